Context: an optimization exercise on an open-source flow, tuned for small area. The choices shown serve that exercise and are no tape-out recipe. At most, simulation tests tie the RTL to the original design; equivalence was not proved. Order is by start time. A run may have started before the one above it ended, and the first run may already hold edits. Not every run is shown, and edits may drop behaviour that the tests do not exercise. No functional check of the RTL was part of run 1.

`design/flow/config.mk`:
```
export PLATFORM = sky130hd
export DESIGN_NAME = ERM16_microprocessor
export DESIGN_NICKNAME = ERM16_microprocessor
export VERILOG_FILES = /design/flow/design.v
export SDC_FILE = /design/flow/constraint.sdc
export NUM_CORES = 4
export LEC_CHECK = 0
export CAP_MARGIN = 20
export CORE_MARGIN = 2
export CORE_UTILIZATION = 40
export SLEW_MARGIN = 20
```
`design/flow/constraint.sdc`:
```
create_clock -name core_clock -period 30.0 [get_ports {clk}]
set_input_delay 6.0000 -clock core_clock [delete_from_list [all_inputs] [get_ports {clk}]]
set_output_delay 6.0000 -clock core_clock [all_outputs]
set_load 0.01 [all_outputs]
```
`design/flow/design.v`:
```
module register 
 #(parameter bits = 6)
 (input logic [bits-1:0]  D,input logic clk,rst,hlt,output logic [bits-1:0] Q);
 always_ff @ (posedge clk) begin
	 if (rst) Q <= 'b0;
	 else if (hlt) Q <= D;
 end
endmodule
module muxN
 #(parameter bits = 16,size = 2,set=1)
 (input logic [size-1:0] [bits-1:0] DI,input logic [set-1:0] sel,output logic [bits-1:0] DO);
 assign DO = DI[sel];
 endmodule
module muxflags (input logic [5:0] DI,input logic [2:0] sel,output logic DO);
assign DO = DI[sel];
endmodule
module extension
#(parameter inp_bits = 6)
(input logic [inp_bits-1:0] DI,output logic [2*inp_bits-1:0] DO);
always_comb begin
	DO = 'b0;
	case(DI[inp_bits-1])
		1: begin 
			DO[inp_bits-1:0] = DI;
			DO[2*inp_bits-1:inp_bits] = 'b11111111;
		end
		0: begin
			DO[inp_bits-1:0] = DI;
			DO[2*inp_bits-1:inp_bits] = 'b0;
		 end
		default: DO = 'b0;
	endcase
end
endmodule
module reg_file
 #(parameter bits = 16,N = 3)
 (input logic [N-1:0] RA1,RA2,WA3,input logic WE3,clk,rst,input logic [bits-1:0] WD3,output logic [bits-1:0] RD1,RD2);
 logic [bits-1:0] sram [2**N-1:0];
 always_ff @ (posedge clk) begin
	 if (rst) begin
		 sram[0] <= 'b0;
		 sram[1] <= 'b0;
		 sram[2] <= 'b0;
		 sram[3] <= 'b0;
		 sram[4] <= 'b0;
		 sram[5] <= 'b0;
		 sram[6] <= 'b0;
		 sram[7] <= 'b0;
	end
	 else if (WE3) sram[WA3] <= WD3;
 end
 assign RD1 = sram[RA1];
 assign RD2 = sram[RA2];
endmodule
module alu16
 #(parameter control_alu = 5)
 (input logic [15:0] a,b,input logic [control_alu-1:0] func,input logic [5:0] flagsin,output logic [5:0] flagsout,output logic [15:0] y);
 always_comb begin
	flagsout = 'b0;
	y = 'b0;
	case(func)
		0: {flagsout[4],y} = a+b+flagsin[3];  
		1: {flagsout[4],y} = a-b-flagsin[3];
		2: {flagsout[4],y} = a*b;
		3: {flagsout[4],y} = (b == 16'h0) ? 17'h0ffff : a/b;
		4: y = (b == 16'h0) ? a : a%b;
		5: y = ~b;
		6: y = a|b;
		7: y = a&b;
		8: y = ~(a|b);
		9: y = ~(a&b);
		10: y = a^b;
		11: y = ~(a^b);
		12: begin
			y[7:0] = b[15:8];
			y[15:8] = b[7:0];
		    end
		13: {flagsout[3],y} = a << b;
		14: {flagsout[3],y} = a >> b;
		15: {flagsout[3],y} = a >>> b;
		16: y = y;
		17: begin
		flagsout[5] = (a == b);
		flagsout[2] = (y%2);
		flagsout[1] = (a>b);
		flagsout[0] = (a<b); 
		end
		default: begin
			y = 'b0;
			flagsout = 'b0;
		 end
	endcase
 end	 
endmodule
module control_unit
 #(parameter FLAGS_size = 6)
 (input logic [6:0] opcode,input logic clk,state_flag_bit,init,
 output logic wrmem,ioe,intreq,decodeinstr,we3,rst,hlt,wrpc,prefix,jump,ch,ret,wrflags,seladdr,
 output logic [FLAGS_size-1:0] Jcc,output logic [4:0] func,output logic [2:0] stwr,
 output logic [1:0] spc_a,output logic [2:0] spc_b);
 typedef enum logic [5:0] {LDW = 6'b0,STW,MOV,
			HLT,RST,INT,IN,OUT,CH,RET,
			ADD,SUB,MUL,DIV,
			MVN,OR,AND,ORN,ANDN,EOR,EON,LSL,
			LSR,ASR,REV,
			J,JZ,JNZ,JC,JNC,JO,JNO,JP,JNP,JG,JL,JNG,JNL,CMP,MOD} instr;
	typedef enum logic [4:0] {ADD_OP = 5'b0,SUB_OP,MUL_OP,DIV_OP,MOD_OP,
			MVN_OP,OR_OP,AND_OP,ORN_OP,ANDN_OP,EOR_OP,EON_OP,REV_OP,
			LSL_OP,LSR_OP,ASR_OP,
			NOP_OP,CMP_OP} alu;
 typedef enum logic {r=1'b0,i} prefx;
 instr command;
 alu alu_op;
 prefx ext;
 logic [2:0] state;
 assign {command,ext} = opcode;
 always_ff @(posedge clk,posedge init) begin
	if (init) begin
		func <= NOP_OP;
		wrmem <= 0;
		ioe <= 0;
		intreq <= 0;
		decodeinstr <= 1; 
		stwr <= 'b0;
		we3 <= 0;
		rst <= 1;
		wrpc <= 0;
		prefix <= 0;
		jump <= 0;
		ch <= 0;
		hlt <= 0;
		ret <= 0;
		spc_a <= 'b0;
		spc_b <= 'b0;
		wrflags <= 0;
		Jcc <= 'b0;
		seladdr <= 0;
		state <= 0;
	end
	else begin
		if (hlt) state <= state;
		else begin 
			hlt <= 0;
			state <= state + 3'b001;
		end
		case(state)
			0: begin  
				func <= NOP_OP;
				wrmem <= 0;
				ioe <= 0;
				intreq <= 0;
				decodeinstr <= 1;
				stwr <= 'b0;
				we3 <= 0;
				rst <= 0;
				wrpc <= 0; 
				prefix <= 0;
				jump <= 0;
				ch <= 0;
				hlt <= 0;
				ret <= 0;
				spc_a <= 'b0;
				spc_b <= 'b0;
				wrflags <= 0;
				Jcc <= 'b0;
				seladdr <= 0;
			   end
			 1: begin  
				spc_a <= 1;
				spc_b <= 2;
				func <= ADD_OP;
				decodeinstr <= 0;
			   end
			2: begin
				wrpc <= 1;
			  end 
			3: begin  
				case(command)
					LDW: begin  
						seladdr <= 1;
						wrpc <= 0;
						func <= NOP_OP;
					   end
					STW: begin  
						wrpc <= 0;
						func <= NOP_OP;
						seladdr <= 1;
					   end
					 MOV: begin  
						func <= NOP_OP;
						wrpc <= 0;
						we3 <= 1;
						if (ext == r) stwr <= 2;
						else stwr <= 1;
						state <= 0;
					   end
					  RST: begin  
						rst <= 1;
						state <= 0;
					  end
					  HLT: begin  
						hlt <= 1;
						wrpc <= 0;
						state <= 7;
					  end
					  IN: begin  
						wrpc <= 0;
						func <= NOP_OP;
						seladdr <= 1;
					   end
					   OUT: begin  
						wrpc <= 0;
						func <= NOP_OP;
						seladdr <= 1;
					  end
					  INT: begin  
						wrpc <= 0;
						func <= NOP_OP;
						seladdr <= 1;
					   end
					  CH: begin  
						wrpc <= 0;
						ch <= 1;
						if (ext == r) prefix <= 0;
						else prefix <= i;
						jump <= 1;
						stwr <= 0;
					   end
					   RET: begin  
						wrpc <= 0;
						func <= NOP_OP;
						ret <= 1;
						prefix <= 0;
						jump <= 1;
					   end
					   CMP: begin
						   spc_a <=0;
						   func <= CMP_OP;
						   wrflags <= 1;
						   wrpc <= 0;
						   state <= 0;
					     end
					   ADD: begin  
						spc_a <= 0;
						func <= ADD_OP;
						wrflags <= 1;
						wrpc <= 0;
						stwr <= 0;
						we3 <= 1;
						state <= 0;
						if (ext == r) spc_b <= 0;
						else spc_b <= 1;
					    end
					   SUB: begin  
						spc_a <= 0;
						func <= SUB_OP;
						wrflags <= 1;
						wrpc <= 0;
						stwr <= 0;
						we3 <= 1;
						state <= 0;
						if (ext == r) spc_b <= 0;
						else spc_b <= 1;
					    end
					   MUL: begin  
						spc_a <= 0;
						func <= MUL_OP;
						wrflags <= 1;
						wrpc <= 0;
						stwr <= 0;
						we3 <= 1;
						state <= 0;
						if (ext == r) spc_b <= 0;
						else spc_b <= 1;
					    end
					    DIV: begin  
						spc_a <= 0;
						func <= DIV_OP;			
						wrflags <= 1;
						wrpc <= 0;
						stwr <= 0;
						we3 <= 1;
						state <= 0;
						if (ext == r) spc_b <= 0;
						else spc_b <= 1;
					    end
					    MOD: begin  
						spc_a <= 0;
						func <= MOD_OP;
						wrflags <= 1;
						wrpc <= 0;
						stwr <= 0;
						we3 <= 1;
						state <= 0;
						if (ext == r) spc_b <= 0;
						else spc_b <= 1;
					    end
					   MVN: begin  
						spc_a <= 0;
						func <= MVN_OP;
						wrflags <= 1;
						wrpc <= 0;
						stwr <= 0;
						we3 <= 1;
						state <= 0;
						if (ext == r) spc_b <= 0;
						else spc_b <= 1;
					    end
					    OR: begin  
						spc_a <= 0;
						func <= OR_OP;
						wrflags <= 1;
						wrpc <= 0;
						stwr <= 0;
						we3 <= 1;
						state <= 0;
						if (ext == r) spc_b <= 0;
						else spc_b <= 1;
					    end
					    AND: begin  
						spc_a <= 0;
						func <= AND_OP;
						wrflags <= 1;
						wrpc <= 0;
						stwr <= 0;
						we3 <= 1;
						state <= 0;
						if (ext == r) spc_b <= 0;
						else spc_b <= 1;
					    end
					   ANDN: begin  
						spc_a <= 0;
						func <= ANDN_OP;
						wrflags <= 1;
						wrpc <= 0;
						stwr <= 0;
						we3 <= 1;
						state <= 0;
						if (ext == r) spc_b <= 0;
						else spc_b <= 1;
					    end
					    ORN: begin  
						spc_a <= 0;
						func <= ORN_OP;
						wrflags <= 1;
						wrpc <= 0;
						stwr <= 0;
						we3 <= 1;
						state <= 0;
						if (ext == r) spc_b <= 0;
						else spc_b <= 1;
					    end
						EOR: begin  
						spc_a <= 0;
						func <= EOR_OP;
						wrflags <= 1;
						wrpc <= 0;
						stwr <= 0;
						we3 <= 1;
						state <= 0;
						if (ext == r) spc_b <= 0;
						else spc_b <= 1;
					    end
					    EON: begin  
						spc_a <= 0;
						func <= EON_OP;
						wrflags <= 1;
						wrpc <= 0;
						stwr <= 0;
						we3 <= 1;
						state <= 0;
						if (ext == r) spc_b <= 0;
						else spc_b <= 1;
					    end
					    REV: begin  
						spc_a <= 0;
						func <= REV_OP;
						wrflags <= 1;
						wrpc <= 0;
						stwr <= 0;
						we3 <= 1;
						state <= 0;
						if (ext == r) spc_b <= 0;
						else spc_b <= 1;
					    end
					    LSL: begin  
						spc_a <= 0;
						func <= LSL_OP;
						wrflags <= 1;
						wrpc <= 0;
						stwr <= 0;
						we3 <= 1;
						state <= 0;
						if (ext == r) spc_b <= 0;
						else spc_b <= 1;
					    end
					    LSR: begin  
						spc_a <= 0;
						func <= LSR_OP;
						wrflags <= 1;
						wrpc <= 0;
						stwr <= 0;
						we3 <= 1;
						state <= 0;
						if (ext == r) spc_b <= 0;
						else spc_b <= 1;
					    end
					    ASR: begin  
						spc_a <= 0;
						func <= ASR_OP;
						wrflags <= 1;
						wrpc <= 0;
						stwr <= 0;
						we3 <= 1;
						state <= 0;
						if (ext == r) spc_b <= 0;
						else spc_b <= 1;
					    end
					    J: begin  
						if (ext == r) prefix <= 0;
						else prefix <= 1;
						jump <= 1;
						func <= NOP_OP;
						wrpc <= 0;
						end
						JZ: begin  
						if (ext == r) prefix <= 0;
						else prefix <= 1;
						Jcc <= 5;
						jump <= 1;
						func <= NOP_OP;
						wrpc <= 0;
						end
						JNZ: begin  
						if (ext == r) prefix <= 0;
						else prefix <= 1;
						Jcc <= 5;
						jump <= 1;
						func <= NOP_OP;
						wrpc <= 0;
						end
						JC: begin  
						if (ext == r) prefix <= 0;
						else prefix <= 1;
						Jcc <= 3;
						jump <= 1;
						func <= NOP_OP;
						wrpc <= 0;
						end
						JNC: begin  
						if (ext == r) prefix <= 0;
						else prefix <= 1;
						Jcc <= 3;
						jump <= 1;
						func <= NOP_OP;
						wrpc <= 0;
						end
						JO: begin  
						if (ext == r) prefix <= 0;
						else prefix <= 1;
						Jcc <= 4;
						jump <= 1;
						func <= NOP_OP;
						wrpc <= 0;
						end
						JNO: begin  
						if (ext == r) prefix <= 0;
						else prefix <= 1;
						Jcc <= 4;
						jump <= 1;
						func <= NOP_OP;
						wrpc <= 0;
						end
						JP: begin  
						if (ext == r) prefix <= 0;
						else prefix <= 1;
						Jcc <= 2;
						jump <= 1;
						func <= NOP_OP;
						wrpc <= 0;
						end
						JNP: begin  
						if (ext == r) prefix <= 0;
						else prefix <= 1;
						Jcc <= 2;
						jump <= 1;
						func <= NOP_OP;
						wrpc <= 0;
						end
						JG: begin  
						if (ext == r) prefix <= 0;
						else prefix <= 1;
						Jcc <= 1;
						jump <= 1;
						func <= NOP_OP;
						wrpc <= 0;
						end
						JL: begin  
						if (ext == r) prefix <= 0;
						else prefix <= 1;
						Jcc <= 0;
						jump <= 1;
						func <= NOP_OP;
						wrpc <= 0;
						end
						JNG: begin  
						if (ext == r) prefix <= 0;
						else prefix <= 1;
						Jcc <= 1;
						jump <= 1;
						func <= NOP_OP;
						wrpc <= 0;
						end
						JNL: begin  
						if (ext == r) prefix <= 0;
						else prefix <= 1;
						Jcc <= 0;
						jump <= 1;
						func <= NOP_OP;
						wrpc <= 0;
						end
					    default: state <= 0;
				endcase
			   end
			4: begin  
				case(command)
					LDW: begin  
						stwr <= 4;
						we3 <= 1;
						seladdr <= 0;
						state <= 0;
					   end
					STW: begin  
						wrmem <= 1;
						state <= 0;
					   end
					IN: begin  
							ioe <= 1;
					end
					OUT: begin  
							ioe <= 1;
							state <= 0;
					end
					INT: begin  
							intreq <= 1;
							state <= 0;
					end
					CH: begin  
						we3 <= 1;
						ch <= 0;
					 end
					RET: begin  
						wrpc <= 1;
						state <= 0;
					end
					J: begin  
						state <= 0;
						wrpc <= 1;
					end
					JZ: begin  
						state <= 0;
						wrpc <= state_flag_bit;
					end
					JNZ: begin  
						state <= 0;
						wrpc <= ~state_flag_bit;
					end
					JC: begin  
						state <= 0;
						wrpc <= state_flag_bit;
					end
					JNC: begin  
						state <= 0;
						wrpc <= ~state_flag_bit;
					end
					JO: begin  
						state <= 0;
						wrpc <= state_flag_bit;
					end
					JNO: begin  
						state <= 0;
						wrpc <= ~state_flag_bit;
					end
					JP: begin  
						state <= 0;
						wrpc <= state_flag_bit;
					end
					JNP: begin  
						state <= 0;
						wrpc <= ~state_flag_bit;
					end
					JG: begin  
						state <= 0;
						wrpc <= state_flag_bit;
					end
					JL: begin  
						state <= 0;
						wrpc <= state_flag_bit;
					end
					JNG: begin  
						state <= 0;
						wrpc <= ~state_flag_bit;
					end
					JNL: begin  
						state <= 0;
						wrpc <= ~state_flag_bit;
					end				
				endcase
			end
			    5: begin  
					if(command == CH) begin
						wrpc <= 1;
						state <= 0;
					end
					else if(command == IN) begin
						stwr <= 4;
						we3 <= 1;
						state <= 0;
					end
				end 
			endcase	
		end
 end
endmodule
module ERM16_microprocessor (input logic init,clk,input logic [15:0] DI,output logic [15:0] ADDR_BUS,DO,output logic wrmem,ioe,intreq);
logic [15:0] WD3,RD1,RD2;
logic [6:0] q_ir;
logic [8:0] q_op;
logic [15:0] imm,a,b,ALUresult;
logic [15:0] DI_PC,DO_PC;
logic [2:0] A1,A3;
logic [2:0] raf_const;
logic [15:0] w1,w2;
logic [15:0] A_ALU,B_ALU;
logic [5:0] flags_in,flags_out;
logic decodeinstr,we3,rst,hlt,wrpc,prefix,jump,ch,ret,wrflags,seladdr,state_flag_bit;
 logic [5:0] Jcc;
 logic [4:0] func;
 logic [2:0] stwr;
 logic [1:0] spc_a;
 logic [2:0] spc_b;
 logic [15:0] w_ALUresult;
register #(7) IR(DI[15:9],clk,rst,~hlt|decodeinstr,q_ir);
register #(9) AR(DI[8:0],clk,rst,~hlt|decodeinstr,q_op);
muxN #(16,5,3) mux4({DI,a,b,imm,w_ALUresult},stwr,WD3);
assign raf_const = 3'b111; 
muxN #(3) mux_A1 ({raf_const,q_op[8:6]},ret,A1);
muxN #(3) mux_A3 ({raf_const,q_op[8:6]},ch,A3);
reg_file regfile(A1,q_op[5:3],A3,we3,clk,rst,WD3,RD1,RD2);
extension ext16(q_op[5:0],imm[11:0]);
assign imm[15:12] = {4{imm[11]}};
register #(16*2) DR({RD1,RD2},clk,rst,~hlt,{a,b});
muxN #(16,2,2) mux_spc_a ({DO_PC,a},spc_a,A_ALU);
muxN #(16,3,3) mux_spc_b ({16'b010,imm,b},spc_b,B_ALU);
alu16 ALU(A_ALU,B_ALU,func,flags_out,flags_in,ALUresult);
latch_mem save_aluresultREG(ALUresult,clk,rst,~wrpc,w_ALUresult);
register flags(flags_in,clk,rst,wrflags,flags_out);
muxflags mux_Jcc(flags_out,Jcc[2:0],state_flag_bit);
muxN mux_prefix({imm,a},prefix,w1);
muxN mux_jump({w1,w_ALUresult},jump,DI_PC);
register #(16) PC(DI_PC,clk,rst,wrpc,DO_PC);
muxN mux_sel_addr ({b,DO_PC},seladdr,w2);
register #(16) ARR(w2,clk,rst,~hlt,ADDR_BUS);
register #(16) MD(a,clk,rst,~hlt,DO);
control_unit cb(q_ir,clk,state_flag_bit,init,wrmem,ioe,intreq,decodeinstr,we3,rst,hlt,wrpc,prefix,jump,ch,ret,wrflags,seladdr,Jcc,func,stwr,spc_a,spc_b);
endmodule
module latch_mem (input logic [15:0] DI,input logic clk,rst,wrpc,output logic [15:0] DO);
logic [15:0] held;
always_ff @ (posedge clk) begin
	if (wrpc) held <= DI;
end
assign DO = wrpc ? DI : (rst ? 16'h0 : held);
endmodule
```
`design/flow/run.sh`:
```
#!/bin/bash
# synth_recipe.tcl (not shown) runs the flow's synth.tcl, then flattens the netlist and writes it again
# the make line also repeats each setting of config.mk as NAME=value (left out here)
make -C /OpenROAD-flow-scripts/flow DESIGN_CONFIG=/design/flow/config.mk WORK_HOME=/design/flow/orfs CLKGATE_MAP_FILE= SYNTH_SCRIPT=/design/flow/synth_recipe.tcl finish
```
==> qor.txt, run 1 <==
# rows: 115
Worst R2R Setup Slack: 1.04 ns
Crit Path Max Fanout: 19
r2r startpoint: cb.spc_b[0]
Worst-Margin Slew: 1.15 ns
Synth Cell Area: 0.0397 mm²
synth unique cells: 111
number of DRC markers in iteration 0: 4,329
via count: 41,100
drt pass-1 iters: 6
cell family with most CP delay: compound AO/OA/AOI/OAI gates
GRT met3 Usage: 0.0537
Final Cycle Share: 0.965
Slew headroom: 0.225
Critical Path End Type: register
IO Pins: 53
status: no timing/DRC/antenna violations
Seq/Total Area, Yosys: 0.179
final wirelength: 170,000 µm
CP peak stage delay: 0.60 ns
Worst Path Arrival: 29.26 ns
Place WS: -1.27 ns
CTS tree: done
Crit path top cell by count: ha_1
Core ar.: 0.0984 mm²
RR Endpoint: regfile.sram[0][0]
final-report max-slew violation count: 0
IO Port Bufs: 52
first-pass GRT wire length: 249,000 µm
top_reg_cell synth: edfxtp_1
Worst-Skew Late Latency: 0.59 ns
most used routing layer in global routing: met2
Setup WS post-layout: 1.04 ns
vias per inst: 6.32
initial antenna violation count: 2
Final setup viols: 0
Hold Fails Final Rpt: 0
Synth Instances: 5,031
Buf/Inv on CP: 11
largest net degree at the start of global routing: 78
CTS root buffer: clkbuf_16
Avg Cell Area, Syn: 7.90 µm²
H-tree depth: 1
CP max-delay cell: o31ai_2
die height: 319 µm
clk buf depth: 3
Synth area leaders: ha_1 13%, edfxtp_1 11%, nor2_1 6.2%
residual DRC count: 0
share of Yosys cell area claimed by the top area cell type: 0.132
depth of the most critical reg-to-reg path: 131
synth warn: 10
WL per Instance: 26.1 µm
Worst Hold Launch: flags.Q[5]
Final min period: 28.96 ns
grt total ovfl: 0
CP Launch Type: register
Antenna Cells: 0
required time of the critical path: 30.30 ns
Total Routing Usage GR: 0.318
Initial Util: 0.404
worst hold path type: register to register
skew final: 0.0216 ns
Num CTS Buffers: 29
Final Net Count: 5,724
die width: 319 µm
antenna-violating nets left: 0
Fmax: 0.0345 GHz
Max Cap Violations: 0
clock sinks: 276
grt met2 use: 0.505
routability cong.: 1.02
Area growth syn-to-layout: 13.9%
M1 GR Usage: 0.422
die area: 0.102 mm²
syn_nets: 5,568
share of cells above drive strength 1: 0.144
post-synth top area cell: ha_1
worst hold stages: 2
vias in the first global route: 38,800
Seq cells post-synth: 276
WHS Endpoint: flags.Q[5]
Synth async-reset ratio: 0.112
clock-pin slew on the worst setup and hold paths: 0.07 ns
placed wire-length estimate: 126,000 µm
Post-synth EDFFs: 144
crit path kind: register to register
-- state kept, by name, indices dropped and copies added (netlist names), 2 cells and up --
| signal | count |
|---|---|
| AR.Q | 9 |
| ARR.Q | 16 |
| DR.Q | 32 |
| IR.Q | 7 |
| MD.Q | 16 |
| PC.Q | 16 |
| cb.Jcc | 3 |
| cb.func | 5 |
| cb.spc_b | 2 |
| cb.state | 3 |
| cb.stwr | 3 |
| flags.Q | 5 |
| regfile.sram | 128 |
| save_aluresultREG.held | 16 |
-- worst min-delay path, delay by kind of cell (launching register included) --
family / cells / cell delay, ns
AOI/OAI and AO/OA: 1 / 0.05
DFF: 1 / 0.31
and+or+nand+nor: 1 / 0.05
-- routing by layer --
layer / routed length (µm) / part of all wire
met4: 9270 / 0.055
met1: 69500 / 0.41
met2: 75000 / 0.44
met3: 15800 / 0.093
met5: 23 / 0.00014
-- cell usage after synthesis (17+ instances only) --
master / instances
a211o_1: 32
dfrtp_1: 28
buf_1: 36
buf_2: 35
o21ai_0: 254
o211ai_1: 54
and3_1: 24
o21a_1: 87
or3_1: 54
mux2i_1: 119
nand2b_1: 61
and2_1: 26
a211oi_1: 68
mux2_2: 80
xor2_1: 81
nor2_1: 655
mux4_2: 58
clkbuf_1: 163
o31ai_1: 26
nand4_1: 30
a2111oi_0: 19
a21o_1: 93
edfxtp_1: 144
nor4_1: 27
nand3_1: 120
o22ai_1: 51
a21oi_1: 394
a22oi_1: 26
inv_1: 268
nor2b_1: 45
ha_1: 420
nor3_1: 137
nand2_1: 467
a31oi_1: 62
xnor2_1: 164
a21boi_0: 24
or2_2: 34
o221ai_1: 17
dfxtp_1: 101
fa_1: 99
-- cell type report --
cell class	count	area [µm²]
fill	9930	53200
multi-input combinational	4225	31300
sequential	276	7140
timing repair buffer	371	3080
tap	1287	1610
inverter	284	1070
clock buffer	44	895
clock inverter	10	145
-- per-stage QoR --
step	instance area, µm²	TNS, ns	utilization	cells	hold WS (ns)
after CTS	44200	0	0.449	6451	0.456
after floorplan	39800	0	-	5031	0.429
after detailed placement	43000	-40.43	0.437	6393	0.446
after global routing	45300	-2.38	0.460	6497	0.505
after global placement	43000	-30.32	0.437	6393	0.440
final	45300	0	0.460	6497	0.452
-- worst max-delay path by stage --
stage | startpoint | endpoint | slack [ns] | depth (start not counted)
floorplan | cb.spc_b[0] | regfile.sram[0][0] | 0.05 | 141
global placement | cb.spc_b[0] | regfile.sram[4][0] | -0.68 | 132
detailed placement | cb.spc_b[0] | regfile.sram[0][0] | -1.27 | 132
CTS | cb.spc_b[0] | regfile.sram[0][0] | 0.04 | 133
global route | cb.spc_b[0] | regfile.sram[2][0] | -0.23 | 137
finish | cb.spc_b[0] | regfile.sram[0][0] | 1.04 | 131
-- kinds of logic after synthesis --
logic type,Yosys count,share of synthesized area
AND/OR/NAND/NOR,1756,0.202
AO/OA/AOI/OAI,1438,0.240
buffers and inverters,533,0.0536
adder cells (fa/ha/maj),519,0.182
flip-flops,276,0.179
multiplexers,264,0.0886
XOR/XNOR,245,0.0540
-- cells in the final DEF (no fill, tap or decap), types with 19 or more instances in the layout --
cell type        count
nor2_1             643
a31oi_1             53
nor4_1              23
a211o_1             32
o211ai_1            54
mux4_2              58
a21oi_1            373
a22oi_1             26
nor3_1             126
clkdlybuf4s50_1     52
dfxtp_1            100
or2_2               36
clkbuf_16           32
or3_1               52
nand4_1             30
o22ai_1             50
and2_1              25
o31ai_1             21
o21ai_0            236
dfrtp_1             23
o21ai_1             22
nand2_1            464
mux2_2              80
a211oi_1            60
xor2_1              81
and3_1              24
a21boi_0            21
nand2b_1            58
nor2b_1             45
a21o_1              92
nand3_1            118
inv_1              267
buf_4              301
o21a_1              87
ha_1               416
xnor2_1            164
a21oi_2             19
fa_1                99
edfxtp_1           144
mux2i_1            109
-- what timing repair did --
| item | CTS | global route |
|---|---|---|
| resized for setup | 29 | 152 |
| gates cloned | 0 | 6 |
| hold buffers | 0 | 0 |
| pin swaps | 4 | 35 |
| endpoints found under the setup margin | 129 | 144 |
| setup buffers | 4 | 39 |
| hold endpoints to repair | 0 | 0 |
Power of run 1 is left out: the tool's default activity adds up to more than one toggle a clock period on the data nets, which glitch-free logic cannot reach.
==> run 2: changes to the inputs <==
==> design/flow/design.v (replaced) <==
module muxflags (input logic [5:0] DI, input logic [2:0] sel, output logic DO);
  always_comb begin
    case (sel)
      3'd0: DO = DI[0];
      3'd1: DO = DI[1];
      3'd3: DO = DI[3];
      3'd4: DO = DI[4];
      3'd5: DO = DI[5];
      default: DO = 1'b0;
    endcase
  end
endmodule
module reg_file (input logic clk, rst, input logic [2:0] RA1, RA2, WA3, input logic WE3,
                 input logic [15:0] WD3, output logic [15:0] RD1, RD2);
  logic [15:0] sram [0:7];
  logic [15:0] wd;
  logic [7:0]  en, s1, s2;
  assign wd = WD3 & {16{~rst}};
  always_comb begin
    for (int i = 0; i < 8; i++) begin
      en[i] = rst | (WE3 & (WA3 == 3'(i)));
      s1[i] = (RA1 == 3'(i));
      s2[i] = (RA2 == 3'(i));
    end
  end
  always_ff @(posedge clk) begin
    for (int i = 0; i < 8; i++)
      if (en[i]) sram[i] <= wd;
  end
  always_comb begin
    RD1 = 16'h0;
    RD2 = 16'h0;
    for (int i = 0; i < 8; i++) begin
      RD1 = RD1 | (sram[i] & {16{s1[i]}});
      RD2 = RD2 | (sram[i] & {16{s2[i]}});
    end
  end
endmodule
module alu16 (input logic [15:0] a, b, input logic [4:0] func, input logic f3in,
              output logic [5:0] flagsout, output logic [15:0] y);
  logic sub;
  logic [16:0] sum;
  assign sub = (func == 5'd1);
  assign sum = {1'b0, a} + {1'b0, b ^ {16{sub}}} + {16'b0, f3in ^ sub};
  logic [16:0] prod;
  mul17 u_mul(.a(a), .b(b), .p(prod));
  logic [15:0] quo, rem;
  divmod16 u_div(.a(a), .b(b), .q(quo), .r(rem));
  logic [16:0] shl;
  logic [15:0] shr;
  assign shl = {1'b0, a} << b;
  assign shr = a >> b;
  logic cmp_eq, cmp_lt;
  assign cmp_lt = (a[15:1] == 15'd0);
  assign cmp_eq = (a[15:2] == 14'd0) & a[1] & ~a[0];
  always_comb begin
    flagsout = 6'b0;
    y = 16'b0;
    case (func)
      5'd0, 5'd1: begin y = sum[15:0]; flagsout[4] = sum[16] ^ sub; end
      5'd2:  begin y = prod[15:0]; flagsout[4] = prod[16]; end
      5'd3:  y = quo;
      5'd4:  y = rem;
      5'd5:  y = ~b;
      5'd6:  y = a | b;
      5'd7:  y = a & b;
      5'd8:  y = ~(a | b);
      5'd9:  y = ~(a & b);
      5'd10: y = a ^ b;
      5'd11: y = ~(a ^ b);
      5'd12: y = {b[7:0], b[15:8]};
      5'd13: begin y = shl[15:0]; flagsout[3] = shl[16]; end
      5'd14, 5'd15: y = shr;
      5'd17: begin flagsout[5] = cmp_eq; flagsout[0] = cmp_lt; flagsout[1] = ~cmp_eq & ~cmp_lt; end
      default: ;
    endcase
  end
endmodule
module mul17 (input logic [15:0] a, b, output logic [16:0] p);
  logic [16:0] s, c, pp, ns, nc;
  always_comb begin
    s = {1'b0, a & {16{b[0]}}};
    c = 17'd0;
    for (int j = 1; j < 16; j++) begin
      pp = ({1'b0, a} << j) & {17{b[j]}};
      for (int k = 0; k < 17; k++) begin
        ns[k] = s[k] ^ c[k] ^ pp[k];
        nc[k] = (s[k] & c[k]) | (s[k] & pp[k]) | (c[k] & pp[k]);
      end
      s = ns;
      c = {nc[15:0], 1'b0};
    end
  end
  assign p = s + c;
endmodule
module divmod16 (input logic [15:0] a, b, output logic [15:0] q, r);
  logic [16:0] hz;
  always_comb begin
    hz[16] = 1'b1;
    for (int k = 15; k >= 0; k--) hz[k] = hz[k+1] & ~b[k];
  end
  genvar i;
  generate for (i = 15; i >= 0; i--) begin : row
    localparam int W = 16 - i;
    logic [W-1:0] s, rr;
    logic [W:0] d;
    if (W == 1) begin : f
      assign s = a[i];
    end else begin : n
      assign s = {row[i+1].rr[W-2:0], a[i]};
    end
    assign d = {1'b0, s} - {1'b0, b[W-1:0]};
    assign q[i] = hz[W] & ~d[W];
    assign rr = q[i] ? d[W-1:0] : s;
  end endgenerate
  assign r = row[0].rr;
endmodule
module control_unit (
  input  logic [6:0] opcode, input logic clk, state_flag_bit, init,
  output logic wrmem, ioe, intreq, we3, rst, hlt, wrpc, pcen, prefix, jump, ch, ret, wrflags, seladdr,
  output logic [2:0] jsel, output logic [4:0] func, output logic [2:0] stwr,
  output logic spc_a, output logic [1:0] spc_b);
  typedef enum logic [5:0] {LDW = 6'b0,STW,MOV,HLT,RST,INT,IN,OUT,CH,RET,
    ADD,SUB,MUL,DIV,MVN,OR,AND,ORN,ANDN,EOR,EON,LSL,LSR,ASR,REV,
    J,JZ,JNZ,JC,JNC,JO,JNO,JP,JNP,JG,JL,JNG,JNL,CMP,MOD} instr;
  localparam logic [4:0] ADD_OP=0, SUB_OP=1, MUL_OP=2, DIV_OP=3, MOD_OP=4, MVN_OP=5, OR_OP=6, AND_OP=7,
    ORN_OP=8, ANDN_OP=9, EOR_OP=10, EON_OP=11, REV_OP=12, LSL_OP=13, LSR_OP=14, ASR_OP=15, NOP_OP=16, CMP_OP=17;
  instr command;
  logic ext;
  logic [2:0] state;
  assign {command, ext} = opcode;
  assign pcen = wrpc & ~(state == 3'd3 && command == HLT);
  always_ff @(posedge clk, posedge init) begin
    if (init) begin
      func <= NOP_OP; wrmem <= 0; ioe <= 0; intreq <= 0; stwr <= 0; we3 <= 0; rst <= 1; wrpc <= 0;
      prefix <= 0; jump <= 0; ch <= 0; hlt <= 0; ret <= 0; spc_a <= 0; spc_b <= 0; wrflags <= 0;
      jsel <= 0; seladdr <= 0; state <= 0;
    end else begin
      if (!hlt) state <= state + 3'd1;
      case (state)
        3'd0: begin
          func <= NOP_OP; wrmem <= 0; ioe <= 0; intreq <= 0; stwr <= 0; we3 <= 0; rst <= 0; wrpc <= 0;
          prefix <= 0; jump <= 0; ch <= 0; hlt <= 0; ret <= 0; spc_a <= 0; spc_b <= 0; wrflags <= 0;
          jsel <= 0; seladdr <= 0;
        end
        3'd1: begin
          spc_a <= 1; spc_b <= 2; func <= ADD_OP;
        end
        3'd2: wrpc <= 1;
        3'd3: begin
          case (command)
            LDW, STW, IN, OUT, INT: begin seladdr <= 1; wrpc <= 0; func <= NOP_OP; end
            MOV: begin func <= NOP_OP; wrpc <= 0; we3 <= 1; stwr <= ext ? 3'd1 : 3'd2; state <= 0; end
            RST: begin rst <= 1; state <= 0; end
            HLT: begin hlt <= 1; wrpc <= 0; state <= 7; end
            CH:  begin wrpc <= 0; ch <= 1; prefix <= ext; jump <= 1; stwr <= 0; end
            RET: begin wrpc <= 0; func <= NOP_OP; ret <= 1; prefix <= 0; jump <= 1; end
            CMP: begin spc_a <= 0; func <= CMP_OP; wrflags <= 1; wrpc <= 0; state <= 0; end
            ADD, SUB, MUL, DIV, MOD, MVN, OR, AND, ANDN, ORN, EOR, EON, REV, LSL, LSR, ASR: begin
              spc_a <= 0; wrflags <= 1; wrpc <= 0; stwr <= 0; we3 <= 1; state <= 0; spc_b <= {1'b0, ext};
              case (command)
                ADD: func <= ADD_OP;   SUB: func <= SUB_OP;   MUL: func <= MUL_OP;   DIV: func <= DIV_OP;
                MOD: func <= MOD_OP;   MVN: func <= MVN_OP;   OR:  func <= OR_OP;    AND: func <= AND_OP;
                ANDN: func <= ANDN_OP; ORN: func <= ORN_OP;   EOR: func <= EOR_OP;   EON: func <= EON_OP;
                REV: func <= REV_OP;   LSL: func <= LSL_OP;   LSR: func <= LSR_OP;   default: func <= ASR_OP;
              endcase
            end
            J, JZ, JNZ, JC, JNC, JO, JNO, JP, JNP, JG, JL, JNG, JNL: begin
              prefix <= ext; jump <= 1; func <= NOP_OP; wrpc <= 0;
              case (command)
                JZ, JNZ: jsel <= 5;
                JC, JNC: jsel <= 3;
                JO, JNO: jsel <= 4;
                JP, JNP: jsel <= 2;
                JG, JNG: jsel <= 1;
                default: jsel <= 0;
              endcase
            end
            default: begin wrpc <= 0; state <= 0; end
          endcase
        end
        3'd4: begin
          case (command)
            LDW: begin stwr <= 4; we3 <= 1; seladdr <= 0; state <= 0; end
            STW: begin wrmem <= 1; state <= 0; end
            IN:  ioe <= 1;
            OUT: begin ioe <= 1; state <= 0; end
            INT: begin intreq <= 1; state <= 0; end
            CH:  begin we3 <= 1; ch <= 0; end
            RET, J: begin wrpc <= 1; state <= 0; end
            JZ, JC, JO, JP, JG, JL: begin wrpc <= state_flag_bit; state <= 0; end
            JNZ, JNC, JNO, JNP, JNG, JNL: begin wrpc <= ~state_flag_bit; state <= 0; end
            default: ;
          endcase
        end
        3'd5: begin
          if (command == CH) begin wrpc <= 1; state <= 0; end
          else if (command == IN) begin stwr <= 4; we3 <= 1; state <= 0; end
        end
        default: ;
      endcase
    end
  end
endmodule
module ERM16_microprocessor (input logic init,clk,input logic [15:0] DI,output logic [15:0] ADDR_BUS,DO,output logic wrmem,ioe,intreq);
  logic we3, rst, hlt, wrpc, pcen, prefix, jump, ch, ret, wrflags, seladdr, spc_a, flagbit;
  logic [1:0] spc_b;
  logic [2:0] stwr;
  logic [4:0] func;
  logic [6:0]  q_ir;
  logic [8:0]  q_op;
  logic [15:0] RD1, RD2, a, b, imm, PC, A_ALU, B_ALU, y, WD3;
  logic [2:0]  A1, A3;
  logic [5:0]  flags, flags_in;
  always_ff @(posedge clk) begin
    q_ir <= DI[15:9];
    q_op <= DI[8:0];
  end
  assign imm = {{10{q_op[5]}}, q_op[5:0]};
  assign A1  = ret ? 3'b111 : q_op[8:6];
  assign A3  = ch  ? 3'b111 : q_op[8:6];
  always_comb begin
    case (stwr)
      3'd1:    WD3 = imm;
      3'd2:    WD3 = b;
      3'd4:    WD3 = DI;
      default: WD3 = y;
    endcase
  end
  reg_file regfile(.clk(clk), .rst(rst), .RA1(A1), .RA2(q_op[5:3]), .WA3(A3), .WE3(we3), .WD3(WD3), .RD1(RD1), .RD2(RD2));
  always_ff @(posedge clk) begin
    if (rst) a <= 16'h0; else if (!hlt) a <= RD1;
    b <= RD2;
  end
  assign A_ALU = spc_a ? PC : a;
  always_comb begin
    case (spc_b)
      2'd0:    B_ALU = b;
      2'd1:    B_ALU = imm;
      default: B_ALU = 16'd2;
    endcase
  end
  alu16 ALU(.a(A_ALU), .b(B_ALU), .func(func), .f3in(flags[3]), .flagsout(flags_in), .y(y));
  always_ff @(posedge clk) begin
    if (rst) flags <= 6'h0; else if (wrflags) flags <= flags_in;
  end
  muxflags mux_Jcc(.DI(flags), .sel(jsel), .DO(flagbit));
  logic [2:0] jsel;
  always_ff @(posedge clk) begin
    if (rst) PC <= 16'h0;
    else if (pcen) PC <= jump ? (prefix ? imm : a) : y;
  end
  always_ff @(posedge clk) begin
    if (rst) ADDR_BUS <= 16'h0; else ADDR_BUS <= seladdr ? b : PC;
    if (rst) DO <= 16'h0; else if (!hlt) DO <= a;
  end
  control_unit cb(.opcode(q_ir), .clk(clk), .state_flag_bit(flagbit), .init(init),
    .wrmem(wrmem), .ioe(ioe), .intreq(intreq), .we3(we3), .rst(rst), .hlt(hlt), .wrpc(wrpc), .pcen(pcen),
    .prefix(prefix), .jump(jump), .ch(ch), .ret(ret), .wrflags(wrflags), .seladdr(seladdr),
    .jsel(jsel), .func(func), .stwr(stwr), .spc_a(spc_a), .spc_b(spc_b));
endmodule
==> qor.txt, run 2 <==
status: no timing/DRC/antenna violations
Num CTS Buffers: 25
Largest Register: regfile.sram
Area growth syn-to-layout: 11.5%
crit path kind: register to register
DP Area: 0.0299 mm²
antenna-violating nets left: 0
max FFs per register: 128
non-filler instance count after layout: 4,215
routability cong.: 1.01
die width: 268 µm
skew final: 0.0156 ns
grt total ovfl: 0
mux share of post-synthesis cell area: 0.0682
CP peak stage delay: 0.65 ns
Slew headroom: 0.154
synth unique cells: 112
Core ar.: 0.0687 mm²
Synth Cell Area: 0.0278 mm²
Seq/Total Area, Yosys: 0.241
die height: 268 µm
Hold Fails Final Rpt: 0
CTS tree: done
vias in the first global route: 25,800
design area: 0.0310 mm²
Final Net Count: 3,629
CTS root buffer: clkbuf_16
most common cell in the netlist: nand2_1
Final min period: 28.24 ns
Final setup viols: 0
vias per inst: 6.34
post-synth top area cell: edfxtp_1
placed wire-length estimate: 80,000 µm
Max Cap Violations: 0
required time of the critical path: 30.25 ns
RSZ-0062 raised after global routing: false
Fmax: 0.0354 GHz
# rows: 96
number of DRC markers in iteration 0: 3,187
top_reg_cell synth: edfxtp_1
CP max-delay cell: a31oi_1
Cells after DPL: 4,162
commonest cells after routing, fill and taps aside: 290 x nand2_1, 275 x nor2_1, 224 x ha_1, 208 x a21oi_1, 175 x o21ai_0
WL per Instance: 25.9 µm
Avg Cell Area, Syn: 8.63 µm²
clk buf depth: 3
most common cell after layout, fill and taps aside: nand2_1
post-synthesis xor/xnor area fraction: 0.0472
largest net degree at the start of global routing: 54
Seq cells post-synth: 263
Antenna Cells: 0
Worst-Skew Late Latency: 0.56 ns
simple-gate share of the synthesized area: 0.168
syn_nets: 3,589
clock-pin slew on the worst setup and hold paths: 0.06 ns
Worst Path Arrival: 28.49 ns
initial antenna violation count: 2
Post-synth EDFFs: 128
top cells by count, synth: 292 x nand2_1, 281 x nor2_1, 224 x ha_1
worst hold path type: register to register
Worst-Margin Slew: 1.24 ns
H-tree depth: 1
Total Routing Usage GR: 0.299
first-pass GRT wire length: 163,000 µm
clock sinks: 263
IO Port Bufs: 52
combinational family with the most area after synthesis: compound AO/OA/AOI/OAI gates
final wirelength: 109,000 µm
residual DRC count: 0
Crit path top cell by count: ha_1
adder-cell share of the synthesized area: 0.188
Synth Instances: 3,225
TNS Setup: 0 ns
share of Yosys cell area claimed by the top area cell type: 0.138
Synth area leaders: edfxtp_1 14%, ha_1 10%, fa_1 8.8%
Crit Path Max Fanout: 26
via count: 26,700
Final Cycle Share: 0.941
Compound-Gate Fraction of Synth Area: 0.244
Synth async-reset ratio: 0.114
hold_buf cts: 0
Critical Path End Type: register
CP Launch Type: register
die area: 0.0717 mm²
drt pass-1 iters: 6
IO Pins: 53
Initial Util: 0.405
share of cells above drive strength 1: 0.102
final-report max-slew violation count: 0
synth warn: 8
==> run 2: cell types whose count changed in the layout (fill, tap and decap cells not counted), moves of 62 or more <==
cell and delta:
buf_4 -182, nor2_1 -368, inv_1 -119, ha_1 -192, nand2_1 -174, a21oi_1 -165
nand3_1 -62
==> run 2: critical path, delay by kind of cell, from the launching register on <==
family / cells / cell delay, ns
and+or+nand+nor: 29 / 5.77
AOI/OAI and AO/OA: 53 / 12.05
adders and majority gates: 16 / 5.47
buffers and inverters: 11 / 1.84
muxes: 6 / 2.10
DFF: 1 / 0.62
==> run 2: final timing paths <==
path / startpoint / end / slack (ns) / cells after the start
hold reg to reg: register / cb.func[2] / 0.45 / 1
min in group asynchronous: init / cb.state[1] / 5.83 / 3
setup / recovery: cb.spc_b[0] / regfile.sram[6][7] / 1.76 / 115
setup reg to reg: cb.spc_b[0] / regfile.sram[6][7] / 1.76 / 115
hold / removal: register / cb.func[2] / 0.45 / 1
max in group asynchronous: init / cb.func[4] / 23.84 / 3
==> run 2: cells by family (layout without fill, tap and decap cells) <==
group	after synthesis	in the layout
XOR/XNOR	150	150
AO/OA/AOI/OAI	991	991
flip-flops	263	263
multiplexers	169	169
buffers and inverters	320	379
adder cells (fa/ha/maj)	346	346
AND/OR/NAND/NOR	986	986
==> run 2: per-stage QoR <==
step / setup WS [ns] / utilization / hold WS (ns)
detailed placement: 0.0138 / 0.435 / 0.436
floorplan: 0.825 / - / 0.427
global route: 0.0270 / 0.452 / 0.485
CTS: 0.139 / 0.448 / 0.451
global placement: 0.279 / 0.435 / 0.430
finish: 1.76 / 0.452 / 0.448
==> run 2: per-layer routing <==
metal / vias up / global-route usage / part of all wire
met5: - / 0 / 0.00021
met4: 4 / 0.150 / 0.060
met3: 330 / 0.0428 / 0.094
met2: 1461 / 0.462 / 0.43
met1: 12900 / 0.410 / 0.42
li1: 12000 / - / -
==> run 2: timing repair <==
action / in CTS / in global routing
gates resized for setup: 2 / 49
cloned: 0 / 0
buffers inserted: 0 / 6
pin swaps: 0 / 5
setup endpoints to repair: 16 / 144
endpoints found under the hold margin: 0 / 0
==> run 2: final cells by class <==
class	count	area, µm²
fill	6851	37700
multi-input combinational	2642	20300
sequential	263	6710
timing repair buffer	172	1430
tap	931	1160
clock buffer	31	668
inverter	161	604
clock inverter	15	181
Power of run 2 is left out for the same reason.
==> run 3: changes to the inputs <==
--- a/design/flow/design.v
+++ b/design/flow/design.v
@@ -40,6 +40,15 @@
               output logic [5:0] flagsout, output logic [15:0] y);
-  logic sub;
+  logic is_logic, is_as, is_sub, is_mul, is_div, is_mod, is_rev, is_lsl, is_lsr, is_cmp;
+  assign is_logic = func[4];
+  assign is_as  = (func[4:1] == 4'b0000);
+  assign is_sub = is_as & func[0];
+  assign is_mul = (func == 5'b00010);
+  assign is_div = (func == 5'b00011);
+  assign is_mod = (func == 5'b00100);
+  assign is_rev = (func == 5'b00101);
+  assign is_lsl = (func == 5'b00110);
+  assign is_lsr = (func == 5'b00111);
+  assign is_cmp = (func == 5'b01000);
   logic [16:0] sum;
-  assign sub = (func == 5'd1);
-  assign sum = {1'b0, a} + {1'b0, b ^ {16{sub}}} + {16'b0, f3in ^ sub};
+  assign sum = {1'b0, a} + {1'b0, b ^ {16{func[0]}}} + {16'b0, f3in ^ func[0]};
   logic [16:0] prod;
@@ -48,6 +57,16 @@
   divmod16 u_div(.a(a), .b(b), .q(quo), .r(rem));
-  logic [16:0] shl;
-  logic [15:0] shr;
-  assign shl = {1'b0, a} << b;
-  assign shr = a >> b;
+  logic [15:0] lg;
+  always_comb
+    for (int i = 0; i < 16; i++) lg[i] = func[{a[i], b[i]}];
+  logic [16:0] sx, sz;
+  always_comb begin
+    for (int i = 0; i < 17; i++) sx[i] = is_lsl ? (i == 0 ? 1'b0 : a[16-i]) : (i == 16 ? 1'b0 : a[i]);
+    sz = (b[15:5] != 11'd0) ? 17'd0 : (sx >> b[4:0]);
+  end
+  logic [15:0] shl, shr;
+  always_comb
+    for (int i = 0; i < 16; i++) begin
+      shl[i] = sz[16-i];
+      shr[i] = sz[i];
+    end
   logic cmp_eq, cmp_lt;
@@ -55,24 +74,16 @@
   assign cmp_eq = (a[15:2] == 14'd0) & a[1] & ~a[0];
-  always_comb begin
-    flagsout = 6'b0;
-    y = 16'b0;
-    case (func)
-      5'd0, 5'd1: begin y = sum[15:0]; flagsout[4] = sum[16] ^ sub; end
-      5'd2:  begin y = prod[15:0]; flagsout[4] = prod[16]; end
-      5'd3:  y = quo;
-      5'd4:  y = rem;
-      5'd5:  y = ~b;
-      5'd6:  y = a | b;
-      5'd7:  y = a & b;
-      5'd8:  y = ~(a | b);
-      5'd9:  y = ~(a & b);
-      5'd10: y = a ^ b;
-      5'd11: y = ~(a ^ b);
-      5'd12: y = {b[7:0], b[15:8]};
-      5'd13: begin y = shl[15:0]; flagsout[3] = shl[16]; end
-      5'd14, 5'd15: y = shr;
-      5'd17: begin flagsout[5] = cmp_eq; flagsout[0] = cmp_lt; flagsout[1] = ~cmp_eq & ~cmp_lt; end
-      default: ;
-    endcase
-  end
+  assign y = ({16{is_logic}} & lg)
+           | ({16{is_as}}    & sum[15:0])
+           | ({16{is_mul}}   & prod[15:0])
+           | ({16{is_div}}   & quo)
+           | ({16{is_mod}}   & rem)
+           | ({16{is_rev}}   & {b[7:0], b[15:8]})
+           | ({16{is_lsl}}   & shl)
+           | ({16{is_lsr}}   & shr);
+  assign flagsout[5] = is_cmp & cmp_eq;
+  assign flagsout[4] = (is_as & (sum[16] ^ func[0])) | (is_mul & prod[16]);
+  assign flagsout[3] = is_lsl & sz[0];
+  assign flagsout[2] = 1'b0;
+  assign flagsout[1] = is_cmp & ~cmp_eq & ~cmp_lt;
+  assign flagsout[0] = is_cmp & cmp_lt;
 endmodule
@@ -125,4 +136,6 @@
     J,JZ,JNZ,JC,JNC,JO,JNO,JP,JNP,JG,JL,JNG,JNL,CMP,MOD} instr;
-  localparam logic [4:0] ADD_OP=0, SUB_OP=1, MUL_OP=2, DIV_OP=3, MOD_OP=4, MVN_OP=5, OR_OP=6, AND_OP=7,
-    ORN_OP=8, ANDN_OP=9, EOR_OP=10, EON_OP=11, REV_OP=12, LSL_OP=13, LSR_OP=14, ASR_OP=15, NOP_OP=16, CMP_OP=17;
+  localparam logic [4:0] ADD_OP=5'b00000, SUB_OP=5'b00001, MUL_OP=5'b00010, DIV_OP=5'b00011, MOD_OP=5'b00100,
+    REV_OP=5'b00101, LSL_OP=5'b00110, LSR_OP=5'b00111, ASR_OP=5'b00111, CMP_OP=5'b01000,
+    MVN_OP=5'b10101, OR_OP=5'b11110, AND_OP=5'b11000, ORN_OP=5'b10001, ANDN_OP=5'b10111,
+    EOR_OP=5'b10110, EON_OP=5'b11001, NOP_OP=5'b10000;
   instr command;
--- a/design/flow/config.mk
+++ b/design/flow/config.mk
@@ -7,2 +7,3 @@
 export LEC_CHECK = 0
+export ABC_AREA = 1
 export CAP_MARGIN = 20
==> qor.txt, run 3 <==
Hold WS: 0.458 ns
Core ar.: 0.0619 mm²
crit path kind: register to register
share of Yosys cell area claimed by the top area cell type: 0.153
H-tree depth: 1
most common cell in the netlist: nand2_1
cell family with most CP delay: compound AO/OA/AOI/OAI gates
final-report max-slew violation count: 0
vias per inst: 5.63
IO Pins: 53
non-filler instance count after layout: 4,270
CP Launch Type: register
vias in the first global route: 22,700
Final Net Count: 3,746
antenna-violating nets left: 0
Largest Register: regfile.sram
via count: 24,000
synth warn: 8
Slew headroom: 0.250
required time of the critical path: 30.27 ns
CP peak stage delay: 0.46 ns
Crit path top cell by count: nand2_1
Synth Cell Area: 0.0252 mm²
Post-synth EDFFs: 128
placed wire-length estimate: 67,100 µm
Critical Path End Type: register
most common cell after layout, fill and taps aside: nand2_1
TNS Setup: 0 ns
Initial Util: 0.406
WHS Endpoint: cb.func[3]
clk buf depth: 3
skew final: 0.0242 ns
IO Port Bufs: 52
CTS tree: done
Final min period: 27.50 ns
post-synth top area cell: edfxtp_1
die height: 255 µm
Synth Instances: 3,306
Hold Fails Final Rpt: 0
Worst-Skew Late Latency: 0.55 ns
WL per Instance: 21.1 µm
Num CTS Buffers: 26
die width: 255 µm
worst hold stages: 2
share of cells above drive strength 1: 0.114
Cells after DPL: 4,175
clock-pin slew on the worst setup and hold paths: 0.07 ns
fin util: 0.461
# rows: 91
routability cong.: 0.995
Fmax: 0.0364 GHz
status: no timing/DRC/antenna violations
first-pass GRT wire length: 136,000 µm
Total Routing Usage GR: 0.274
Synth area leaders: edfxtp_1 15%, nand2_1 9.9%, fa_1 9.7%
synth unique cells: 70
Buf/Inv on CP: 23
max FFs per register: 128
worst hold path type: register to register
Final Cycle Share: 0.917
die area: 0.0649 mm²
Avg Cell Area, Syn: 7.61 µm²
Antenna Cells: 0
drt pass-1 iters: 6
r2r startpoint: cb.spc_b[0]
Synth async-reset ratio: 0.114
top_reg_cell synth: edfxtp_1
clock sinks: 264
Max Cap Violations: 0
CTS root buffer: clkbuf_16
residual DRC count: 0
largest net degree at the start of global routing: 49
Worst Path Arrival: 27.77 ns
Worst-Margin Slew: 1.10 ns
final wirelength: 90,100 µm
Crit Path Max Fanout: 21
Seq cells post-synth: 264
grt total ovfl: 0
hold_buf cts: 0
depth of the most critical reg-to-reg path: 194
commonest cells after routing, fill and taps aside: 659 x nand2_1, 429 x inv_1, 244 x a21oi_1, 233 x nor2_1, 200 x o21ai_0
top cells by count, synth: 664 x nand2_1, 433 x inv_1, 253 x a21oi_1
RR Endpoint: regfile.sram[6][7]
Final setup viols: 0
Area growth syn-to-layout: 13.4%
Seq/Total Area, Yosys: 0.267
Worst R2R Setup Slack: 2.50 ns
number of DRC markers in iteration 0: 2,695
initial antenna violation count: 0
syn_nets: 3,639
CP max-delay cell: fa_1
-- run 3: logic make-up after synthesis --
logic type / synth area share
AOI/OAI and AO/OA: 0.204
xor gates and xnor gates: 0.0400
adders and majority gates: 0.193
buffers and inverters: 0.0881
DFF: 0.267
muxes: 0.00169
and+or+nand+nor: 0.207
-- run 3: worst max-delay path by stage --
stage                start            endpoint  slack, ns  cells after the start
6_report       cb.spc_b[0]  regfile.sram[6][7]       2.50                    194
3_5_place_dp   cb.spc_b[0]  regfile.sram[1][2]      -0.96                    188
2_1_floorplan  cb.spc_b[0]  regfile.sram[0][2]       2.71                    196
5_1_grt        cb.spc_b[0]  regfile.sram[4][1]      -0.13                    197
4_1_cts        cb.spc_b[0]  regfile.sram[6][7]       0.01                    189
3_3_place_gp   cb.spc_b[0]  regfile.sram[6][8]      -0.30                    189
-- run 3: worst register-to-register path: cells and delay by family (launching register included) --
kind | cells | cell delay, ns
adder cells (fa/ha/maj) | 15 | 5.41
flip-flops | 1 | 0.42
AND/OR/NAND/NOR | 73 | 6.60
AO/OA/AOI/OAI | 83 | 12.08
buffers and inverters | 23 | 2.77
-- run 3: metrics by stage --
stage / setup slack, ns / area [µm²]
5_1_grt: -0.126 / 28500
6_report: 2.50 / 28500
3_5_place_dp: -0.958 / 27000
3_3_place_gp: -0.295 / 27000
4_1_cts: 0.0120 / 27900
2_1_floorplan: 2.71 / 25200
-- run 3: what timing repair did --
action,CTS,global route
buffers inserted,0,40
pin swaps,0,33
gates cloned,1,6
resized for setup,8,88
endpoints found under the setup margin,134,144
-- run 3: layout make-up --
type / count / area (µm²)
repair inverters: 2 / 15.0
clock buffers: 40 / 778
fillers: 6271 / 33400
repair buffers: 190 / 1580
flip-flops and latches: 264 / 6720
clock inverters: 8 / 82.6
multi-input cells: 2473 / 16600
inverters: 456 / 1730
well taps: 837 / 1050
-- run 3: per-layer routing --
| layer | vias up | global-route usage | share of wire | routed length [µm] |
|---|---|---|---|---|
| met5 | - | 0 | 0 | 0 |
| met4 | 0 | 0.120 | 0.051 | 4610 |
| met3 | 244 | 0.0404 | 0.082 | 7350 |
| met1 | 11300 | 0.366 | 0.42 | 37700 |
| met2 | 1078 | 0.440 | 0.45 | 40400 |
| li1 | 11400 | - | - | - |
Power of run 3 is left out for the same reason.
==> run 4: changes to the inputs <==
--- a/design/flow/design.v
+++ b/design/flow/design.v
@@ -53,6 +53,2 @@
   assign sum = {1'b0, a} + {1'b0, b ^ {16{func[0]}}} + {16'b0, f3in ^ func[0]};
-  logic [16:0] prod;
-  mul17 u_mul(.a(a), .b(b), .p(prod));
-  logic [15:0] quo, rem;
-  divmod16 u_div(.a(a), .b(b), .q(quo), .r(rem));
   logic [15:0] lg;
@@ -76,5 +72,2 @@
            | ({16{is_as}}    & sum[15:0])
-           | ({16{is_mul}}   & prod[15:0])
-           | ({16{is_div}}   & quo)
-           | ({16{is_mod}}   & rem)
            | ({16{is_rev}}   & {b[7:0], b[15:8]})
@@ -83,3 +76,3 @@
   assign flagsout[5] = is_cmp & cmp_eq;
-  assign flagsout[4] = (is_as & (sum[16] ^ func[0])) | (is_mul & prod[16]);
+  assign flagsout[4] = is_as & (sum[16] ^ func[0]);
   assign flagsout[3] = is_lsl & sz[0];
@@ -89,21 +82,6 @@
 endmodule
-module mul17 (input logic [15:0] a, b, output logic [16:0] p);
-  logic [16:0] s, c, pp, ns, nc;
-  always_comb begin
-    s = {1'b0, a & {16{b[0]}}};
-    c = 17'd0;
-    for (int j = 1; j < 16; j++) begin
-      pp = ({1'b0, a} << j) & {17{b[j]}};
-      for (int k = 0; k < 17; k++) begin
-        ns[k] = s[k] ^ c[k] ^ pp[k];
-        nc[k] = (s[k] & c[k]) | (s[k] & pp[k]) | (c[k] & pp[k]);
-      end
-      s = ns;
-      c = {nc[15:0], 1'b0};
-    end
-  end
-  assign p = s + c;
-endmodule
-module divmod16 (input logic [15:0] a, b, output logic [15:0] q, r);
-  logic [16:0] hz;
+module mdu_rows #(parameter int TLO = 0, THI = 15) (
+  input  logic [TLO:0] rin, input logic [15-TLO:15-THI] abit, input logic [15:0] b, input logic mul,
+  output logic [15-TLO:15-THI] q, output logic [THI+1:0] rout);
+  logic [16:0] hz;    
   always_comb begin
@@ -112,17 +90,30 @@
   end
-  genvar i;
-  generate for (i = 15; i >= 0; i--) begin : row
-    localparam int W = 16 - i;
-    logic [W-1:0] s, rr;
-    logic [W:0] d;
-    if (W == 1) begin : f
-      assign s = a[i];
+  genvar t, k;
+  generate for (t = TLO; t <= THI; t++) begin : row
+    logic [t+1:0] s, yv, sm, r;
+    logic [t+2:0] c;
+    logic sel;
+    assign s[0] = ~mul & abit[15-t];
+    if (t == TLO) begin : f
+      assign s[t+1:1] = rin;
     end else begin : n
-      assign s = {row[i+1].rr[W-2:0], a[i]};
-    end
-    assign d = {1'b0, s} - {1'b0, b[W-1:0]};
-    assign q[i] = hz[W] & ~d[W];
-    assign rr = q[i] ? d[W-1:0] : s;
+      assign s[t+1:1] = row[t-1].r;
+    end
+    for (k = 0; k <= t + 1; k++) begin : bitk
+      if (k < 16) begin : lo
+        assign yv[k] = mul ? (abit[15-t] & b[k]) : ~b[k];
+      end else begin : hi
+        assign yv[k] = ~mul;
+      end
+    end
+    assign c[0] = ~mul;
+    for (k = 0; k <= t + 1; k++) begin : add
+      assign sm[k] = s[k] ^ yv[k] ^ c[k];
+      assign c[k+1] = (s[k] & yv[k]) | (s[k] & c[k]) | (yv[k] & c[k]);
+    end
+    assign q[15-t] = hz[t+1] & c[t+1];
+    assign sel = mul | q[15-t];
+    assign r = sel ? sm : s;
   end endgenerate
-  assign r = row[0].rr;
+  assign rout = row[THI].r;
 endmodule
@@ -242,6 +233,35 @@
   end
-  reg_file regfile(.clk(clk), .rst(rst), .RA1(A1), .RA2(q_op[5:3]), .WA3(A3), .WE3(we3), .WD3(WD3), .RD1(RD1), .RD2(RD2));
-  always_ff @(posedge clk) begin
-    if (rst) a <= 16'h0; else if (!hlt) a <= RD1;
-    b <= RD2;
+  logic md_e, mul_e;
+  assign md_e  = (func == 5'b00010) | (func == 5'b00011) | (func == 5'b00100);
+  assign mul_e = (func == 5'b00010);
+  logic [15:8] q1;  logic [8:0]  r1o;
+  logic [7:3]  q2;  logic [13:0] r2o;
+  logic [2:0]  q3;  logic [16:0] r3o;
+  logic v1, v2, m1, m2, dv1, dv2, a_stale;
+  logic [2:0] d1, d2;
+  logic [8:0]  r1;
+  logic [13:0] r2;
+  logic [15:0] x1, x2, mdres;
+  mdu_rows #(0, 7)   mdu1(.rin(1'b0), .abit(A_ALU[15:8]), .b(B_ALU), .mul(mul_e), .q(q1), .rout(r1o));
+  mdu_rows #(8, 12)  mdu2(.rin(r1), .abit(x1[7:3]), .b(b), .mul(m1), .q(q2), .rout(r2o));
+  mdu_rows #(13, 15) mdu3(.rin(r2), .abit(x2[2:0]), .b(b), .mul(m2), .q(q3), .rout(r3o));
+  always_ff @(posedge clk) begin
+    v1 <= md_e; m1 <= mul_e; dv1 <= (func == 5'b00011); d1 <= A3;
+    r1 <= r1o; x1 <= {q1, A_ALU[7:0]};
+    v2 <= v1 & ~rst; m2 <= m1; dv2 <= dv1; d2 <= d1;
+    r2 <= r2o; x2 <= {x1[15:8], q2, x1[2:0]};
+    a_stale <= (A1 == d1);
+  end
+  assign mdres = (dv2 & ~m2) ? {x2[15:3], q3} : r3o[15:0];
+  logic fwd1, rf_we;
+  logic [2:0] rf_wa;
+  logic [15:0] rf_wd;
+  assign fwd1  = v2 & (A1 == d2);
+  assign rf_we = (we3 & ~md_e) | v2;
+  assign rf_wa = v2 ? d2 : A3;
+  assign rf_wd = v2 ? mdres : WD3;
+  reg_file regfile(.clk(clk), .rst(rst), .RA1(A1), .RA2(q_op[5:3]), .WA3(rf_wa), .WE3(rf_we), .WD3(rf_wd), .RD1(RD1), .RD2(RD2));
+  always_ff @(posedge clk) begin
+    if (rst) a <= 16'h0; else if (!hlt) a <= fwd1 ? mdres : RD1;
+    b <= (md_e | v1) ? B_ALU : RD2;
   end
@@ -257,3 +277,5 @@
   always_ff @(posedge clk) begin
-    if (rst) flags <= 6'h0; else if (wrflags) flags <= flags_in;
+    if (rst) flags <= 6'h0;
+    else if (wrflags) flags <= flags_in;
+    else if (v2 & m2) flags[4] <= r3o[16];
   end
@@ -267,3 +289,3 @@
     if (rst) ADDR_BUS <= 16'h0; else ADDR_BUS <= seladdr ? b : PC;
-    if (rst) DO <= 16'h0; else if (!hlt) DO <= a;
+    if (rst) DO <= 16'h0; else if (!hlt) DO <= (v2 & a_stale) ? mdres : a;
   end
==> qor.txt, run 4 <==
status: no timing/DRC/antenna violations
crit path kind: register to register
depth of the most critical reg-to-reg path: 78
share of Yosys cell area claimed by the top area cell type: 0.165
Initial Util: 0.404
Area growth syn-to-layout: 11.4%
Slew headroom: 0.246
CTS resizes: 0
CTS tree: done
commonest cells after routing, fill and taps aside: 771 x nand2_1, 345 x o21ai_0, 343 x inv_1, 217 x a21oi_1, 206 x nor2_1
Seq/Total Area, Yosys: 0.347
Worst-Margin Slew: 1.13 ns
non-filler instance count after layout: 3,895
Worst-Skew Late Latency: 0.60 ns
IO Port Bufs: 52
Avg Cell Area, Syn: 7.53 µm²
Final Cycle Share: 0.828
die area: 0.0601 mm²
Antenna Cells: 0
largest net degree at the start of global routing: 65
IO Pins: 53
combinational family with the most area after synthesis: simple AND/OR/NAND/NOR gates
drt pass-1 iters: 7
CP max-delay cell: inv_1
final wirelength: 92,000 µm
synth warn: 9
synth unique cells: 68
die width: 245 µm
antenna-violating nets left: 0
TNS Setup: 0 ns
Synth Instances: 3,090
clock-pin slew on the worst setup and hold paths: 0.05 ns
cell family with most CP delay: adder cells
via count: 22,800
Critical Path End Type: register
placed wire-length estimate: 68,800 µm
Largest Register: regfile.sram
adder-cell share of the synthesized area: 0.117
die height: 245 µm
Post-synth EDFFs: 128
Buf/Inv on CP: 9
share of cells above drive strength 1: 0.0636
first-pass GRT wire length: 138,000 µm
Max Cap Violations: 0
Setup Fix Bufs, Post-CTS: 0
initial antenna violation count: 2
Total Routing Usage GR: 0.306
mux share of post-synthesis cell area: 0.0181
routability cong.: 0.952
vias in the first global route: 21,900
hold_buf cts: 0
Synth async-reset ratio: 0.0904
CTS root buffer: clkbuf_16
required time of the critical path: 30.43 ns
Cells after DPL: 3,825
Core ar.: 0.0576 mm²
WL per Instance: 23.6 µm
Synth area leaders: edfxtp_1 17%, dfxtp_1 15%, nand2_1 12%
grt total ovfl: 0
most common cell in the netlist: nand2_1
CP peak stage delay: 0.63 ns
post-synthesis xor/xnor area fraction: 0.0188
skew final: 0.0468 ns
Synth Cell Area: 0.0233 mm²
# rows: 88
RSZ-0062 raised after global routing: false
simple-gate share of the synthesized area: 0.215
Final Net Count: 3,264
Final min period: 24.83 ns
max FFs per register: 128
syn_nets: 3,254
top_reg_cell synth: dfxtp_1
residual DRC count: 0
Compound-Gate Fraction of Synth Area: 0.201
clk buf depth: 3
final-report max-slew violation count: 0
Final setup viols: 0
number of DRC markers in iteration 0: 2,614
post-synth top area cell: edfxtp_1
top cells by count, synth: 771 x nand2_1, 353 x o21ai_0, 344 x inv_1
H-tree depth: 2
worst hold path type: register to register
Hold Fails Final Rpt: 0
vias per inst: 5.85
Crit path top cell by count: fa_1
CP Launch Type: register
Crit Path Max Fanout: 59
Seq cells post-synth: 332
critical path depth: 78
Worst Path Arrival: 25.26 ns
Fmax: 0.0403 GHz
Num CTS Buffers: 38
worst hold stages: 0
clock sinks: 332
most common cell after layout, fill and taps aside: nand2_1
run 4: final cells by class:
cell class | count | area [µm²]
fillers | 5749 | 31700
inverters | 366 | 1380
flip-flops and latches | 332 | 8080
well taps | 765 | 957
clock inverters | 23 | 284
clock buffers | 47 | 1030
multi-input cells | 2261 | 13300
repair buffers | 101 | 888
run 4: metrics by stage:
stage	instance area [µm²]	util	setup WS (ns)	hold slack [ns]
2_1_floorplan	23300	-	7.33	0.310
3_3_place_gp	24600	0.427	5.69	0.313
3_5_place_dp	24600	0.427	5.32	0.312
4_1_cts	25900	0.450	5.25	0.319
5_1_grt	25900	0.450	3.90	0.337
6_report	25900	0.450	5.17	0.322
run 4: worst reg2reg max path: cells and delay by family, from the launching register on:
kind | cells | cell delay (ns)
fa+ha+maj | 48 | 18.92
simple gates | 14 | 2.54
buf+inv | 9 | 1.64
compound gates | 6 | 1.04
flops | 1 | 0.29
mux | 1 | 0.28
run 4: worst paths after layout:
path / start / to / slack [ns]
setup / recovery: m1 / r2[3] / 5.17
hold / removal: x1[9] / x2[9] / 0.32
setup reg to reg: m1 / r2[3] / 5.17
hold reg to reg: x1[9] / x2[9] / 0.32
max in group asynchronous: init / cb.func[4] / 23.85
min in group asynchronous: init / cb.ioe / 5.56
run 4: cell families after synthesis:
| family | after synthesis |
|---|---|
| AND/OR/NAND/NOR | 1205 |
| AO/OA/AOI/OAI | 818 |
| buffers and inverters | 497 |
| flip-flops | 332 |
| adder cells (fa/ha/maj) | 146 |
| XOR/XNOR | 50 |
| multiplexers | 42 |
run 4: layer usage:
metal | vias up | global-route usage | wire length [µm]
met1 | 10900 | 0.410 | 38000
li1 | 10400 | - | -
met3 | 225 | 0.0529 | 8510
met5 | - | 0 | 7
met2 | 1241 | 0.478 | 40700
met4 | 2 | 0.146 | 4740
Power of run 4 is not shown: the default activity estimate is doubtful for this run.
==> run 5: changes to the inputs <==
--- a/design/flow/design.v
+++ b/design/flow/design.v
@@ -124,14 +124,66 @@
   output logic spc_a, output logic [1:0] spc_b);
-  typedef enum logic [5:0] {LDW = 6'b0,STW,MOV,HLT,RST,INT,IN,OUT,CH,RET,
-    ADD,SUB,MUL,DIV,MVN,OR,AND,ORN,ANDN,EOR,EON,LSL,LSR,ASR,REV,
-    J,JZ,JNZ,JC,JNC,JO,JNO,JP,JNP,JG,JL,JNG,JNL,CMP,MOD} instr;
-  localparam logic [4:0] ADD_OP=5'b00000, SUB_OP=5'b00001, MUL_OP=5'b00010, DIV_OP=5'b00011, MOD_OP=5'b00100,
-    REV_OP=5'b00101, LSL_OP=5'b00110, LSR_OP=5'b00111, ASR_OP=5'b00111, CMP_OP=5'b01000,
-    MVN_OP=5'b10101, OR_OP=5'b11110, AND_OP=5'b11000, ORN_OP=5'b10001, ANDN_OP=5'b10111,
-    EOR_OP=5'b10110, EON_OP=5'b11001, NOP_OP=5'b10000;
-  instr command;
-  logic ext;
+  localparam logic [4:0] ADD_OP=5'b00000, NOP_OP=5'b10000, CMP_OP=5'b01000;
+  logic [5:0] c;
+  logic e;
   logic [2:0] state;
-  assign {command, ext} = opcode;
-  assign pcen = wrpc & ~(state == 3'd3 && command == HLT);
+  assign {c, e} = opcode;
+  logic i_ldw, i_stw, i_mov, i_hlt, i_rst, i_int, i_in, i_out, i_ch, i_ret, i_cmp, i_j;
+  logic c_mem, c_alu, c_jmp, c_jpos, c_jneg, c_def;
+  assign i_ldw = (c == 6'd0);
+  assign i_stw = (c == 6'd1);
+  assign i_mov = (c == 6'd2);
+  assign i_hlt = (c == 6'd3);
+  assign i_rst = (c == 6'd4);
+  assign i_int = (c == 6'd5);
+  assign i_in  = (c == 6'd6);
+  assign i_out = (c == 6'd7);
+  assign i_ch  = (c == 6'd8);
+  assign i_ret = (c == 6'd9);
+  assign i_j   = (c == 6'd25);
+  assign i_cmp = (c == 6'd38);
+  assign c_mem = i_ldw | i_stw | i_int | i_in | i_out;
+  assign c_alu = ((c >= 6'd10) && (c <= 6'd24)) | (c == 6'd39);
+  assign c_jmp = (c >= 6'd25) && (c <= 6'd37);
+  assign c_jpos = (c == 6'd26) | (c == 6'd28) | (c == 6'd30) | (c == 6'd32) | (c == 6'd34) | (c == 6'd35);
+  assign c_jneg = (c == 6'd27) | (c == 6'd29) | (c == 6'd31) | (c == 6'd33) | (c == 6'd36) | (c == 6'd37);
+  assign c_def = (c >= 6'd40);
+  logic [4:0] alu_code;
+  always_comb begin
+    case (c)
+      6'd10: alu_code = 5'b00000;  
+      6'd11: alu_code = 5'b00001;  
+      6'd12: alu_code = 5'b00010;  
+      6'd13: alu_code = 5'b00011;  
+      6'd39: alu_code = 5'b00100;  
+      6'd14: alu_code = 5'b10101;  
+      6'd15: alu_code = 5'b11110;  
+      6'd16: alu_code = 5'b11000;  
+      6'd17: alu_code = 5'b10001;  
+      6'd18: alu_code = 5'b10111;  
+      6'd19: alu_code = 5'b10110;  
+      6'd20: alu_code = 5'b11001;  
+      6'd21: alu_code = 5'b00110;  
+      6'd24: alu_code = 5'b00101;  
+      default: alu_code = 5'b00111;  
+    endcase
+  end
+  logic [2:0] jcode;
+  always_comb begin
+    case (c)
+      6'd26, 6'd27: jcode = 3'd5;
+      6'd28, 6'd29: jcode = 3'd3;
+      6'd30, 6'd31: jcode = 3'd4;
+      6'd32, 6'd33: jcode = 3'd2;
+      6'd34, 6'd36: jcode = 3'd1;
+      default:      jcode = 3'd0;
+    endcase
+  end
+  logic s0, s1, s2, s3, s4, s5;
+  assign s0 = (state == 3'd0);
+  assign s1 = (state == 3'd1);
+  assign s2 = (state == 3'd2);
+  assign s3 = (state == 3'd3);
+  assign s4 = (state == 3'd4);
+  assign s5 = (state == 3'd5);
+  assign pcen = wrpc & ~(s3 & i_hlt);
   always_ff @(posedge clk, posedge init) begin
@@ -142,65 +194,42 @@
     end else begin
-      if (!hlt) state <= state + 3'd1;
-      case (state)
-        3'd0: begin
-          func <= NOP_OP; wrmem <= 0; ioe <= 0; intreq <= 0; stwr <= 0; we3 <= 0; rst <= 0; wrpc <= 0;
-          prefix <= 0; jump <= 0; ch <= 0; hlt <= 0; ret <= 0; spc_a <= 0; spc_b <= 0; wrflags <= 0;
-          jsel <= 0; seladdr <= 0;
-        end
-        3'd1: begin
-          spc_a <= 1; spc_b <= 2; func <= ADD_OP;
-        end
-        3'd2: wrpc <= 1;
-        3'd3: begin
-          case (command)
-            LDW, STW, IN, OUT, INT: begin seladdr <= 1; wrpc <= 0; func <= NOP_OP; end
-            MOV: begin func <= NOP_OP; wrpc <= 0; we3 <= 1; stwr <= ext ? 3'd1 : 3'd2; state <= 0; end
-            RST: begin rst <= 1; state <= 0; end
-            HLT: begin hlt <= 1; wrpc <= 0; state <= 7; end
-            CH:  begin wrpc <= 0; ch <= 1; prefix <= ext; jump <= 1; stwr <= 0; end
-            RET: begin wrpc <= 0; func <= NOP_OP; ret <= 1; prefix <= 0; jump <= 1; end
-            CMP: begin spc_a <= 0; func <= CMP_OP; wrflags <= 1; wrpc <= 0; state <= 0; end
-            ADD, SUB, MUL, DIV, MOD, MVN, OR, AND, ANDN, ORN, EOR, EON, REV, LSL, LSR, ASR: begin
-              spc_a <= 0; wrflags <= 1; wrpc <= 0; stwr <= 0; we3 <= 1; state <= 0; spc_b <= {1'b0, ext};
-              case (command)
-                ADD: func <= ADD_OP;   SUB: func <= SUB_OP;   MUL: func <= MUL_OP;   DIV: func <= DIV_OP;
-                MOD: func <= MOD_OP;   MVN: func <= MVN_OP;   OR:  func <= OR_OP;    AND: func <= AND_OP;
-                ANDN: func <= ANDN_OP; ORN: func <= ORN_OP;   EOR: func <= EOR_OP;   EON: func <= EON_OP;
-                REV: func <= REV_OP;   LSL: func <= LSL_OP;   LSR: func <= LSR_OP;   default: func <= ASR_OP;
-              endcase
-            end
-            J, JZ, JNZ, JC, JNC, JO, JNO, JP, JNP, JG, JL, JNG, JNL: begin
-              prefix <= ext; jump <= 1; func <= NOP_OP; wrpc <= 0;
-              case (command)
-                JZ, JNZ: jsel <= 5;
-                JC, JNC: jsel <= 3;
-                JO, JNO: jsel <= 4;
-                JP, JNP: jsel <= 2;
-                JG, JNG: jsel <= 1;
-                default: jsel <= 0;
-              endcase
-            end
-            default: begin wrpc <= 0; state <= 0; end
-          endcase
-        end
-        3'd4: begin
-          case (command)
-            LDW: begin stwr <= 4; we3 <= 1; seladdr <= 0; state <= 0; end
-            STW: begin wrmem <= 1; state <= 0; end
-            IN:  ioe <= 1;
-            OUT: begin ioe <= 1; state <= 0; end
-            INT: begin intreq <= 1; state <= 0; end
-            CH:  begin we3 <= 1; ch <= 0; end
-            RET, J: begin wrpc <= 1; state <= 0; end
-            JZ, JC, JO, JP, JG, JL: begin wrpc <= state_flag_bit; state <= 0; end
-            JNZ, JNC, JNO, JNP, JNG, JNL: begin wrpc <= ~state_flag_bit; state <= 0; end
-            default: ;
-          endcase
-        end
-        3'd5: begin
-          if (command == CH) begin wrpc <= 1; state <= 0; end
-          else if (command == IN) begin stwr <= 4; we3 <= 1; state <= 0; end
-        end
-        default: ;
-      endcase
+      if ((s3 & (i_mov | i_rst | i_cmp | c_alu | c_def)) |
+          (s4 & (i_ldw | i_stw | i_out | i_int | i_ret | i_j | c_jpos | c_jneg)) |
+          (s5 & (i_ch | i_in)))
+        state <= 3'd0;
+      else if ((s3 & i_hlt) | hlt)
+        state <= 3'd7;
+      else
+        state <= state + 3'd1;
+      if (s0) func <= NOP_OP;
+      else if (s1) func <= ADD_OP;
+      else if (s3 & (c_mem | i_mov | i_ret | c_jmp)) func <= NOP_OP;
+      else if (s3 & i_cmp) func <= CMP_OP;
+      else if (s3 & c_alu) func <= alu_code;
+      wrmem  <= s4 & i_stw;
+      intreq <= s4 & i_int;
+      if (s0) ioe <= 0; else if (s4 & (i_in | i_out)) ioe <= 1;
+      if (s0) stwr <= 0;
+      else if (s3 & i_mov) stwr <= e ? 3'd1 : 3'd2;
+      else if (s3 & (i_ch | c_alu)) stwr <= 0;
+      else if ((s4 & i_ldw) | (s5 & i_in)) stwr <= 3'd4;
+      if (s0) we3 <= 0;
+      else if ((s3 & (i_mov | c_alu)) | (s4 & (i_ldw | i_ch)) | (s5 & i_in)) we3 <= 1;
+      if (s0) rst <= 0; else if (s3 & i_rst) rst <= 1;
+      if (s0) wrpc <= 0;
+      else if (s2) wrpc <= 1;
+      else if (s3 & ~i_rst) wrpc <= 0;
+      else if (s4 & (i_ret | i_j)) wrpc <= 1;
+      else if (s4 & c_jpos) wrpc <= state_flag_bit;
+      else if (s4 & c_jneg) wrpc <= ~state_flag_bit;
+      else if (s5 & i_ch) wrpc <= 1;
+      if (s0) prefix <= 0; else if (s3 & (i_ch | c_jmp)) prefix <= e; else if (s3 & i_ret) prefix <= 0;
+      if (s0) jump <= 0; else if (s3 & (i_ch | i_ret | c_jmp)) jump <= 1;
+      if (s0) ch <= 0; else if (s3 & i_ch) ch <= 1; else if (s4 & i_ch) ch <= 0;
+      if (s0) hlt <= 0; else if (s3 & i_hlt) hlt <= 1;
+      if (s0) ret <= 0; else if (s3 & i_ret) ret <= 1;
+      if (s0) spc_a <= 0; else if (s1) spc_a <= 1; else if (s3 & (i_cmp | c_alu)) spc_a <= 0;
+      if (s0) spc_b <= 0; else if (s1) spc_b <= 2; else if (s3 & c_alu) spc_b <= {1'b0, e};
+      if (s0) wrflags <= 0; else if (s3 & (i_cmp | c_alu)) wrflags <= 1;
+      if (s0) jsel <= 0; else if (s3 & c_jmp) jsel <= jcode;
+      if (s0) seladdr <= 0; else if (s3 & c_mem) seladdr <= 1; else if (s4 & i_ldw) seladdr <= 0;
     end
@@ -236,21 +265,26 @@
   assign mul_e = (func == 5'b00010);
-  logic [15:8] q1;  logic [8:0]  r1o;
-  logic [7:3]  q2;  logic [13:0] r2o;
-  logic [2:0]  q3;  logic [16:0] r3o;
-  logic v1, v2, m1, m2, dv1, dv2, a_stale;
+  logic v1, v2, m1, m2, dv1, dv2, a_stale, smul;
   logic [2:0] d1, d2;
-  logic [8:0]  r1;
-  logic [13:0] r2;
-  logic [15:0] x1, x2, mdres;
-  mdu_rows #(0, 7)   mdu1(.rin(1'b0), .abit(A_ALU[15:8]), .b(B_ALU), .mul(mul_e), .q(q1), .rout(r1o));
-  mdu_rows #(8, 12)  mdu2(.rin(r1), .abit(x1[7:3]), .b(b), .mul(m1), .q(q2), .rout(r2o));
-  mdu_rows #(13, 15) mdu3(.rin(r2), .abit(x2[2:0]), .b(b), .mul(m2), .q(q3), .rout(r3o));
+  logic [12:0] R;           
+  logic [15:0] X;           
+  logic [6:0]  rin0;
+  logic [5:0]  abs;
+  logic [15:10] qs;
+  logic [12:0] rs;
+  logic [3:0]  q3;
+  logic [16:0] r3o;
+  logic [15:0] mdres;
+  assign smul = mul_e | m1;
+  assign rin0 = v1 ? R[6:0] : 7'd0;
+  assign abs  = v1 ? X[15:10] : A_ALU[15:10];
+  mdu_rows #(6, 11)  mdus(.rin(rin0), .abit(abs), .b(B_ALU), .mul(smul), .q(qs), .rout(rs));
+  mdu_rows #(12, 15) mdu3(.rin(R), .abit(X[15:12]), .b(b), .mul(m2), .q(q3), .rout(r3o));
   always_ff @(posedge clk) begin
     v1 <= md_e; m1 <= mul_e; dv1 <= (func == 5'b00011); d1 <= A3;
-    r1 <= r1o; x1 <= {q1, A_ALU[7:0]};
     v2 <= v1 & ~rst; m2 <= m1; dv2 <= dv1; d2 <= d1;
-    r2 <= r2o; x2 <= {x1[15:8], q2, x1[2:0]};
+    R <= rs;
+    X <= {v1 ? X[9:0] : A_ALU[9:0], qs};
     a_stale <= (A1 == d1);
   end
-  assign mdres = (dv2 & ~m2) ? {x2[15:3], q3} : r3o[15:0];
+  assign mdres = (dv2 & ~m2) ? {X[11:0], q3} : r3o[15:0];
   logic fwd1, rf_we;
==> qor.txt, run 5 <==
status: no timing/DRC/antenna violations
Max Cap Violations: 0
design area: 0.0245 mm²
CP Launch Type: register
CTS resizes: 0
worst hold path type: register to register
Setup Fix Bufs, Post-CTS: 0
Synth Cell Area: 0.0219 mm²
die height: 238 µm
IO Port Bufs: 52
Post-synth EDFFs: 128
Seq/Total Area, Yosys: 0.345
Largest Register: regfile.sram
share of cells above drive strength 1: 0.0669
placed wire-length estimate: 69,100 µm
clock-pin slew on the worst setup and hold paths: 0.07 ns
Final Cycle Share: 0.915
vias in the first global route: 21,300
top cells by count, synth: 735 x nand2_1, 382 x o21ai_0, 327 x inv_1
post-synth top area cell: edfxtp_1
Seq cells post-synth: 306
Place WS: 2.81 ns
Worst Setup SP: cb.func[1]
hold_buf cts: 0
largest net degree at the start of global routing: 77
GRT met3 Usage: 0.0580
die width: 238 µm
H-tree depth: 2
Final Net Count: 3,123
sequential cell area: 0.00756 mm²
Critical Path End Type: register
clock sinks: 306
max FFs per register: 128
Total Routing Usage GR: 0.320
routability cong.: 1.04
Crit Path Max Fanout: 48
most common cell after layout, fill and taps aside: nand2_1
commonest cells after routing, fill and taps aside: 735 x nand2_1, 374 x o21ai_0, 325 x inv_1, 235 x a21oi_1, 189 x nor2_1
Synth Instances: 2,964
number of DRC markers in iteration 0: 2,520
synth warn: 8
grt total ovfl: 0
WL per Instance: 24.7 µm
Avg Cell Area, Syn: 7.39 µm²
Hold Fails Final Rpt: 0
initial antenna violation count: 1
crit path kind: register to register
die area: 0.0566 mm²
Worst-Skew Late Latency: 0.57 ns
share of Yosys cell area claimed by the top area cell type: 0.176
first-pass GRT wire length: 136,000 µm
Area growth syn-to-layout: 11.7%
Initial Util: 0.406
Final setup viols: 0
final wirelength: 91,300 µm
IO Pins: 53
Worst Hold Launch: dv1
Crit path top cell by count: fa_1
DP Area: 0.0232 mm²
skew final: 0.0325 ns
Core ar.: 0.0539 mm²
Worst-Margin Slew: 1.11 ns
Worst Path Arrival: 27.91 ns
antenna-violating nets left: 0
required time of the critical path: 30.47 ns
drt pass-1 iters: 8
Slew headroom: 0.257
final-report max-slew violation count: 0
final-layout fill cell count: 5,413
clk buf depth: 3
Synth area leaders: edfxtp_1 18%, dfxtp_1 14%, nand2_1 13%
via count: 22,300
CTS tree: done
most common cell in the netlist: nand2_1
top_reg_cell synth: dfxtp_1
multi-input combinational cell area: 0.0125 mm²
grt met2 use: 0.505
vias per inst: 6.02
M1 GR Usage: 0.434
Num CTS Buffers: 35
synth unique cells: 68
CTS root buffer: clkbuf_16
CP peak stage delay: 0.61 ns
CP max-delay cell: inv_1
Synth async-reset ratio: 0.0980
Fmax: 0.0364 GHz
# rows: 85
r2r startpoint: cb.func[1]
most used routing layer in global routing: met2
fin util: 0.454
Final min period: 27.44 ns
syn_nets: 3,110
residual DRC count: 0
TNS Setup: 0 ns
Setup WS post-layout: 2.56 ns
RSZ-0062 raised after global routing: false
run 5: changes by cell type after synthesis, sizes merged, moves of 22 or more:
cell / before / now
nand2: 780 / 751
o22ai: 57 / 25
nor2: 222 / 200
mux2i: 41 / 17
dfxtp: 174 / 148
inv: 360 / 337
run 5: final timing paths:
kind | slack, ns | end | cells after the start
min in group asynchronous | 5.83 | cb.func[1] | 3
min | 0.34 | dv2 | 0
max | 2.56 | R[12] | 94
max in group asynchronous | 23.83 | cb.rst | 3
min reg2reg | 0.34 | dv2 | 0
max reg2reg | 2.56 | R[12] | 94
run 5: layout make-up:
class                           instances  area share
Multi-Input combinational cell       2186       0.513
Inverter                              342      0.0526
Tap cell                              696      0.0356
Sequential cell                       306       0.309
Antenna cell                            2    0.000205
Clock inverter                         17      0.0106
Clock buffer                           47      0.0410
Timing Repair Buffer                  106      0.0378
run 5: through the flow:
stage | cells | hold WS (ns)
detailed placement | 3635 | 0.321
floorplan | 2964 | 0.310
CTS | 3699 | 0.335
global placement | 3635 | 0.317
finish | 3702 | 0.338
global route | 3700 | 0.346
run 5: worst max-delay path, delay by kind of cell (launching register included):
| kind | cells | cell delay (ns) |
|---|---|---|
| simple gates | 24 | 3.87 |
| flops | 1 | 0.57 |
| xor+xnor | 3 | 0.46 |
| fa+ha+maj | 48 | 19.14 |
| compound gates | 5 | 0.65 |
| buf+inv | 14 | 2.64 |
run 5: routing by layer:
metal	part of all wire	wire length, µm
met1	0.42	37900
met2	0.45	40800
met3	0.091	8350
met4	0.047	4250
met5	0	0
run 5: cells by family after synthesis:
family | count (synthesis) | synth area share
buffers and inverters | 472 | 0.0834
muxes | 17 | 0.00777
and+or+nand+nor | 1166 | 0.222
adders and majority gates | 128 | 0.108
AOI/OAI and AO/OA | 850 | 0.224
xor gates and xnor gates | 25 | 0.0100
DFF | 306 | 0.345
Power of run 5 is not shown: default switching activity piles up to over one toggle a cycle in this logic, so the estimate is an artifact.
==> run 6: changes to the inputs <==
--- a/design/flow/design.v
+++ b/design/flow/design.v
@@ -39,4 +39,5 @@
 module alu16 (input logic [15:0] a, b, input logic [4:0] func, input logic f3in,
+              input logic md_v, input logic [15:0] md_res,
               output logic [5:0] flagsout, output logic [15:0] y);
-  logic is_logic, is_as, is_sub, is_mul, is_div, is_mod, is_rev, is_lsl, is_lsr, is_cmp;
+  logic is_logic, is_as, is_sub, is_rev, is_cmp;
   assign is_logic = func[4];
@@ -44,8 +45,3 @@
   assign is_sub = is_as & func[0];
-  assign is_mul = (func == 5'b00010);
-  assign is_div = (func == 5'b00011);
-  assign is_mod = (func == 5'b00100);
   assign is_rev = (func == 5'b00101);
-  assign is_lsl = (func == 5'b00110);
-  assign is_lsr = (func == 5'b00111);
   assign is_cmp = (func == 5'b01000);
@@ -56,13 +52,2 @@
     for (int i = 0; i < 16; i++) lg[i] = func[{a[i], b[i]}];
-  logic [16:0] sx, sz;
-  always_comb begin
-    for (int i = 0; i < 17; i++) sx[i] = is_lsl ? (i == 0 ? 1'b0 : a[16-i]) : (i == 16 ? 1'b0 : a[i]);
-    sz = (b[15:5] != 11'd0) ? 17'd0 : (sx >> b[4:0]);
-  end
-  logic [15:0] shl, shr;
-  always_comb
-    for (int i = 0; i < 16; i++) begin
-      shl[i] = sz[16-i];
-      shr[i] = sz[i];
-    end
   logic cmp_eq, cmp_lt;
@@ -71,9 +56,8 @@
   assign y = ({16{is_logic}} & lg)
-           | ({16{is_as}}    & sum[15:0])
-           | ({16{is_rev}}   & {b[7:0], b[15:8]})
-           | ({16{is_lsl}}   & shl)
-           | ({16{is_lsr}}   & shr);
+           | ({16{is_as & ~md_v}} & sum[15:0])
+           | ({16{md_v}}     & md_res)
+           | ({16{is_rev}}   & {b[7:0], b[15:8]});
   assign flagsout[5] = is_cmp & cmp_eq;
   assign flagsout[4] = is_as & (sum[16] ^ func[0]);
-  assign flagsout[3] = is_lsl & sz[0];
+  assign flagsout[3] = 1'b0;
   assign flagsout[2] = 1'b0;
@@ -83,3 +67,3 @@
 module mdu_rows #(parameter int TLO = 0, THI = 15) (
-  input  logic [TLO:0] rin, input logic [15-TLO:15-THI] abit, input logic [15:0] b, input logic mul,
+  input  logic [TLO:0] rin, input logic [15-TLO:15-THI] abit, input logic [15:0] b, input logic b16, input logic mul,
   output logic [15-TLO:15-THI] q, output logic [THI+1:0] rout);
@@ -105,3 +89,3 @@
       end else begin : hi
-        assign yv[k] = ~mul;
+        assign yv[k] = mul ? (abit[15-t] & b16) : 1'b1;
       end
@@ -245,2 +229,3 @@
   logic [15:0] RD1, RD2, a, b, imm, PC, A_ALU, B_ALU, y, WD3;
+  logic bh;
   logic [2:0]  A1, A3;
@@ -262,6 +247,15 @@
   end
-  logic md_e, mul_e;
-  assign md_e  = (func == 5'b00010) | (func == 5'b00011) | (func == 5'b00100);
-  assign mul_e = (func == 5'b00010);
-  logic v1, v2, m1, m2, dv1, dv2, a_stale, smul;
+  logic md_e, mul_e, sh_e;
+  logic [15:0] boh, bin;
+  logic b16e, bz;
+  assign md_e  = (func == 5'b00010) | (func == 5'b00011) | (func == 5'b00100) | (func[4:1] == 4'b0011);
+  assign mul_e = (func == 5'b00010) | (func == 5'b00110);
+  assign sh_e  = (func[4:1] == 4'b0011);
+  always_comb begin
+    boh = 16'd0;
+    if (B_ALU[15:4] == 12'd0) boh[B_ALU[3:0]] = 1'b1;
+  end
+  assign b16e = sh_e & (B_ALU == 16'd16);
+  assign bin  = sh_e ? boh : B_ALU;
+  logic v1, v2, m1, m2, qs1, qs2, k1, k2, a_stale, smul;
   logic [2:0] d1, d2;
@@ -279,7 +273,7 @@
   assign abs  = v1 ? X[15:10] : A_ALU[15:10];
-  mdu_rows #(6, 11)  mdus(.rin(rin0), .abit(abs), .b(B_ALU), .mul(smul), .q(qs), .rout(rs));
-  mdu_rows #(12, 15) mdu3(.rin(R), .abit(X[15:12]), .b(b), .mul(m2), .q(q3), .rout(r3o));
+  mdu_rows #(6, 11)  mdus(.rin(rin0), .abit(abs), .b(bin), .b16(1'b0), .mul(smul), .q(qs), .rout(rs));
+  mdu_rows #(12, 15) mdu3(.rin(R), .abit(X[15:12]), .b(b), .b16(bh), .mul(m2), .q(q3), .rout(r3o));
   always_ff @(posedge clk) begin
-    v1 <= md_e; m1 <= mul_e; dv1 <= (func == 5'b00011); d1 <= A3;
-    v2 <= v1 & ~rst; m2 <= m1; dv2 <= dv1; d2 <= d1;
+    v1 <= md_e; m1 <= mul_e; qs1 <= (func == 5'b00011) | (func == 5'b00111); k1 <= sh_e; d1 <= A3;
+    v2 <= v1 & ~rst; m2 <= m1; qs2 <= qs1; k2 <= k1; d2 <= d1;
     R <= rs;
@@ -288,3 +282,4 @@
   end
-  assign mdres = (dv2 & ~m2) ? {X[11:0], q3} : r3o[15:0];
+  assign bz = (b == 16'd0);
+  assign mdres = qs2 ? ((k2 & bz) ? 16'd0 : {X[11:0], q3}) : r3o[15:0];
   logic fwd1, rf_we;
@@ -295,9 +290,10 @@
   assign rf_wa = v2 ? d2 : A3;
-  assign rf_wd = v2 ? mdres : WD3;
+  assign rf_wd = WD3;    
   reg_file regfile(.clk(clk), .rst(rst), .RA1(A1), .RA2(q_op[5:3]), .WA3(rf_wa), .WE3(rf_we), .WD3(rf_wd), .RD1(RD1), .RD2(RD2));
   always_ff @(posedge clk) begin
-    if (rst) a <= 16'h0; else if (!hlt) a <= fwd1 ? mdres : RD1;
-    b <= (md_e | v1) ? B_ALU : RD2;
+    if (rst) a <= 16'h0; else a <= fwd1 ? mdres : RD1;
+    b <= (md_e | v1) ? bin : RD2;
+    bh <= md_e ? b16e : bh;
   end
-  assign A_ALU = spc_a ? PC : a;
+  assign A_ALU = wrflags ? a : PC;
   always_comb begin
@@ -309,3 +305,3 @@
   end
-  alu16 ALU(.a(A_ALU), .b(B_ALU), .func(func), .f3in(flags[3]), .flagsout(flags_in), .y(y));
+  alu16 ALU(.a(A_ALU), .b(B_ALU), .func(func), .f3in(flags[3]), .md_v(v2), .md_res(mdres), .flagsout(flags_in), .y(y));
   always_ff @(posedge clk) begin
@@ -313,3 +309,4 @@
     else if (wrflags) flags <= flags_in;
-    else if (v2 & m2) flags[4] <= r3o[16];
+    else if (v2 & m2 & ~k2) flags[4] <= r3o[16];
+    else if (v2 & m2 & k2) flags[3] <= r3o[16];
   end
==> qor.txt, run 6 <==
share of Yosys cell area claimed by the top area cell type: 0.182
CTS root buffer: clkbuf_16
Hold Fails Final Rpt: 0
required time of the critical path: 30.27 ns
clk buf depth: 3
IO Port Bufs: 52
Avg Cell Area, Syn: 7.66 µm²
Synth Instances: 2,773
CP peak stage delay: 0.53 ns
CTS resizes: 0
Num CTS Buffers: 37
most common cell in the netlist: nand2_1
drt pass-1 iters: 7
CP max-delay cell: inv_1
Max Cap Violations: 0
share of cells above drive strength 1: 0.0638
via count: 20,500
Final Net Count: 2,962
Final min period: 27.53 ns
first-pass GRT wire length: 125,000 µm
Synth async-reset ratio: 0.0942
vias in the first global route: 19,500
Slew headroom: 0.216
vias per inst: 5.83
post-synth top area cell: edfxtp_1
Seq cells post-synth: 308
Total Routing Usage GR: 0.308
placed wire-length estimate: 64,300 µm
Seq/Total Area, Yosys: 0.358
H-tree depth: 2
commonest cells after routing, fill and taps aside: 573 x nand2_1, 422 x inv_1, 320 x o21ai_0, 175 x a21oi_1, 156 x nand3_1
grt total ovfl: 0
Synth area leaders: edfxtp_1 18%, dfxtp_1 14%, nand2_1 10%
Crit path top cell by count: fa_1
Setup WS post-layout: 2.47 ns
status: no timing/DRC/antenna violations
hold_buf cts: 0
top cells by count, synth: 573 x nand2_1, 423 x inv_1, 328 x o21ai_0
Fmax: 0.0363 GHz
Largest Register: regfile.sram
Worst-Skew Late Latency: 0.57 ns
Synth Cell Area: 0.0212 mm²
Setup Fix Bufs, Post-CTS: 0
IO Pins: 53
number of DRC markers in iteration 0: 2,314
antenna-violating nets left: 0
# rows: 84
worst hold path type: register to register
max FFs per register: 128
Critical Path End Type: register
clock-pin slew on the worst setup and hold paths: 0.06 ns
Final setup viols: 0
clock sinks: 308
die area: 0.0550 mm²
top_reg_cell synth: dfxtp_1
die width: 234 µm
Place WS: 2.78 ns
Area growth syn-to-layout: 12.7%
CTS tree: done
most common cell after layout, fill and taps aside: nand2_1
crit path kind: register to register
Worst-Margin Slew: 1.16 ns
Final Cycle Share: 0.918
largest net degree at the start of global routing: 66
Worst Path Arrival: 27.80 ns
final-layout fill cell count: 5,282
residual DRC count: 0
routability cong.: 1.01
Core ar.: 0.0526 mm²
initial antenna violation count: 2
RSZ-0062 raised after global routing: false
Initial Util: 0.404
CP Launch Type: register
final-report max-slew violation count: 0
Post-synth EDFFs: 129
WL per Instance: 24.0 µm
final wirelength: 84,600 µm
synth unique cells: 63
skew final: 0.0383 ns
die height: 234 µm
TNS Setup: 0 ns
Buf/Inv on CP: 8
syn_nets: 2,928
synth warn: 8
Crit Path Max Fanout: 50
cell family with most CP delay: adder cells
-- run 6: cell count changes in the layout (fill, tap and decap cells not counted), moves of 10 or more --
cell,change
o21ai_1,-16
nand3_1,+32
a21oi_1,-60
xor2_1,+13
o21ai_0,-54
nor3_1,-13
o22ai_1,+32
inv_1,+97
nand2_1,-162
and2_1,+12
nor2_1,-40
nor4_1,+10
a22oi_1,-16
-- run 6: routing by layer --
| layer | part of all wire | routed length (µm) | vias up | GRT usage |
|---|---|---|---|---|
| li1 | - | - | 9397 | - |
| met1 | 0.42 | 35700 | 9910 | 0.416 |
| met2 | 0.44 | 37600 | 1027 | 0.479 |
| met3 | 0.086 | 7290 | 204 | 0.0591 |
| met4 | 0.048 | 4040 | 2 | 0.138 |
| met5 | 0.00013 | 11 | - | 0 |
-- run 6: path summary, 6_finish.rpt --
| check | start | to | slack (ns) | depth (start not counted) |
|---|---|---|---|---|
| min in group asynchronous | init | cb.func[0] | 5.82 | 3 |
| worst max register to register | m2 | regfile.sram[3][9] | 2.47 | 82 |
| worst max-delay path | m2 | regfile.sram[3][9] | 2.47 | 82 |
| worst min register to register | qs1 | qs2 | 0.33 | 0 |
| worst min-delay path | qs1 | qs2 | 0.33 | 0 |
| max in group asynchronous | init | cb.rst | 23.83 | 3 |
-- run 6: area by class of cell --
type	count	area, µm²	share of cell area
timing repair buffer	103	907	0.0379
multi-input combinational	1923	11600	0.486
clock buffer	45	977	0.0408
antenna	1	2.50	0.000104
tap	688	861	0.0359
sequential	308	7600	0.318
clock inverter	23	322	0.0134
inverter	434	1630	0.0681
-- run 6: logic make-up after synthesis --
kind of cell | Yosys count | synth area share
compound gates | 738 | 0.204
flops | 308 | 0.358
mux | 14 | 0.00665
xor+xnor | 35 | 0.0144
simple gates | 999 | 0.201
buf+inv | 542 | 0.0967
fa+ha+maj | 137 | 0.118
-- run 6: stage by stage --
stage	hold WS, ns	cells	area, µm²	utilization
2_1_floorplan	0.310	2773	21200	-
3_3_place_gp	0.311	3455	22600	0.431
3_5_place_dp	0.314	3456	22600	0.431
4_1_cts	0.327	3524	23900	0.456
5_1_grt	0.333	3524	23900	0.456
6_report	0.327	3525	24000	0.456
Power of run 6 is left out for the same reason.
==> run 7: changes to the inputs <==
--- a/design/flow/config.mk
+++ b/design/flow/config.mk
@@ -11,2 +11,5 @@
 export CORE_UTILIZATION = 40
+export CTS_BUF_LIST = sky130_fd_sc_hd__clkbuf_16
+export CTS_CLUSTER_DIAMETER = 100
+export CTS_CLUSTER_SIZE = 30
 export SLEW_MARGIN = 20
==> qor.txt, run 7 <==
Total Routing Usage GR: 0.305
first-pass GRT wire length: 124,000 µm
Synth Cell Area: 0.0212 mm²
Worst-Skew Late Latency: 0.55 ns
Final Cycle Share: 0.914
die width: 234 µm
Critical Path End Type: register
worst hold stages: 0
Final min period: 27.41 ns
adder-cell share of the synthesized area: 0.118
routability cong.: 1.01
Post-synth EDFFs: 129
syn_nets: 2,928
Hold Fails Final Rpt: 0
Seq/Total Area, Yosys: 0.358
largest net degree at the start of global routing: 66
design area: 0.0232 mm²
Initial Util: 0.404
final-layout fill cell count: 5,350
number of DRC markers in iteration 0: 2,348
sequential cell area: 0.00760 mm²
Compound-Gate Fraction of Synth Area: 0.204
TNS Setup: 0 ns
max FFs per register: 128
skew final: 0.0318 ns
required time of the critical path: 30.27 ns
fin util: 0.442
mux share of post-synthesis cell area: 0.00665
Avg Cell Area, Syn: 7.66 µm²
hold_buf cts: 0
Core ar.: 0.0526 mm²
CTS tree: done
residual DRC count: 0
placed wire-length estimate: 64,300 µm
WL per Instance: 24.1 µm
Final setup viols: 0
crit path kind: register to register
Largest Register: regfile.sram
Synth area leaders: edfxtp_1 18%, dfxtp_1 14%, nand2_1 10%
Num CTS Buffers: 16
vias in the first global route: 19,200
combinational family with the most area after synthesis: compound AO/OA/AOI/OAI gates
CP Launch Type: register
grt total ovfl: 0
DP Area: 0.0226 mm²
multi-input combinational cell area: 0.0116 mm²
share of Yosys cell area claimed by the top area cell type: 0.182
Setup Fix Bufs, Post-CTS: 0
via count: 20,300
final wirelength: 83,900 µm
clock-pin slew on the worst setup and hold paths: 0.12 ns
Crit Path Max Fanout: 50
antenna-violating nets left: 0
simple-gate share of the synthesized area: 0.201
most common cell in the netlist: nand2_1
CP peak stage delay: 0.53 ns
vias per inst: 5.83
Worst Path Arrival: 27.68 ns
Max Cap Violations: 0
H-tree depth: 1
synth warn: 8
initial antenna violation count: 2
commonest cells after routing, fill and taps aside: 573 x nand2_1, 427 x inv_1, 320 x o21ai_0, 175 x a21oi_1, 156 x nand3_1
depth of the most critical reg-to-reg path: 82
worst hold path type: register to register
synth unique cells: 63
CP max-delay cell: inv_1
IO Port Bufs: 52
Area growth syn-to-layout: 9.22%
Synth Instances: 2,773
post-synth top area cell: edfxtp_1
CTS root buffer: clkbuf_16
CTS resizes: 0
final-report max-slew violation count: 0
status: no timing/DRC/antenna violations
clk buf depth: 3
# rows: 84
top_reg_cell synth: dfxtp_1
most common cell after layout, fill and taps aside: nand2_1
Worst-Margin Slew: 1.14 ns
Synth async-reset ratio: 0.0942
share of cells above drive strength 1: 0.0529
Fmax: 0.0365 GHz
RSZ-0062 raised after global routing: false
die area: 0.0550 mm²
clock sinks: 308
Final Net Count: 2,941
die height: 234 µm
Slew headroom: 0.243
IO Pins: 53
drt pass-1 iters: 5
Crit path top cell by count: fa_1
top cells by count, synth: 573 x nand2_1, 423 x inv_1, 328 x o21ai_0
Seq cells post-synth: 308
post-synthesis xor/xnor area fraction: 0.0144
## run 7: cell counts after synthesis
Identical to the previous run, type by type.
## run 7: metrics by stage
| step | worst slack [ns] | hold slack [ns] | cells |
|---|---|---|---|
| after floorplan | 5.35 | 0.310 | 2773 |
| after global placement | 3.18 | 0.311 | 3455 |
| after detailed placement | 2.78 | 0.314 | 3456 |
| after CTS | 2.78 | 0.339 | 3484 |
| after global routing | 1.48 | 0.346 | 3484 |
| final | 2.59 | 0.339 | 3485 |
## run 7: worst paths after layout
check | from | end | slack [ns]
max | m2 | regfile.sram[3][9] | 2.59
min | qs1 | qs2 | 0.34
max reg2reg | m2 | regfile.sram[3][9] | 2.59
min reg2reg | qs1 | qs2 | 0.34
max in group asynchronous | init | cb.rst | 23.83
min in group asynchronous | init | cb.stwr[1] | 5.84
## run 7: cells by family (layout without fill, tap and decap cells)
family	Yosys count	after routing
multiplexers	14	14
XOR/XNOR	35	35
buffers and inverters	542	565
adder cells (fa/ha/maj)	137	137
AND/OR/NAND/NOR	999	999
AO/OA/AOI/OAI	738	738
flip-flops	308	308
other	0	1
## run 7: layer usage
layer | vias up | track usage | routed length [µm]
met3 | 180 | 0.0500 | 7020
met4 | 2 | 0.121 | 3750
met2 | 986 | 0.480 | 37400
met1 | 9820 | 0.418 | 35700
met5 | - | 0 | 12
li1 | 9322 | - | -
## run 7: final cells by class
class,count,area share
Multi-Input combinational cell,1923,0.502
Tap cell,688,0.0371
Timing Repair Buffer,103,0.0391
Inverter,434,0.0703
Clock inverter,11,0.00555
Sequential cell,308,0.328
Antenna cell,1,0.000108
Clock buffer,17,0.0183
## run 7: critical path: cells and delay by family, from the launching register on
kind / cells / cell delay (ns)
AND/OR/NAND/NOR: 11 / 1.67
flip-flops: 1 / 0.31
AO/OA/AOI/OAI: 9 / 1.78
buffers and inverters: 8 / 1.77
adder cells (fa/ha/maj): 54 / 21.58
Power of run 7 is left out for the same reason.
==> run 8: changes to the inputs <==
--- a/design/flow/config.mk
+++ b/design/flow/config.mk
@@ -11,5 +11,5 @@
 export CORE_UTILIZATION = 40
-export CTS_BUF_LIST = sky130_fd_sc_hd__clkbuf_16
-export CTS_CLUSTER_DIAMETER = 100
-export CTS_CLUSTER_SIZE = 30
+export CTS_BUF_LIST = sky130_fd_sc_hd__clkbuf_8
+export CTS_CLUSTER_DIAMETER = 60
+export CTS_CLUSTER_SIZE = 16
 export SLEW_MARGIN = 20
==> qor.txt, run 8 <==
Avg Cell Area, Syn: 7.66 µm²
clk buf depth: 3
TNS Setup: 0 ns
CTS root buffer: clkbuf_8
depth of the most critical reg-to-reg path: 82
worst hold stages: 0
commonest cells after routing, fill and taps aside: 573 x nand2_1, 430 x inv_1, 320 x o21ai_0, 175 x a21oi_1, 156 x nand3_1
largest net degree at the start of global routing: 66
placed wire-length estimate: 64,300 µm
Crit Path Max Fanout: 50
final-report max-slew violation count: 0
synth unique cells: 63
most common cell after layout, fill and taps aside: nand2_1
die area: 0.0550 mm²
first-pass GRT wire length: 124,000 µm
crit path kind: register to register
WL per Instance: 23.9 µm
top cells by count, synth: 573 x nand2_1, 423 x inv_1, 328 x o21ai_0
Synth area leaders: edfxtp_1 18%, dfxtp_1 14%, nand2_1 10%
vias in the first global route: 19,400
status: no timing/DRC/antenna violations
synth warn: 8
Max Cap Violations: 0
post-synth top area cell: edfxtp_1
Total Routing Usage GR: 0.305
Initial Util: 0.404
skew final: 0.0340 ns
Final Net Count: 2,956
Final setup viols: 0
CTS resizes: 0
final wirelength: 84,100 µm
Seq/Total Area, Yosys: 0.358
residual DRC count: 0
DP Area: 0.0226 mm²
Worst Path Arrival: 27.93 ns
Synth async-reset ratio: 0.0942
required time of the critical path: 30.38 ns
antenna-violating nets left: 0
H-tree depth: 1
Area growth syn-to-layout: 9.87%
grt total ovfl: 0
Num CTS Buffers: 31
syn_nets: 2,928
CP Launch Type: register
Cells after DPL: 3,456
RSZ-0062 raised after global routing: false
most common cell in the netlist: nand2_1
Worst-Skew Late Latency: 0.66 ns
Post-synth EDFFs: 129
Largest Register: regfile.sram
Slew headroom: 0.219
die width: 234 µm
share of cells above drive strength 1: 0.0616
IO Port Bufs: 52
clock-pin slew on the worst setup and hold paths: 0.10 ns
Fmax: 0.0363 GHz
max FFs per register: 128
Crit path top cell by count: fa_1
via count: 20,500
routability cong.: 1.01
Seq cells post-synth: 308
Critical Path End Type: register
Hold Fails Final Rpt: 0
Antenna Cells: 0
Setup Fix Bufs, Post-CTS: 0
Setup WS post-layout: 2.45 ns
# rows: 84
vias per inst: 5.83
design area: 0.0233 mm²
hold_buf cts: 0
die height: 234 µm
CP max-delay cell: inv_1
Final min period: 27.55 ns
IO Pins: 53
CP peak stage delay: 0.52 ns
Worst-Margin Slew: 1.16 ns
CTS tree: done
top_reg_cell synth: dfxtp_1
share of Yosys cell area claimed by the top area cell type: 0.182
initial antenna violation count: 1
Place WS: 2.78 ns
worst hold path type: register to register
Synth Cell Area: 0.0212 mm²
Synth Instances: 2,773
number of DRC markers in iteration 0: 2,293
Core ar.: 0.0526 mm²
clock sinks: 308
drt pass-1 iters: 6
non-filler instance count after layout: 3,513
Final Cycle Share: 0.918
[run 8: cell types whose count changed in the layout (fill, tap and decap cells not counted), moves of 2 or more]
cell       before  now
clkbuf_16      17    0
inv_1         427  430
inv_8           1    5
bufinv_16       0    2
clkinv_16       2    0
inv_6           0    2
clkbuf_8        0   32
[run 8: layer usage]
metal,routed length (µm),up-vias,track usage
li1,-,9374,-
met5,0,-,0
met2,37600,1023,0.481
met3,7260,189,0.0510
met1,35600,9895,0.418
met4,3670,0,0.123
[run 8: kinds of logic (layout without fill, tap and decap cells)]
group                    after synthesis  count (layout)  share of synthesized area
AND/OR/NAND/NOR                      999             999                      0.201
AO/OA/AOI/OAI                        738             738                      0.204
buffers and inverters                542             594                     0.0967
flip-flops                           308             308                      0.358
adder cells (fa/ha/maj)              137             137                      0.118
XOR/XNOR                              35              35                     0.0144
multiplexers                          14              14                    0.00665
[run 8: worst paths after layout]
check                      from                  to  slack (ns)
hold reg to reg              k1                  k2        0.34
setup reg to reg             m2  regfile.sram[5][9]        2.45
min in group asynchronous  init          cb.func[0]        5.73
setup / recovery             m2  regfile.sram[5][9]        2.45
max in group asynchronous  init              cb.rst       23.93
hold / removal               k1                  k2        0.34
[run 8: area by class of cell]
class | count | area, µm²
Clock inverter | 25 | 255
Sequential cell | 308 | 7600
Tap cell | 688 | 861
Timing Repair Buffer | 103 | 907
Fill cell | 5349 | 29200
Clock buffer | 32 | 440
Multi-Input combinational cell | 1923 | 11600
Inverter | 434 | 1630
[run 8: per-stage QoR]
stage	hold slack [ns]	utilization
3_5_place_dp	0.314	0.431
4_1_cts	0.334	0.444
2_1_floorplan	0.310	-
5_1_grt	0.342	0.444
3_3_place_gp	0.311	0.431
6_report	0.336	0.444
[run 8: critical path: cells and delay by family, from the launching register on]
kind / cells / cell delay [ns]
AO/OA/AOI/OAI: 9 / 1.83
adder cells (fa/ha/maj): 54 / 21.65
buffers and inverters: 8 / 1.76
flip-flops: 1 / 0.31
AND/OR/NAND/NOR: 11 / 1.73
Power of run 8 is left out for the same reason.
==> run 9: changes to the inputs <==
--- a/design/flow/design.v
+++ b/design/flow/design.v
@@ -106,4 +106,4 @@
   output logic wrmem, ioe, intreq, we3, rst, hlt, wrpc, pcen, prefix, jump, ch, ret, wrflags, seladdr,
-  output logic [2:0] jsel, output logic [4:0] func, output logic [2:0] stwr,
-  output logic spc_a, output logic [1:0] spc_b);
+  output logic [2:0] jsel, output logic [4:0] func, output logic [1:0] stwr,
+  output logic [1:0] spc_b);
   localparam logic [4:0] ADD_OP=5'b00000, NOP_OP=5'b10000, CMP_OP=5'b01000;
@@ -175,3 +175,3 @@
       func <= NOP_OP; wrmem <= 0; ioe <= 0; intreq <= 0; stwr <= 0; we3 <= 0; rst <= 1; wrpc <= 0;
-      prefix <= 0; jump <= 0; ch <= 0; hlt <= 0; ret <= 0; spc_a <= 0; spc_b <= 0; wrflags <= 0;
+      prefix <= 0; jump <= 0; ch <= 0; hlt <= 0; ret <= 0; spc_b <= 0; wrflags <= 0;
       jsel <= 0; seladdr <= 0; state <= 0;
@@ -195,5 +195,5 @@
       if (s0) stwr <= 0;
-      else if (s3 & i_mov) stwr <= e ? 3'd1 : 3'd2;
+      else if (s3 & i_mov) stwr <= e ? 2'd1 : 2'd2;
       else if (s3 & (i_ch | c_alu)) stwr <= 0;
-      else if ((s4 & i_ldw) | (s5 & i_in)) stwr <= 3'd4;
+      else if ((s4 & i_ldw) | (s5 & i_in)) stwr <= 2'd3;
       if (s0) we3 <= 0;
@@ -213,3 +213,2 @@
       if (s0) ret <= 0; else if (s3 & i_ret) ret <= 1;
-      if (s0) spc_a <= 0; else if (s1) spc_a <= 1; else if (s3 & (i_cmp | c_alu)) spc_a <= 0;
       if (s0) spc_b <= 0; else if (s1) spc_b <= 2; else if (s3 & c_alu) spc_b <= {1'b0, e};
@@ -222,5 +221,5 @@
 module ERM16_microprocessor (input logic init,clk,input logic [15:0] DI,output logic [15:0] ADDR_BUS,DO,output logic wrmem,ioe,intreq);
-  logic we3, rst, hlt, wrpc, pcen, prefix, jump, ch, ret, wrflags, seladdr, spc_a, flagbit;
+  logic we3, rst, hlt, wrpc, pcen, prefix, jump, ch, ret, wrflags, seladdr, flagbit;
   logic [1:0] spc_b;
-  logic [2:0] stwr;
+  logic [1:0] stwr;
   logic [4:0] func;
@@ -241,5 +240,5 @@
     case (stwr)
-      3'd1:    WD3 = imm;
-      3'd2:    WD3 = b;
-      3'd4:    WD3 = DI;
+      2'd1:    WD3 = imm;
+      2'd2:    WD3 = b;
+      2'd3:    WD3 = DI;
       default: WD3 = y;
@@ -259,4 +258,4 @@
   assign bin  = sh_e ? boh : B_ALU;
-  logic v1, v2, m1, m2, qs1, qs2, k1, k2, a_stale, smul;
-  logic [2:0] d1, d2;
+  logic v1, v2, m1, qs1, k1, a_stale, smul;
+  logic [2:0] d1;
   logic [12:0] R;           
@@ -270,12 +269,15 @@
   logic [15:0] mdres;
-  assign smul = mul_e | m1;
+  assign smul = v1 ? m1 : mul_e;
   assign rin0 = v1 ? R[6:0] : 7'd0;
-  assign abs  = v1 ? X[15:10] : A_ALU[15:10];
+  assign abs  = v1 ? X[15:10] : a[15:10];
   mdu_rows #(6, 11)  mdus(.rin(rin0), .abit(abs), .b(bin), .b16(1'b0), .mul(smul), .q(qs), .rout(rs));
-  mdu_rows #(12, 15) mdu3(.rin(R), .abit(X[15:12]), .b(b), .b16(bh), .mul(m2), .q(q3), .rout(r3o));
+  mdu_rows #(12, 15) mdu3(.rin(R), .abit(X[15:12]), .b(b), .b16(bh), .mul(m1), .q(q3), .rout(r3o));
   always_ff @(posedge clk) begin
-    v1 <= md_e; m1 <= mul_e; qs1 <= (func == 5'b00011) | (func == 5'b00111); k1 <= sh_e; d1 <= A3;
-    v2 <= v1 & ~rst; m2 <= m1; qs2 <= qs1; k2 <= k1; d2 <= d1;
+    v1 <= md_e;
+    v2 <= v1 & ~rst;
+    if (md_e) begin
+      m1 <= mul_e; qs1 <= (func == 5'b00011) | (func == 5'b00111); k1 <= sh_e; d1 <= A3;
+    end
     R <= rs;
-    X <= {v1 ? X[9:0] : A_ALU[9:0], qs};
+    X <= {v1 ? X[9:0] : a[9:0], qs};
     a_stale <= (A1 == d1);
@@ -283,3 +285,3 @@
   assign bz = (b == 16'd0);
-  assign mdres = qs2 ? ((k2 & bz) ? 16'd0 : {X[11:0], q3}) : r3o[15:0];
+  assign mdres = qs1 ? ((k1 & bz) ? 16'd0 : {X[11:0], q3}) : r3o[15:0];
   logic fwd1, rf_we;
@@ -287,5 +289,5 @@
   logic [15:0] rf_wd;
-  assign fwd1  = v2 & (A1 == d2);
+  assign fwd1  = v2 & (A1 == d1);
   assign rf_we = (we3 & ~md_e) | v2;
-  assign rf_wa = v2 ? d2 : A3;
+  assign rf_wa = v2 ? d1 : A3;
   assign rf_wd = WD3;    
@@ -309,4 +311,4 @@
     else if (wrflags) flags <= flags_in;
-    else if (v2 & m2 & ~k2) flags[4] <= r3o[16];
-    else if (v2 & m2 & k2) flags[3] <= r3o[16];
+    else if (v2 & m1 & ~k1) flags[4] <= r3o[16];
+    else if (v2 & m1 & k1) flags[3] <= r3o[16];
   end
@@ -325,3 +327,3 @@
     .prefix(prefix), .jump(jump), .ch(ch), .ret(ret), .wrflags(wrflags), .seladdr(seladdr),
-    .jsel(jsel), .func(func), .stwr(stwr), .spc_a(spc_a), .spc_b(spc_b));
+    .jsel(jsel), .func(func), .stwr(stwr), .spc_b(spc_b));
 endmodule
==> qor.txt, run 9 <==
Final min period: 26.93 ns
Crit path top cell by count: fa_1
synth unique cells: 62
clock-pin slew on the worst setup and hold paths: 0.10 ns
TNS Setup: 0 ns
RR Endpoint: regfile.sram[6][1]
Crit Path Max Fanout: 50
Worst Setup SP: m1
Final Cycle Share: 0.898
share of Yosys cell area claimed by the top area cell type: 0.191
Largest Register: regfile.sram
required time of the critical path: 30.40 ns
Synth area leaders: edfxtp_1 19%, dfxtp_1 13%, fa_1 10%
Core ar.: 0.0526 mm²
Synth Cell Area: 0.0212 mm²
antenna-violating nets left: 0
CP Launch Type: register
clk buf depth: 3
WHS Endpoint: DO[15]
via count: 20,400
# rows: 84
Worst-Skew Late Latency: 0.69 ns
IO Pins: 53
most common cell after layout, fill and taps aside: nand2_1
r2r startpoint: m1
Final Net Count: 2,917
routability cong.: 1.00
initial antenna violation count: 2
Worst Hold Launch: DO[15]
placed wire-length estimate: 65,500 µm
CTS root buffer: clkbuf_8
Setup Fix Bufs, Post-CTS: 0
worst hold stages: 2
drt pass-1 iters: 5
Hold Fails Final Rpt: 0
share of cells above drive strength 1: 0.0678
Worst-Margin Slew: 1.14 ns
hold_buf cts: 0
Worst R2R Setup Slack: 3.07 ns
die width: 234 µm
vias per inst: 5.87
Synth async-reset ratio: 0.0930
Post-synth EDFFs: 135
Fmax: 0.0371 GHz
post-synth top area cell: edfxtp_1
residual DRC count: 0
worst hold path type: register to register
skew final: 0.0467 ns
Critical Path End Type: register
Seq cells post-synth: 301
syn_nets: 2,906
Slew headroom: 0.237
Total Routing Usage GR: 0.312
Area growth syn-to-layout: 9.11%
Num CTS Buffers: 30
RSZ-0062 raised after global routing: false
crit path kind: register to register
max FFs per register: 128
WL per Instance: 24.7 µm
number of DRC markers in iteration 0: 2,242
CP max-delay cell: fa_1
Worst Path Arrival: 27.34 ns
largest net degree at the start of global routing: 60
final-report max-slew violation count: 0
cell family with most CP delay: adder cells
status: no timing/DRC/antenna violations
first-pass GRT wire length: 126,000 µm
commonest cells after routing, fill and taps aside: 565 x nand2_1, 410 x inv_1, 303 x o21ai_0, 178 x a21oi_1, 139 x nand3_1
Seq/Total Area, Yosys: 0.354
Buf/Inv on CP: 8
Max Cap Violations: 0
top cells by count, synth: 565 x nand2_1, 408 x inv_1, 311 x o21ai_0
top_reg_cell synth: dfxtp_1
die area: 0.0550 mm²
grt total ovfl: 0
Initial Util: 0.404
Synth Instances: 2,751
Avg Cell Area, Syn: 7.72 µm²
H-tree depth: 1
clock sinks: 301
IO Port Bufs: 52
final wirelength: 85,900 µm
most common cell in the netlist: nand2_1
synth warn: 8
Final setup viols: 0
depth of the most critical reg-to-reg path: 80
vias in the first global route: 19,700
CTS resizes: 0
CP peak stage delay: 0.50 ns
die height: 234 µm
CTS tree: done
run 9: cell count changes in the layout (fill, tap and decap cells not counted), sizes merged, moves of 11 or more:
cell	previous run	this run
buf	51	34
dfxtp	150	138
inv	445	433
nor2	164	146
o211ai	29	44
o21ai	338	327
run 9: how the worst max path moves through the flow:
stage                    endpoint  slack [ns]  depth (start not counted)
2_1_floorplan  regfile.sram[0][1]        5.34                         84
3_3_place_gp   regfile.sram[0][9]        3.57                         82
3_5_place_dp   regfile.sram[3][9]        3.29                         80
4_1_cts        regfile.sram[3][9]        3.27                         80
5_1_grt        regfile.sram[3][9]        1.78                         80
6_report       regfile.sram[6][1]        3.07                         80
run 9: through the flow:
stage / setup slack, ns / hold slack, ns / instance area, µm² / instances / util
2_1_floorplan: 5.34 / 0.425 / 21200 / 2751 / -
3_3_place_gp: 3.57 / 0.444 / 22500 / 3418 / 0.428
3_5_place_dp: 3.29 / 0.447 / 22500 / 3418 / 0.428
4_1_cts: 3.27 / 0.461 / 23200 / 3474 / 0.441
5_1_grt: 1.78 / 0.487 / 23200 / 3474 / 0.441
6_report: 3.07 / 0.461 / 23200 / 3475 / 0.441
run 9: kinds of logic after synthesis:
group           synth area share
buf+inv                   0.0971
fa+ha+maj                  0.118
simple gates               0.208
xor+xnor                  0.0128
flops                      0.354
compound gates             0.204
mux                      0.00660
run 9: layout make-up:
class / instances / area, µm²
multi-input cells: 1909 / 11700
clock buffers: 31 / 427
clock inverters: 25 / 259
flip-flops and latches: 301 / 7520
inverters: 434 / 1640
fillers: 5328 / 29400
diodes: 1 / 2.50
repair buffers: 86 / 776
well taps: 688 / 861
run 9: metal layers:
layer  track usage  wire length, µm  up-vias
li1              -                -     9295
met4         0.157             5080        2
met5             0               12        -
met2         0.495            38500     1048
met1         0.404            34300     9822
met3        0.0624             7960      228
run 9: tightest hold or removal path, delay by kind of cell (launching register included):
kind	cells	cell delay (ns)
flops	1	0.32
simple gates	1	0.05
compound gates	1	0.05
Power of run 9 is left out for the same reason.
==> run 10: changes to the inputs <==
--- a/design/flow/config.mk
+++ b/design/flow/config.mk
@@ -14,2 +14,3 @@
 export CTS_CLUSTER_SIZE = 16
+export GPL_TIMING_DRIVEN = 0
 export SLEW_MARGIN = 20
==> qor.txt, run 10 <==
Hold Fails Final Rpt: 0
first-pass GRT wire length: 128,000 µm
Seq cells post-synth: 301
Initial Util: 0.404
crit path kind: register to register
skew final: 0.0515 ns
Num CTS Buffers: 36
drt pass-1 iters: 8
Worst-Skew Late Latency: 0.65 ns
design area: 0.0235 mm²
Setup Fix Bufs, Post-CTS: 0
Slew headroom: 0.166
post-synth top area cell: edfxtp_1
Avg Cell Area, Syn: 7.72 µm²
Critical Path End Type: register
Worst R2R Setup Slack: 1.04 ns
IO Port Bufs: 52
max FFs per register: 128
commonest cells after routing, fill and taps aside: 565 x nand2_1, 410 x inv_1, 303 x o21ai_0, 178 x a21oi_1, 139 x nand3_1
die width: 234 µm
vias per inst: 5.89
RR Endpoint: regfile.sram[3][13]
top cells by count, synth: 565 x nand2_1, 408 x inv_1, 311 x o21ai_0
status: no timing/DRC/antenna violations
Area growth syn-to-layout: 10.8%
Post-synth EDFFs: 135
clock-pin slew on the worst setup and hold paths: 0.09 ns
worst hold path type: register to register
most common cell after layout, fill and taps aside: nand2_1
RSZ-0062 raised after global routing: false
routability cong.: 1.03
initial antenna violation count: 2
Synth Instances: 2,751
antenna-violating nets left: 0
simple-gate share of the synthesized area: 0.208
die height: 234 µm
Synth Cell Area: 0.0212 mm²
worst hold stages: 2
residual DRC count: 0
most common cell in the netlist: nand2_1
Hold WS: 0.474 ns
syn_nets: 2,906
CP Launch Type: register
Total Routing Usage GR: 0.317
Largest Register: regfile.sram
depth of the most critical reg-to-reg path: 84
# rows: 84
Worst Path Arrival: 29.29 ns
Max Cap Violations: 0
mux share of post-synthesis cell area: 0.00660
Worst Hold Launch: DO[3]
TNS Setup: 0 ns
synth unique cells: 62
Synth area leaders: edfxtp_1 19%, dfxtp_1 13%, fa_1 10%
final-report max-slew violation count: 0
CTS resizes: 0
die area: 0.0550 mm²
Crit path top cell by count: fa_1
synth warn: 8
Worst-Margin Slew: 1.24 ns
required time of the critical path: 30.33 ns
adder-cell share of the synthesized area: 0.118
DP Area: 0.0228 mm²
CTS root buffer: clkbuf_8
Compound-Gate Fraction of Synth Area: 0.204
Core ar.: 0.0526 mm²
combinational family with the most area after synthesis: simple AND/OR/NAND/NOR gates
placed wire-length estimate: 69,900 µm
share of cells above drive strength 1: 0.0627
grt total ovfl: 0
WL per Instance: 24.6 µm
hold_buf cts: 0
CP max-delay cell: o211ai_1
Final Cycle Share: 0.965
CP peak stage delay: 0.68 ns
Seq/Total Area, Yosys: 0.354
Fmax: 0.0345 GHz
clock sinks: 301
Final Net Count: 3,003
final wirelength: 87,700 µm
Final min period: 28.96 ns
IO Pins: 53
via count: 21,000
Final setup viols: 0
largest net degree at the start of global routing: 29
H-tree depth: 2
r2r startpoint: m1
top_reg_cell synth: dfxtp_1
Crit Path Max Fanout: 10
CTS tree: done
post-synthesis xor/xnor area fraction: 0.0128
Synth async-reset ratio: 0.0930
number of DRC markers in iteration 0: 2,599
share of Yosys cell area claimed by the top area cell type: 0.191
WHS Endpoint: DO[3]
clk buf depth: 3
vias in the first global route: 19,400
-- run 10: cell count changes in the layout (fill, tap and decap cells not counted), sizes merged --
cell      change
buf          -10
clkinvlp      +2
bufinv        -2
clkinv        -3
inv           +5
clkbuf       +95
-- run 10: worst max path at each step --
stage / slack, ns / startpoint / endpoint
final: 1.04 / m1 / regfile.sram[3][13]
after global routing: 0.28 / m1 / regfile.sram[3][13]
after CTS: 1.64 / m1 / regfile.sram[3][13]
after detailed placement: 1.73 / m1 / regfile.sram[2][13]
after global placement: 1.84 / m1 / regfile.sram[3][13]
after floorplan: 5.34 / m1 / regfile.sram[0][1]
-- run 10: kinds of logic (layout without fill, tap and decap cells) --
logic type	count (synthesis)	count (layout)
AOI/OAI and AO/OA	736	736
and+or+nand+nor	991	991
adders and majority gates	137	137
buffers and inverters	541	663
other	0	1
muxes	14	14
xor gates and xnor gates	31	31
DFF	301	301
-- run 10: stage by stage --
stage | worst slack, ns | utilization | cells
floorplan | 5.34 | - | 2751
global placement | 1.84 | 0.431 | 3491
detailed placement | 1.73 | 0.433 | 3498
CTS | 1.64 | 0.448 | 3561
global route | 0.281 | 0.448 | 3561
finish | 1.04 | 0.448 | 3562
-- run 10: per-layer routing --
layer / vias to the layer above / global-route usage / share of wire
met1: 10200 / 0.447 / 0.43
met3: 189 / 0.0552 / 0.095
met4: 2 / 0.115 / 0.038
met2: 1137 / 0.488 / 0.44
li1: 9455 / - / -
met5: - / 0 / 0.00014
-- run 10: layout make-up --
class,instances,area (µm²)
diodes,1,2.50
clock inverters,27,272
repair buffers,59,611
multi-input cells,1909,11700
plain buffers,107,425
clock buffers,36,495
flip-flops and latches,301,7520
inverters,434,1640
fillers,5400,29000
well taps,688,861
-- run 10: worst max-delay path: cells and delay by family, from the launching register on --
kind / cells / cell delay (ns)
adder cells (fa/ha/maj): 53 / 21.78
flip-flops: 1 / 0.48
AND/OR/NAND/NOR: 14 / 2.19
buffers and inverters: 11 / 2.52
AO/OA/AOI/OAI: 6 / 1.64
Power of run 10 is left out for the same reason.
==> run 11: changes to the inputs <==
--- a/design/flow/design.v
+++ b/design/flow/design.v
@@ -48,3 +48,13 @@
   logic [16:0] sum;
-  assign sum = {1'b0, a} + {1'b0, b ^ {16{func[0]}}} + {16'b0, f3in ^ func[0]};
+  logic [15:0] bx;
+  assign bx = b ^ {16{func[0]}};
+  always_comb begin
+    logic c;
+    c = f3in ^ func[0];
+    for (int i = 0; i < 16; i++) begin
+      sum[i] = a[i] ^ bx[i] ^ c;
+      c = (a[i] & bx[i]) | (a[i] & c) | (bx[i] & c);
+    end
+    sum[16] = c;
+  end
   logic [15:0] lg;
--- a/design/flow/config.mk
+++ b/design/flow/config.mk
@@ -14,3 +14,2 @@
 export CTS_CLUSTER_SIZE = 16
-export GPL_TIMING_DRIVEN = 0
 export SLEW_MARGIN = 20
==> qor.txt, run 11 <==
initial antenna violation count: 2
Fmax: 0.0359 GHz
final-report max-slew violation count: 0
Core ar.: 0.0513 mm²
clock-pin slew on the worst setup and hold paths: 0.10 ns
CP peak stage delay: 0.93 ns
post-synth top area cell: edfxtp_1
Initial Util: 0.405
Worst Setup SP: cb.func[1]
RR Endpoint: R[12]
Setup Fix Bufs, Post-CTS: 0
CTS resizes: 0
first-pass GRT wire length: 124,000 µm
Synth area leaders: edfxtp_1 20%, dfxtp_1 13%, fa_1 12%
Slew headroom: 0.250
Hold Fails Final Rpt: 0
Total Routing Usage GR: 0.311
Worst-Margin Slew: 1.12 ns
routability cong.: 1.06
Cells after DPL: 3,313
synth warn: 8
met2 wire len: 36,800 µm
CTS root buffer: clkbuf_8
Final Cycle Share: 0.928
Worst Path Arrival: 28.39 ns
largest net degree at the start of global routing: 65
TNS Setup: 0 ns
die width: 232 µm
crit path kind: register to register
Seq/Total Area, Yosys: 0.362
vias per inst: 5.94
via count: 20,000
synth unique cells: 69
required time of the critical path: 30.54 ns
die area: 0.0538 mm²
Crit Path Max Fanout: 26
vias in the first global route: 19,000
Seq cells post-synth: 301
Final min period: 27.85 ns
top cells by count, synth: 566 x nand2_1, 396 x inv_1, 281 x o21ai_0
IO Pins: 53
die height: 232 µm
syn_nets: 2,809
antenna-violating nets left: 0
fin util: 0.442
top_reg_cell synth: dfxtp_1
IO Port Bufs: 52
Hold WS: 0.471 ns
Synth Instances: 2,655
number of DRC markers in iteration 0: 2,896
Area growth syn-to-layout: 9.13%
M1 WL: 34,700 µm
status: no timing/DRC/antenna violations
Worst R2R Setup Slack: 2.15 ns
# rows: 83
worst hold path type: register to register
depth of the most critical reg-to-reg path: 104
Avg Cell Area, Syn: 7.82 µm²
residual DRC count: 0
skew final: 0.0719 ns
Max Cap Violations: 0
Antenna Cells: 0
hold_buf cts: 0
clock sinks: 301
met3 WL post-DR: 8280 µm
max FFs per register: 128
share of cells above drive strength 1: 0.0591
r2r startpoint: cb.func[1]
clk buf depth: 3
grt total ovfl: 0
Largest Register: regfile.sram
drt pass-1 iters: 7
H-tree depth: 1
RSZ-0062 raised after global routing: false
Worst setup endpoint: R[12]
Synth Cell Area: 0.0208 mm²
CP max-delay cell: clkinv_1
Final Net Count: 2,819
CTS tree: done
WL per Instance: 25.1 µm
max layer used: met4
Final setup viols: 0
Critical Path End Type: register
commonest cells after routing, fill and taps aside: 566 x nand2_1, 402 x inv_1, 272 x o21ai_0, 182 x a21oi_1, 143 x nand3_1
Worst-Skew Late Latency: 0.69 ns
final wirelength: 84,500 µm
most common cell after layout, fill and taps aside: nand2_1
most common cell in the netlist: nand2_1
placed wire-length estimate: 63,500 µm
share of Yosys cell area claimed by the top area cell type: 0.195
non-filler instance count after layout: 3,369
Crit path top cell by count: fa_1
Post-synth EDFFs: 135
Synth async-reset ratio: 0.0930
Num CTS Buffers: 30
CP Launch Type: register
[run 11: cell types whose count changed after synthesis, moves of 7 or more]
cell | before | now
xor2_1 | 26 | 14
o21ai_0 | 311 | 281
ha_1 | 30 | 15
o21ai_1 | 13 | 1
fa_1 | 107 | 121
o2111ai_1 | 12 | 5
inv_1 | 408 | 396
or2_2 | 14 | 5
nand3_2 | 18 | 10
[run 11: cell families after synthesis]
| kind of cell | synth area share |
|---|---|
| xor gates and xnor gates | 0.00717 |
| buffers and inverters | 0.0954 |
| DFF | 0.362 |
| adders and majority gates | 0.126 |
| muxes | 0.00627 |
| AOI/OAI and AO/OA | 0.199 |
| and+or+nand+nor | 0.204 |
[run 11: area by class of cell]
cell class | instances | area [µm²]
fillers | 5185 | 28600
multi-input cells | 1834 | 11300
flip-flops and latches | 301 | 7520
inverters | 412 | 1550
well taps | 680 | 851
repair buffers | 86 | 776
clock buffers | 31 | 427
clock inverters | 25 | 251
[run 11: through the flow]
| step | setup slack (ns) | area [µm²] |
|---|---|---|
| after floorplan | 5.36 | 20800 |
| after global placement | 2.61 | 22000 |
| after detailed placement | 2.43 | 22000 |
| after CTS | 2.38 | 22700 |
| after global routing | 0.695 | 22700 |
| final | 2.15 | 22700 |
[run 11: routing by layer]
layer  vias to the layer above  global-route usage
met5                         -                   0
met4                         0               0.152
met3                       242              0.0609
met2                      1159               0.472
met1                      9655               0.425
li1                       8946                   -
[run 11: worst min path at each step]
stage | slack, ns | start | to | depth (start not counted)
4_1_cts | 0.48 | DO[7] | DO[7] | 2
3_3_place_gp | 0.46 | DO[7] | DO[7] | 2
3_5_place_dp | 0.47 | DO[7] | DO[7] | 2
2_1_floorplan | 0.43 | X[5] | X[11] | 2
6_report | 0.47 | DO[7] | DO[7] | 2
5_1_grt | 0.49 | DO[8] | DO[8] | 2
[run 11: critical path, delay by kind of cell (launching register included)]
kind,cells,cell delay [ns]
fa+ha+maj,50,18.57
simple gates,32,5.10
buf+inv,19,2.98
compound gates,3,0.65
flops,1,0.43
Power of run 11 is left out for the same reason.
==> run 12: changes to the inputs <==
--- a/design/flow/config.mk
+++ b/design/flow/config.mk
@@ -11,5 +11,5 @@
 export CORE_UTILIZATION = 40
-export CTS_BUF_LIST = sky130_fd_sc_hd__clkbuf_8
-export CTS_CLUSTER_DIAMETER = 60
-export CTS_CLUSTER_SIZE = 16
+export CTS_BUF_LIST = sky130_fd_sc_hd__clkbuf_16
+export CTS_CLUSTER_DIAMETER = 80
+export CTS_CLUSTER_SIZE = 24
 export SLEW_MARGIN = 20
==> qor.txt, run 12 <==
share of cells above drive strength 1: 0.0553
placed wire-length estimate: 63,500 µm
synth warn: 8
grt total ovfl: 0
Final min period: 27.85 ns
clock sinks: 301
clock-pin slew on the worst setup and hold paths: 0.08 ns
share of Yosys cell area claimed by the top area cell type: 0.195
top cells by count, synth: 566 x nand2_1, 396 x inv_1, 281 x o21ai_0
Final setup viols: 0
Final Cycle Share: 0.928
Worst-Skew Late Latency: 0.59 ns
r2r startpoint: cb.func[1]
die area: 0.0538 mm²
max FFs per register: 128
Largest Register: regfile.sram
critical path depth: 104
multi-input combinational cell area: 0.0113 mm²
IO Pins: 53
Seq cells post-synth: 301
top_reg_cell synth: dfxtp_1
Buf/Inv on CP: 19
Total Routing Usage GR: 0.311
initial antenna violation count: 4
vias in the first global route: 18,900
drt pass-1 iters: 8
antenna-violating nets left: 0
die width: 232 µm
WL per Instance: 25.2 µm
H-tree depth: 1
Worst Hold Launch: DO[7]
Worst-Margin Slew: 1.13 ns
final-report max-slew violation count: 0
Crit path top cell by count: fa_1
CTS root buffer: clkbuf_16
Final Net Count: 2,812
Crit Path Max Fanout: 26
Seq/Total Area, Yosys: 0.362
syn_nets: 2,809
clk buf depth: 3
Worst Path Arrival: 28.31 ns
Area growth syn-to-layout: 9.59%
synth unique cells: 69
IO Port Bufs: 52
commonest cells after routing, fill and taps aside: 566 x nand2_1, 397 x inv_1, 272 x o21ai_0, 182 x a21oi_1, 143 x nand3_1
TNS Setup: 0 ns
final wirelength: 84,600 µm
Slew headroom: 0.247
CP peak stage delay: 0.93 ns
Fmax: 0.0359 GHz
hold_buf cts: 0
most common cell after layout, fill and taps aside: nand2_1
RSZ-0062 raised after global routing: false
largest net degree at the start of global routing: 65
Avg Cell Area, Syn: 7.82 µm²
Post-synth EDFFs: 135
Max Cap Violations: 0
Hold Fails Final Rpt: 0
residual DRC count: 0
vias per inst: 5.94
first-pass GRT wire length: 124,000 µm
Worst Setup SP: cb.func[1]
Synth Instances: 2,655
Core ar.: 0.0513 mm²
crit path kind: register to register
Cells after DPL: 3,313
worst hold stages: 2
skew final: 0.0360 ns
non-filler instance count after layout: 3,356
# rows: 83
Num CTS Buffers: 23
post-synth top area cell: edfxtp_1
final-layout fill cell count: 5,162
depth of the most critical reg-to-reg path: 104
CTS tree: done
Initial Util: 0.405
CP Launch Type: register
Synth Cell Area: 0.0208 mm²
status: no timing/DRC/antenna violations
Synth async-reset ratio: 0.0930
sequential cell area: 0.00752 mm²
CP max-delay cell: clkinv_1
worst hold path type: register to register
via count: 19,900
number of DRC markers in iteration 0: 2,901
cell family with most CP delay: adder cells
most common cell in the netlist: nand2_1
Setup Fix Bufs, Post-CTS: 0
Synth area leaders: edfxtp_1 20%, dfxtp_1 13%, fa_1 12%
Critical Path End Type: register
required time of the critical path: 30.47 ns
die height: 232 µm
CTS resizes: 0
routability cong.: 1.06
run 12: cell counts after synthesis:
Identical to the previous run, type by type.
run 12: kinds of logic after synthesis:
family	count (synthesis)	synth area share
and+or+nand+nor	967	0.204
AOI/OAI and AO/OA	701	0.199
buffers and inverters	520	0.0954
DFF	301	0.362
adders and majority gates	136	0.126
xor gates and xnor gates	17	0.00717
muxes	13	0.00627
run 12: cell type report:
cell class | count | area share
Tap cell | 680 | 0.0374
Multi-Input combinational cell | 1834 | 0.496
Clock buffer | 23 | 0.0253
Clock inverter | 19 | 0.00858
Sequential cell | 301 | 0.330
Antenna cell | 1 | 0.000110
Timing Repair Buffer | 86 | 0.0341
Inverter | 412 | 0.0680
run 12: final timing paths:
kind / to / slack (ns)
max: R[12] / 2.15
min: DO[7] / 0.47
max reg2reg: R[12] / 2.15
min reg2reg: DO[7] / 0.47
max in group asynchronous: cb.func[4] / 23.89
min in group asynchronous: cb.we3 / 5.80
run 12: stage by stage:
step	setup slack (ns)	hold WS [ns]	util	area [µm²]
floorplan	5.36	0.425	-	20800
global placement	2.61	0.460	0.429	22000
detailed placement	2.43	0.467	0.429	22000
CTS	2.40	0.477	0.444	22800
global route	0.705	0.495	0.444	22800
finish	2.15	0.469	0.444	22800
run 12: worst reg2reg max path, delay by kind of cell, from the launching register on:
family	cells	cell delay (ns)
adders and majority gates	50	18.57
and+or+nand+nor	32	5.10
buffers and inverters	19	3.02
AOI/OAI and AO/OA	3	0.68
DFF	1	0.42
run 12: per-layer routing:
metal	share of wire	global-route usage	vias up
met4	0.060	0.160	2
met5	0.00012	0	-
met2	0.43	0.472	1171
met3	0.10	0.0693	250
met1	0.40	0.415	9559
li1	-	-	8945
Power of run 12 is left out for the same reason.
==> run 13: changes to the inputs <==
==> design/flow/flow/run.sh (new file) <==
#!/bin/bash
# The standard layout (standard.sh, unchanged), with the input and output port buffers
# made from the smallest buffer cell instead of the flow's default. Every port still gets
# its own buffer. All of make's output goes to standard_flow.log in this folder.
set -euo pipefail
export BUFFER_PORTS_ARGS="-buffer_cell sky130_fd_sc_hd__buf_1"
bash standard.sh > standard_flow.log 2>&1
==> design/flow/standard.sh (new file) <==
#!/bin/bash
# synth_recipe.tcl (not shown) runs the flow's synth.tcl, then flattens the netlist and writes it again
# the make line also repeats each setting of config.mk as NAME=value (left out here)
make -C /OpenROAD-flow-scripts/flow DESIGN_CONFIG=/design/flow/config.mk WORK_HOME=/design/flow/orfs CLKGATE_MAP_FILE= SYNTH_SCRIPT=/design/flow/synth_recipe.tcl "${@:-finish}"
--- a/design/flow/config.mk
+++ b/design/flow/config.mk
@@ -11,5 +11,5 @@
 export CORE_UTILIZATION = 40
-export CTS_BUF_LIST = sky130_fd_sc_hd__clkbuf_16
-export CTS_CLUSTER_DIAMETER = 80
-export CTS_CLUSTER_SIZE = 24
+export CTS_BUF_LIST = sky130_fd_sc_hd__clkbuf_8
+export CTS_CLUSTER_DIAMETER = 60
+export CTS_CLUSTER_SIZE = 16
 export SLEW_MARGIN = 20
removed: design/flow/run.sh
==> qor.txt, run 13 <==
Hold Fails Final Rpt: 0
Worst Setup SP: cb.func[1]
Core ar.: 0.0513 mm²
Synth area leaders: edfxtp_1 20%, dfxtp_1 13%, fa_1 12%
synth unique cells: 69
final wirelength: 83,600 µm
clk buf depth: 3
skew final: 0.0364 ns
CP Launch Type: register
Worst-Skew Late Latency: 0.66 ns
Slew headroom: 0.232
Place WS: 2.25 ns
first-pass GRT wire length: 122,000 µm
drt pass-1 iters: 8
top cells by count, synth: 566 x nand2_1, 396 x inv_1, 281 x o21ai_0
RSZ-0062 raised after global routing: false
share of cells above drive strength 1: 0.0588
Final Cycle Share: 0.937
max FFs per register: 128
Largest Register: regfile.sram
grt met2 use: 0.461
Setup Fix Bufs, Post-CTS: 0
Worst Path Arrival: 28.64 ns
Final min period: 28.10 ns
Synth Instances: 2,655
Setup WS post-layout: 1.90 ns
CTS resizes: 0
Synth Cell Area: 0.0208 mm²
clock sinks: 301
H-tree depth: 1
initial antenna violation count: 2
final-report max-slew violation count: 0
Area growth syn-to-layout: 7.28%
Final setup viols: 0
vias per inst: 5.97
routability cong.: 1.06
Worst setup endpoint: R[12]
residual DRC count: 0
TNS Setup: 0 ns
Worst R2R Setup Slack: 1.90 ns
placed wire-length estimate: 63,300 µm
antenna-violating nets left: 0
Post-synth EDFFs: 135
share of Yosys cell area claimed by the top area cell type: 0.195
post-synth top area cell: edfxtp_1
Fmax: 0.0356 GHz
RR Endpoint: R[12]
Initial Util: 0.405
most common cell after layout, fill and taps aside: nand2_1
depth of the most critical reg-to-reg path: 104
Synth async-reset ratio: 0.0930
die height: 232 µm
r2r startpoint: cb.func[1]
fin util: 0.434
Crit Path Max Fanout: 26
die area: 0.0538 mm²
largest net degree at the start of global routing: 65
grt total ovfl: 0
Worst-Margin Slew: 1.15 ns
syn_nets: 2,809
IO Pins: 53
Max Cap Violations: 0
top_reg_cell synth: dfxtp_1
CTS root buffer: clkbuf_8
most common cell in the netlist: nand2_1
Seq/Total Area, Yosys: 0.362
Critical Path End Type: register
hold_buf cts: 0
CTS tree: done
synth warn: 8
Num CTS Buffers: 29
clock-pin slew on the worst setup and hold paths: 0.09 ns
status: no timing/DRC/antenna violations
Avg Cell Area, Syn: 7.82 µm²
commonest cells after routing, fill and taps aside: 566 x nand2_1, 403 x inv_1, 273 x o21ai_0, 182 x a21oi_1, 143 x nand3_1
CP max-delay cell: clkinv_1
required time of the critical path: 30.54 ns
via count: 20,100
vias in the first global route: 19,100
WL per Instance: 24.8 µm
Final Net Count: 2,820
CP peak stage delay: 0.96 ns
Crit path top cell by count: fa_1
die width: 232 µm
Seq cells post-synth: 301
Total Routing Usage GR: 0.306
M1 GR Usage: 0.420
GRT met3 Usage: 0.0599
Worst Hold Launch: DO[9]
# rows: 83
IO Port Bufs: 52
worst hold path type: register to register
number of DRC markers in iteration 0: 2,848
most used routing layer in global routing: met2
crit path kind: register to register
==> run 13: cell counts after synthesis <==
No cell type changed its count.
==> run 13: worst min-delay path by stage <==
stage	endpoint	slack, ns	cells after the start
global placement	X[12]	0.45	2
global route	DO[9]	0.50	2
floorplan	X[11]	0.43	2
finish	DO[9]	0.47	2
detailed placement	X[12]	0.46	2
CTS	DO[1]	0.48	2
==> run 13: stage by stage <==
step	cell area [µm²]	hold slack [ns]	std cells
2_1_floorplan	20800	0.425	2655
3_3_place_gp	21700	0.450	3315
3_5_place_dp	21700	0.461	3315
4_1_cts	22300	0.478	3369
5_1_grt	22300	0.497	3370
6_report	22300	0.475	3373
==> run 13: critical path, delay by kind of cell (launching register included) <==
| family | cells | cell delay [ns] |
|---|---|---|
| fa+ha+maj | 50 | 18.46 |
| simple gates | 32 | 5.13 |
| buf+inv | 19 | 3.01 |
| compound gates | 3 | 0.94 |
| flops | 1 | 0.44 |
==> run 13: area by class of cell <==
cell class                      count  area (µm²)
Antenna cell                        4        10.0
Clock buffer                       29         399
Clock inverter                     25         201
Fill cell                        5237       29000
Inverter                          412        1550
Multi-Input combinational cell   1834       11300
Sequential cell                   301        7520
Tap cell                          680         851
Timing Repair Buffer               88         465
==> run 13: cell families (layout without fill, tap and decap cells) <==
kind of cell,count (synthesis),in the layout,share of synthesized area
other cells,0,4,0
simple gates,967,967,0.204
fa+ha+maj,136,136,0.126
xor+xnor,17,17,0.00717
flops,301,301,0.362
compound gates,701,701,0.199
mux,13,13,0.00627
buf+inv,520,554,0.0954
==> run 13: per-layer routing <==
metal	routed length (µm)	up-vias
li1	-	8967
met1	34500	9751
met2	35900	1160
met3	8460	249
met4	4730	2
met5	13	-
Power of run 13 is left out for the same reason.
==> run 14: changes to the inputs <==
--- a/design/flow/design.v
+++ b/design/flow/design.v
@@ -61,3 +61,3 @@
   always_comb
-    for (int i = 0; i < 16; i++) lg[i] = func[{a[i], b[i]}];
+    for (int i = 0; i < 16; i++) lg[i] = b[i] ? (a[i] ? func[3] : func[1]) : (a[i] ? func[2] : func[0]);
   logic cmp_eq, cmp_lt;
@@ -262,6 +262,4 @@
   assign sh_e  = (func[4:1] == 4'b0011);
-  always_comb begin
-    boh = 16'd0;
-    if (B_ALU[15:4] == 12'd0) boh[B_ALU[3:0]] = 1'b1;
-  end
+  always_comb
+    for (int i = 0; i < 16; i++) boh[i] = (B_ALU[15:4] == 12'd0) && (B_ALU[3:0] == 4'(i));
   assign b16e = sh_e & (B_ALU == 16'd16);
==> qor.txt, run 14 <==
IO Pins: 53
drt pass-1 iters: 8
Synth Instances: 2,667
final-layout fill cell count: 5,254
clock-pin slew on the worst setup and hold paths: 0.11 ns
Worst Path Arrival: 28.11 ns
IO Port Bufs: 52
# rows: 83
Worst-Skew Late Latency: 0.68 ns
largest net degree at the start of global routing: 50
CP Launch Type: register
max FFs per register: 128
initial antenna violation count: 1
die area: 0.0540 mm²
top_reg_cell synth: dfxtp_1
Hold Fails Final Rpt: 0
H-tree depth: 1
Core ar.: 0.0514 mm²
Num CTS Buffers: 31
residual DRC count: 0
Final Net Count: 2,828
Final min period: 27.76 ns
Seq/Total Area, Yosys: 0.361
Synth Cell Area: 0.0208 mm²
via count: 20,000
final wirelength: 86,200 µm
Final setup viols: 0
top cells by count, synth: 650 x nand2_1, 334 x inv_1, 314 x o21ai_0
Setup Fix Bufs, Post-CTS: 0
required time of the critical path: 30.35 ns
Avg Cell Area, Syn: 7.82 µm²
CP max-delay cell: o21ai_0
antenna-violating nets left: 0
clock sinks: 301
clk buf depth: 3
hold_buf cts: 0
CTS tree: done
placed wire-length estimate: 64,400 µm
Synth async-reset ratio: 0.0930
WL per Instance: 25.4 µm
routability cong.: 1.01
die height: 232 µm
Area growth syn-to-layout: 7.96%
Hold WS: 0.473 ns
synth unique cells: 72
crit path kind: register to register
Max Cap Violations: 0
most common cell after layout, fill and taps aside: nand2_1
Final Cycle Share: 0.925
Seq cells post-synth: 301
commonest cells after routing, fill and taps aside: 650 x nand2_1, 338 x inv_1, 305 x o21ai_0, 155 x nor2_1, 138 x dfxtp_1
synth warn: 8
Post-synth EDFFs: 135
Crit path top cell by count: fa_1
Largest Register: regfile.sram
Worst-Margin Slew: 1.15 ns
status: no timing/DRC/antenna violations
Fmax: 0.0360 GHz
Critical Path End Type: register
number of DRC markers in iteration 0: 2,761
skew final: 0.0494 ns
Slew headroom: 0.233
Crit Path Max Fanout: 24
TNS Setup: 0 ns
post-synth top area cell: edfxtp_1
vias per inst: 5.91
grt total ovfl: 0
CTS root buffer: clkbuf_8
most common cell in the netlist: nand2_1
Synth area leaders: edfxtp_1 19%, dfxtp_1 13%, nand2_1 12%
share of Yosys cell area claimed by the top area cell type: 0.194
Initial Util: 0.406
first-pass GRT wire length: 126,000 µm
CTS resizes: 0
vias in the first global route: 19,100
syn_nets: 2,814
CP peak stage delay: 0.67 ns
share of cells above drive strength 1: 0.0787
die width: 232 µm
worst hold path type: register to register
final-report max-slew violation count: 0
RSZ-0062 raised after global routing: false
Total Routing Usage GR: 0.315
-- run 14: cell types whose count changed in the layout (fill, tap and decap cells not counted), moves of 15 or more --
cell,previous run,this run
o21ai_0,273,305
o211ai_1,47,29
nand3_1,143,99
nor3_1,28,13
a21oi_1,182,126
a221oi_1,34,58
nor2_1,121,155
o21ai_2,2,18
o22ai_1,64,27
nand2_1,566,650
inv_1,403,338
-- run 14: critical path: cells and delay by family, from the launching register on --
family / cells / cell delay [ns]
adders and majority gates: 53 / 21.33
and+or+nand+nor: 12 / 2.13
buffers and inverters: 8 / 1.77
muxes: 1 / 0.30
AOI/OAI and AO/OA: 7 / 1.53
DFF: 1 / 0.38
-- run 14: final timing paths --
path | start | end | slack (ns) | cells past startpoint
max in group asynchronous | init | cb.state[2] | 24.19 | 2
setup reg to reg | m1 | regfile.sram[3][4] | 2.24 | 81
hold reg to reg | DO[10] | DO[10] | 0.47 | 2
min in group asynchronous | init | cb.stwr[0] | 5.38 | 2
hold / removal | DO[10] | DO[10] | 0.47 | 2
setup / recovery | m1 | regfile.sram[3][4] | 2.24 | 81
-- run 14: logic make-up after synthesis --
| group | share of synthesized area |
|---|---|
| adders and majority gates | 0.120 |
| muxes | 0.00630 |
| and+or+nand+nor | 0.213 |
| xor gates and xnor gates | 0.0146 |
| buffers and inverters | 0.0879 |
| DFF | 0.361 |
| AOI/OAI and AO/OA | 0.197 |
-- run 14: routing by layer --
metal	up-vias	track usage	wire (µm)
met3	207	0.0605	8680
met2	1189	0.485	37800
met5	-	0	14
met4	2	0.127	3850
met1	9653	0.433	35800
li1	8969	-	-
-- run 14: cell type report --
class / count / area, µm² / area share
clock buffer: 34 / 468 / 0.0208
inverter: 358 / 1350 / 0.0599
clock inverter: 24 / 238 / 0.0106
sequential: 301 / 7520 / 0.334
timing repair buffer: 97 / 533 / 0.0237
tap: 680 / 851 / 0.0378
multi-input combinational: 1892 / 11500 / 0.513
antenna: 1 / 2.50 / 0.000111
-- run 14: through the flow --
step	instances	util	instance area (µm²)	setup WS, ns
floorplan	2667	-	20800	5.13
global placement	3328	0.424	21800	2.40
detailed placement	3328	0.424	21800	2.19
CTS	3386	0.438	22500	2.19
global route	3386	0.438	22500	1.38
finish	3387	0.438	22500	2.24
Power of run 14 is left out for the same reason.
==> run 15: changes to the inputs <==
==> design/flow/run.sh (new file) <==
#!/bin/bash
# synth_recipe.tcl (not shown) runs the flow's synth.tcl, then flattens the netlist and writes it again
# the make line also repeats each setting of config.mk as NAME=value (left out here)
make -C /OpenROAD-flow-scripts/flow DESIGN_CONFIG=/design/flow/config.mk WORK_HOME=/design/flow/orfs CLKGATE_MAP_FILE= SYNTH_SCRIPT=/design/flow/synth_recipe.tcl finish
removed: design/flow/flow/run.sh
removed: design/flow/standard.sh
==> qor.txt, run 15 <==
synth unique cells: 72
CTS tree: done
multi-input combinational cell area: 0.0115 mm²
routability cong.: 1.01
Synth Cell Area: 0.0208 mm²
Max Cap Violations: 0
via count: 20,000
simple-gate share of the synthesized area: 0.213
r2r startpoint: m1
adder-cell share of the synthesized area: 0.120
number of DRC markers in iteration 0: 2,518
Worst Path Arrival: 27.54 ns
Final min period: 27.15 ns
synth warn: 8
die width: 232 µm
combinational family with the most area after synthesis: simple AND/OR/NAND/NOR gates
WHS Endpoint: cb.func[1]
clock sinks: 301
CP max-delay cell: fa_1
max FFs per register: 128
worst hold stages: 2
share of Yosys cell area claimed by the top area cell type: 0.194
Seq cells post-synth: 301
largest net degree at the start of global routing: 52
syn_nets: 2,814
drt pass-1 iters: 8
Worst-Margin Slew: 1.13 ns
Final setup viols: 0
Core ar.: 0.0514 mm²
vias per inst: 5.90
clk buf depth: 3
H-tree depth: 1
Buf/Inv on CP: 9
top cells by count, synth: 650 x nand2_1, 334 x inv_1, 314 x o21ai_0
hold_buf cts: 0
post-synth top area cell: edfxtp_1
RSZ-0062 raised after global routing: false
CTS root buffer: clkbuf_8
die area: 0.0540 mm²
vias in the first global route: 19,000
Worst-Skew Late Latency: 0.70 ns
Crit path top cell by count: fa_1
Synth async-reset ratio: 0.0930
Compound-Gate Fraction of Synth Area: 0.197
WL per Instance: 25.3 µm
Final Cycle Share: 0.905
commonest cells after routing, fill and taps aside: 650 x nand2_1, 339 x inv_1, 306 x o21ai_0, 156 x nor2_1, 138 x dfxtp_1
most common cell after layout, fill and taps aside: nand2_1
status: no timing/DRC/antenna violations
Worst Hold Launch: cb.alu_code[1]
depth of the most critical reg-to-reg path: 83
TNS Setup: 0 ns
IO Pins: 53
Area growth syn-to-layout: 9.60%
Critical Path End Type: register
top_reg_cell synth: dfxtp_1
Hold Fails Final Rpt: 0
grt total ovfl: 0
skew final: 0.0469 ns
Total Routing Usage GR: 0.315
post-synthesis xor/xnor area fraction: 0.0146
final-layout fill cell count: 5,163
die height: 232 µm
most common cell in the netlist: nand2_1
# rows: 83
sequential cell area: 0.00752 mm²
Synth Instances: 2,667
cell family with most CP delay: adder cells
share of cells above drive strength 1: 0.0780
Post-synth EDFFs: 135
Synth area leaders: edfxtp_1 19%, dfxtp_1 13%, nand2_1 12%
Initial Util: 0.406
final wirelength: 85,800 µm
Slew headroom: 0.241
antenna-violating nets left: 0
mux share of post-synthesis cell area: 0.00630
Largest Register: regfile.sram
clock-pin slew on the worst setup and hold paths: 0.10 ns
CP Launch Type: register
RR Endpoint: regfile.sram[0][8]
Final Net Count: 2,830
first-pass GRT wire length: 126,000 µm
Avg Cell Area, Syn: 7.82 µm²
placed wire-length estimate: 64,000 µm
final-report max-slew violation count: 0
crit path kind: register to register
CTS resizes: 0
residual DRC count: 0
Seq/Total Area, Yosys: 0.361
Crit Path Max Fanout: 30
Setup Fix Bufs, Post-CTS: 0
worst hold path type: register to register
initial antenna violation count: 2
IO Port Bufs: 52
Worst R2R Setup Slack: 2.85 ns
CP peak stage delay: 0.49 ns
required time of the critical path: 30.39 ns
Num CTS Buffers: 30
Fmax: 0.0368 GHz
==> run 15: cell types whose count changed in the layout (fill, tap and decap cells not counted), moves of 2 or more <==
| cell | delta |
|---|---|
| buf_4 | +3 |
| inv_8 | -2 |
| clkdlybuf4s50_1 | +52 |
| clkinvlp_4 | -2 |
| clkinv_4 | -3 |
| buf_1 | -52 |
| clkbuf_8 | -2 |
==> run 15: worst max-delay path by stage <==
stage | from | to | cells past startpoint
after floorplan | m1 | regfile.sram[0][6] | 83
after global placement | m1 | regfile.sram[1][8] | 83
after detailed placement | m1 | regfile.sram[1][8] | 83
after CTS | m1 | regfile.sram[1][8] | 83
after global routing | m1 | regfile.sram[5][3] | 81
final | m1 | regfile.sram[0][8] | 83
==> run 15: worst register-to-register path, delay by kind of cell (launching register included) <==
family          cells  cell delay, ns
buf+inv             9            1.67
flops               1            0.37
simple gates       13            1.75
compound gates      7            1.25
fa+ha+maj          54           21.82
==> run 15: cells by family (layout without fill, tap and decap cells) <==
kind of cell,after synthesis,after routing
simple gates,1032,1032
compound gates,684,684
buf+inv,474,513
flops,301,301
fa+ha+maj,129,129
xor+xnor,34,34
mux,13,13
other cells,0,1
==> run 15: layout make-up <==
cell class / instances / share of cell area
Antenna cell: 1 / 0.000110
Clock buffer: 32 / 0.0193
Clock inverter: 23 / 0.0115
Inverter: 358 / 0.0590
Multi-Input combinational cell: 1892 / 0.505
Sequential cell: 301 / 0.329
Tap cell: 680 / 0.0372
Timing Repair Buffer: 100 / 0.0386
==> run 15: per-layer routing <==
metal / GRT usage / up-vias / share of wire
met2: 0.475 / 1152 / 0.43
li1: - / 8979 / -
met4: 0.157 / 2 / 0.060
met5: 0 / - / 0.00015
met1: 0.425 / 9611 / 0.41
met3: 0.0706 / 241 / 0.098
==> run 15: stage by stage <==
stage	cells	hold WS (ns)	utilization	worst slack, ns	area, µm²
after detailed placement	3331	0.454	0.431	3.32	22100
final	3387	0.467	0.444	2.85	22800
after floorplan	2667	0.423	-	5.13	20800
after global placement	3331	0.467	0.431	3.51	22100
after global routing	3386	0.507	0.444	2.05	22800
after CTS	3386	0.473	0.444	3.24	22800
Power of run 15 is left out for the same reason.
==> run 16: changes to the inputs <==
==> design/flow/flow/run.sh (new file) <==
#!/bin/bash
# The standard layout (standard.sh, unchanged), with the input and output port buffers
# made from the smallest buffer cell instead of the flow's default. Every port still gets
# its own buffer. All of make's output goes to standard_flow.log in this folder.
set -euo pipefail
export BUFFER_PORTS_ARGS="-buffer_cell sky130_fd_sc_hd__buf_1"
bash standard.sh > standard_flow.log 2>&1
==> design/flow/standard.sh (new file) <==
#!/bin/bash
# synth_recipe.tcl (not shown) runs the flow's synth.tcl, then flattens the netlist and writes it again
# the make line also repeats each setting of config.mk as NAME=value (left out here)
make -C /OpenROAD-flow-scripts/flow DESIGN_CONFIG=/design/flow/config.mk WORK_HOME=/design/flow/orfs CLKGATE_MAP_FILE= SYNTH_SCRIPT=/design/flow/synth_recipe.tcl "${@:-finish}"
--- a/design/flow/config.mk
+++ b/design/flow/config.mk
@@ -8,3 +8,3 @@
 export ABC_AREA = 1
-export CAP_MARGIN = 20
+export CAP_MARGIN = 5
 export CORE_MARGIN = 2
@@ -14,2 +14,2 @@
 export CTS_CLUSTER_SIZE = 16
-export SLEW_MARGIN = 20
+export SLEW_MARGIN = 5
removed: design/flow/run.sh
==> qor.txt, run 16 <==
Worst setup endpoint: regfile.sram[3][4]
mux share of post-synthesis cell area: 0.00630
routability cong.: 1.01
Max Cap Violations: 0
Compound-Gate Fraction of Synth Area: 0.197
placed wire-length estimate: 64,400 µm
CP Launch Type: register
Final Cycle Share: 0.929
post-synth top area cell: edfxtp_1
Seq cells post-synth: 301
Critical Path End Type: register
vias in the first global route: 19,100
Seq/Total Area, Yosys: 0.361
Fmax: 0.0359 GHz
combinational family with the most area after synthesis: simple AND/OR/NAND/NOR gates
IO Port Bufs: 52
most common cell in the netlist: nand2_1
Worst-Margin Slew: 1.17 ns
CTS tree: done
sequential cell area: 0.00752 mm²
crit path kind: register to register
worst hold path type: register to register
CTS root buffer: clkbuf_8
multi-input combinational cell area: 0.0115 mm²
final wirelength: 86,100 µm
Synth async-reset ratio: 0.0930
commonest cells after routing, fill and taps aside: 650 x nand2_1, 339 x inv_1, 306 x o21ai_0, 156 x nor2_1, 138 x dfxtp_1
final-report max-slew violation count: 0
Worst-Skew Late Latency: 0.68 ns
CP max-delay cell: o21ai_0
drt pass-1 iters: 6
RSZ-0062 raised after global routing: false
Worst Path Arrival: 28.24 ns
Final Net Count: 2,828
Num CTS Buffers: 31
Initial Util: 0.406
Hold WS: 0.473 ns
initial antenna violation count: 1
post-synthesis xor/xnor area fraction: 0.0146
Slew headroom: 0.208
Synth Instances: 2,667
IO Pins: 53
antenna-violating nets left: 0
Final setup viols: 0
Buf/Inv on CP: 8
# rows: 83
Core ar.: 0.0514 mm²
vias per inst: 5.93
CTS resizes: 0
top cells by count, synth: 650 x nand2_1, 334 x inv_1, 314 x o21ai_0
Hold Fails Final Rpt: 0
simple-gate share of the synthesized area: 0.213
die height: 232 µm
Synth Cell Area: 0.0208 mm²
die area: 0.0540 mm²
DP Area: 0.0218 mm²
CP peak stage delay: 0.67 ns
WL per Instance: 25.4 µm
clk buf depth: 3
syn_nets: 2,814
max FFs per register: 128
die width: 232 µm
Largest Register: regfile.sram
top_reg_cell synth: dfxtp_1
adder-cell share of the synthesized area: 0.120
Final min period: 27.88 ns
share of cells above drive strength 1: 0.0780
depth of the most critical reg-to-reg path: 81
Crit path top cell by count: fa_1
critical path depth: 81
Post-synth EDFFs: 135
Setup WS post-layout: 2.12 ns
via count: 20,100
hold_buf cts: 0
cell family with most CP delay: adder cells
grt total ovfl: 0
Place WS: 2.19 ns
required time of the critical path: 30.35 ns
Setup Fix Bufs, Post-CTS: 0
final-layout fill cell count: 5,253
Crit Path Max Fanout: 24
synth unique cells: 72
Total Routing Usage GR: 0.315
skew final: 0.0535 ns
Avg Cell Area, Syn: 7.82 µm²
clock-pin slew on the worst setup and hold paths: 0.11 ns
Worst R2R Setup Slack: 2.12 ns
H-tree depth: 1
TNS Setup: 0 ns
most common cell after layout, fill and taps aside: nand2_1
synth warn: 8
clock sinks: 301
Area growth syn-to-layout: 7.95%
Synth area leaders: edfxtp_1 19%, dfxtp_1 13%, nand2_1 12%
largest net degree at the start of global routing: 50
status: no timing/DRC/antenna violations
first-pass GRT wire length: 126,000 µm
share of Yosys cell area claimed by the top area cell type: 0.194
r2r startpoint: m1
residual DRC count: 0
RR Endpoint: regfile.sram[3][4]
Worst Setup SP: m1
number of DRC markers in iteration 0: 2,684
design area: 0.0225 mm²
-- run 16: changes by cell type in the layout (fill, tap and decap cells not counted), moves of 2 or more --
cell | previous run | this run
clkinv_4 | 0 | 3
buf_4 | 48 | 45
clkdlybuf4s50_1 | 52 | 0
clkinvlp_4 | 0 | 2
buf_1 | 0 | 52
clkbuf_8 | 32 | 34
inv_8 | 2 | 4
-- run 16: worst reg2reg max path, delay by kind of cell (launching register included) --
| family | cells | cell delay, ns |
|---|---|---|
| DFF | 1 | 0.38 |
| and+or+nand+nor | 12 | 2.24 |
| buffers and inverters | 8 | 1.80 |
| muxes | 1 | 0.31 |
| adders and majority gates | 53 | 21.33 |
| AOI/OAI and AO/OA | 7 | 1.54 |
-- run 16: cell type report --
cell class / instances / area share
antenna: 1 / 0.000111
tap: 680 / 0.0378
timing repair buffer: 97 / 0.0237
sequential: 301 / 0.334
clock inverter: 24 / 0.0106
multi-input combinational: 1892 / 0.513
clock buffer: 34 / 0.0208
inverter: 358 / 0.0599
-- run 16: worst min path at each step --
stage	startpoint	endpoint	slack, ns	cells after the start
floorplan	X[0]	X[6]	0.42	2
global placement	DO[3]	DO[3]	0.46	2
detailed placement	DO[10]	DO[10]	0.46	2
CTS	DO[10]	DO[10]	0.48	2
global route	X[0]	X[6]	0.49	2
finish	DO[10]	DO[10]	0.47	2
-- run 16: metal layers --
layer  share of wire  global-route usage  routed length (µm)  vias up
met5         0.00016                   0                  14        -
met4           0.045               0.127                3870        2
met3           0.096              0.0605                8280      221
met2            0.44               0.485               38000     1220
met1            0.42               0.433               36000     9649
li1                -                   -                   -     8978
-- run 16: kinds of logic after synthesis --
logic type / after synthesis
XOR/XNOR: 34
multiplexers: 13
AO/OA/AOI/OAI: 684
buffers and inverters: 474
flip-flops: 301
AND/OR/NAND/NOR: 1032
adder cells (fa/ha/maj): 129
-- run 16: through the flow --
| stage | util | cells |
|---|---|---|
| finish | 0.438 | 3387 |
| global route | 0.438 | 3386 |
| CTS | 0.438 | 3386 |
| detailed placement | 0.424 | 3328 |
| global placement | 0.424 | 3328 |
| floorplan | - | 2667 |
Power of run 16 is left out for the same reason.
==> run 17: changes to the inputs <==
--- a/design/flow/design.v
+++ b/design/flow/design.v
@@ -116,5 +116,5 @@
   output logic wrmem, ioe, intreq, we3, rst, hlt, wrpc, pcen, prefix, jump, ch, ret, wrflags, seladdr,
-  output logic [2:0] jsel, output logic [4:0] func, output logic [1:0] stwr,
+  output logic [2:0] jsel, output logic [4:0] func, output logic stwr,
   output logic [1:0] spc_b);
-  localparam logic [4:0] ADD_OP=5'b00000, NOP_OP=5'b10000, CMP_OP=5'b01000;
+  localparam logic [4:0] ADD_OP=5'b00000, NOP_OP=5'b10000, CMP_OP=5'b01000, PASSB_OP=5'b11010;
   logic [5:0] c;
@@ -198,3 +198,4 @@
       else if (s1) func <= ADD_OP;
-      else if (s3 & (c_mem | i_mov | i_ret | c_jmp)) func <= NOP_OP;
+      else if (s3 & (c_mem | i_ret | c_jmp)) func <= NOP_OP;
+      else if (s3 & i_mov) func <= PASSB_OP;
       else if (s3 & i_cmp) func <= CMP_OP;
@@ -205,5 +206,4 @@
       if (s0) stwr <= 0;
-      else if (s3 & i_mov) stwr <= e ? 2'd1 : 2'd2;
-      else if (s3 & (i_ch | c_alu)) stwr <= 0;
-      else if ((s4 & i_ldw) | (s5 & i_in)) stwr <= 2'd3;
+      else if (s3 & (i_mov | i_ch | c_alu)) stwr <= 0;
+      else if ((s4 & i_ldw) | (s5 & i_in)) stwr <= 1;
       if (s0) we3 <= 0;
@@ -223,3 +223,3 @@
       if (s0) ret <= 0; else if (s3 & i_ret) ret <= 1;
-      if (s0) spc_b <= 0; else if (s1) spc_b <= 2; else if (s3 & c_alu) spc_b <= {1'b0, e};
+      if (s0) spc_b <= 0; else if (s1) spc_b <= 2; else if (s3 & (c_alu | i_mov)) spc_b <= {1'b0, e};
       if (s0) wrflags <= 0; else if (s3 & (i_cmp | c_alu)) wrflags <= 1;
@@ -233,3 +233,3 @@
   logic [1:0] spc_b;
-  logic [1:0] stwr;
+  logic stwr;
   logic [4:0] func;
@@ -249,8 +249,3 @@
   always_comb begin
-    case (stwr)
-      2'd1:    WD3 = imm;
-      2'd2:    WD3 = b;
-      2'd3:    WD3 = DI;
-      default: WD3 = y;
-    endcase
+    WD3 = stwr ? DI : y;
   end
--- a/design/flow/config.mk
+++ b/design/flow/config.mk
@@ -8,3 +8,3 @@
 export ABC_AREA = 1
-export CAP_MARGIN = 5
+export CAP_MARGIN = 20
 export CORE_MARGIN = 2
@@ -14,2 +14,2 @@
 export CTS_CLUSTER_SIZE = 16
-export SLEW_MARGIN = 5
+export SLEW_MARGIN = 20
==> qor.txt, run 17 <==
Synth Instances: 2,574
Worst-Margin Slew: 1.16 ns
via count: 19,300
max FFs per register: 128
share of Yosys cell area claimed by the top area cell type: 0.197
clock-pin slew on the worst setup and hold paths: 0.11 ns
WL per Instance: 25.0 µm
die area: 0.0531 mm²
Synth async-reset ratio: 0.0900
CTS tree: done
largest net degree at the start of global routing: 56
final-layout fill cell count: 5,158
Final min period: 27.71 ns
IO Pins: 53
Final Net Count: 2,735
CP max-delay cell: edfxtp_1
Synth area leaders: edfxtp_1 20%, dfxtp_1 13%, fa_1 12%
vias in the first global route: 18,300
Synth Cell Area: 0.0205 mm²
Core ar.: 0.0510 mm²
top cells by count, synth: 581 x nand2_1, 329 x inv_1, 298 x o21ai_0
Post-synth EDFFs: 135
IO Port Bufs: 52
commonest cells after routing, fill and taps aside: 581 x nand2_1, 336 x inv_1, 290 x o21ai_0, 158 x nor2_1, 138 x dfxtp_1
most common cell in the netlist: nand2_1
syn_nets: 2,721
top_reg_cell synth: dfxtp_1
synth warn: 8
status: no timing/DRC/antenna violations
skew final: 0.0572 ns
placed wire-length estimate: 62,000 µm
worst hold path type: register to register
grt total ovfl: 0
Final setup viols: 0
die height: 231 µm
crit path kind: register to register
Initial Util: 0.403
clock sinks: 300
Crit Path Max Fanout: 22
Max Cap Violations: 0
Seq cells post-synth: 300
antenna-violating nets left: 0
final-report max-slew violation count: 0
TNS Setup: 0 ns
Area growth syn-to-layout: 8.04%
drt pass-1 iters: 7
hold_buf cts: 0
required time of the critical path: 30.41 ns
Slew headroom: 0.225
RSZ-0062 raised after global routing: false
Crit path top cell by count: fa_1
die width: 231 µm
CTS resizes: 0
most common cell after layout, fill and taps aside: nand2_1
post-synth top area cell: edfxtp_1
Critical Path End Type: register
# rows: 83
Final Cycle Share: 0.924
Seq/Total Area, Yosys: 0.365
Avg Cell Area, Syn: 7.97 µm²
CP Launch Type: register
first-pass GRT wire length: 121,000 µm
H-tree depth: 1
number of DRC markers in iteration 0: 2,537
synth unique cells: 72
Largest Register: regfile.sram
routability cong.: 0.983
share of cells above drive strength 1: 0.0853
CTS root buffer: clkbuf_8
initial antenna violation count: 2
Total Routing Usage GR: 0.306
Num CTS Buffers: 31
Worst Path Arrival: 28.12 ns
Hold Fails Final Rpt: 0
final wirelength: 82,200 µm
vias per inst: 5.85
Fmax: 0.0361 GHz
CP peak stage delay: 0.71 ns
clk buf depth: 3
Setup Fix Bufs, Post-CTS: 0
residual DRC count: 0
Worst-Skew Late Latency: 0.71 ns
## run 17: worst paths after layout
path / start / end / slack (ns) / cells after the start
max in group asynchronous: init / cb.rst / 24.23 / 4
worst max-delay path: m1 / regfile.sram[0][10] / 2.29 / 83
worst min register to register: cb.alu_code[2] / cb.func[2] / 0.47 / 2
min in group asynchronous: init / cb.func[1] / 5.18 / 2
worst max register to register: m1 / regfile.sram[0][10] / 2.29 / 83
worst min-delay path: cb.alu_code[2] / cb.func[2] / 0.47 / 2
## run 17: kinds of logic after synthesis
family / count (synthesis) / share of synthesized area
simple gates: 947 / 0.197
compound gates: 666 / 0.196
buf+inv: 462 / 0.0864
flops: 300 / 0.365
fa+ha+maj: 129 / 0.122
mux: 37 / 0.0197
xor+xnor: 33 / 0.0141
## run 17: metrics by stage
step                      utilization  cell area (µm²)  worst slack, ns  hold WS (ns)  std cells
after floorplan                     -            20500             5.10         0.423       2574
after global placement          0.420            21400             2.93         0.471       3231
after detailed placement        0.421            21500             2.58         0.467       3234
after CTS                       0.435            22200             2.53         0.473       3292
after global routing            0.435            22200             1.20         0.492       3294
final                           0.435            22200             2.29         0.471       3294
## run 17: worst max-delay path: cells and delay by family (launching register included)
| kind | cells | cell delay, ns |
|---|---|---|
| and+or+nand+nor | 13 | 1.86 |
| adders and majority gates | 54 | 21.77 |
| DFF | 1 | 0.71 |
| AOI/OAI and AO/OA | 7 | 1.23 |
| buffers and inverters | 9 | 1.87 |
## run 17: metal layers
layer	share of wire	track usage	wire length, µm	vias up
met1	0.41	0.424	33800	9287
met5	0.00016	0	13	-
met2	0.45	0.474	36800	1121
met4	0.052	0.139	4270	2
met3	0.089	0.0447	7300	206
li1	-	-	-	8667
## run 17: layout make-up
type | count | area (µm²) | share of cell area
Tap cell | 680 | 851 | 0.0384
Timing Repair Buffer | 91 | 500 | 0.0226
Inverter | 352 | 1330 | 0.0597
Clock buffer | 31 | 427 | 0.0192
Sequential cell | 300 | 7490 | 0.338
Clock inverter | 27 | 260 | 0.0117
Multi-Input combinational cell | 1812 | 11300 | 0.510
Antenna cell | 1 | 2.50 | 0.000113
Power of run 17 is left out for the same reason.
==> run 18: changes to the inputs <==
--- a/design/flow/config.mk
+++ b/design/flow/config.mk
@@ -10,3 +10,3 @@
 export CORE_MARGIN = 2
-export CORE_UTILIZATION = 40
+export CORE_UTILIZATION = 55
 export CTS_BUF_LIST = sky130_fd_sc_hd__clkbuf_8
@@ -14,2 +14,3 @@
 export CTS_CLUSTER_SIZE = 16
+export PLACE_DENSITY = 0.7
 export SLEW_MARGIN = 20
==> qor.txt, run 18 <==
status: no timing/DRC/antenna violations
Largest Register: regfile.sram
Seq cells post-synth: 300
Worst Hold Launch: X[0]
Synth async-reset ratio: 0.0900
Worst R2R Setup Slack: 2.76 ns
share of cells above drive strength 1: 0.0796
Slew headroom: 0.211
RR Endpoint: regfile.sram[7][10]
placed wire-length estimate: 56,300 µm
routability cong.: 1.05
Worst-Margin Slew: 1.18 ns
Area growth syn-to-layout: 6.09%
Num CTS Buffers: 29
final wirelength: 75,300 µm
skew final: 0.0517 ns
IO Pins: 53
r2r startpoint: m1
initial antenna violation count: 1
most common cell in the netlist: nand2_1
Initial Util: 0.559
top_reg_cell synth: dfxtp_1
Final setup viols: 0
Worst-Skew Late Latency: 0.67 ns
max FFs per register: 128
clk buf depth: 3
Worst Setup SP: m1
Avg Cell Area, Syn: 7.97 µm²
Synth Cell Area: 0.0205 mm²
Final min period: 27.24 ns
Max Cap Violations: 0
CP max-delay cell: fa_1
H-tree depth: 1
CTS root buffer: clkbuf_8
clock-pin slew on the worst setup and hold paths: 0.10 ns
share of Yosys cell area claimed by the top area cell type: 0.197
depth of the most critical reg-to-reg path: 82
top cells by count, synth: 581 x nand2_1, 329 x inv_1, 298 x o21ai_0
number of DRC markers in iteration 0: 2,737
syn_nets: 2,721
WL per Instance: 24.5 µm
Seq/Total Area, Yosys: 0.365
Buf/Inv on CP: 8
CTS tree: done
Hold Fails Final Rpt: 0
Crit Path Max Fanout: 21
CP Launch Type: register
hold_buf cts: 0
synth warn: 8
commonest cells after routing, fill and taps aside: 581 x nand2_1, 337 x inv_1, 290 x o21ai_0, 160 x nor2_1, 138 x dfxtp_1
IO Port Bufs: 52
TNS Setup: 0 ns
grt met2 use: 0.609
largest net degree at the start of global routing: 67
post-synth top area cell: edfxtp_1
final-report max-slew violation count: 0
crit path kind: register to register
die height: 197 µm
Setup Fix Bufs, Post-CTS: 0
Crit path top cell by count: fa_1
RSZ-0062 raised after global routing: false
worst hold path type: register to register
vias in the first global route: 18,800
cell family with most CP delay: adder cells
Post-synth EDFFs: 135
grt total ovfl: 0
vias per inst: 6.33
Synth Instances: 2,574
CTS resizes: 0
Synth area leaders: edfxtp_1 20%, dfxtp_1 13%, fa_1 12%
most used routing layer in global routing: met2
Fmax: 0.0367 GHz
drt pass-1 iters: 7
residual DRC count: 0
Critical Path End Type: register
worst hold stages: 2
via count: 19,400
required time of the critical path: 30.36 ns
CP peak stage delay: 0.49 ns
die width: 197 µm
M1 GR Usage: 0.508
most common cell after layout, fill and taps aside: nand2_1
synth unique cells: 72
Final Cycle Share: 0.908
Final Net Count: 2,725
die area: 0.0389 mm²
GRT met3 Usage: 0.0784
Core ar.: 0.0367 mm²
# rows: 70
antenna-violating nets left: 0
Total Routing Usage GR: 0.390
Worst Path Arrival: 27.60 ns
WHS Endpoint: X[6]
clock sinks: 300
first-pass GRT wire length: 113,000 µm
## run 18: area by class of cell
type	instances	area (µm²)
flip-flops and latches	300	7490
clock buffers	30	413
diodes	2	5.00
fillers	3410	14900
well taps	468	586
inverters	352	1330
multi-input cells	1812	11300
repair buffers	83	428
clock inverters	24	224
## run 18: worst max path at each step
stage                          end  slack, ns  cells past startpoint
2_1_floorplan   regfile.sram[0][1]       5.10                     83
5_1_grt         regfile.sram[7][0]       1.83                     80
6_report       regfile.sram[7][10]       2.76                     82
3_5_place_dp    regfile.sram[7][0]       3.04                     80
4_1_cts         regfile.sram[2][0]       3.03                     80
3_3_place_gp   regfile.sram[4][10]       3.21                     82
## run 18: routing by layer
metal | part of all wire | wire length [µm]
met1 | 0.38 | 28400
met2 | 0.45 | 33700
met3 | 0.11 | 8320
met4 | 0.063 | 4750
met5 | 0 | 0
## run 18: kinds of logic (layout without fill, tap and decap cells)
kind of cell             after synthesis  in the layout  synth area share
AND/OR/NAND/NOR                      947            947             0.197
AO/OA/AOI/OAI                        666            666             0.196
buffers and inverters                462            489            0.0864
flip-flops                           300            300             0.365
adder cells (fa/ha/maj)              129            129             0.122
multiplexers                          37             37            0.0197
XOR/XNOR                              33             33            0.0141
other                                  0              2                 0
## run 18: metrics by stage
step,instances,hold WS (ns),setup slack [ns],util,cell area (µm²)
2_1_floorplan,2574,0.423,5.10,-,20500
3_3_place_gp,3015,0.449,3.21,0.576,21100
3_5_place_dp,3015,0.455,3.04,0.576,21100
4_1_cts,3069,0.458,3.03,0.593,21800
5_1_grt,3069,0.488,1.83,0.593,21800
6_report,3071,0.448,2.76,0.593,21800
## run 18: worst reg2reg max path, delay by kind of cell (launching register included)
kind	cells	cell delay, ns
compound gates	7	1.26
fa+ha+maj	54	21.73
buf+inv	8	1.62
flops	1	0.39
simple gates	13	1.96
Power of run 18 is left out for the same reason.
==> run 19: changes to the inputs <==
--- a/design/flow/config.mk
+++ b/design/flow/config.mk
@@ -10,3 +10,3 @@
 export CORE_MARGIN = 2
-export CORE_UTILIZATION = 55
+export CORE_UTILIZATION = 65
 export CTS_BUF_LIST = sky130_fd_sc_hd__clkbuf_8
@@ -14,3 +14,3 @@
 export CTS_CLUSTER_SIZE = 16
-export PLACE_DENSITY = 0.7
+export PLACE_DENSITY = 0.8
 export SLEW_MARGIN = 20
==> qor.txt, run 19 <==
status: no timing/DRC/antenna violations
crit path kind: register to register
Seq/Total Area, Yosys: 0.365
final-report max-slew violation count: 0
Worst-Margin Slew: 1.18 ns
met3 WL post-DR: 9720 µm
RSZ-0062 raised after global routing: false
drt pass-1 iters: 6
synth unique cells: 72
skew final: 0.0297 ns
CTS root buffer: clkbuf_8
largest net degree at the start of global routing: 68
Post-synth EDFFs: 135
CP peak stage delay: 0.55 ns
# rows: 65
routability cong.: 1.06
IO Pins: 53
clock sinks: 300
CTS resizes: 0
Area growth syn-to-layout: 5.56%
Final Net Count: 2,726
final wirelength: 75,000 µm
Initial Util: 0.656
Avg Cell Area, Syn: 7.97 µm²
Setup WS post-layout: 2.60 ns
max FFs per register: 128
Place WS: 2.94 ns
CP max-delay cell: inv_1
residual DRC count: 0
vias in the first global route: 19,100
Synth async-reset ratio: 0.0900
Synth Cell Area: 0.0205 mm²
M1 WL: 26,100 µm
antenna-violating nets left: 0
max layer used: met5
IO Port Bufs: 52
Crit path top cell by count: fa_1
most common cell in the netlist: nand2_1
Buf/Inv on CP: 10
Critical Path End Type: register
die area: 0.0330 mm²
initial antenna violation count: 1
Antenna Cells: 0
grt total ovfl: 0
top_reg_cell synth: dfxtp_1
Synth Instances: 2,574
placed wire-length estimate: 55,800 µm
Worst Path Arrival: 27.75 ns
H-tree depth: 1
Fmax: 0.0365 GHz
Largest Register: regfile.sram
Worst-Skew Late Latency: 0.64 ns
met2 wire len: 32,700 µm
Synth area leaders: edfxtp_1 20%, dfxtp_1 13%, fa_1 12%
via count: 19,900
die height: 182 µm
Num CTS Buffers: 27
Hold Fails Final Rpt: 0
Setup Fix Bufs, Post-CTS: 0
cell family with most CP delay: adder cells
share of cells above drive strength 1: 0.0777
Core ar.: 0.0313 mm²
Final setup viols: 0
worst hold path type: register to register
clk buf depth: 3
commonest cells after routing, fill and taps aside: 581 x nand2_1, 338 x inv_1, 290 x o21ai_0, 162 x nor2_1, 138 x dfxtp_1
Final Cycle Share: 0.913
top cells by count, synth: 581 x nand2_1, 329 x inv_1, 298 x o21ai_0
required time of the critical path: 30.35 ns
syn_nets: 2,721
synth warn: 8
die width: 182 µm
Total Routing Usage GR: 0.458
fin util: 0.692
CTS tree: done
WL per Instance: 25.0 µm
TNS Setup: 0 ns
most common cell after layout, fill and taps aside: nand2_1
final-layout fill cell count: 2,584
first-pass GRT wire length: 113,000 µm
clock-pin slew on the worst setup and hold paths: 0.10 ns
number of DRC markers in iteration 0: 3,372
vias per inst: 6.64
Crit Path Max Fanout: 67
Max Cap Violations: 0
Slew headroom: 0.214
hold_buf cts: 0
CP Launch Type: register
Seq cells post-synth: 300
share of Yosys cell area claimed by the top area cell type: 0.197
post-synth top area cell: edfxtp_1
Final min period: 27.40 ns
run 19: cell counts after synthesis:
Identical to the previous run, type by type.
run 19: stage by stage:
step	area, µm²	cells	hold WS (ns)
after floorplan	20500	2574	0.423
after global placement	21100	2952	0.449
after detailed placement	21100	2952	0.443
after CTS	21700	3002	0.466
after global routing	21700	3002	0.506
final	21700	3002	0.468
run 19: cell type report:
type | count | area (µm²) | area share
clock buffer | 27 | 372 | 0.0171
clock inverter | 23 | 231 | 0.0107
inverter | 352 | 1330 | 0.0612
multi-input combinational | 1812 | 11300 | 0.521
sequential | 300 | 7490 | 0.346
tap | 402 | 503 | 0.0232
timing repair buffer | 86 | 450 | 0.0208
run 19: final timing paths:
check                           from                 end  slack (ns)  cells after the start
worst min register to register  X[6]               X[12]        0.47                      2
worst max-delay path              m1  regfile.sram[2][8]        2.60                     83
worst min-delay path            X[6]               X[12]        0.47                      2
min in group asynchronous       init            cb.wrmem        5.38                      2
worst max register to register    m1  regfile.sram[2][8]        2.60                     83
max in group asynchronous       init         cb.state[1]       24.23                      2
run 19: layer usage:
layer,vias up,GRT usage
li1,8657,-
met1,9209,0.576
met2,1669,0.700
met3,384,0.112
met4,4,0.316
met5,-,0
run 19: logic make-up after synthesis:
group                      after synthesis  share of synthesized area
buffers and inverters                  462                     0.0864
and+or+nand+nor                        947                      0.197
xor gates and xnor gates                33                     0.0141
muxes                                   37                     0.0197
DFF                                    300                      0.365
AOI/OAI and AO/OA                      666                      0.196
adders and majority gates              129                      0.122
run 19: worst register-to-register path, delay by kind of cell (launching register included):
kind | cells | cell delay, ns
AOI/OAI and AO/OA | 8 | 1.52
buffers and inverters | 10 | 2.09
and+or+nand+nor | 11 | 1.45
adders and majority gates | 54 | 21.67
DFF | 1 | 0.37
Power of run 19 is left out for the same reason.
==> run 20: changes to the inputs <==
--- a/design/flow/design.v
+++ b/design/flow/design.v
@@ -241,5 +241,7 @@
   logic [5:0]  flags, flags_in;
+  logic [12:0] rs;
+  logic mdld;
   always_ff @(posedge clk) begin
-    q_ir <= DI[15:9];
-    q_op <= DI[8:0];
+    {q_ir, q_op[5:0]} <= mdld ? rs : {DI[15:9], DI[5:0]};
+    q_op[8:6] <= DI[8:6];
   end
@@ -268,3 +270,2 @@
   logic [15:10] qs;
-  logic [12:0] rs;
   logic [3:0]  q3;
@@ -273,2 +274,4 @@
   assign smul = v1 ? m1 : mul_e;
+  assign mdld = md_e | v1;
+  assign R    = {q_ir, q_op[5:0]};
   assign rin0 = v1 ? R[6:0] : 7'd0;
@@ -283,3 +286,2 @@
     end
-    R <= rs;
     X <= {v1 ? X[9:0] : a[9:0], qs};
==> design/flow/flow/run.sh (replaced) <==
#!/bin/bash
# The standard layout (standard.sh, unchanged), with two settings passed to ORFS:
# - the input and output port buffers are made from the smallest buffer cell (every port
#   still gets its own buffer);
set -euo pipefail
export BUFFER_PORTS_ARGS="-buffer_cell sky130_fd_sc_hd__buf_1"
export CTS_ARGS="-sink_clustering_enable -repair_clock_nets -sink_clustering_size 16 -sink_clustering_max_diameter 60 -buf_list sky130_fd_sc_hd__clkbuf_8 -dont_use_dummy_load"
bash standard.sh > standard_flow.log 2>&1
--- a/design/flow/config.mk
+++ b/design/flow/config.mk
@@ -10,3 +10,3 @@
 export CORE_MARGIN = 2
-export CORE_UTILIZATION = 65
+export CORE_UTILIZATION = 55
 export CTS_BUF_LIST = sky130_fd_sc_hd__clkbuf_8
@@ -14,3 +14,3 @@
 export CTS_CLUSTER_SIZE = 16
-export PLACE_DENSITY = 0.8
+export PLACE_DENSITY = 0.7
 export SLEW_MARGIN = 20
==> qor.txt, run 20 <==
share of Yosys cell area claimed by the top area cell type: 0.199
Synth Cell Area: 0.0204 mm²
Final Net Count: 2,795
worst hold path type: register to register
number of DRC markers in iteration 0: 2,743
crit path kind: register to register
r2r startpoint: m1
H-tree depth: 1
die height: 197 µm
Fmax: 0.0362 GHz
IO Port Bufs: 52
Hold Fails Final Rpt: 0
final wirelength: 80,700 µm
most common cell in the netlist: nand2_1
vias per inst: 6.46
synth unique cells: 67
IO Pins: 53
Worst R2R Setup Slack: 2.35 ns
largest net degree at the start of global routing: 68
RR Endpoint: regfile.sram[5][7]
WL per Instance: 25.9 µm
CP Launch Type: register
hold_buf cts: 0
Avg Cell Area, Syn: 7.70 µm²
synth warn: 8
RSZ-0062 raised after global routing: false
top_reg_cell synth: edfxtp_1
CTS root buffer: clkbuf_8
Slew headroom: 0.143
Core ar.: 0.0366 mm²
antenna-violating nets left: 0
share of cells above drive strength 1: 0.0624
first-pass GRT wire length: 120,000 µm
Num CTS Buffers: 27
clk buf depth: 3
Crit Path Max Fanout: 67
Seq cells post-synth: 287
Critical Path End Type: register
CTS resizes: 0
Largest Register: regfile.sram
Worst-Skew Late Latency: 0.66 ns
# rows: 70
most common cell after layout, fill and taps aside: nand2_1
placed wire-length estimate: 60,500 µm
initial antenna violation count: 2
Setup Fix Bufs, Post-CTS: 0
clock-pin slew on the worst setup and hold paths: 0.10 ns
design area: 0.0214 mm²
Area growth syn-to-layout: 4.82%
syn_nets: 2,797
Final min period: 27.65 ns
drt pass-1 iters: 8
Synth async-reset ratio: 0.0941
depth of the most critical reg-to-reg path: 79
Setup WS post-layout: 2.35 ns
Worst Hold Launch: a[3]
Synth area leaders: edfxtp_1 20%, dfxtp_1 12%, fa_1 12%
max FFs per register: 128
die area: 0.0387 mm²
Post-synth EDFFs: 135
status: no timing/DRC/antenna violations
post-synth top area cell: edfxtp_1
residual DRC count: 0
grt total ovfl: 0
commonest cells after routing, fill and taps aside: 615 x nand2_1, 366 x inv_1, 297 x o21ai_0, 184 x nor2_1, 154 x a21oi_1
Max Cap Violations: 0
Initial Util: 0.557
via count: 20,100
required time of the critical path: 30.38 ns
Total Routing Usage GR: 0.417
CP max-delay cell: inv_1
top cells by count, synth: 615 x nand2_1, 366 x inv_1, 306 x o21ai_0
final-report max-slew violation count: 0
TNS Setup: 0 ns
WHS Endpoint: X[9]
CP peak stage delay: 0.53 ns
Worst Path Arrival: 28.02 ns
vias in the first global route: 18,900
die width: 197 µm
Crit path top cell by count: fa_1
Place WS: 2.73 ns
clock sinks: 287
skew final: 0.0581 ns
Seq/Total Area, Yosys: 0.354
Final Cycle Share: 0.922
Final setup viols: 0
Synth Instances: 2,649
CTS tree: done
routability cong.: 1.08
Worst-Margin Slew: 1.27 ns
worst hold stages: 2
DP Area: 0.0210 mm²
[run 20: cell count changes after synthesis, moves of 16 or more]
| cell | previous run | this run |
|---|---|---|
| inv_1 | 329 | 366 |
| nand2_1 | 581 | 615 |
| mux2_2 | 28 | 1 |
| o22ai_1 | 36 | 63 |
| a21oi_1 | 132 | 154 |
| nor2_1 | 164 | 186 |
| a31oi_1 | 8 | 26 |
| a221oi_1 | 54 | 38 |
[run 20: layer usage]
metal / track usage / up-vias / share of wire
met3: 0.104 / 310 / 0.13
met4: 0.245 / 0 / 0.070
met1: 0.563 / 9482 / 0.38
met5: 0 / - / 0
li1: - / 8805 / -
met2: 0.612 / 1530 / 0.42
[run 20: how the worst max path moves through the flow]
stage | start | slack, ns | cells after the start | end
after detailed placement | m1 | 2.73 | 79 | regfile.sram[3][7]
after global placement | q_op[5] | 3.18 | 105 | cb.alu_code[1]
after global routing | q_op[5] | 1.09 | 102 | cb.alu_code[3]
final | m1 | 2.35 | 79 | regfile.sram[5][7]
after floorplan | m1 | 4.94 | 82 | regfile.sram[0][12]
after CTS | m1 | 2.74 | 79 | regfile.sram[5][7]
[run 20: layout make-up]
cell class,count,area (µm²)
timing repair buffer,91,495
clock buffer,27,372
tap,468,586
sequential,287,7230
antenna,3,7.51
fill,3509,15200
multi-input combinational,1855,11300
inverter,385,1450
[run 20: kinds of logic after synthesis]
kind of cell    Yosys count  synth area share
mux                       6           0.00300
buf+inv                 507            0.0959
simple gates            997             0.210
fa+ha+maj               130             0.124
flops                   287             0.354
xor+xnor                 28            0.0120
compound gates          694             0.201
[run 20: metrics by stage]
step	util	hold WS (ns)	cells
global placement	0.574	0.447	3085
CTS	0.584	0.459	3113
floorplan	-	0.425	2649
global route	0.584	0.491	3113
finish	0.584	0.456	3116
detailed placement	0.574	0.456	3086
[run 20: worst max-delay path: cells and delay by family (launching register included)]
| kind | cells | cell delay (ns) |
|---|---|---|
| fa+ha+maj | 53 | 21.51 |
| buf+inv | 7 | 2.13 |
| compound gates | 8 | 1.72 |
| simple gates | 11 | 1.63 |
| flops | 1 | 0.37 |
Power of run 20 is left out for the same reason.
==> run 21: changes to the inputs <==
--- a/design/flow/design.v
+++ b/design/flow/design.v
@@ -241,7 +241,5 @@
   logic [5:0]  flags, flags_in;
-  logic [12:0] rs;
-  logic mdld;
   always_ff @(posedge clk) begin
-    {q_ir, q_op[5:0]} <= mdld ? rs : {DI[15:9], DI[5:0]};
-    q_op[8:6] <= DI[8:6];
+    q_ir <= DI[15:9];
+    q_op <= DI[8:0];
   end
@@ -270,2 +268,3 @@
   logic [15:10] qs;
+  logic [12:0] rs;
   logic [3:0]  q3;
@@ -274,4 +273,2 @@
   assign smul = v1 ? m1 : mul_e;
-  assign mdld = md_e | v1;
-  assign R    = {q_ir, q_op[5:0]};
   assign rin0 = v1 ? R[6:0] : 7'd0;
@@ -286,2 +283,3 @@
     end
+    R <= rs;
     X <= {v1 ? X[9:0] : a[9:0], qs};
==> qor.txt, run 21 <==
status: no timing/DRC/antenna violations
Final min period: 27.26 ns
Final setup viols: 0
CP peak stage delay: 0.81 ns
CTS tree: done
top cells by count, synth: 581 x nand2_1, 329 x inv_1, 298 x o21ai_0
Worst-Skew Late Latency: 0.67 ns
worst hold path type: register to register
synth unique cells: 72
grt total ovfl: 0
Worst R2R Setup Slack: 2.74 ns
Total Routing Usage GR: 0.388
hold_buf cts: 0
depth of the most critical reg-to-reg path: 80
largest net degree at the start of global routing: 67
Num CTS Buffers: 29
residual DRC count: 0
Max Cap Violations: 0
Worst-Margin Slew: 1.15 ns
skew final: 0.108 ns
Area growth syn-to-layout: 4.98%
Post-synth EDFFs: 135
Synth area leaders: edfxtp_1 20%, dfxtp_1 13%, fa_1 12%
CP Launch Type: register
vias in the first global route: 18,700
initial antenna violation count: 0
Critical Path End Type: register
number of DRC markers in iteration 0: 2,583
Synth async-reset ratio: 0.0900
final wirelength: 74,900 µm
clk buf depth: 3
Core ar.: 0.0367 mm²
Avg Cell Area, Syn: 7.97 µm²
# rows: 70
placed wire-length estimate: 56,300 µm
Slew headroom: 0.235
crit path kind: register to register
top_reg_cell synth: dfxtp_1
Worst Setup SP: m1
Antenna Cells: 0
max FFs per register: 128
commonest cells after routing, fill and taps aside: 581 x nand2_1, 328 x inv_1, 290 x o21ai_0, 160 x nor2_1, 138 x dfxtp_1
Synth Cell Area: 0.0205 mm²
Seq/Total Area, Yosys: 0.365
r2r startpoint: m1
die height: 197 µm
most common cell in the netlist: nand2_1
vias per inst: 6.36
syn_nets: 2,721
via count: 19,400
Seq cells post-synth: 300
Final Cycle Share: 0.909
share of Yosys cell area claimed by the top area cell type: 0.197
WL per Instance: 24.6 µm
share of cells above drive strength 1: 0.0741
Crit path top cell by count: fa_1
synth warn: 8
CTS root buffer: clkbuf_8
Fmax: 0.0367 GHz
TNS Setup: 0 ns
H-tree depth: 1
RR Endpoint: regfile.sram[2][0]
Synth Instances: 2,574
IO Port Bufs: 52
Largest Register: regfile.sram
Hold Fails Final Rpt: 0
CP max-delay cell: o21ai_0
IO Pins: 53
die width: 197 µm
most common cell after layout, fill and taps aside: nand2_1
Crit Path Max Fanout: 21
required time of the critical path: 30.35 ns
routability cong.: 1.05
RSZ-0062 raised after global routing: false
Worst Path Arrival: 27.61 ns
drt pass-1 iters: 8
clock sinks: 300
Worst setup endpoint: regfile.sram[2][0]
CTS resizes: 0
first-pass GRT wire length: 113,000 µm
post-synth top area cell: edfxtp_1
Final Net Count: 2,726
antenna-violating nets left: 0
clock-pin slew on the worst setup and hold paths: 0.09 ns
final-report max-slew violation count: 0
Setup Fix Bufs, Post-CTS: 0
die area: 0.0389 mm²
Initial Util: 0.559
[run 21: changes by cell type in the layout (fill, tap and decap cells not counted), sizes merged, moves of 24 or more]
| cell | before | now |
|---|---|---|
| mux2 | 1 | 28 |
| o22ai | 64 | 39 |
| nor2 | 198 | 174 |
| nand2 | 635 | 606 |
| a21oi | 158 | 134 |
| inv | 380 | 344 |
[run 21: layer usage]
metal  up-vias  global-route usage  routed length [µm]
li1       8622                   -                   -
met1      9163               0.507               28100
met2      1308               0.604               33300
met3       265              0.0767                8640
met4         0               0.223                4850
met5         -                   0                   0
[run 21: critical path, delay by kind of cell (launching register included)]
family                     cells  cell delay [ns]
and+or+nand+nor               10             1.27
AOI/OAI and AO/OA              9             2.46
adders and majority gates     54            21.70
DFF                            1             0.38
buffers and inverters          7             1.18
[run 21: final cells by class]
class	count	area [µm²]
Sequential cell	300	7490
Clock buffer	29	399
Tap cell	468	586
Fill cell	3429	15100
Multi-Input combinational cell	1812	11300
Inverter	352	1330
Timing Repair Buffer	84	443
[run 21: logic make-up after synthesis]
group,synth area share
muxes,0.0197
xor gates and xnor gates,0.0141
adders and majority gates,0.122
buffers and inverters,0.0864
and+or+nand+nor,0.197
AOI/OAI and AO/OA,0.196
DFF,0.365
[run 21: through the flow]
stage | setup WS, ns | cells | hold WS, ns | utilization | instance area (µm²)
3_3_place_gp | 3.21 | 3015 | 0.449 | 0.576 | 21100
4_1_cts | 3.10 | 3044 | 0.421 | 0.587 | 21500
6_report | 2.74 | 3045 | 0.420 | 0.587 | 21500
5_1_grt | 1.91 | 3045 | 0.452 | 0.587 | 21500
3_5_place_dp | 3.04 | 3015 | 0.455 | 0.576 | 21100
2_1_floorplan | 5.10 | 2574 | 0.423 | - | 20500
[run 21: how the worst min path moves through the flow]
| stage | start | to | depth (start not counted) |
|---|---|---|---|
| after floorplan | X[0] | X[6] | 2 |
| after global placement | X[6] | X[12] | 2 |
| after detailed placement | DO[13] | DO[13] | 2 |
| after CTS | X[0] | X[6] | 2 |
| after global routing | X[0] | X[6] | 2 |
| final | X[0] | X[6] | 2 |
Power of run 21 is left out for the same reason.
==> run 22: changes to the inputs <==
--- a/design/flow/design.v
+++ b/design/flow/design.v
@@ -241,5 +241,7 @@
   logic [5:0]  flags, flags_in;
+  logic [12:0] rs;
+  logic mdld;
   always_ff @(posedge clk) begin
-    q_ir <= DI[15:9];
-    q_op <= DI[8:0];
+    {q_ir, q_op[5:0]} <= mdld ? rs : {DI[15:9], DI[5:0]};
+    q_op[8:6] <= DI[8:6];
   end
@@ -268,3 +270,2 @@
   logic [15:10] qs;
-  logic [12:0] rs;
   logic [3:0]  q3;
@@ -273,2 +274,4 @@
   assign smul = v1 ? m1 : mul_e;
+  assign mdld = md_e | v1;
+  assign R    = {q_ir, q_op[5:0]};
   assign rin0 = v1 ? R[6:0] : 7'd0;
@@ -283,3 +286,2 @@
     end
-    R <= rs;
     X <= {v1 ? X[9:0] : a[9:0], qs};
==> design/flow/flow/run.sh (replaced) <==
#!/bin/bash
# The standard layout (standard.sh, unchanged), with two settings passed to ORFS:
# - the input and output port buffers are made from the smallest buffer cell (every port
#   still gets its own buffer);
set -euo pipefail
export BUFFER_PORTS_ARGS="-buffer_cell sky130_fd_sc_hd__buf_1"
export CTS_ARGS="-sink_clustering_enable -repair_clock_nets -sink_clustering_size 10 -sink_clustering_max_diameter 50 -buf_list sky130_fd_sc_hd__clkbuf_4 -dont_use_dummy_load"
bash standard.sh > standard_flow.log 2>&1
--- a/design/flow/config.mk
+++ b/design/flow/config.mk
@@ -11,5 +11,5 @@
 export CORE_UTILIZATION = 55
-export CTS_BUF_LIST = sky130_fd_sc_hd__clkbuf_8
-export CTS_CLUSTER_DIAMETER = 60
-export CTS_CLUSTER_SIZE = 16
+export CTS_BUF_LIST = sky130_fd_sc_hd__clkbuf_4
+export CTS_CLUSTER_DIAMETER = 50
+export CTS_CLUSTER_SIZE = 10
 export PLACE_DENSITY = 0.7
==> qor.txt, run 22 <==
status: no timing/DRC/antenna violations
crit path kind: register to register
largest net degree at the start of global routing: 68
Crit path top cell by count: fa_1
clk buf depth: 3
clock-pin slew on the worst setup and hold paths: 0.11 ns
Final setup viols: 0
Final min period: 27.61 ns
Worst Path Arrival: 28.10 ns
Worst-Skew Late Latency: 0.84 ns
Worst R2R Setup Slack: 2.39 ns
hold_buf cts: 0
share of Yosys cell area claimed by the top area cell type: 0.199
CTS resizes: 0
max FFs per register: 128
first-pass GRT wire length: 120,000 µm
Area growth syn-to-layout: 4.48%
routability cong.: 1.08
WL per Instance: 25.8 µm
CTS tree: done
most common cell after layout, fill and taps aside: nand2_1
fin util: 0.582
required time of the critical path: 30.48 ns
Setup WS post-layout: 2.39 ns
Slew headroom: 0.180
Final Net Count: 2,808
post-synth top area cell: edfxtp_1
clock sinks: 287
Total Routing Usage GR: 0.421
Core ar.: 0.0366 mm²
Max Cap Violations: 0
Synth async-reset ratio: 0.0941
placed wire-length estimate: 60,500 µm
initial antenna violation count: 4
skew final: 0.123 ns
synth unique cells: 67
Crit Path Max Fanout: 67
Seq/Total Area, Yosys: 0.354
Initial Util: 0.557
Hold Fails Final Rpt: 0
residual DRC count: 0
CTS root buffer: clkbuf_4
top cells by count, synth: 615 x nand2_1, 366 x inv_1, 306 x o21ai_0
number of DRC markers in iteration 0: 3,055
drt pass-1 iters: 6
CP peak stage delay: 0.52 ns
antenna-violating nets left: 0
vias per inst: 6.42
final-layout fill cell count: 3,527
Setup Fix Bufs, Post-CTS: 0
Num CTS Buffers: 40
worst hold path type: register to register
TNS Setup: 0 ns
IO Port Bufs: 52
Critical Path End Type: register
most common cell in the netlist: nand2_1
CP max-delay cell: inv_1
Largest Register: regfile.sram
syn_nets: 2,797
Fmax: 0.0362 GHz
Synth Cell Area: 0.0204 mm²
RSZ-0062 raised after global routing: false
vias in the first global route: 19,100
Synth area leaders: edfxtp_1 20%, dfxtp_1 12%, fa_1 12%
IO Pins: 53
Synth Instances: 2,649
commonest cells after routing, fill and taps aside: 615 x nand2_1, 366 x inv_1, 297 x o21ai_0, 184 x nor2_1, 154 x a21oi_1
Worst-Margin Slew: 1.22 ns
Final Cycle Share: 0.920
final wirelength: 80,800 µm
die area: 0.0387 mm²
Avg Cell Area, Syn: 7.70 µm²
final-report max-slew violation count: 0
synth warn: 8
die height: 197 µm
Seq cells post-synth: 287
via count: 20,100
H-tree depth: 2
grt total ovfl: 0
top_reg_cell synth: edfxtp_1
Post-synth EDFFs: 135
share of cells above drive strength 1: 0.0670
Place WS: 2.73 ns
Hold WS: 0.447 ns
CP Launch Type: register
die width: 197 µm
# rows: 70
## run 22: cell count changes in the layout (fill, tap and decap cells not counted), sizes merged, moves of 8 or more
| cell | previous run | this run |
|---|---|---|
| nand2 | 606 | 635 |
| a31oi | 8 | 28 |
| nand3 | 95 | 103 |
| mux2 | 28 | 1 |
| o21ai | 329 | 320 |
| dfxtp | 138 | 125 |
| a21oi | 134 | 158 |
| a221oi | 54 | 38 |
| clkbuf | 29 | 40 |
| inv | 344 | 380 |
| o22ai | 39 | 64 |
| nor2 | 174 | 198 |
## run 22: per-layer routing
metal,wire [µm],part of all wire,global-route usage,vias to the layer above
met1,30600,0.38,0.561,9459
met3,10700,0.13,0.119,298
met5,0,0,0,-
li1,-,-,-,8851
met4,5820,0.072,0.267,0
met2,33800,0.42,0.604,1478
## run 22: cell type report
cell class                      count  area [µm²]  area share
Multi-Input combinational cell   1855       11300       0.528
Clock buffer                       40         300      0.0141
Sequential cell                   287        7230       0.339
Timing Repair Buffer               91         495      0.0232
Inverter                          385        1450      0.0679
Tap cell                          468         586      0.0275
Antenna cell                        4        10.0    0.000469
## run 22: cells by family (layout without fill, tap and decap cells)
kind of cell,after synthesis,count (layout),synth area share
compound gates,694,694,0.201
xor+xnor,28,28,0.0120
fa+ha+maj,130,130,0.124
buf+inv,507,516,0.0959
flops,287,287,0.354
mux,6,6,0.00300
other cells,0,4,0
simple gates,997,997,0.210
## run 22: worst max-delay path, delay by kind of cell, from the launching register on
kind / cells / cell delay (ns)
AO/OA/AOI/OAI: 8 / 1.61
adder cells (fa/ha/maj): 53 / 21.46
buffers and inverters: 7 / 2.11
flip-flops: 1 / 0.37
AND/OR/NAND/NOR: 12 / 1.71
## run 22: stage by stage
stage	cells	cell area, µm²
after floorplan	2649	20400
after global placement	3085	21000
after detailed placement	3086	21000
after CTS	3126	21300
after global routing	3129	21300
final	3130	21300
## run 22: final timing paths
path                       startpoint             endpoint  cells past startpoint
min in group asynchronous        init           cb.func[0]                      2
min reg2reg                      a[3]                 X[9]                      2
max in group asynchronous        init               cb.rst                      3
min                              a[3]                 X[9]                      2
max                                m1  regfile.sram[0][10]                     80
max reg2reg                        m1  regfile.sram[0][10]                     80
Power of run 22 is left out for the same reason.
==> run 23: changes to the inputs <==
--- a/design/flow/design.v
+++ b/design/flow/design.v
@@ -95,8 +95,9 @@
     end
-    for (k = 0; k <= t + 1; k++) begin : bitk
-      if (k < 16) begin : lo
-        assign yv[k] = mul ? (abit[15-t] & b[k]) : ~b[k];
-      end else begin : hi
-        assign yv[k] = mul ? (abit[15-t] & b16) : 1'b1;
-      end
+    for (k = 0; k <= t; k++) begin : bitk
+      assign yv[k] = mul ? (abit[15-t] & b[k]) : ~b[k];
+    end
+    if (t + 1 < 16) begin : top
+      assign yv[t+1] = abit[15-t] & b[t+1];
+    end else begin : top16
+      assign yv[t+1] = abit[15-t] & b16;
     end
@@ -109,3 +110,3 @@
     assign sel = mul | q[15-t];
-    assign r = sel ? sm : s;
+    assign r = {sm[t+1], sel ? sm[t:0] : s[t:0]};
   end endgenerate
==> design/flow/flow/run.sh (replaced) <==
#!/bin/bash
# The standard layout (standard.sh, unchanged), with two settings passed to ORFS:
# - the input and output port buffers are made from the smallest buffer cell (every port
#   still gets its own buffer);
set -euo pipefail
export BUFFER_PORTS_ARGS="-buffer_cell sky130_fd_sc_hd__buf_1"
export CTS_ARGS="-sink_clustering_enable -repair_clock_nets -sink_clustering_size 16 -sink_clustering_max_diameter 60 -buf_list sky130_fd_sc_hd__clkbuf_8 -dont_use_dummy_load"
bash standard.sh > standard_flow.log 2>&1
--- a/design/flow/config.mk
+++ b/design/flow/config.mk
@@ -11,5 +11,5 @@
 export CORE_UTILIZATION = 55
-export CTS_BUF_LIST = sky130_fd_sc_hd__clkbuf_4
-export CTS_CLUSTER_DIAMETER = 50
-export CTS_CLUSTER_SIZE = 10
+export CTS_BUF_LIST = sky130_fd_sc_hd__clkbuf_8
+export CTS_CLUSTER_DIAMETER = 60
+export CTS_CLUSTER_SIZE = 16
 export PLACE_DENSITY = 0.7
==> qor.txt, run 23 <==
Final min period: 27.54 ns
skew final: 0.108 ns
Slew headroom: 0.214
die width: 195 µm
Avg Cell Area, Syn: 8.03 µm²
Final setup viols: 0
Crit path top cell by count: fa_1
synth warn: 8
Post-synth EDFFs: 135
synth unique cells: 67
Largest Register: regfile.sram
final-report max-slew violation count: 0
clock-pin slew on the worst setup and hold paths: 0.10 ns
Seq cells post-synth: 287
syn_nets: 2,650
top_reg_cell synth: edfxtp_1
hold_buf cts: 0
die area: 0.0381 mm²
Area growth syn-to-layout: 5.45%
Fmax: 0.0363 GHz
CP peak stage delay: 0.57 ns
# rows: 70
RSZ-0062 raised after global routing: false
crit path kind: register to register
IO Port Bufs: 52
Synth Cell Area: 0.0201 mm²
Total Routing Usage GR: 0.408
H-tree depth: 1
clock sinks: 287
CP max-delay cell: a22oi_1
IO Pins: 53
status: no timing/DRC/antenna violations
TNS Setup: 0 ns
Final Net Count: 2,673
via count: 19,300
Setup Fix Bufs, Post-CTS: 0
first-pass GRT wire length: 116,000 µm
Critical Path End Type: register
Worst-Margin Slew: 1.18 ns
Worst Path Arrival: 27.95 ns
CTS tree: done
Synth async-reset ratio: 0.0941
CTS resizes: 0
WL per Instance: 26.1 µm
most common cell after layout, fill and taps aside: nand2_1
commonest cells after routing, fill and taps aside: 524 x nand2_1, 324 x inv_1, 247 x o21ai_0, 195 x nor2_1, 136 x a21oi_1
largest net degree at the start of global routing: 65
Antenna Cells: 0
Worst-Skew Late Latency: 0.68 ns
number of DRC markers in iteration 0: 2,948
Num CTS Buffers: 28
post-synth top area cell: edfxtp_1
placed wire-length estimate: 58,200 µm
CTS root buffer: clkbuf_8
initial antenna violation count: 4
Max Cap Violations: 0
max FFs per register: 128
share of Yosys cell area claimed by the top area cell type: 0.202
antenna-violating nets left: 0
vias per inst: 6.46
worst hold path type: register to register
die height: 195 µm
drt pass-1 iters: 8
Seq/Total Area, Yosys: 0.360
Worst R2R Setup Slack: 2.46 ns
Hold Fails Final Rpt: 0
Crit Path Max Fanout: 28
Synth area leaders: edfxtp_1 20%, dfxtp_1 12%, fa_1 12%
top cells by count, synth: 524 x nand2_1, 325 x inv_1, 255 x o21ai_0
most common cell in the netlist: nand2_1
grt total ovfl: 0
final wirelength: 78,000 µm
clk buf depth: 3
Core ar.: 0.0363 mm²
Synth Instances: 2,504
Initial Util: 0.553
required time of the critical path: 30.41 ns
routability cong.: 1.07
residual DRC count: 0
share of cells above drive strength 1: 0.0832
CP Launch Type: register
Final Cycle Share: 0.918
vias in the first global route: 18,500
run 23: area by class of cell:
| class | count | area (µm²) |
|---|---|---|
| fillers | 3364 | 15100 |
| repair buffers | 97 | 533 |
| multi-input cells | 1764 | 11200 |
| well taps | 468 | 586 |
| clock buffers | 28 | 385 |
| flip-flops and latches | 287 | 7230 |
| inverters | 349 | 1310 |
run 23: cells by family (layout without fill, tap and decap cells):
kind of cell,after synthesis,after routing,share of synthesized area
AOI/OAI and AO/OA,592,592,0.177
adders and majority gates,128,128,0.124
xor gates and xnor gates,55,55,0.0239
buffers and inverters,453,474,0.0873
DFF,287,287,0.360
and+or+nand+nor,958,958,0.211
muxes,31,31,0.0171
run 23: final timing paths:
check                      cells after the start                  to  startpoint
min in group asynchronous                      2               cb.ch        init
max reg2reg                                   77  regfile.sram[0][1]          m1
max                                           77  regfile.sram[0][1]          m1
min                                            2              DO[15]      DO[15]
min reg2reg                                    2              DO[15]      DO[15]
max in group asynchronous                      2          cb.func[3]        init
run 23: through the flow:
| step | util | instances | setup WS [ns] | area [µm²] | hold WS [ns] |
|---|---|---|---|---|---|
| 6_report | 0.584 | 2993 | 2.46 | 21200 | 0.463 |
| 4_1_cts | 0.584 | 2993 | 2.71 | 21200 | 0.465 |
| 5_1_grt | 0.584 | 2993 | 1.60 | 21200 | 0.480 |
| 2_1_floorplan | - | 2504 | 5.07 | 20100 | 0.423 |
| 3_5_place_dp | 0.573 | 2965 | 2.66 | 20800 | 0.453 |
| 3_3_place_gp | 0.573 | 2965 | 2.79 | 20800 | 0.444 |
run 23: worst max-delay path, delay by kind of cell (launching register included):
kind | cells | cell delay [ns]
flops | 1 | 0.34
simple gates | 10 | 2.17
buf+inv | 5 | 1.22
compound gates | 9 | 2.13
fa+ha+maj | 53 | 21.38
run 23: metal layers:
layer,up-vias,track usage,part of all wire
met1,9121,0.544,0.37
li1,8411,-,-
met3,310,0.0952,0.13
met5,-,0,0.00044
met4,6,0.224,0.064
met2,1474,0.616,0.43
Power of run 23 is left out for the same reason.
==> run 24: changes to the inputs <==
--- a/design/flow/design.v
+++ b/design/flow/design.v
@@ -88,4 +88,5 @@
     logic [t+2:0] c;
-    logic sel;
-    assign s[0] = ~mul & abit[15-t];
+    logic sel, m;
+    assign m = abit[15-t] | ~mul;      
+    assign s[0] = ~abit[15-t] & ~mul;  
     if (t == TLO) begin : f
@@ -95,11 +96,10 @@
     end
-    for (k = 0; k <= t; k++) begin : bitk
-      assign yv[k] = mul ? (abit[15-t] & b[k]) : ~b[k];
+    for (k = 0; k <= t + 1; k++) begin : bitk
+      if (k < 16) begin : lo
+        assign yv[k] = m & b[k];
+      end else begin : hi
+        assign yv[k] = m & b16;
+      end
     end
-    if (t + 1 < 16) begin : top
-      assign yv[t+1] = abit[15-t] & b[t+1];
-    end else begin : top16
-      assign yv[t+1] = abit[15-t] & b16;
-    end
-    assign c[0] = ~mul;
+    assign c[0] = 1'b0;
     for (k = 0; k <= t + 1; k++) begin : add
@@ -108,3 +108,3 @@
     end
-    assign q[15-t] = hz[t+1] & c[t+1];
+    assign q[15-t] = hz[t+1] & ~c[t+1];
     assign sel = mul | q[15-t];
@@ -277,3 +277,3 @@
   assign R    = {q_ir, q_op[5:0]};
-  assign rin0 = v1 ? R[6:0] : 7'd0;
+  assign rin0 = v1 ? R[6:0] : {7{~mul_e}};    
   assign abs  = v1 ? X[15:10] : a[15:10];
@@ -291,3 +291,3 @@
   assign bz = (b == 16'd0);
-  assign mdres = qs1 ? ((k1 & bz) ? 16'd0 : {X[11:0], q3}) : r3o[15:0];
+  assign mdres = qs1 ? ((k1 & bz) ? 16'd0 : {X[11:0], q3}) : (r3o[15:0] ^ {16{~m1}});
   logic fwd1, rf_we;
==> qor.txt, run 24 <==
status: no timing/DRC/antenna violations
Worst Hold Launch: X[2]
# rows: 69
first-pass GRT wire length: 115,000 µm
RR Endpoint: cb.alu_code[1]
Setup WS post-layout: 1.88 ns
number of DRC markers in iteration 0: 3,038
Seq/Total Area, Yosys: 0.365
antenna-violating nets left: 0
skew final: 0.121 ns
routability cong.: 1.12
top_reg_cell synth: edfxtp_1
final-report max-slew violation count: 0
Core ar.: 0.0356 mm²
IO Pins: 53
placed wire-length estimate: 58,000 µm
largest net degree at the start of global routing: 50
drt pass-1 iters: 8
Crit Path Max Fanout: 18
Max Cap Violations: 0
RSZ-0062 raised after global routing: false
via count: 19,100
Initial Util: 0.557
clk buf depth: 3
CP max-delay cell: dfrtp_1
r2r startpoint: cb.func[1]
CTS resizes: 0
multi-input combinational cell area: 0.0110 mm²
most common cell in the netlist: nand2_1
die width: 194 µm
post-synth top area cell: edfxtp_1
max FFs per register: 128
share of cells above drive strength 1: 0.0717
top cells by count, synth: 467 x nand2_1, 304 x inv_1, 270 x nor2_1
Setup Fix Bufs, Post-CTS: 0
synth warn: 8
worst hold stages: 2
Synth Instances: 2,480
Post-synth EDFFs: 135
share of Yosys cell area claimed by the top area cell type: 0.204
CP peak stage delay: 0.89 ns
Hold Fails Final Rpt: 0
sequential cell area: 0.00723 mm²
Avg Cell Area, Syn: 8.00 µm²
final wirelength: 77,800 µm
depth of the most critical reg-to-reg path: 108
grt total ovfl: 0
vias per inst: 6.44
WL per Instance: 26.3 µm
worst hold path type: register to register
IO Port Bufs: 52
Hold WS: 0.464 ns
Final Net Count: 2,656
Num CTS Buffers: 30
Slew headroom: 0.279
Synth async-reset ratio: 0.0941
Worst R2R Setup Slack: 1.88 ns
commonest cells after routing, fill and taps aside: 467 x nand2_1, 303 x inv_1, 266 x nor2_1, 217 x o21ai_0, 157 x a21oi_1
CTS tree: done
residual DRC count: 0
die area: 0.0376 mm²
Area growth syn-to-layout: 5.85%
CP Launch Type: register
Fmax: 0.0356 GHz
final-layout fill cell count: 3,330
die height: 194 µm
syn_nets: 2,636
Final setup viols: 0
Crit path top cell by count: fa_1
Synth area leaders: edfxtp_1 20%, dfxtp_1 13%, fa_1 12%
most common cell after layout, fill and taps aside: nand2_1
Largest Register: regfile.sram
Worst-Skew Late Latency: 0.68 ns
WHS Endpoint: X[8]
clock sinks: 287
Place WS: 2.15 ns
required time of the critical path: 30.51 ns
H-tree depth: 1
Seq cells post-synth: 287
Total Routing Usage GR: 0.409
Worst Path Arrival: 28.63 ns
Synth Cell Area: 0.0198 mm²
initial antenna violation count: 3
Critical Path End Type: register
Final Cycle Share: 0.937
crit path kind: register to register
Final min period: 28.12 ns
TNS Setup: 0 ns
hold_buf cts: 0
vias in the first global route: 18,100
clock-pin slew on the worst setup and hold paths: 0.10 ns
Worst-Margin Slew: 1.08 ns
synth unique cells: 62
CTS root buffer: clkbuf_8
## run 24: cell count changes after synthesis, moves of 17 or more
cell | previous run | this run
nand2_1 | 524 | 467
inv_1 | 325 | 304
a21oi_1 | 136 | 157
mux2_2 | 27 | 0
o21ai_0 | 255 | 225
nor2_1 | 201 | 270
nand3_1 | 100 | 80
a32o_1 | 20 | 3
## run 24: kinds of logic (layout without fill, tap and decap cells)
logic type,count (synthesis),in the layout,share of synthesized area
multiplexers,3,3,0.00151
adder cells (fa/ha/maj),138,138,0.133
AND/OR/NAND/NOR,941,941,0.205
other,0,1,0
buffers and inverters,442,460,0.0854
AO/OA/AOI/OAI,629,629,0.192
flip-flops,287,287,0.365
XOR/XNOR,40,40,0.0177
## run 24: critical path, delay by kind of cell, from the launching register on
kind            cells  cell delay, ns
buf+inv            21            2.53
fa+ha+maj          53           18.60
compound gates      6            1.16
simple gates       28            4.79
flops               1            0.89
## run 24: metrics by stage
step	instance area, µm²	utilization	instances
after detailed placement	20600	0.578	2927
after global placement	20500	0.577	2925
after CTS	21000	0.589	2957
final	21000	0.590	2960
after floorplan	19800	-	2480
after global routing	21000	0.590	2959
## run 24: area by class of cell
| class | count | share of cell area |
|---|---|---|
| sequential | 287 | 0.345 |
| multi-input combinational | 1751 | 0.523 |
| tap | 461 | 0.0275 |
| timing repair buffer | 95 | 0.0254 |
| antenna | 1 | 0.000119 |
| clock buffer | 30 | 0.0197 |
| inverter | 335 | 0.0599 |
## run 24: worst max-delay path by stage
stage	start	endpoint	slack, ns
2_1_floorplan	m1	regfile.sram[0][3]	6.15
4_1_cts	cb.func[1]	cb.alu_code[1]	2.09
3_5_place_dp	cb.func[1]	cb.alu_code[1]	2.15
6_report	cb.func[1]	cb.alu_code[1]	1.88
3_3_place_gp	cb.func[1]	cb.alu_code[1]	2.35
5_1_grt	cb.func[1]	cb.alu_code[1]	0.48
## run 24: layer usage
layer | global-route usage | wire, µm
met5 | 0 | 18
met4 | 0.251 | 5790
met3 | 0.114 | 10500
met2 | 0.602 | 32700
met1 | 0.536 | 28700
Power of run 24 is left out for the same reason.
==> run 25: changes to the inputs <==
--- a/design/flow/design.v
+++ b/design/flow/design.v
@@ -77,3 +77,3 @@
 module mdu_rows #(parameter int TLO = 0, THI = 15) (
-  input  logic [TLO:0] rin, input logic [15-TLO:15-THI] abit, input logic [15:0] b, input logic b16, input logic mul,
+  input  logic [TLO:0] rin, input logic [15-TLO:15-THI] abit, input logic [15:0] b, input logic b16, input logic mul, input logic big,
   output logic [15-TLO:15-THI] q, output logic [THI+1:0] rout);
@@ -81,3 +81,3 @@
   always_comb begin
-    hz[16] = 1'b1;
+    hz[16] = ~big;
     for (int k = 15; k >= 0; k--) hz[k] = hz[k+1] & ~b[k];
@@ -260,4 +260,6 @@
   assign sh_e  = (func[4:1] == 4'b0011);
+  logic bhi, bige, bigs;
+  assign bhi = (B_ALU[15:4] != 12'd0);
   always_comb
-    for (int i = 0; i < 16; i++) boh[i] = (B_ALU[15:4] == 12'd0) && (B_ALU[3:0] == 4'(i));
+    for (int i = 0; i < 16; i++) boh[i] = !bhi && (B_ALU[3:0] == 4'(i));
   assign b16e = sh_e & (B_ALU == 16'd16);
@@ -279,4 +281,6 @@
   assign abs  = v1 ? X[15:10] : a[15:10];
-  mdu_rows #(6, 11)  mdus(.rin(rin0), .abit(abs), .b(bin), .b16(1'b0), .mul(smul), .q(qs), .rout(rs));
-  mdu_rows #(12, 15) mdu3(.rin(R), .abit(X[15:12]), .b(b), .b16(bh), .mul(m1), .q(q3), .rout(r3o));
+  assign bige = sh_e & bhi;
+  assign bigs = v1 ? (k1 & bz) : bige;
+  mdu_rows #(6, 11)  mdus(.rin(rin0), .abit(abs), .b(bin), .b16(1'b0), .mul(smul), .big(bigs), .q(qs), .rout(rs));
+  mdu_rows #(12, 15) mdu3(.rin(R), .abit(X[15:12]), .b(b), .b16(bh), .mul(m1), .big(k1 & bz), .q(q3), .rout(r3o));
   always_ff @(posedge clk) begin
@@ -291,3 +295,3 @@
   assign bz = (b == 16'd0);
-  assign mdres = qs1 ? ((k1 & bz) ? 16'd0 : {X[11:0], q3}) : (r3o[15:0] ^ {16{~m1}});
+  assign mdres = qs1 ? {X[11:0], q3} : (r3o[15:0] ^ {16{~m1}});
   logic fwd1, rf_we;
==> qor.txt, run 25 <==
top_reg_cell synth: edfxtp_1
crit path kind: register to register
placed wire-length estimate: 56,200 µm
Synth Cell Area: 0.0197 mm²
most common cell after layout, fill and taps aside: nand2_1
Area growth syn-to-layout: 5.40%
Hold Fails Final Rpt: 0
Critical Path End Type: register
via count: 18,800
RSZ-0062 raised after global routing: false
Fmax: 0.0361 GHz
number of DRC markers in iteration 0: 2,561
die width: 193 µm
Avg Cell Area, Syn: 7.93 µm²
synth unique cells: 65
Total Routing Usage GR: 0.396
Initial Util: 0.557
synth warn: 8
CP Launch Type: register
CP max-delay cell: clkinv_1
Num CTS Buffers: 28
Final min period: 27.68 ns
WL per Instance: 25.5 µm
CTS root buffer: clkbuf_8
commonest cells after routing, fill and taps aside: 432 x nand2_1, 305 x inv_1, 285 x nor2_1, 204 x o21ai_0, 196 x a21oi_1
Post-synth EDFFs: 135
routability cong.: 1.04
Crit path top cell by count: fa_1
Synth async-reset ratio: 0.0941
CTS resizes: 0
H-tree depth: 1
Worst-Margin Slew: 1.20 ns
residual DRC count: 0
die area: 0.0374 mm²
clock-pin slew on the worst setup and hold paths: 0.09 ns
IO Port Bufs: 52
share of Yosys cell area claimed by the top area cell type: 0.206
Seq cells post-synth: 287
vias per inst: 6.37
max FFs per register: 128
status: no timing/DRC/antenna violations
Core ar.: 0.0354 mm²
hold_buf cts: 0
Final Net Count: 2,654
Final setup viols: 0
share of cells above drive strength 1: 0.0621
worst hold path type: register to register
Final Cycle Share: 0.923
Synth Instances: 2,484
grt total ovfl: 0
required time of the critical path: 30.54 ns
Largest Register: regfile.sram
antenna-violating nets left: 0
CTS tree: done
TNS Setup: 0 ns
Seq/Total Area, Yosys: 0.367
Worst-Skew Late Latency: 0.65 ns
final wirelength: 75,300 µm
Slew headroom: 0.189
most common cell in the netlist: nand2_1
largest net degree at the start of global routing: 41
post-synth top area cell: edfxtp_1
IO Pins: 53
top cells by count, synth: 432 x nand2_1, 306 x inv_1, 289 x nor2_1
Crit Path Max Fanout: 32
# rows: 69
drt pass-1 iters: 8
Antenna Cells: 0
final-layout fill cell count: 3,336
initial antenna violation count: 3
CP peak stage delay: 0.84 ns
clock sinks: 287
Max Cap Violations: 0
Setup Fix Bufs, Post-CTS: 0
Synth area leaders: edfxtp_1 21%, dfxtp_1 13%, fa_1 12%
Worst Path Arrival: 28.22 ns
die height: 193 µm
vias in the first global route: 17,700
final-report max-slew violation count: 0
clk buf depth: 3
skew final: 0.0683 ns
first-pass GRT wire length: 112,000 µm
syn_nets: 2,640
-- run 25: final timing paths --
| check | depth (start not counted) | slack (ns) | to | start |
|---|---|---|---|---|
| worst max-delay path | 103 | 2.32 | cb.alu_code[1] | m1 |
| worst min-delay path | 2 | 0.47 | DO[10] | DO[10] |
| worst max register to register | 103 | 2.32 | cb.alu_code[1] | m1 |
| worst min register to register | 2 | 0.47 | DO[10] | DO[10] |
| max in group asynchronous | 2 | 24.15 | cb.seladdr | init |
| min in group asynchronous | 2 | 5.42 | cb.func[0] | init |
-- run 25: cell families after synthesis --
group / count (synthesis) / synth area share
and+or+nand+nor: 931 / 0.203
AOI/OAI and AO/OA: 649 / 0.192
muxes: 3 / 0.00152
adders and majority gates: 138 / 0.134
DFF: 287 / 0.367
buffers and inverters: 434 / 0.0841
xor gates and xnor gates: 42 / 0.0187
-- run 25: per-layer routing --
layer | vias to the layer above | track usage | wire [µm]
li1 | 8342 | - | -
met1 | 8971 | 0.541 | 29700
met2 | 1253 | 0.595 | 32100
met3 | 262 | 0.0880 | 8650
met4 | 4 | 0.201 | 4820
met5 | - | 0 | 22
-- run 25: area by class of cell --
| cell class | count | area [µm²] | share of cell area |
|---|---|---|---|
| clock buffers | 28 | 385 | 0.0186 |
| inverters | 331 | 1250 | 0.0601 |
| multi-input cells | 1763 | 10900 | 0.523 |
| flip-flops and latches | 287 | 7230 | 0.348 |
| well taps | 461 | 577 | 0.0278 |
| repair buffers | 87 | 458 | 0.0220 |
-- run 25: through the flow --
stage          setup WS, ns  instance area [µm²]  hold slack (ns)  std cells  utilization
2_1_floorplan          6.12                19700            0.420       2484            -
3_3_place_gp           2.99                20400            0.455       2929        0.576
3_5_place_dp           2.86                20400            0.457       2929        0.576
4_1_cts                2.67                20800            0.471       2957        0.587
5_1_grt                1.12                20800            0.495       2957        0.587
6_report               2.32                20800            0.469       2957        0.587
-- run 25: critical path, delay by kind of cell, from the launching register on --
family / cells / cell delay [ns]
buffers and inverters: 21 / 3.07
DFF: 1 / 0.68
adders and majority gates: 52 / 18.36
AOI/OAI and AO/OA: 8 / 1.88
and+or+nand+nor: 22 / 3.58
Power of run 25 is left out for the same reason.

## afterwards: timing with drivers on the ports
Ports are ideal in the flow. The routed layouts listed here were re-timed in OpenROAD. Step 1 sets driving cells, clkbuf_16 on the clock port and buf_2 on the other inputs (assumed; they add their load-dependent delay and slew). Step 2 also shifts input and output timing later by t, the mid clock arrival at the registers, as if the neighbouring blocks saw the same clock. a / b / c = ideal / step 1 / step 2; a / b = the first two.
run | shift t [ns] | setup slack, ns | latest minus earliest clock arrival (ns) | slew at the worst register clock pin (ns) | cell pins on the clock port's net
run 1 | 0.639 | 1.041 / 1.041 / 1.041 | 0.021 / 0.022 | 0.07 / 0.07 | 1
run 2 | 0.608 | 1.755 / 1.755 / 1.755 | 0.016 / 0.016 | 0.07 / 0.07 | 1
run 3 | 0.597 | 2.503 / 2.503 / 2.503 | 0.024 / 0.024 | 0.07 / 0.07 | 1
run 4 | 0.633 | 5.165 / 5.165 / 5.165 | 0.047 / 0.047 | 0.07 / 0.07 | 1
run 5 | 0.615 | 2.558 / 2.558 / 2.558 | 0.033 / 0.033 | 0.07 / 0.07 | 1
run 6 | 0.612 | 2.472 / 2.472 / 2.472 | 0.038 / 0.038 | 0.06 / 0.06 | 1
run 7 | 0.595 | 2.589 / 2.589 / 2.589 | 0.032 / 0.031 | 0.12 / 0.12 | 1
run 8 | 0.695 | 2.455 / 2.455 / 2.455 | 0.035 / 0.034 | 0.11 / 0.11 | 1
run 9 | 0.722 | 3.068 / 3.068 / 3.068 | 0.047 / 0.048 | 0.10 / 0.10 | 1
run 10 | 0.678 | 1.037 / 1.037 / 1.037 | 0.051 / 0.052 | 0.11 / 0.11 | 1
run 11 | 0.711 | 2.148 / 2.148 / 2.148 | 0.072 / 0.072 | 0.11 / 0.11 | 1
run 12 | 0.631 | 2.153 / 2.153 / 2.153 | 0.036 / 0.037 | 0.10 / 0.10 | 1
run 13 | 0.697 | 1.900 / 1.900 / 1.900 | 0.037 / 0.037 | 0.11 / 0.11 | 1
run 14 | 0.708 | 2.244 / 2.244 / 2.244 | 0.055 / 0.055 | 0.11 / 0.11 | 1
run 15 | 0.725 | 2.849 / 2.849 / 2.849 | 0.051 / 0.050 | 0.11 / 0.11 | 1
run 16 | 0.711 | 2.117 / 2.117 / 2.117 | 0.058 / 0.058 | 0.11 / 0.11 | 1
run 17 | 0.736 | 2.289 / 2.289 / 2.289 | 0.057 / 0.057 | 0.11 / 0.11 | 1
run 18 | 0.700 | 2.760 / 2.760 / 2.760 | 0.052 / 0.052 | 0.11 / 0.11 | 1
run 19 | 0.679 | 2.600 / 2.600 / 2.600 | 0.029 / 0.029 | 0.11 / 0.11 | 1
run 20 | 0.689 | 2.353 / 2.353 / 2.353 | 0.058 / 0.059 | 0.10 / 0.10 | 1
run 21 | 0.669 | 2.744 / 2.744 / 2.744 | 0.108 / 0.107 | 0.11 / 0.11 | 1
run 22 | 0.826 | 2.386 / 2.386 / 2.386 | 0.123 / 0.123 | 0.12 / 0.12 | 1
run 23 | 0.679 | 2.460 / 2.460 / 2.460 | 0.109 / 0.109 | 0.10 / 0.10 | 1
run 24 | 0.670 | 1.878 / 1.878 / 1.878 | 0.121 / 0.121 | 0.11 / 0.11 | 1
run 25 | 0.662 | 2.321 / 2.321 / 2.321 | 0.068 / 0.069 | 0.11 / 0.11 | 1
After both steps setup and hold are still met in every run listed.
